What follows belongs to an exercise in optimizing a design on an open flow for small area and a short achievable clock period; a production flow would make more cautious choices.
RTL that was checked went through simulation tests only; none was proved equivalent to the original.
Order is by start time. A run may have started before the one above it ended, and the first run may already hold edits.
Not every run is shown, and edits may drop behaviour that the tests do not exercise.
The RTL of runs 1 to 5 was laid out without a check of its function.

==> flow/design.v <==
module FA(a,b,cin,s,cout);
	output s,cout;
	input cin,a,b;
	wire x,y,z;
	xor(x,a,b); 
	xor(s,x,cin);
	and(y,a,b);
	and(z,cin,x);
	or (cout,y,z);
endmodule
module adder #(parameter DATA_WIDTH = 32) (s,co,cin,a,b);  
	output [DATA_WIDTH-1:0] s;
	output co;
	input cin;
	input [DATA_WIDTH-1:0] a,b;
	wire [DATA_WIDTH-1:0] cout;
	assign co = cout[DATA_WIDTH-1];
	genvar i;
	generate
		for(i = 0; i < DATA_WIDTH; i = i+1)
			begin :gen_loop
				if(i == 0) FA ins(a[i],b[i],cin,s[i],cout[i]); 
				else FA ins(a[i],b[i],cout[i-1],s[i],cout[i]);
			end
	endgenerate
endmodule
module D_FF #(parameter WIDTH = 16 )(CLK,RST,IN,Q,E);
input CLK,RST,E;
input [WIDTH-1:0] IN;
output reg [WIDTH-1:0] Q;
always @(posedge CLK or negedge RST) begin
	if	(!RST)	
		Q<=0;
	else if(E==1'b1)
		Q <= IN;
	else Q<=Q;
end
endmodule
module delay_clock #(parameter DATA_WIDTH = 8,	parameter N_CLOCKs = 12)(CLK,RST,E,IN,out);  
	input CLK,RST,E;
	input [DATA_WIDTH-1:0] IN;
	output [DATA_WIDTH-1:0] out;
	wire [DATA_WIDTH-1:0] tmp [0 : N_CLOCKs-1];
	assign out = tmp[N_CLOCKs-1];
genvar i;
generate
	for (i = 0; i < N_CLOCKs; i=i+1) begin: DFF
		if(i==0) D_FF#(DATA_WIDTH) D_FF_INS(.CLK(CLK),
														.RST(RST),
														.IN(IN),
														.Q(tmp[i]), 
														.E(E) );
		else 		 D_FF#(DATA_WIDTH) D_FF_INS(.CLK(CLK),
														.RST(RST),
														.IN(tmp[i-1]),
														.Q(tmp[i]),
														.E(E) );
	end
	endgenerate
endmodule
module delay_valid #(parameter N_CLOCKs = 12) (clk,resetn,valid_in,valid_out);
	input clk;
	input resetn;
	input valid_in;
	output valid_out;
    wire out_valid;
    delay_clock #(.DATA_WIDTH(1),.N_CLOCKs(N_CLOCKs)) valid_inst(clk,resetn,valid_in,valid_in,out_valid);
    assign valid_out = out_valid& valid_in;
endmodule
module LINE_BUFFER #(parameter DATA_WIDTH = 16,  parameter IMG_WIDTH = 28) (CLK,RST,IN,OUT,E);
input CLK,RST,E;
input [DATA_WIDTH-1:0] IN;
output [DATA_WIDTH-1:0] OUT;
wire [DATA_WIDTH-1:0] tmp [0:IMG_WIDTH-1];
assign OUT = tmp[IMG_WIDTH-1];
genvar i;
generate
	for (i = 0; i < IMG_WIDTH; i=i+1) begin: DFF
		if(i==0) D_FF#(DATA_WIDTH) D_FF_INS(.CLK(CLK),
														.RST(RST),
														.IN(IN),
														.Q(tmp[i]), 
														.E(E) );
		else 		 D_FF#(DATA_WIDTH) D_FF_INS(.CLK(CLK),
														.RST(RST),
														.IN(tmp[i-1]),
														.Q(tmp[i]),
														.E(E) );
	end
	endgenerate
endmodule
module four_line_buffer 	#(	parameter DATA_WIDTH = 16,parameter IMG_WIDTH = 28 )(CLK,RST,data_in,w1,w2,w3,w4,w5,w6,w7,w8,w9,w10,w11,w12,w13,w14,w15,w16,w17,w18,w19,w20,w21,w22,w23,w24,w25,data_valid_in,valid_out);
input CLK,RST,data_valid_in;
input [DATA_WIDTH-1:0] data_in;
output [DATA_WIDTH-1:0] w1,w2,w3,w4,w5,w6,w7,w8,w9,w10,w11,w12,w13,w14,w15,w16,w17,w18,w19,w20,w21,w22,w23,w24,w25;
output valid_out;
LINE_BUFFER #(DATA_WIDTH,IMG_WIDTH ) LB1(.CLK(CLK),
																.RST(RST),
																.IN(w25),
																.OUT(w20),
																.E(data_valid_in));
 LINE_BUFFER #(DATA_WIDTH,IMG_WIDTH ) LB2(.CLK(CLK),
																.RST(RST),
																.IN(w20),
																.OUT(w15),
																.E(data_valid_in));
 LINE_BUFFER #(DATA_WIDTH,IMG_WIDTH ) LB3(.CLK(CLK),
																.RST(RST),
																.IN(w15),
																.OUT(w10),
																.E(data_valid_in));																
LINE_BUFFER #(DATA_WIDTH,IMG_WIDTH ) LB4(.CLK(CLK),
																.RST(RST),
																.IN(w10),
																.OUT(w5),
																.E(data_valid_in));
D_FF #(DATA_WIDTH )DFF1 (	.CLK(CLK),
									.RST(RST),
									.IN(data_in),
									.Q(w25),
									.E(data_valid_in));
D_FF #(DATA_WIDTH )DFF2 (	.CLK(CLK),
									.RST(RST),
									.IN(w25),
									.Q(w24),
									.E(data_valid_in));
D_FF #(DATA_WIDTH )DFF3 (	.CLK(CLK),
									.RST(RST),
									.IN(w24),
									.Q(w23),
									.E(data_valid_in));
D_FF #(DATA_WIDTH )DFF4 (	.CLK(CLK),
									.RST(RST),
									.IN(w23),
									.Q(w22),
									.E(data_valid_in));
D_FF #(DATA_WIDTH )DFF5 (	.CLK(CLK),
									.RST(RST),
									.IN(w22),
									.Q(w21),
									.E(data_valid_in));	
D_FF #(DATA_WIDTH )DFF6 (	.CLK(CLK),
									.RST(RST),
									.IN(w20),
									.Q(w19),
									.E(data_valid_in));	
D_FF #(DATA_WIDTH )DFF7 (	.CLK(CLK),
									.RST(RST),
									.IN(w19),
									.Q(w18),
									.E(data_valid_in));	
D_FF #(DATA_WIDTH )DFF8 (	.CLK(CLK),
									.RST(RST),
									.IN(w18),
									.Q(w17),
									.E(data_valid_in));
D_FF #(DATA_WIDTH )DFF9 (	.CLK(CLK),
									.RST(RST),
									.IN(w17),
									.Q(w16),
									.E(data_valid_in));
D_FF #(DATA_WIDTH )DFF10 (	.CLK(CLK),
									.RST(RST),
									.IN(w15),
									.Q(w14),
									.E(data_valid_in));
D_FF #(DATA_WIDTH )DFF11 (	.CLK(CLK),
									.RST(RST),
									.IN(w14),
									.Q(w13),
									.E(data_valid_in));
D_FF #(DATA_WIDTH )DFF12 (	.CLK(CLK),
									.RST(RST),
									.IN(w13),
									.Q(w12),
									.E(data_valid_in));	
D_FF #(DATA_WIDTH )DFF13 (	.CLK(CLK),
									.RST(RST),
									.IN(w12),
									.Q(w11),
									.E(data_valid_in));	
D_FF #(DATA_WIDTH )DFF14 (	.CLK(CLK),
									.RST(RST),
									.IN(w10),
									.Q(w9),
									.E(data_valid_in));
D_FF #(DATA_WIDTH )DFF21 (	.CLK(CLK),
									.RST(RST),
									.IN(w9),
									.Q(w8),
									.E(data_valid_in));
D_FF #(DATA_WIDTH )DFF15 (	.CLK(CLK),
									.RST(RST),
									.IN(w8),
									.Q(w7),
									.E(data_valid_in));
D_FF #(DATA_WIDTH )DFF16 (	.CLK(CLK),
									.RST(RST),
									.IN(w7),
									.Q(w6),
									.E(data_valid_in));
D_FF #(DATA_WIDTH )DFF17 (	.CLK(CLK),
									.RST(RST),
									.IN(w5),
									.Q(w4),
									.E(data_valid_in));
D_FF #(DATA_WIDTH )DFF18 (	.CLK(CLK),
									.RST(RST),
									.IN(w4),
									.Q(w3),
									.E(data_valid_in));
D_FF #(DATA_WIDTH )DFF19 (	.CLK(CLK),
									.RST(RST),
									.IN(w3),
									.Q(w2),
									.E(data_valid_in));	
D_FF #(DATA_WIDTH )DFF20 (	.CLK(CLK),
									.RST(RST),
									.IN(w2),
									.Q(w1),
									.E(data_valid_in));	
delay_valid #(.N_CLOCKs(IMG_WIDTH*4+5)) valid_ins(CLK,RST,data_valid_in,valid_out);
endmodule 						
module mult_24bit #(parameter A_WIDTH = 8, parameter B_WIDTH = 8, parameter P_WIDTH = 16) (a,b,p);  
input [A_WIDTH-1:0] a;
input [B_WIDTH-1:0] b;
output [P_WIDTH-1:0] p;
wire [A_WIDTH-1:0] l [0:B_WIDTH-1];
wire [P_WIDTH-1:0] s [0:B_WIDTH-1];
genvar i;
generate
	for (i = 0; i < B_WIDTH; i = i+1) begin: ROW
		assign l[i] = {A_WIDTH{b[i]}}&a[A_WIDTH-1:0];
		if (i == 0) assign s[i] = {{(P_WIDTH-A_WIDTH){1'b0}},l[i]};
		else        assign s[i] = s[i-1] + ({{(P_WIDTH-A_WIDTH){1'b0}},l[i]}<<i);
	end
endgenerate
assign p= s[B_WIDTH-1];
endmodule
module conv2d #(  parameter DATA_WIDTH = 8,  parameter KERNEL_WIDTH = 8,  parameter IMG_WIDTH = 32,  parameter OUT_WIDTH = 21) (
	 input     wire            CLK,
    input     wire            RST,
    input     wire            data_valid_in,
    input     wire   [DATA_WIDTH-1:0]    data_in,
    input     wire            load_kernel,
    input     wire   [KERNEL_WIDTH-1:0]   kernel,    
    output    wire   [OUT_WIDTH-1:0]    data_out,
    output     valid_out, 
	 output reg load_kernel_done);
wire [DATA_WIDTH-1:0] w1,w2,w3,w4,w5,w6,w7,w8,w9,w10,w11,w12,w13,w14,w15,w16,w17,w18,w19,w20,w21,w22,w23,w24,w25;
    reg [KERNEL_WIDTH-1:0] kernelR [0:24];
	 reg [4:0] counter_load;
always @(posedge CLK)
      if (load_kernel)
        kernelR[counter_load] <= kernel;
    always @ (posedge CLK or negedge RST) begin
      if(RST == 1'b0) begin
        counter_load <= 4'b0;
      end
      else if (load_kernel == 1'b1) begin
        counter_load <= counter_load + 5'b1;
      end
      else if (load_kernel == 1'b0) begin
        counter_load <= counter_load;
      end
	  end
	always @ (posedge CLK or negedge RST) begin
		if(RST == 1'b0) begin
			load_kernel_done <= 1'b0;
		end
		else if (counter_load == 5'd25) begin
			load_kernel_done <= 1'b1;
		end
		else begin
			load_kernel_done <= load_kernel_done;
		end
	end
	 four_line_buffer #(.DATA_WIDTH(DATA_WIDTH),.IMG_WIDTH(IMG_WIDTH)) 
					four_lbs	  (CLK,
									RST,
									data_in,
									w1,
									w2,
									w3,
									w4,
									w5,
									w6,
									w7,
									w8,
									w9,
									w10,
									w11,
									w12,
									w13,
									w14,
									w15,
									w16,
									w17,
									w18,
									w19,
									w20,
									w21,
									w22,
									w23,
									w24,
									w25,
									data_valid_in,
									valid_out);
wire [OUT_WIDTH-1:0] m0,m1,m2,m3,m4,m5,m6,m7,m8,m9,m10,m11,m12,m13,m14,m15,m16,m17,m18,m19,m20,m21,m22,m23,m24;								
mult_24bit #(.A_WIDTH(KERNEL_WIDTH),.B_WIDTH(DATA_WIDTH),.P_WIDTH(OUT_WIDTH)) mult1(.a(kernelR[0]),.b(w25),.p(m0));
mult_24bit #(.A_WIDTH(KERNEL_WIDTH),.B_WIDTH(DATA_WIDTH),.P_WIDTH(OUT_WIDTH)) mult2(.a(kernelR[1]),.b(w24),.p(m1));
mult_24bit #(.A_WIDTH(KERNEL_WIDTH),.B_WIDTH(DATA_WIDTH),.P_WIDTH(OUT_WIDTH)) mult3(.a(kernelR[2]),.b(w23),.p(m2));
mult_24bit #(.A_WIDTH(KERNEL_WIDTH),.B_WIDTH(DATA_WIDTH),.P_WIDTH(OUT_WIDTH)) mult4(.a(kernelR[3]),.b(w22),.p(m3));
mult_24bit #(.A_WIDTH(KERNEL_WIDTH),.B_WIDTH(DATA_WIDTH),.P_WIDTH(OUT_WIDTH)) mult5(.a(kernelR[4]),.b(w21),.p(m4));
mult_24bit #(.A_WIDTH(KERNEL_WIDTH),.B_WIDTH(DATA_WIDTH),.P_WIDTH(OUT_WIDTH)) mult6(.a(kernelR[5]),.b(w20),.p(m5));
mult_24bit #(.A_WIDTH(KERNEL_WIDTH),.B_WIDTH(DATA_WIDTH),.P_WIDTH(OUT_WIDTH)) mult7(.a(kernelR[6]),.b(w19),.p(m6));
mult_24bit #(.A_WIDTH(KERNEL_WIDTH),.B_WIDTH(DATA_WIDTH),.P_WIDTH(OUT_WIDTH)) mult8(.a(kernelR[7]),.b(w18),.p(m7));
mult_24bit #(.A_WIDTH(KERNEL_WIDTH),.B_WIDTH(DATA_WIDTH),.P_WIDTH(OUT_WIDTH)) mult9(.a(kernelR[8]),.b(w17),.p(m8));
mult_24bit #(.A_WIDTH(KERNEL_WIDTH),.B_WIDTH(DATA_WIDTH),.P_WIDTH(OUT_WIDTH)) mult10(.a(kernelR[9]),.b(w16),.p(m9));
mult_24bit #(.A_WIDTH(KERNEL_WIDTH),.B_WIDTH(DATA_WIDTH),.P_WIDTH(OUT_WIDTH)) mult11(.a(kernelR[10]),.b(w15),.p(m10));
mult_24bit #(.A_WIDTH(KERNEL_WIDTH),.B_WIDTH(DATA_WIDTH),.P_WIDTH(OUT_WIDTH)) mult12(.a(kernelR[11]),.b(w14),.p(m11));
mult_24bit #(.A_WIDTH(KERNEL_WIDTH),.B_WIDTH(DATA_WIDTH),.P_WIDTH(OUT_WIDTH)) mult13(.a(kernelR[12]),.b(w13),.p(m12));
mult_24bit #(.A_WIDTH(KERNEL_WIDTH),.B_WIDTH(DATA_WIDTH),.P_WIDTH(OUT_WIDTH)) mult14(.a(kernelR[13]),.b(w12),.p(m13));
mult_24bit #(.A_WIDTH(KERNEL_WIDTH),.B_WIDTH(DATA_WIDTH),.P_WIDTH(OUT_WIDTH)) mult15(.a(kernelR[14]),.b(w11),.p(m14));
mult_24bit #(.A_WIDTH(KERNEL_WIDTH),.B_WIDTH(DATA_WIDTH),.P_WIDTH(OUT_WIDTH)) mult16(.a(kernelR[15]),.b(w10),.p(m15));
mult_24bit #(.A_WIDTH(KERNEL_WIDTH),.B_WIDTH(DATA_WIDTH),.P_WIDTH(OUT_WIDTH)) mult17(.a(kernelR[16]),.b(w9),.p(m16));
mult_24bit #(.A_WIDTH(KERNEL_WIDTH),.B_WIDTH(DATA_WIDTH),.P_WIDTH(OUT_WIDTH)) mult18(.a(kernelR[17]),.b(w8),.p(m17));
mult_24bit #(.A_WIDTH(KERNEL_WIDTH),.B_WIDTH(DATA_WIDTH),.P_WIDTH(OUT_WIDTH)) mult19(.a(kernelR[18]),.b(w7),.p(m18));
mult_24bit #(.A_WIDTH(KERNEL_WIDTH),.B_WIDTH(DATA_WIDTH),.P_WIDTH(OUT_WIDTH)) mult20(.a(kernelR[19]),.b(w6),.p(m19));
mult_24bit #(.A_WIDTH(KERNEL_WIDTH),.B_WIDTH(DATA_WIDTH),.P_WIDTH(OUT_WIDTH)) mult21(.a(kernelR[20]),.b(w5),.p(m20));
mult_24bit #(.A_WIDTH(KERNEL_WIDTH),.B_WIDTH(DATA_WIDTH),.P_WIDTH(OUT_WIDTH)) mult22(.a(kernelR[21]),.b(w4),.p(m21));
mult_24bit #(.A_WIDTH(KERNEL_WIDTH),.B_WIDTH(DATA_WIDTH),.P_WIDTH(OUT_WIDTH)) mult23(.a(kernelR[22]),.b(w3),.p(m22));
mult_24bit #(.A_WIDTH(KERNEL_WIDTH),.B_WIDTH(DATA_WIDTH),.P_WIDTH(OUT_WIDTH)) mult24(.a(kernelR[23]),.b(w2),.p(m23));
mult_24bit #(.A_WIDTH(KERNEL_WIDTH),.B_WIDTH(DATA_WIDTH),.P_WIDTH(OUT_WIDTH)) mult25(.a(kernelR[24]),.b(w1),.p(m24));
wire [OUT_WIDTH-1:0] s0,s1,s2,s3,s4,s5,s6,s7,s8,s9,s10,s11,s12,s13,s14,s15,s16,s17,s18,s19,s20,s21,s22,s23,s24;
adder #( .DATA_WIDTH(OUT_WIDTH) ) add1(.s(s0),.co(),.cin(1'b0),.a(m0),.b(m1));
adder #( .DATA_WIDTH(OUT_WIDTH) ) add2(.s(s1),.co(),.cin(1'b0),.a(s0),.b(m2));
adder #( .DATA_WIDTH(OUT_WIDTH) ) add3(.s(s2),.co(),.cin(1'b0),.a(s1),.b(m3));
adder #( .DATA_WIDTH(OUT_WIDTH) ) add4(.s(s3),.co(),.cin(1'b0),.a(s2),.b(m4));
adder #( .DATA_WIDTH(OUT_WIDTH) ) add5(.s(s4),.co(),.cin(1'b0),.a(s3),.b(m5));
adder #( .DATA_WIDTH(OUT_WIDTH) ) add6(.s(s5),.co(),.cin(1'b0),.a(s4),.b(m6));
adder #( .DATA_WIDTH(OUT_WIDTH) ) add7(.s(s6),.co(),.cin(1'b0),.a(s5),.b(m7));
adder #( .DATA_WIDTH(OUT_WIDTH) ) add8(.s(s7),.co(),.cin(1'b0),.a(s6),.b(m8));
adder #( .DATA_WIDTH(OUT_WIDTH) ) add9(.s(s8),.co(),.cin(1'b0),.a(s7),.b(m9));
adder #( .DATA_WIDTH(OUT_WIDTH) ) add10(.s(s9),.co(),.cin(1'b0),.a(s8),.b(m10));
adder #( .DATA_WIDTH(OUT_WIDTH) ) add11(.s(s10),.co(),.cin(1'b0),.a(s9),.b(m11));
adder #( .DATA_WIDTH(OUT_WIDTH) ) add12(.s(s11),.co(),.cin(1'b0),.a(s10),.b(m12));
adder #( .DATA_WIDTH(OUT_WIDTH) ) add13(.s(s12),.co(),.cin(1'b0),.a(s11),.b(m13));
adder #( .DATA_WIDTH(OUT_WIDTH) ) add14(.s(s13),.co(),.cin(1'b0),.a(s12),.b(m14));
adder #( .DATA_WIDTH(OUT_WIDTH) ) add15(.s(s14),.co(),.cin(1'b0),.a(s13),.b(m15));
adder #( .DATA_WIDTH(OUT_WIDTH) ) add16(.s(s15),.co(),.cin(1'b0),.a(s14),.b(m16));
adder #( .DATA_WIDTH(OUT_WIDTH) ) add17(.s(s16),.co(),.cin(1'b0),.a(s15),.b(m17));
adder #( .DATA_WIDTH(OUT_WIDTH) ) add18(.s(s17),.co(),.cin(1'b0),.a(s16),.b(m18));
adder #( .DATA_WIDTH(OUT_WIDTH) ) add19(.s(s18),.co(),.cin(1'b0),.a(s17),.b(m19));
adder #( .DATA_WIDTH(OUT_WIDTH) ) add20(.s(s19),.co(),.cin(1'b0),.a(s18),.b(m20));
adder #( .DATA_WIDTH(OUT_WIDTH) ) add21(.s(s20),.co(),.cin(1'b0),.a(s19),.b(m21));
adder #( .DATA_WIDTH(OUT_WIDTH) ) add22(.s(s21),.co(),.cin(1'b0),.a(s20),.b(m22));
adder #( .DATA_WIDTH(OUT_WIDTH) ) add23(.s(s22),.co(),.cin(1'b0),.a(s21),.b(m23));
adder #( .DATA_WIDTH(OUT_WIDTH) ) add24(.s(s23),.co(),.cin(1'b0),.a(s22),.b(m24));
assign data_out=s23;
endmodule
==> flow/run.sh <==
#!/bin/bash
# synth_recipe.tcl (not shown) runs the flow's synth.tcl, then flattens the netlist and writes it again
# the make line also repeats each setting of config.mk as NAME=value (left out here)
make -C /OpenROAD-flow-scripts/flow DESIGN_CONFIG=/design/flow/config.mk WORK_HOME=/design/flow/orfs CLKGATE_MAP_FILE= SYNTH_SCRIPT=/design/flow/synth_recipe.tcl finish
==> flow/config.mk <==
export PLATFORM = sky130hd
export DESIGN_NAME = conv2d
export DESIGN_NICKNAME = conv2d
export VERILOG_FILES = /design/flow/design.v
export SDC_FILE = /design/flow/constraint.sdc
export NUM_CORES = 4
export LEC_CHECK = 0
export CAP_MARGIN = 20
export CORE_MARGIN = 2
export CORE_UTILIZATION = 40
export SLEW_MARGIN = 20
==> flow/constraint.sdc <==
create_clock -name core_clock -period 35.0 [get_ports {CLK}]
set_input_delay 7.0000 -clock core_clock [delete_from_list [all_inputs] [get_ports {CLK}]]
set_output_delay 7.0000 -clock core_clock [all_outputs]
set_load 0.01 [all_outputs]
==> summary.md, run 1 <==
| Metric | Value |
|---|---|
| Antenna Violating Nets Remaining | 0 |
| Asr flop ratio synth | 85.7% |
| Synthesized flop and latch total | 1,403 |
| Clock skew | 50.0 ps |
| Fin crit period | 32,230 ps |
| Worst Reg-to-Reg Cells | 4 |
| WL/cell | 18.3 um |
| Remaining global-route overflow | 0 |
| Post-Syn Instances | 9,408 |
| Final Wtd Congestion | 0.876 |
| Met3 routed wirelength | 8240 um |
| H-Tree Depth | 4 |
| Hold Buf Count CTS | 0 |
| Kind of critical path | flop to output pin |
| Clock transition at path regs | 60 ps |
| CTS tree | yes |
| Mapped cell area | 112,000 um2 |
| Worst Setup Start Kind | flop |
| Yosys warning total | 6 |
| Hold Startpoint | four_lbs.LB2.DFF[6].genblk1.D_FF_INS.Q[7] |
| Worst hold path class | flop to flop |
| DRC | 0 |
| Pre-CTS setup slack | 3550 ps |
| Largest net degree at the start of global routing | 195 |
| Hold Crit Depth | 1 |
| Layout Nets | 11,700 |
| Distinct cell type count after synthesis | 47 |
| Post-CTS sizing | 0 |
| # IOs | 43 |
| Max-cap violation count | 0 |
| Post-synth EDFFs | 200 |
| Most common flop cell mapped by yosys | dfrtp_1 |
| R2r setup slk | 32,280 ps |
| Initial core utilization | 40.3% |
| TritonCTS buffer count | 169 |
| Worst setup margin | 2770 ps |
| M1 WL | 97,700 um |
| Die Footprint | 283,000 um2 |
| Hold EP | four_lbs.LB2.DFF[7].genblk1.D_FF_INS.Q[7] |
| CP endpoint kind | output pin |
| Crit path max-delay cell type | xnor2_1 |
| All-layer global routing usage | 17.5% |
| Vias in the first global route | 73,300 |
| Area grow syn2layout | 8.63% |
| FP Rows | 193 |
| Setup Fix Bufs, Post-CTS | 0 |
| Starting DRC count in detailed routing | 3,211 |
| Detail Placement HPWL | 182,000 um |
| Unrepaired setup endpoints after global routing | no |
| Setup TNS | 0 ps |
| Syn_area_per_cell | 11.9 um2 |
| Slew HR | 30.3% |
| Status | finished clean |
| Critical Path RT | 28,000 ps |
| Worst R2R End | kernelR[20][0] |
| FMAX | 31.0 MHz |
| WL met2 | 127,000 um |
| Largest stage delay on the critical path | 750 ps |
| Core box area | 277,000 um2 |
| Max clock buf depth | 4 |
| Clock Latency Late Sink | 830 ps |
| Overall routed net length | 242,000 um |
| Most Frequent Cell on Critical Path | fa_1 |
| DR top layer | met4 |
| TritonCTS Sinks | 1,403 |
| Slew of the pin with the lowest slew margin | 1040 ps |
| Critical Path AT | 25,230 ps |
| Detailed Routing Iterations Pass 1 | 5 |
| Die Y | 532 um |
| Root buf cell | clkbuf_16 |
| First-pass GRT wire length | 396,000 um |
| Final Setup Violations | 0 |
| Seq/Total Area, Yosys | 32.4% |
| Die X | 532 um |
| Initial antenna violation count | 11 |
| Final Hold Viols | 0 |
| Syn nets | 11,700 |
| Max Slew Vio Count | 0 |
| Tcrit/Tclk final | 92.1% |
| Layout cells sized above 1 | 13.1% |
| IO Port Bufs | 42 |
| Vias post-DR | 66,500 |
| FF-to-FF Start | counter_load[1] |
| Worst Path Max Fanout | 10 |
| Via density | 5.03 |
## placed cells by master, fill, tap and decap left out, types with 22 or more instances in the layout
| master | Yosys | final |
|---|---|---|
| nor3_1 | 84 | 84 |
| o21a_1 | 25 | 25 |
| ha_1 | 1021 | 1021 |
| inv_1 | 1011 | 1011 |
| nand2b_1 | 44 | 44 |
| o21bai_1 | 46 | 46 |
| edfxtp_1 | 200 | 200 |
| a2bb2oi_1 | 22 | 22 |
| nor2_1 | 263 | 263 |
| xor2_1 | 163 | 163 |
| clkbuf_8 | 0 | 35 |
| a21o_1 | 76 | 76 |
| clkinv_2 | 0 | 23 |
| nor2b_1 | 50 | 50 |
| xnor2_1 | 229 | 229 |
| mux2_2 | 894 | 894 |
| and2_1 | 1042 | 1042 |
| fa_1 | 1260 | 1260 |
| o21ai_0 | 32 | 32 |
| a21oi_1 | 104 | 104 |
| o21ai_1 | 105 | 105 |
| mux2_1 | 302 | 302 |
| a31oi_1 | 39 | 39 |
| nand2_1 | 738 | 738 |
| clkbuf_1 | 129 | 38 |
| a21oi_2 | 48 | 48 |
| o41ai_1 | 35 | 35 |
| or3_1 | 49 | 49 |
| buf_4 | 38 | 30 |
| dfrtp_1 | 1203 | 1203 |
| clkdlybuf4s50_1 | 0 | 32 |
| clkbuf_16 | 0 | 175 |
## layer usage
layer | vias up | track usage, %
met5 | - | 0
met4 | 0 | 6.56
met3 | 384 | 1.79
li1 | 30600 | -
met2 | 1064 | 32.1
met1 | 34500 | 21.0
## worst max-delay path by stage
stage                                                    startpoint      endpoint  slack (ps)  depth (start not counted)
after floorplan           four_lbs.LB1.DFF[0].genblk1.D_FF_INS.Q[1]  data_out[20]        6210                         63
after global placement                           four_lbs.DFF1.Q[1]  data_out[20]        3750                         63
after detailed placement                         four_lbs.DFF1.Q[1]  data_out[20]        3550                         63
after CTS                                        four_lbs.DFF1.Q[1]  data_out[20]        2610                         63
after global routing                             four_lbs.DFF1.Q[0]  data_out[20]        1980                         63
final                                            four_lbs.DFF1.Q[1]  data_out[20]        2770                         63
## flip-flops by register name, indices dropped and copies added (netlist names)
name	count
four_lbs.LB4.DFF.genblk1.D_FF_INS.Q	256
four_lbs.LB1.DFF.genblk1.D_FF_INS.Q	256
four_lbs.DFF20.Q	8
four_lbs.DFF19.Q	8
four_lbs.LB3.DFF.genblk1.D_FF_INS.Q	256
four_lbs.LB2.DFF.genblk1.D_FF_INS.Q	256
counter_load	5
four_lbs.DFF18.Q	8
load_kernel_done	1
four_lbs.DFF17.Q	8
four_lbs.valid_ins.valid_inst.DFF.genblk1.D_FF_INS.Q	133
kernelR	200
four_lbs.DFF1.Q	8
## cells by family after synthesis
| group | after synthesis | synth area share [%] |
|---|---|---|
| AOI/OAI and AO/OA | 553 | 3.27 |
| xor gates and xnor gates | 392 | 3.08 |
| adders and majority gates | 2281 | 34.1 |
| buffers and inverters | 1285 | 4.57 |
| DFF | 1403 | 32.4 |
| muxes | 1196 | 12.1 |
| and+or+nand+nor | 2298 | 10.6 |
## synth_stat cells (50+ instances only)
master / count / area, um2
edfxtp_1: 200 / 6010
nor2b_1: 50 / 313
buf_2: 107 / 536
clkbuf_1: 129 / 484
a21o_1: 76 / 571
nor3_1: 84 / 420
and2_1: 1042 / 6520
a21oi_1: 104 / 521
inv_1: 1011 / 3790
nor2_1: 263 / 987
ha_1: 1021 / 12800
dfrtp_1: 1203 / 30100
nand2_1: 738 / 2770
fa_1: 1260 / 25200
xnor2_1: 229 / 2010
xor2_1: 163 / 1430
o21ai_1: 105 / 526
mux2_1: 302 / 3400
mux2_2: 894 / 10100
## worst max-delay path: cells and delay by family, from the launching register on
kind	cells	cell delay [ps]
flip-flops	1	510
AO/OA/AOI/OAI	3	450
XOR/XNOR	6	1750
adder cells (fa/ha/maj)	43	20170
AND/OR/NAND/NOR	3	370
buffers and inverters	8	1130
## per-stage QoR
step                utilization [%]  cells  hold slack, ps  instance area (um2)
floorplan                         -   9408             433               112000
global placement               41.7  12900             446               116000
detailed placement             41.7  12900             462               116000
CTS                            43.7  13200             462               121000
global route                   43.7  13200             480               121000
finish                         43.7  13200             470               121000
## area by class of cell
class                   instances  area (um2)
diodes                          6        15.0
flip-flops and latches       1403       36100
multi-input cells            6720       70300
repair buffers                 71         741
fillers                     25600      156000
well taps                    3705        4640
clock inverters                48         536
clock buffers                 248        5000
inverters                    1011        3790
Power of run 1 is left out: the tool's default activity adds up to more than one toggle a clock period on the data nets, which glitch-free logic cannot reach.
==> inputs of run 2 (changes only) <==
==> flow/design.v (replaced) <==
module conv2d #(  parameter DATA_WIDTH = 8,  parameter KERNEL_WIDTH = 8,  parameter IMG_WIDTH = 32,  parameter OUT_WIDTH = 21) (
    input  wire                    CLK,
    input  wire                    RST,
    input  wire                    data_valid_in,
    input  wire [DATA_WIDTH-1:0]   data_in,
    input  wire                    load_kernel,
    input  wire [KERNEL_WIDTH-1:0] kernel,
    output wire [OUT_WIDTH-1:0]    data_out,
    output wire                    valid_out,
    output reg                     load_kernel_done);
localparam NTAP = 4*IMG_WIDTH + 5;        
localparam PW   = DATA_WIDTH*NTAP;
localparam KW   = KERNEL_WIDTH*25;
reg [KW-1:0] kr;
reg [4:0]    counter_load;
wire         k_we = load_kernel & (counter_load < 5'd25);
always @(posedge CLK)
    if (k_we) kr <= {kr[KW-KERNEL_WIDTH-1:0], kernel};
always @(posedge CLK or negedge RST)
    if (!RST) counter_load <= 5'd0;
    else if (load_kernel) counter_load <= counter_load + 5'd1;
always @(posedge CLK or negedge RST)
    if (!RST) load_kernel_done <= 1'b0;
    else if (counter_load == 5'd25) load_kernel_done <= 1'b1;
reg [PW-1:0] pv;
always @(posedge CLK)
    if (data_valid_in) pv <= {pv[PW-DATA_WIDTH-1:0], data_in};
reg [7:0] cnt;
reg       full;
always @(posedge CLK or negedge RST)
    if (!RST) begin
        cnt  <= 8'd0;
        full <= 1'b0;
    end else if (data_valid_in & ~full) begin
        cnt  <= cnt + 8'd1;
        full <= (cnt == NTAP-1);
    end
assign valid_out = data_valid_in & full;
function [KERNEL_WIDTH-1:0] K;
    input integer k;
    K = kr[KERNEL_WIDTH*(24-k) +: KERNEL_WIDTH];
endfunction
function [DATA_WIDTH-1:0] P;
    input integer j;
    P = pv[DATA_WIDTH*j +: DATA_WIDTH];
endfunction
reg [OUT_WIDTH-1:0] acc_d;
integer k;
always @* begin
    acc_d = 0;
    for (k = 1; k < 25; k = k + 1)
        acc_d = acc_d + K(k) * P((k % 5) + IMG_WIDTH*(k / 5) - 1);
end
reg [OUT_WIDTH-1:0] acc;
always @(posedge CLK)
    if (data_valid_in) acc <= acc_d;
assign data_out = acc + K(0) * P(0);
endmodule
==> run 2 against run 1 <==
Effect of this change: still clean on timing, DRC and antenna; critical path depth shrank 60; register-to-register slack lost 7300 ps; maximum frequency grew 110%; via count shrank 23%; wire length shrank 6.6%; design area shrank 14%; sequential share of layout area grew 7.1 points; synthesized cell count shrank 24%; highest routed layer is now met5.
==> summary.md, run 2 <==
| Metric | Value |
|---|---|
| Setup TNS | 0 ps |
| Max clock buf depth | 3 |
| Setup Fix Bufs, Post-CTS | 0 |
| Share of the synthesized area in the top cell type | 40.1% |
| FP Rows | 179 |
| FF-to-FF Start | pv[6] |
| Syn_area_per_cell | 13.3 um2 |
| Root buf cell | clkbuf_16 |
| DRC | 0 |
| Clock skew | 46.8 ps |
| Slew HR | 26.0% |
| R2r setup slk | 24,940 ps |
| Yosys warning total | 1 |
| Tcrit/Tclk final | 43.7% |
| WL/cell | 21.2 um |
| All-layer global routing usage | 19.4% |
| First-pass GRT wire length | 353,000 um |
| Area grow syn2layout | 9.72% |
| FMAX | 65.5 MHz |
| Worst Reg-to-Reg Cells | 25 |
| Post-synth EDFFs | 1,277 |
| Worst Path Max Fanout | 81 |
| Most frequent cells in the layout | 1,790 x inv_1, 1,554 x fa_1, 1,277 x edfxtp_1 |
| Worst Setup Start Kind | input port |
| Layout cells sized above 1 | 3.11% |
| Core box area | 238,000 um2 |
| Distinct cell type count after synthesis | 46 |
| Final Hold Viols | 0 |
| Largest Register | pv |
| Max Slew Vio Count | 0 |
| Setup crit start | data_valid_in |
| Synthesized flop and latch total | 1,292 |
| Clock transition at path regs | 60 ps |
| Regs by FF count | pv: 1056 flops, kr: 200 flops, acc: 21 flops |
| Remaining global-route overflow | 0 |
| Max-cap violation count | 0 |
| Detailed Routing Iterations Pass 1 | 7 |
| Fillers | 21,400 |
| # IOs | 43 |
| Antenna Violating Nets Remaining | 0 |
| Vias post-DR | 51,300 |
| Asr flop ratio synth | 1.16% |
| Detail Placement HPWL | 177,000 um |
| Final Setup Violations | 0 |
| Post-CTS sizing | 0 |
| Kind of critical path | input port to output pin |
| Worst R2R End | acc[19] |
| Max reg flops | 1,056 |
| Initial core utilization | 40.2% |
| Area leader, netlist | edfxtp_1 |
| Fin crit period | 15,280 ps |
| Via density | 4.81 |
| Ranking of synthesized cells by area | edfxtp_1 40%, fa_1 33%, ha_1 9.3% |
| Largest net degree at the start of global routing | 186 |
| Post-Syn Instances | 7,181 |
| Status | finished clean |
| Seq/Total Area, Yosys | 40.5% |
| Die Y | 493 um |
| Initial antenna violation count | 9 |
| CP endpoint kind | output pin |
| Most common flop cell mapped by yosys | edfxtp_1 |
| Starting DRC count in detailed routing | 3,716 |
| Slew of the pin with the lowest slew margin | 1110 ps |
| Overall routed net length | 226,000 um |
| Critical Path AT | 8280 ps |
| Worst hold path class | flop to flop |
| TritonCTS Sinks | 1,292 |
| Critical Path RT | 28,000 ps |
| TritonCTS buffer count | 140 |
| Die Footprint | 243,000 um2 |
| Crit path to | valid_out |
| Hold Buf Count CTS | 0 |
| Layout Nets | 9,653 |
| IO Port Bufs | 42 |
| Post-synth top cells | 1,790 x inv_1, 1,554 x fa_1, 1,277 x edfxtp_1 |
| Final Wtd Congestion | 0.916 |
| Most frequent cell after synthesis | inv_1 |
| Vias in the first global route | 55,900 |
| Most common cell after layout, fill and taps aside | inv_1 |
| Clock Latency Late Sink | 820 ps |
| Syn nets | 9,465 |
| H-Tree Depth | 4 |
| Mapped cell area | 95,500 um2 |
| Die X | 493 um |
| Unrepaired setup endpoints after global routing | no |
| CTS tree | yes |
run 2: cell count changes after synthesis, moves of 107 or more:
| cell | change |
|---|---|
| ha_1 | -311 |
| dfrtp_1 | -1188 |
| nand2_1 | -154 |
| nor2_1 | -248 |
| inv_1 | +779 |
| xnor2_1 | -200 |
| buf_2 | -107 |
| clkbuf_1 | -116 |
| edfxtp_1 | +1077 |
| xor2_1 | -149 |
| fa_1 | +294 |
| mux2_1 | -302 |
| mux2_2 | -894 |
run 2: stage by stage:
step / std cells / setup slack, ps / hold WS, ps / util, % / instance area, um2
5_1_grt: 10700 / 19650 / 415 / 44.1 / 105000
3_3_place_gp: 10400 / 19740 / 400 / 42.1 / 100000
4_1_cts: 10700 / 19680 / 405 / 44.1 / 105000
6_report: 10700 / 19720 / 406 / 44.1 / 105000
3_5_place_dp: 10400 / 19690 / 405 / 42.1 / 100000
2_1_floorplan: 7181 / 20850 / 400 / - / 95500
run 2: per-layer routing:
| layer | vias up | global-route usage [%] | part of all wire (%) |
|---|---|---|---|
| met5 | - | 0 | 0.0057 |
| met4 | 2 | 5.39 | 2.7 |
| met3 | 258 | 2.70 | 4.6 |
| met2 | 1083 | 30.6 | 47 |
| met1 | 27500 | 28.1 | 46 |
| li1 | 22500 | - | - |
run 2: critical path, stage by stage:
cell and delay [ps]:
buf_8 410, and2_1 240, clkdlybuf4s50_1 540
run 2: layout make-up:
| type | instances | area, um2 | area share [%] |
|---|---|---|---|
| Antenna cell | 3 | 7.51 | 0.00716 |
| Clock buffer | 169 | 3650 | 3.49 |
| Clock inverter | 88 | 1110 | 1.06 |
| Inverter | 1790 | 6720 | 6.41 |
| Multi-Input combinational cell | 4086 | 50000 | 47.7 |
| Sequential cell | 1292 | 38700 | 36.9 |
| Tap cell | 3167 | 3960 | 3.78 |
| Timing Repair Buffer | 59 | 594 | 0.567 |
run 2: worst min path at each step:
stage,from,endpoint,cells past startpoint
floorplan,pv[992],pv[1000],0
global placement,pv[501],pv[509],0
detailed placement,pv[105],pv[113],0
CTS,pv[1013],pv[1021],0
global route,pv[921],pv[929],0
finish,pv[907],pv[915],0
run 2: logic make-up after synthesis:
kind of cell / share of synthesized area [%]
AOI/OAI and AO/OA: 0.663
xor gates and xnor gates: 0.394
DFF: 40.5
adders and majority gates: 41.9
and+or+nand+nor: 9.45
buffers and inverters: 7.09
Power of run 2 is left out for the same reason.
## Run 3: large edit since run 2, in outline
flow/design.v: 58 -> 3322 lines; modules unchanged: 0
  FA: new, 10 lines
  conv2d: edited, 58 -> 3312 lines, shown in part
==> module FA as of run 3 <==
module FA(a,b,cin,s,cout);
	output s,cout;
	input cin,a,b;
	wire x,y,z;
	xor(x,a,b); 
	xor(s,x,cin);
	and(y,a,b);
	and(z,cin,x);
	or (cout,y,z);
endmodule
==> module conv2d, changes in run 3, first 45 of 3312 lines <==
@@ -15,7 +15,7 @@
 reg [4:0]    counter_load;
 wire         k_we = load_kernel & (counter_load < 5'd25);
 always @(posedge CLK)
-    if (k_we) kr <= {kr[KW-KERNEL_WIDTH-1:0], kernel};
+    if (k_we) kr <= {kr[KW-KERNEL_WIDTH-1:0], ~kernel};
 always @(posedge CLK or negedge RST)
     if (!RST) counter_load <= 5'd0;
     else if (load_kernel) counter_load <= counter_load + 5'd1;
@@ -24,7 +24,7 @@
     else if (counter_load == 5'd25) load_kernel_done <= 1'b1;
 reg [PW-1:0] pv;
 always @(posedge CLK)
-    if (data_valid_in) pv <= {pv[PW-DATA_WIDTH-1:0], data_in};
+    if (data_valid_in) pv <= {pv[PW-DATA_WIDTH-1:0], ~data_in};
 reg [7:0] cnt;
 reg       full;
 always @(posedge CLK or negedge RST)
@@ -36,23 +36,3277 @@
         full <= (cnt == NTAP-1);
     end
 assign valid_out = data_valid_in & full;
-function [KERNEL_WIDTH-1:0] K;
-    input integer k;
-    K = kr[KERNEL_WIDTH*(24-k) +: KERNEL_WIDTH];
-endfunction
-function [DATA_WIDTH-1:0] P;
-    input integer j;
-    P = pv[DATA_WIDTH*j +: DATA_WIDTH];
-endfunction
-reg [OUT_WIDTH-1:0] acc_d;
-integer k;
-always @* begin
-    acc_d = 0;
-    for (k = 1; k < 25; k = k + 1)
-        acc_d = acc_d + K(k) * P((k % 5) + IMG_WIDTH*(k / 5) - 1);
-end
+wire [KERNEL_WIDTH-1:0] K0 = kr[KERNEL_WIDTH*24 +: KERNEL_WIDTH];
+wire [KERNEL_WIDTH-1:0] K1 = kr[KERNEL_WIDTH*23 +: KERNEL_WIDTH];
+wire [KERNEL_WIDTH-1:0] K2 = kr[KERNEL_WIDTH*22 +: KERNEL_WIDTH];
+wire [KERNEL_WIDTH-1:0] K3 = kr[KERNEL_WIDTH*21 +: KERNEL_WIDTH];
+wire [KERNEL_WIDTH-1:0] K4 = kr[KERNEL_WIDTH*20 +: KERNEL_WIDTH];
+wire [KERNEL_WIDTH-1:0] K5 = kr[KERNEL_WIDTH*19 +: KERNEL_WIDTH];
+wire [KERNEL_WIDTH-1:0] K6 = kr[KERNEL_WIDTH*18 +: KERNEL_WIDTH];
+wire [KERNEL_WIDTH-1:0] K7 = kr[KERNEL_WIDTH*17 +: KERNEL_WIDTH];
==> run 3 against run 2 <==
Effect of this change: design area is 9.1% lower; flip-flop and latch count stayed put; via count decreased by 6.7%.
==> summary.md, run 3 <==
| Metric | Value |
|---|---|
| Status | finished clean |
| Unrepaired setup endpoints after global routing | no |
| Hold Buf Count CTS | 0 |
| Tcrit/Tclk final | 44.0% |
| Clock skew | 63.2 ps |
| # IOs | 43 |
| Vias in the first global route | 51,900 |
| Hold EP | pv[554] |
| Remaining global-route overflow | 0 |
| Worst Setup Start Kind | input port |
| Critical Path AT | 8380 ps |
| Most frequent cell after synthesis | inv_1 |
| First-pass GRT wire length | 383,000 um |
| Post-synth EDFFs | 1,277 |
| Via density | 5.04 |
| Asr flop ratio synth | 1.16% |
| Detailed Routing Iterations Pass 1 | 6 |
| Critical Path RT | 28,000 ps |
| Starting DRC count in detailed routing | 5,007 |
| Kind of critical path | input port to output pin |
| Setup TNS | 0 ps |
| Share of the synthesized area in the top cell type | 44.3% |
| Clock Latency Late Sink | 840 ps |
| Detail Placement HPWL | 214,000 um |
| Worst R2R End | acc[19] |
| Distinct cell type count after synthesis | 47 |
| Cell area after layout | 95,300 um2 |
| IO Port Bufs | 42 |
| Max Slew Vio Count | 0 |
| Initial antenna violation count | 9 |
| Final Setup Violations | 0 |
| Most common flop cell mapped by yosys | edfxtp_1 |
| Placement-stage cell area | 90,700 um2 |
| Worst Path Max Fanout | 107 |
| Syn nets | 7,985 |
| Clock transition at path regs | 60 ps |
| FF-to-FF Start | pv[2] |
| FMAX | 65.0 MHz |
| TritonCTS Sinks | 1,292 |
| WL/cell | 28.4 um |
| Initial core utilization | 40.3% |
| Hold Startpoint | pv[546] |
| Largest Register | pv |
| Max-cap violation count | 0 |
| Post-CTS sizing | 0 |
| Hold slack | 386 ps |
| Setup crit start | data_valid_in |
| Die Footprint | 220,000 um2 |
| Yosys warning total | 1 |
| CP endpoint kind | output pin |
| Post-synth top cells | 1,580 x inv_1, 1,547 x fa_1, 1,277 x edfxtp_1 |
| Max clock buf depth | 3 |
| Setup Fix Bufs, Post-CTS | 0 |
| Area grow syn2layout | 10.1% |
| Synthesized flop and latch total | 1,292 |
| Fin crit period | 15,380 ps |
| H-Tree Depth | 4 |
| CTS tree | yes |
| Worst Reg-to-Reg Cells | 25 |
| Area leader, netlist | edfxtp_1 |
| Multi-input gate area | 41,900 um2 |
| Most common cell after layout, fill and taps aside | inv_1 |
| Ranking of synthesized cells by area | edfxtp_1 44%, fa_1 36%, or2_2 7.0% |
| All-layer global routing usage | 24.8% |
| Core box area | 215,000 um2 |
| Syn_area_per_cell | 13.7 um2 |
| Overall routed net length | 269,000 um |
| Regs by FF count | pv: 1056 flops, kr: 200 flops, acc: 21 flops |
| Post-Syn Instances | 6,343 |
| Most frequent cells in the layout | 1,580 x inv_1, 1,547 x fa_1, 1,277 x edfxtp_1 |
| TritonCTS buffer count | 140 |
| Vias post-DR | 47,800 |
| Seq/Total Area, Yosys | 44.7% |
| Fillers | 19,500 |
| FP Rows | 170 |
| Mapped cell area | 86,600 um2 |
| Diodes inserted | 0 |
| Root buf cell | clkbuf_16 |
| Final Hold Viols | 0 |
| Register area | 38,700 um2 |
| DRC | 0 |
| Die Y | 469 um |
| Antenna Violating Nets Remaining | 0 |
| Largest net degree at the start of global routing | 108 |
| Die X | 469 um |
| Slew of the pin with the lowest slew margin | 1050 ps |
| Layout Nets | 8,178 |
| R2r setup slk | 24,840 ps |
| Slew HR | 30.3% |
| Layout cells sized above 1 | 17.9% |
| Max reg flops | 1,056 |
| Hold Crit Depth | 0 |
| Final Wtd Congestion | 1.01 |
| Worst hold path class | flop to flop |
## run 3: cell types whose count changed in the layout (fill, tap and decap cells not counted), sizes merged, moves of 213 or more
cell / delta
or2: +965
nand2: -563
inv: -213
and2: -1044
ha: -635
nor2: +642
## run 3: logic make-up after synthesis
family | after synthesis | synth area share (%)
adders and majority gates | 1622 | 36.8
muxes | 2 | 0.0231
and+or+nand+nor | 1682 | 10.2
DFF | 1292 | 44.7
AOI/OAI and AO/OA | 110 | 0.887
xor gates and xnor gates | 43 | 0.435
buffers and inverters | 1592 | 6.90
## run 3: area by class of cell
| type | count | area share, % |
|---|---|---|
| clock buffer | 174 | 3.83 |
| sequential | 1292 | 40.6 |
| tap | 2838 | 3.73 |
| timing repair buffer | 63 | 0.612 |
| inverter | 1580 | 6.22 |
| multi-input combinational | 3459 | 44.0 |
| clock inverter | 75 | 1.01 |
## run 3: worst max path at each step
stage	endpoint	slack, ps	depth (start not counted)
3_5_place_dp	valid_out	19540	3
2_1_floorplan	valid_out	20850	1
3_3_place_gp	valid_out	19590	3
5_1_grt	valid_out	19480	3
6_report	valid_out	19620	3
4_1_cts	valid_out	19550	3
## run 3: per-stage QoR
stage / util, % / instances / worst slack [ps]
after floorplan: - / 6343 / 20850
after global placement: 42.2 / 9232 / 19590
after detailed placement: 42.2 / 9232 / 19540
after CTS: 44.4 / 9481 / 19550
after global routing: 44.4 / 9481 / 19480
final: 44.4 / 9481 / 19620
## run 3: metal layers
metal	wire length (um)	track usage, %
met3	20500	4.91
met4	11800	9.74
met2	120000	37.3
met5	50	0
met1	116000	35.5
## run 3: worst max-delay path, cell delays in order
cell	delay, ps
buf_8	510
and2_1	250
clkdlybuf4s50_1	550
Power of run 3 is left out for the same reason.
## Run 4: large edit since run 3, in outline
flow/design.v: 3322 -> 3322 lines; modules unchanged: 1
  conv2d: edited, 3312 -> 3312 lines, shown in part
==> module conv2d as of run 4, first 42 of 3312 lines <==
module conv2d #(  parameter DATA_WIDTH = 8,  parameter KERNEL_WIDTH = 8,  parameter IMG_WIDTH = 32,  parameter OUT_WIDTH = 21) (
    input  wire                    CLK,
    input  wire                    RST,
    input  wire                    data_valid_in,
    input  wire [DATA_WIDTH-1:0]   data_in,
    input  wire                    load_kernel,
    input  wire [KERNEL_WIDTH-1:0] kernel,
    output wire [OUT_WIDTH-1:0]    data_out,
    output wire                    valid_out,
    output reg                     load_kernel_done);
localparam NTAP = 4*IMG_WIDTH + 5;        
localparam PW   = DATA_WIDTH*NTAP;
localparam KW   = KERNEL_WIDTH*25;
reg [KW-1:0] kr;
reg [4:0]    counter_load;
wire         k_we = load_kernel & (counter_load < 5'd25);
always @(posedge CLK)
    if (k_we) kr <= {kr[KW-KERNEL_WIDTH-1:0], ~kernel};
always @(posedge CLK or negedge RST)
    if (!RST) counter_load <= 5'd0;
    else if (load_kernel) counter_load <= counter_load + 5'd1;
always @(posedge CLK or negedge RST)
    if (!RST) load_kernel_done <= 1'b0;
    else if (counter_load == 5'd25) load_kernel_done <= 1'b1;
reg [PW-1:0] pv;
always @(posedge CLK)
    if (data_valid_in) pv <= {pv[PW-DATA_WIDTH-1:0], ~data_in};
reg [7:0] cnt;
reg       full;
always @(posedge CLK or negedge RST)
    if (!RST) begin
        cnt  <= 8'd0;
        full <= 1'b0;
    end else if (data_valid_in & ~full) begin
        cnt  <= cnt + 8'd1;
        full <= (cnt == NTAP-1);
    end
assign valid_out = data_valid_in & full;
wire [KERNEL_WIDTH-1:0] K0 = kr[KERNEL_WIDTH*24 +: KERNEL_WIDTH];
wire [KERNEL_WIDTH-1:0] K1 = kr[KERNEL_WIDTH*23 +: KERNEL_WIDTH];
wire [KERNEL_WIDTH-1:0] K2 = kr[KERNEL_WIDTH*22 +: KERNEL_WIDTH];
wire [KERNEL_WIDTH-1:0] K3 = kr[KERNEL_WIDTH*21 +: KERNEL_WIDTH];
removed: flow/run.sh
==> flow/flow/run.sh (new file) <==
#!/bin/bash
set -euo pipefail
W=$(pwd)
sed '1s/.*/proc synth {args} { yosys synth -nofsm -noshare -noabc {*}$args }/' \
    synth_recipe.tcl > own_synth.tcl
MARGIN=$(cat flow/margin.txt 2>/dev/null || echo 0)
bash standard.sh SYNTH_SCRIPT="$W/own_synth.tcl" SETUP_SLACK_MARGIN="$MARGIN" finish \
    > own_flow.log 2>&1
==> flow/standard.sh (new file) <==
#!/bin/bash
# synth_recipe.tcl (not shown) runs the flow's synth.tcl, then flattens the netlist and writes it again
# the make line also repeats each setting of config.mk as NAME=value (left out here)
make -C /OpenROAD-flow-scripts/flow DESIGN_CONFIG=/design/flow/config.mk WORK_HOME=/design/flow/orfs CLKGATE_MAP_FILE= SYNTH_SCRIPT=/design/flow/synth_recipe.tcl "${@:-finish}"
==> run 4 against run 3 <==
Effect of this change: utilization fell by 0.64 points; wire length decreased by 8.7%; global-route usage decreased by 0.21 points; count of clock-buffer cells in the layout is 8 lower; die area shrank 7.8%; synthesized area down 7.8%; register-to-register slack improved by 720 ps; highest routed layer unchanged; via count fell by 10%; critical path depth unchanged; worst hold slack improved by 12 ps; still clean on timing, DRC and antenna; cell count fell by 19%; design area decreased by 9.3%.
==> summary.md, run 4 <==
| Metric | Value |
|---|---|
| FP Rows | 163 |
| H-Tree Depth | 4 |
| Max Slew Vio Count | 0 |
| Share of the synthesized area in the top cell type | 48.0% |
| Die Footprint | 203,000 um2 |
| Syn_area_per_cell | 15.5 um2 |
| Overall routed net length | 245,000 um |
| Die X | 451 um |
| Largest net degree at the start of global routing | 119 |
| Slew HR | 29.0% |
| Seq/Total Area, Yosys | 48.5% |
| First-pass GRT wire length | 348,000 um |
| Post-Syn Instances | 5,165 |
| # IOs | 43 |
| Fin crit period | 15,410 ps |
| Post-CTS sizing | 0 |
| Root buf cell | clkbuf_16 |
| Remaining global-route overflow | 0 |
| Area grow syn2layout | 8.36% |
| Kind of critical path | input port to output pin |
| All-layer global routing usage | 24.5% |
| Regs by FF count | pv: 1056 flops, kr: 200 flops, acc: 21 flops |
| Ranking of synthesized cells by area | edfxtp_1 48%, fa_1 39%, nor2_1 7.6% |
| Max clock buf depth | 3 |
| Detailed Routing Iterations Pass 1 | 7 |
| Core box area | 198,000 um2 |
| Most frequent cells in the layout | 1,610 x nor2_1, 1,547 x fa_1, 1,277 x edfxtp_1 |
| Status | finished clean |
| Starting DRC count in detailed routing | 6,004 |
| FMAX | 64.9 MHz |
| Synthesized flop and latch total | 1,292 |
| Die Y | 451 um |
| Critical Path AT | 8410 ps |
| Initial antenna violation count | 8 |
| Yosys warning total | 1 |
| Final Hold Viols | 0 |
| Compound-Gate Fraction of Synth Area | 0.928% |
| Critical Path RT | 28,000 ps |
| Antenna Violating Nets Remaining | 0 |
| Vias in the first global route | 45,400 |
| Final Setup Violations | 0 |
| Clock transition at path regs | 60 ps |
| Setup TNS | 0 ps |
| Layout cells sized above 1 | 4.47% |
| Area leader, netlist | edfxtp_1 |
| Hold Crit Depth | 0 |
| Setup Fix Bufs, Post-CTS | 0 |
| DRC | 0 |
| Crit path max-delay cell type | clkdlybuf4s50_1 |
| Slew of the pin with the lowest slew margin | 1070 ps |
| R2r setup slk | 25,560 ps |
| Via density | 5.58 |
| Asr flop ratio synth | 1.16% |
| Max-cap violation count | 0 |
| Worst Reg-to-Reg Cells | 19 |
| Layout Nets | 6,601 |
| Worst hold path class | flop to flop |
| Simple-gate share of the synthesized area | 8.06% |
| Main combinational cell family by area after synthesis | adder cells |
| Most frequent cell after synthesis | nor2_1 |
| Tcrit/Tclk final | 44.0% |
| Initial core utilization | 40.3% |
| Post-synth EDFFs | 1,277 |
| Clock Latency Late Sink | 810 ps |
| Post-synth top cells | 1,610 x nor2_1, 1,547 x fa_1, 1,277 x edfxtp_1 |
| Mux contribution to synthesized area | 0.0188% |
| TritonCTS buffer count | 133 |
| Hold Buf Count CTS | 0 |
| Vias post-DR | 43,000 |
| Xor and xnor area share after synthesis | 0.483% |
| Most common flop cell mapped by yosys | edfxtp_1 |
| IO Port Bufs | 42 |
| Unrepaired setup endpoints after global routing | no |
| Syn nets | 6,807 |
| Post-synthesis adder-cell area fraction | 40.0% |
| Critical path, cell by cell | buf_8 -> and2_1 -> clkdlybuf4s50_1 |
| TritonCTS Sinks | 1,292 |
| CP endpoint kind | output pin |
| Most common cell after layout, fill and taps aside | nor2_1 |
| Worst Setup Start Kind | input port |
| Distinct cell type count after synthesis | 60 |
| Final Wtd Congestion | 1.03 |
| Clock skew | 37.4 ps |
| CTS tree | yes |
| Worst Path Max Fanout | 118 |
| Largest stage delay on the critical path | 540 ps |
| Largest Register | pv |
| Mapped cell area | 79,800 um2 |
| Max reg flops | 1,056 |
| Detail Placement HPWL | 193,000 um |
| WL/cell | 31.9 um |
## run 4: changes by cell type after synthesis, moves of 6 or more
cell,change
buf_1,+9
nor2_1,+953
clkbuf_1,+382
a21o_1,-6
inv_1,-1554
or2_2,-966
## run 4: logic make-up (layout without fill, tap and decap cells)
logic type	count (synthesis)	in the layout
mux	1	1
buf+inv	427	319
flops	1292	1292
compound gates	102	102
simple gates	1677	1677
xor+xnor	44	44
other cells	0	5
fa+ha+maj	1622	1622
## run 4: final timing paths
kind | startpoint | to
max in group asynchronous | RST | full
worst max-delay path | data_valid_in | valid_out
worst min-delay path | pv[474] | pv[482]
worst min register to register | pv[474] | pv[482]
worst max register to register | pv[3] | acc[15]
min in group asynchronous | RST | counter_load[3]
## run 4: metal layers
metal	vias up	part of all wire [%]	GRT usage [%]
li1	16400	-	-
met1	23600	42	35.7
met2	2576	43	34.4
met3	448	11	7.89
met4	8	4.6	9.30
met5	-	0.026	0
## run 4: through the flow
step | instances | area (um2) | hold WS (ps) | setup WS, ps | utilization, %
2_1_floorplan | 5165 | 79800 | 400 | 20840 | -
3_3_place_gp | 7464 | 82200 | 401 | 19590 | 41.5
3_5_place_dp | 7464 | 82200 | 405 | 19560 | 41.5
4_1_cts | 7697 | 86500 | 390 | 19570 | 43.7
5_1_grt | 7697 | 86500 | 395 | 19480 | 43.7
6_report | 7702 | 86500 | 398 | 19590 | 43.7
## run 4: worst max-delay path, delay by kind of cell
kind | cells | cell delay [ps]
and+or+nand+nor | 1 | 230
buffers and inverters | 2 | 1070
## run 4: layout make-up
class                           instances  area, um2
Multi-Input combinational cell       3446      39500
Inverter                               26       97.6
Clock buffer                          166       3500
Tap cell                             2640       3300
Antenna cell                            5       12.5
Timing Repair Buffer                   60        572
Fill cell                           17500     111000
Sequential cell                      1292      38700
Clock inverter                         67        792
Power of run 4 is left out for the same reason.
==> inputs of run 5 (changes only) <==
==> flow/flow/margin.txt (new file) <==
20.6
--- a/flow/config.mk
+++ b/flow/config.mk
@@ -8,4 +8,5 @@
 export CAP_MARGIN = 20
 export CORE_MARGIN = 2
 export CORE_UTILIZATION = 40
+export CTS_BUF_LIST = sky130_fd_sc_hd__clkbuf_8
 export SLEW_MARGIN = 20
==> run 5 against run 4 <==
Effect of this change: still clean; die area unchanged; wire length increased by 0.93%; critical path depth unchanged; design area down 0.32%; global-route usage is 0.17 points higher; via count increased by 0.83%; worst hold slack got worse by 50 ps; sequential share of layout area increased by 0.14 points; cell count up 1.7%; critical path type unchanged; largest cell class unchanged.
==> summary.md, run 5 <==
| Metric | Value |
|---|---|
| Status | finished clean |
| Setup TNS | 0 ps |
| Area leader, netlist | edfxtp_1 |
| Worst Path Max Fanout | 4 |
| Area grow syn2layout | 8.02% |
| DRC | 0 |
| Post-Syn Instances | 5,165 |
| R2r setup slk | 25,560 ps |
| TritonCTS Sinks | 1,292 |
| Distinct cell type count after synthesis | 60 |
| Critical Path AT | 7370 ps |
| Vias in the first global route | 46,100 |
| Clock transition at path regs | 60 ps |
| Max Slew Vio Count | 0 |
| Share of the synthesized area in the top cell type | 48.0% |
| Simple-gate share of the synthesized area | 8.06% |
| Main combinational cell family by area after synthesis | adder cells |
| Multi-input gate area | 39,500 um2 |
| Initial antenna violation count | 16 |
| Xor and xnor area share after synthesis | 0.483% |
| Layout cells sized above 1 | 5.86% |
| Worst Setup Start Kind | input port |
| Detailed Routing Iterations Pass 1 | 6 |
| CP endpoint kind | output pin |
| Fin crit period | 14,370 ps |
| WL/cell | 31.6 um |
| Clock Latency Late Sink | 990 ps |
| Max-cap violation count | 0 |
| Worst Reg-to-Reg Cells | 19 |
| Layout Nets | 6,673 |
| Post-synthesis adder-cell area fraction | 40.0% |
| Worst R2R End | acc[15] |
| H-Tree Depth | 4 |
| FP Rows | 163 |
| Remaining global-route overflow | 0 |
| Most common cell after layout, fill and taps aside | nor2_1 |
| Most frequent cells in the layout | 1,610 x nor2_1, 1,547 x fa_1, 1,277 x edfxtp_1 |
| Antenna Violating Nets Remaining | 0 |
| Most frequent cell after synthesis | nor2_1 |
| Final Hold Viols | 0 |
| Kind of critical path | input port to output pin |
| Die Footprint | 203,000 um2 |
| Final Setup Violations | 0 |
| Mapped cell area | 79,800 um2 |
| TritonCTS buffer count | 201 |
| Die X | 451 um |
| Hold Startpoint | pv[499] |
| Compound-Gate Fraction of Synth Area | 0.928% |
| Ranking of synthesized cells by area | edfxtp_1 48%, fa_1 39%, nor2_1 7.6% |
| Max reg flops | 1,056 |
| Die Y | 451 um |
| Initial core utilization | 40.3% |
| Worst hold path class | flop to flop |
| Regs by FF count | pv: 1056 flops, kr: 200 flops, acc: 21 flops |
| Root buf cell | clkbuf_8 |
| Final Wtd Congestion | 1.03 |
| Post-synth EDFFs | 1,277 |
| Hold Crit Depth | 0 |
| FF-to-FF Start | pv[3] |
| Critical Path RT | 28,000 ps |
| FMAX | 69.6 MHz |
| Via density | 5.54 |
| CTS tree | yes |
| Tcrit/Tclk final | 41.0% |
| Register area | 38,700 um2 |
| Clock skew | 72.7 ps |
| First-pass GRT wire length | 351,000 um |
| Post-synth top cells | 1,610 x nor2_1, 1,547 x fa_1, 1,277 x edfxtp_1 |
| Vias post-DR | 43,400 |
| Largest Register | pv |
| Fillers | 17,500 |
| Starting DRC count in detailed routing | 6,326 |
| # IOs | 43 |
| Seq/Total Area, Yosys | 48.5% |
| Asr flop ratio synth | 1.16% |
| Detail Placement HPWL | 193,000 um |
| Yosys warning total | 1 |
| Most common flop cell mapped by yosys | edfxtp_1 |
| Hold EP | pv[507] |
| Largest net degree at the start of global routing | 93 |
| Syn_area_per_cell | 15.5 um2 |
| Syn nets | 6,807 |
| Overall routed net length | 248,000 um |
| Slew of the pin with the lowest slew margin | 1050 ps |
| Max clock buf depth | 3 |
| Unrepaired setup endpoints after global routing | no |
| Core box area | 198,000 um2 |
| Synthesized flop and latch total | 1,292 |
| Mux contribution to synthesized area | 0.0188% |
| Slew HR | 30.3% |
| All-layer global routing usage | 24.7% |
| IO Port Bufs | 42 |
==> run 5: changes by cell type in the layout (fill, tap and decap cells not counted), sizes merged <==
cell and delta:
clkdlybuf4s50 -1, clkinv +28, clkinvlp -1, clkbuf +37, inv +57, bufbuf +3
bufinv +2, buf +2, diode +1
==> run 5: timing repair <==
action / CTS / global route
endpoints found under the setup margin: 1 / 0
gates resized for setup: 8 / 0
hold buffers: 0 / 0
buffers inserted: 1 / 0
==> run 5: area by class of cell <==
| class | count | area share, % |
|---|---|---|
| repair buffers | 64 | 0.801 |
| diodes | 6 | 0.0174 |
| clock buffers | 203 | 3.24 |
| flip-flops and latches | 1292 | 44.9 |
| clock inverters | 153 | 1.28 |
| well taps | 2640 | 3.83 |
| multi-input cells | 3446 | 45.8 |
| inverters | 26 | 0.113 |
==> run 5: cells by family (layout without fill, tap and decap cells) <==
family / after synthesis / after routing
AND/OR/NAND/NOR: 1677 / 1677
adder cells (fa/ha/maj): 1622 / 1622
flip-flops: 1292 / 1292
buffers and inverters: 427 / 446
AO/OA/AOI/OAI: 102 / 102
XOR/XNOR: 44 / 44
multiplexers: 1 / 1
other: 0 / 6
==> run 5: worst max-delay path by stage <==
stage	from	to	slack [ps]	cells after the start
2_1_floorplan	data_valid_in	valid_out	20840	1
3_3_place_gp	data_valid_in	valid_out	19590	3
3_5_place_dp	data_valid_in	valid_out	19560	3
4_1_cts	data_valid_in	valid_out	20630	3
5_1_grt	data_valid_in	valid_out	20630	3
6_report	data_valid_in	valid_out	20630	3
==> run 5: worst max-delay path, stage by stage <==
cell,delay [ps]
buf_16,110
and2_4,150
buf_6,110
==> run 5: per-stage QoR <==
step / util, % / area [um2] / cells / hold slack [ps] / setup slack, ps
floorplan: - / 79800 / 5165 / 400 / 20840
global placement: 41.5 / 82200 / 7464 / 401 / 19590
detailed placement: 41.5 / 82200 / 7464 / 405 / 19560
CTS: 43.6 / 86200 / 7824 / 347 / 20630
global route: 43.6 / 86200 / 7827 / 352 / 20630
finish: 43.6 / 86200 / 7830 / 347 / 20630
==> run 5: layer usage <==
layer	GRT usage, %	vias up	part of all wire (%)
met5	0	-	0.11
li1	-	16500	-
met2	34.4	2612	42
met1	35.5	23700	41
met3	8.34	510	12
met4	10.1	20	4.8
Power of run 5 is left out for the same reason.
==> inputs of run 6 (changes only) <==
--- a/flow/design.v
+++ b/flow/design.v
@@ -32,9 +32,10 @@
 always @(posedge CLK or negedge RST)
     if (!RST) load_kernel_done <= 1'b0;
     else if (counter_load == 5'd25) load_kernel_done <= 1'b1;
+wire [DATA_WIDTH-1:0] DI = ~data_in;
 reg [PW-1:0] pv;
 always @(posedge CLK)
-    if (data_valid_in) pv <= {pv[PW-DATA_WIDTH-1:0], ~data_in};
+    if (data_valid_in) pv <= {pv[PW-DATA_WIDTH-1:0], DI};
 reg [7:0] cnt;
 reg       full;
 always @(posedge CLK or negedge RST)
@@ -1631,70 +1632,70 @@
 wire pp24_7_5 = (~K24[7] & ~P131[5]);
 wire pp24_7_6 = (~K24[7] & ~P131[6]);
 wire pp24_7_7 = (~K24[7] & ~P131[7]);
-wire pp0_0_0 = (~K0[0] & ~P0[0]);
-wire pp0_0_1 = (~K0[0] & ~P0[1]);
-wire pp0_0_2 = (~K0[0] & ~P0[2]);
-wire pp0_0_3 = (~K0[0] & ~P0[3]);
-wire pp0_0_4 = (~K0[0] & ~P0[4]);
-wire pp0_0_5 = (~K0[0] & ~P0[5]);
-wire pp0_0_6 = (~K0[0] & ~P0[6]);
-wire pp0_0_7 = (~K0[0] & ~P0[7]);
-wire pp0_1_0 = (~K0[1] & ~P0[0]);
-wire pp0_1_1 = (~K0[1] & ~P0[1]);
-wire pp0_1_2 = (~K0[1] & ~P0[2]);
-wire pp0_1_3 = (~K0[1] & ~P0[3]);
-wire pp0_1_4 = (~K0[1] & ~P0[4]);
-wire pp0_1_5 = (~K0[1] & ~P0[5]);
-wire pp0_1_6 = (~K0[1] & ~P0[6]);
-wire pp0_1_7 = (~K0[1] & ~P0[7]);
-wire pp0_2_0 = (~K0[2] & ~P0[0]);
-wire pp0_2_1 = (~K0[2] & ~P0[1]);
-wire pp0_2_2 = (~K0[2] & ~P0[2]);
-wire pp0_2_3 = (~K0[2] & ~P0[3]);
-wire pp0_2_4 = (~K0[2] & ~P0[4]);
-wire pp0_2_5 = (~K0[2] & ~P0[5]);
-wire pp0_2_6 = (~K0[2] & ~P0[6]);
-wire pp0_2_7 = (~K0[2] & ~P0[7]);
-wire pp0_3_0 = (~K0[3] & ~P0[0]);
-wire pp0_3_1 = (~K0[3] & ~P0[1]);
-wire pp0_3_2 = (~K0[3] & ~P0[2]);
-wire pp0_3_3 = (~K0[3] & ~P0[3]);
-wire pp0_3_4 = (~K0[3] & ~P0[4]);
-wire pp0_3_5 = (~K0[3] & ~P0[5]);
-wire pp0_3_6 = (~K0[3] & ~P0[6]);
-wire pp0_3_7 = (~K0[3] & ~P0[7]);
-wire pp0_4_0 = (~K0[4] & ~P0[0]);
-wire pp0_4_1 = (~K0[4] & ~P0[1]);
-wire pp0_4_2 = (~K0[4] & ~P0[2]);
-wire pp0_4_3 = (~K0[4] & ~P0[3]);
-wire pp0_4_4 = (~K0[4] & ~P0[4]);
-wire pp0_4_5 = (~K0[4] & ~P0[5]);
-wire pp0_4_6 = (~K0[4] & ~P0[6]);
-wire pp0_4_7 = (~K0[4] & ~P0[7]);
-wire pp0_5_0 = (~K0[5] & ~P0[0]);
-wire pp0_5_1 = (~K0[5] & ~P0[1]);
-wire pp0_5_2 = (~K0[5] & ~P0[2]);
-wire pp0_5_3 = (~K0[5] & ~P0[3]);
-wire pp0_5_4 = (~K0[5] & ~P0[4]);
-wire pp0_5_5 = (~K0[5] & ~P0[5]);
-wire pp0_5_6 = (~K0[5] & ~P0[6]);
-wire pp0_5_7 = (~K0[5] & ~P0[7]);
-wire pp0_6_0 = (~K0[6] & ~P0[0]);
-wire pp0_6_1 = (~K0[6] & ~P0[1]);
-wire pp0_6_2 = (~K0[6] & ~P0[2]);
-wire pp0_6_3 = (~K0[6] & ~P0[3]);
-wire pp0_6_4 = (~K0[6] & ~P0[4]);
-wire pp0_6_5 = (~K0[6] & ~P0[5]);
-wire pp0_6_6 = (~K0[6] & ~P0[6]);
-wire pp0_6_7 = (~K0[6] & ~P0[7]);
-wire pp0_7_0 = (~K0[7] & ~P0[0]);
-wire pp0_7_1 = (~K0[7] & ~P0[1]);
-wire pp0_7_2 = (~K0[7] & ~P0[2]);
-wire pp0_7_3 = (~K0[7] & ~P0[3]);
-wire pp0_7_4 = (~K0[7] & ~P0[4]);
-wire pp0_7_5 = (~K0[7] & ~P0[5]);
-wire pp0_7_6 = (~K0[7] & ~P0[6]);
-wire pp0_7_7 = (~K0[7] & ~P0[7]);
+wire pp0_0_0 = (~K0[0] & ~DI[0]);
+wire pp0_0_1 = (~K0[0] & ~DI[1]);
+wire pp0_0_2 = (~K0[0] & ~DI[2]);
+wire pp0_0_3 = (~K0[0] & ~DI[3]);
+wire pp0_0_4 = (~K0[0] & ~DI[4]);
+wire pp0_0_5 = (~K0[0] & ~DI[5]);
+wire pp0_0_6 = (~K0[0] & ~DI[6]);
+wire pp0_0_7 = (~K0[0] & ~DI[7]);
+wire pp0_1_0 = (~K0[1] & ~DI[0]);
+wire pp0_1_1 = (~K0[1] & ~DI[1]);
+wire pp0_1_2 = (~K0[1] & ~DI[2]);
+wire pp0_1_3 = (~K0[1] & ~DI[3]);
+wire pp0_1_4 = (~K0[1] & ~DI[4]);
+wire pp0_1_5 = (~K0[1] & ~DI[5]);
+wire pp0_1_6 = (~K0[1] & ~DI[6]);
+wire pp0_1_7 = (~K0[1] & ~DI[7]);
+wire pp0_2_0 = (~K0[2] & ~DI[0]);
+wire pp0_2_1 = (~K0[2] & ~DI[1]);
+wire pp0_2_2 = (~K0[2] & ~DI[2]);
+wire pp0_2_3 = (~K0[2] & ~DI[3]);
+wire pp0_2_4 = (~K0[2] & ~DI[4]);
+wire pp0_2_5 = (~K0[2] & ~DI[5]);
+wire pp0_2_6 = (~K0[2] & ~DI[6]);
+wire pp0_2_7 = (~K0[2] & ~DI[7]);
+wire pp0_3_0 = (~K0[3] & ~DI[0]);
+wire pp0_3_1 = (~K0[3] & ~DI[1]);
+wire pp0_3_2 = (~K0[3] & ~DI[2]);
+wire pp0_3_3 = (~K0[3] & ~DI[3]);
+wire pp0_3_4 = (~K0[3] & ~DI[4]);
+wire pp0_3_5 = (~K0[3] & ~DI[5]);
+wire pp0_3_6 = (~K0[3] & ~DI[6]);
+wire pp0_3_7 = (~K0[3] & ~DI[7]);
+wire pp0_4_0 = (~K0[4] & ~DI[0]);
+wire pp0_4_1 = (~K0[4] & ~DI[1]);
+wire pp0_4_2 = (~K0[4] & ~DI[2]);
+wire pp0_4_3 = (~K0[4] & ~DI[3]);
+wire pp0_4_4 = (~K0[4] & ~DI[4]);
+wire pp0_4_5 = (~K0[4] & ~DI[5]);
+wire pp0_4_6 = (~K0[4] & ~DI[6]);
+wire pp0_4_7 = (~K0[4] & ~DI[7]);
+wire pp0_5_0 = (~K0[5] & ~DI[0]);
+wire pp0_5_1 = (~K0[5] & ~DI[1]);
+wire pp0_5_2 = (~K0[5] & ~DI[2]);
+wire pp0_5_3 = (~K0[5] & ~DI[3]);
+wire pp0_5_4 = (~K0[5] & ~DI[4]);
+wire pp0_5_5 = (~K0[5] & ~DI[5]);
+wire pp0_5_6 = (~K0[5] & ~DI[6]);
+wire pp0_5_7 = (~K0[5] & ~DI[7]);
+wire pp0_6_0 = (~K0[6] & ~DI[0]);
+wire pp0_6_1 = (~K0[6] & ~DI[1]);
+wire pp0_6_2 = (~K0[6] & ~DI[2]);
+wire pp0_6_3 = (~K0[6] & ~DI[3]);
+wire pp0_6_4 = (~K0[6] & ~DI[4]);
+wire pp0_6_5 = (~K0[6] & ~DI[5]);
+wire pp0_6_6 = (~K0[6] & ~DI[6]);
+wire pp0_6_7 = (~K0[6] & ~DI[7]);
+wire pp0_7_0 = (~K0[7] & ~DI[0]);
+wire pp0_7_1 = (~K0[7] & ~DI[1]);
+wire pp0_7_2 = (~K0[7] & ~DI[2]);
+wire pp0_7_3 = (~K0[7] & ~DI[3]);
+wire pp0_7_4 = (~K0[7] & ~DI[4]);
+wire pp0_7_5 = (~K0[7] & ~DI[5]);
+wire pp0_7_6 = (~K0[7] & ~DI[6]);
+wire pp0_7_7 = (~K0[7] & ~DI[7]);
 wire bt_w1, bt_w2, bt_w3, bt_w4, bt_w5, bt_w6, bt_w7, bt_w8, bt_w9, bt_w10, bt_w11, bt_w12, bt_w13, bt_w14, bt_w15, bt_w16, bt_w17, bt_w18, bt_w19, bt_w20, bt_w21, bt_w22, bt_w23, bt_w24, bt_w25, bt_w26, bt_w27, bt_w28, bt_w29, bt_w30, bt_w31, bt_w32, bt_w33, bt_w34, bt_w35, bt_w36, bt_w37, bt_w38, bt_w39, bt_w40, bt_w41, bt_w42, bt_w43, bt_w44, bt_w45, bt_w46, bt_w47, bt_w48, bt_w49, bt_w50, bt_w51, bt_w52, bt_w53, bt_w54, bt_w55, bt_w56, bt_w57, bt_w58, bt_w59, bt_w60, bt_w61, bt_w62, bt_w63, bt_w64, bt_w65, bt_w66, bt_w67, bt_w68, bt_w69, bt_w70, bt_w71, bt_w72, bt_w73, bt_w74, bt_w75, bt_w76, bt_w77, bt_w78, bt_w79, bt_w80, bt_w81, bt_w82, bt_w83, bt_w84, bt_w85, bt_w86, bt_w87, bt_w88, bt_w89, bt_w90, bt_w91, bt_w92, bt_w93, bt_w94, bt_w95, bt_w96, bt_w97, bt_w98, bt_w99, bt_w100, bt_w101, bt_w102, bt_w103, bt_w104, bt_w105, bt_w106, bt_w107, bt_w108, bt_w109, bt_w110, bt_w111, bt_w112, bt_w113, bt_w114, bt_w115, bt_w116, bt_w117, bt_w118, bt_w119, bt_w120, bt_w121, bt_w122, bt_w123, bt_w124, bt_w125, bt_w126, bt_w127, bt_w128, bt_w129, bt_w130, bt_w131, bt_w132, bt_w133, bt_w134, bt_w135, bt_w136, bt_w137, bt_w138, bt_w139, bt_w140, bt_w141, bt_w142, bt_w143, bt_w144, bt_w145, bt_w146, bt_w147, bt_w148, bt_w149, bt_w150, bt_w151, bt_w152, bt_w153, bt_w154, bt_w155, bt_w156, bt_w157, bt_w158, bt_w159, bt_w160, bt_w161, bt_w162, bt_w163, bt_w164, bt_w165, bt_w166, bt_w167, bt_w168, bt_w169, bt_w170, bt_w171, bt_w172, bt_w173, bt_w174, bt_w175, bt_w176, bt_w177, bt_w178, bt_w179, bt_w180, bt_w181, bt_w182, bt_w183, bt_w184, bt_w185, bt_w186, bt_w187, bt_w188, bt_w189, bt_w190, bt_w191, bt_w192, bt_w193, bt_w194, bt_w195, bt_w196, bt_w197, bt_w198, bt_w199, bt_w200, bt_w201, bt_w202, bt_w203, bt_w204, bt_w205, bt_w206, bt_w207, bt_w208, bt_w209, bt_w210, bt_w211, bt_w212, bt_w213, bt_w214, bt_w215, bt_w216, bt_w217, bt_w218, bt_w219, bt_w220, bt_w221, bt_w222, bt_w223, bt_w224, bt_w225, bt_w226, bt_w227, bt_w228, bt_w229, bt_w230, bt_w231, bt_w232, bt_w233, bt_w234, bt_w235, bt_w236, bt_w237, bt_w238, bt_w239, bt_w240, bt_w241, bt_w242, bt_w243, bt_w244, bt_w245, bt_w246, bt_w247, bt_w248, bt_w249, bt_w250, bt_w251, bt_w252, bt_w253, bt_w254, bt_w255, bt_w256, bt_w257, bt_w258, bt_w259, bt_w260, bt_w261, bt_w262, bt_w263, bt_w264, bt_w265, bt_w266, bt_w267, bt_w268, bt_w269, bt_w270, bt_w271, bt_w272, bt_w273, bt_w274, bt_w275, bt_w276, bt_w277, bt_w278, bt_w279, bt_w280, bt_w281, bt_w282, bt_w283, bt_w284, bt_w285, bt_w286, bt_w287, bt_w288, bt_w289, bt_w290, bt_w291, bt_w292, bt_w293, bt_w294, bt_w295, bt_w296, bt_w297, bt_w298, bt_w299, bt_w300, bt_w301, bt_w302, bt_w303, bt_w304, bt_w305, bt_w306, bt_w307, bt_w308, bt_w309, bt_w310, bt_w311, bt_w312, bt_w313, bt_w314, bt_w315, bt_w316, bt_w317, bt_w318, bt_w319, bt_w320, bt_w321, bt_w322, bt_w323, bt_w324, bt_w325, bt_w326, bt_w327, bt_w328, bt_w329, bt_w330, bt_w331, bt_w332, bt_w333, bt_w334, bt_w335, bt_w336, bt_w337, bt_w338, bt_w339, bt_w340, bt_w341, bt_w342, bt_w343, bt_w344, bt_w345, bt_w346, bt_w347, bt_w348, bt_w349, bt_w350, bt_w351, bt_w352, bt_w353, bt_w354, bt_w355, bt_w356, bt_w357, bt_w358, bt_w359, bt_w360, bt_w361, bt_w362, bt_w363, bt_w364, bt_w365, bt_w366, bt_w367, bt_w368, bt_w369, bt_w370, bt_w371, bt_w372, bt_w373, bt_w374, bt_w375, bt_w376, bt_w377, bt_w378, bt_w379, bt_w380, bt_w381, bt_w382, bt_w383, bt_w384, bt_w385, bt_w386, bt_w387, bt_w388, bt_w389, bt_w390, bt_w391, bt_w392, bt_w393, bt_w394, bt_w395, bt_w396, bt_w397, bt_w398, bt_w399, bt_w400, bt_w401, bt_w402, bt_w403, bt_w404, bt_w405, bt_w406, bt_w407, bt_w408, bt_w409, bt_w410, bt_w411, bt_w412, bt_w413, bt_w414, bt_w415, bt_w416, bt_w417, bt_w418, bt_w419, bt_w420, bt_w421, bt_w422, bt_w423, bt_w424, bt_w425, bt_w426, bt_w427, bt_w428, bt_w429, bt_w430, bt_w431, bt_w432, bt_w433, bt_w434, bt_w435, bt_w436, bt_w437, bt_w438, bt_w439, bt_w440, bt_w441, bt_w442, bt_w443, bt_w444, bt_w445, bt_w446, bt_w447, bt_w448, bt_w449, bt_w450, bt_w451, bt_w452, bt_w453, bt_w454, bt_w455, bt_w456, bt_w457, bt_w458, bt_w459, bt_w460, bt_w461, bt_w462, bt_w463, bt_w464, bt_w465, bt_w466, bt_w467, bt_w468, bt_w469, bt_w470, bt_w471, bt_w472, bt_w473, bt_w474, bt_w475, bt_w476, bt_w477, bt_w478, bt_w479, bt_w480, bt_w481, bt_w482, bt_w483, bt_w484, bt_w485, bt_w486, bt_w487, bt_w488, bt_w489, bt_w490, bt_w491, bt_w492, bt_w493, bt_w494, bt_w495, bt_w496, bt_w497, bt_w498, bt_w499, bt_w500, bt_w501, bt_w502, bt_w503, bt_w504, bt_w505, bt_w506, bt_w507, bt_w508, bt_w509, bt_w510, bt_w511, bt_w512, bt_w513, bt_w514, bt_w515, bt_w516, bt_w517, bt_w518, bt_w519, bt_w520, bt_w521, bt_w522, bt_w523, bt_w524, bt_w525, bt_w526, bt_w527, bt_w528, bt_w529, bt_w530, bt_w531, bt_w532, bt_w533, bt_w534, bt_w535, bt_w536, bt_w537, bt_w538, bt_w539, bt_w540, bt_w541, bt_w542, bt_w543, bt_w544, bt_w545, bt_w546, bt_w547, bt_w548, bt_w549, bt_w550, bt_w551, bt_w552, bt_w553, bt_w554, bt_w555, bt_w556, bt_w557, bt_w558, bt_w559, bt_w560, bt_w561, bt_w562, bt_w563, bt_w564, bt_w565, bt_w566, bt_w567, bt_w568, bt_w569, bt_w570, bt_w571, bt_w572, bt_w573, bt_w574, bt_w575, bt_w576, bt_w577, bt_w578, bt_w579, bt_w580, bt_w581, bt_w582, bt_w583, bt_w584, bt_w585, bt_w586, bt_w587, bt_w588, bt_w589, bt_w590, bt_w591, bt_w592, bt_w593, bt_w594, bt_w595, bt_w596, bt_w597, bt_w598, bt_w599, bt_w600, bt_w601, bt_w602, bt_w603, bt_w604, bt_w605, bt_w606, bt_w607, bt_w608, bt_w609, bt_w610, bt_w611, bt_w612, bt_w613, bt_w614, bt_w615, bt_w616, bt_w617, bt_w618, bt_w619, bt_w620, bt_w621, bt_w622, bt_w623, bt_w624, bt_w625, bt_w626, bt_w627, bt_w628, bt_w629, bt_w630, bt_w631, bt_w632, bt_w633, bt_w634, bt_w635, bt_w636, bt_w637, bt_w638, bt_w639, bt_w640, bt_w641, bt_w642, bt_w643, bt_w644, bt_w645, bt_w646, bt_w647, bt_w648, bt_w649, bt_w650, bt_w651, bt_w652, bt_w653, bt_w654, bt_w655, bt_w656, bt_w657, bt_w658, bt_w659, bt_w660, bt_w661, bt_w662, bt_w663, bt_w664, bt_w665, bt_w666, bt_w667, bt_w668, bt_w669, bt_w670, bt_w671, bt_w672, bt_w673, bt_w674, bt_w675, bt_w676, bt_w677, bt_w678, bt_w679, bt_w680, bt_w681, bt_w682, bt_w683, bt_w684, bt_w685, bt_w686, bt_w687, bt_w688, bt_w689, bt_w690, bt_w691, bt_w692, bt_w693, bt_w694, bt_w695, bt_w696, bt_w697, bt_w698, bt_w699, bt_w700, bt_w701, bt_w702, bt_w703, bt_w704, bt_w705, bt_w706, bt_w707, bt_w708, bt_w709, bt_w710, bt_w711, bt_w712, bt_w713, bt_w714, bt_w715, bt_w716, bt_w717, bt_w718, bt_w719, bt_w720, bt_w721, bt_w722, bt_w723, bt_w724, bt_w725, bt_w726, bt_w727, bt_w728, bt_w729, bt_w730, bt_w731, bt_w732, bt_w733, bt_w734, bt_w735, bt_w736, bt_w737, bt_w738, bt_w739, bt_w740, bt_w741, bt_w742, bt_w743, bt_w744, bt_w745, bt_w746, bt_w747, bt_w748, bt_w749, bt_w750, bt_w751, bt_w752, bt_w753, bt_w754, bt_w755, bt_w756, bt_w757, bt_w758, bt_w759, bt_w760, bt_w761, bt_w762, bt_w763, bt_w764, bt_w765, bt_w766, bt_w767, bt_w768, bt_w769, bt_w770, bt_w771, bt_w772, bt_w773, bt_w774, bt_w775, bt_w776, bt_w777, bt_w778, bt_w779, bt_w780, bt_w781, bt_w782, bt_w783, bt_w784, bt_w785, bt_w786, bt_w787, bt_w788, bt_w789, bt_w790, bt_w791, bt_w792, bt_w793, bt_w794, bt_w795, bt_w796, bt_w797, bt_w798, bt_w799, bt_w800, bt_w801, bt_w802, bt_w803, bt_w804, bt_w805, bt_w806, bt_w807, bt_w808, bt_w809, bt_w810, bt_w811, bt_w812, bt_w813, bt_w814, bt_w815, bt_w816, bt_w817, bt_w818, bt_w819, bt_w820, bt_w821, bt_w822, bt_w823, bt_w824, bt_w825, bt_w826, bt_w827, bt_w828, bt_w829, bt_w830, bt_w831, bt_w832, bt_w833, bt_w834, bt_w835, bt_w836, bt_w837, bt_w838, bt_w839, bt_w840, bt_w841, bt_w842, bt_w843, bt_w844, bt_w845, bt_w846, bt_w847, bt_w848, bt_w849, bt_w850, bt_w851, bt_w852, bt_w853, bt_w854, bt_w855, bt_w856, bt_w857, bt_w858, bt_w859, bt_w860, bt_w861, bt_w862, bt_w863, bt_w864, bt_w865, bt_w866, bt_w867, bt_w868, bt_w869, bt_w870, bt_w871, bt_w872, bt_w873, bt_w874, bt_w875, bt_w876, bt_w877, bt_w878, bt_w879, bt_w880, bt_w881, bt_w882, bt_w883, bt_w884, bt_w885, bt_w886, bt_w887, bt_w888, bt_w889, bt_w890, bt_w891, bt_w892, bt_w893, bt_w894, bt_w895, bt_w896, bt_w897, bt_w898, bt_w899, bt_w900, bt_w901, bt_w902, bt_w903, bt_w904, bt_w905, bt_w906, bt_w907, bt_w908, bt_w909, bt_w910, bt_w911, bt_w912, bt_w913, bt_w914, bt_w915, bt_w916, bt_w917, bt_w918, bt_w919, bt_w920, bt_w921, bt_w922, bt_w923, bt_w924, bt_w925, bt_w926, bt_w927, bt_w928, bt_w929, bt_w930, bt_w931, bt_w932, bt_w933, bt_w934, bt_w935, bt_w936, bt_w937, bt_w938, bt_w939, bt_w940, bt_w941, bt_w942, bt_w943, bt_w944, bt_w945, bt_w946, bt_w947, bt_w948, bt_w949, bt_w950, bt_w951, bt_w952, bt_w953, bt_w954, bt_w955, bt_w956, bt_w957, bt_w958, bt_w959, bt_w960, bt_w961, bt_w962, bt_w963, bt_w964, bt_w965, bt_w966, bt_w967, bt_w968, bt_w969, bt_w970, bt_w971, bt_w972, bt_w973, bt_w974, bt_w975, bt_w976, bt_w977, bt_w978, bt_w979, bt_w980, bt_w981, bt_w982, bt_w983, bt_w984, bt_w985, bt_w986, bt_w987, bt_w988, bt_w989, bt_w990, bt_w991, bt_w992, bt_w993, bt_w994, bt_w995, bt_w996, bt_w997, bt_w998, bt_w999, bt_w1000, bt_w1001, bt_w1002, bt_w1003, bt_w1004, bt_w1005, bt_w1006, bt_w1007, bt_w1008, bt_w1009, bt_w1010, bt_w1011, bt_w1012, bt_w1013, bt_w1014, bt_w1015, bt_w1016, bt_w1017, bt_w1018, bt_w1019, bt_w1020, bt_w1021, bt_w1022, bt_w1023, bt_w1024, bt_w1025, bt_w1026, bt_w1027, bt_w1028, bt_w1029, bt_w1030, bt_w1031, bt_w1032, bt_w1033, bt_w1034, bt_w1035, bt_w1036, bt_w1037, bt_w1038, bt_w1039, bt_w1040, bt_w1041, bt_w1042, bt_w1043, bt_w1044, bt_w1045, bt_w1046, bt_w1047, bt_w1048, bt_w1049, bt_w1050, bt_w1051, bt_w1052, bt_w1053, bt_w1054, bt_w1055, bt_w1056, bt_w1057, bt_w1058, bt_w1059, bt_w1060, bt_w1061, bt_w1062, bt_w1063, bt_w1064, bt_w1065, bt_w1066, bt_w1067, bt_w1068, bt_w1069, bt_w1070, bt_w1071, bt_w1072, bt_w1073, bt_w1074, bt_w1075, bt_w1076, bt_w1077, bt_w1078, bt_w1079, bt_w1080, bt_w1081, bt_w1082, bt_w1083, bt_w1084, bt_w1085, bt_w1086, bt_w1087, bt_w1088, bt_w1089, bt_w1090, bt_w1091, bt_w1092, bt_w1093, bt_w1094, bt_w1095, bt_w1096, bt_w1097, bt_w1098, bt_w1099, bt_w1100, bt_w1101, bt_w1102, bt_w1103, bt_w1104, bt_w1105, bt_w1106, bt_w1107, bt_w1108, bt_w1109, bt_w1110, bt_w1111, bt_w1112, bt_w1113, bt_w1114, bt_w1115, bt_w1116, bt_w1117, bt_w1118, bt_w1119, bt_w1120, bt_w1121, bt_w1122, bt_w1123, bt_w1124, bt_w1125, bt_w1126, bt_w1127, bt_w1128, bt_w1129, bt_w1130, bt_w1131, bt_w1132, bt_w1133, bt_w1134, bt_w1135, bt_w1136, bt_w1137, bt_w1138, bt_w1139, bt_w1140, bt_w1141, bt_w1142, bt_w1143, bt_w1144, bt_w1145, bt_w1146, bt_w1147, bt_w1148, bt_w1149, bt_w1150, bt_w1151, bt_w1152, bt_w1153, bt_w1154, bt_w1155, bt_w1156, bt_w1157, bt_w1158, bt_w1159, bt_w1160, bt_w1161, bt_w1162, bt_w1163, bt_w1164, bt_w1165, bt_w1166, bt_w1167, bt_w1168, bt_w1169, bt_w1170, bt_w1171, bt_w1172, bt_w1173, bt_w1174, bt_w1175, bt_w1176, bt_w1177, bt_w1178, bt_w1179, bt_w1180, bt_w1181, bt_w1182, bt_w1183, bt_w1184, bt_w1185, bt_w1186, bt_w1187, bt_w1188, bt_w1189, bt_w1190, bt_w1191, bt_w1192, bt_w1193, bt_w1194, bt_w1195, bt_w1196, bt_w1197, bt_w1198, bt_w1199, bt_w1200, bt_w1201, bt_w1202, bt_w1203, bt_w1204, bt_w1205, bt_w1206, bt_w1207, bt_w1208, bt_w1209, bt_w1210, bt_w1211, bt_w1212, bt_w1213, bt_w1214, bt_w1215, bt_w1216, bt_w1217, bt_w1218, bt_w1219, bt_w1220, bt_w1221, bt_w1222, bt_w1223, bt_w1224, bt_w1225, bt_w1226, bt_w1227, bt_w1228, bt_w1229, bt_w1230, bt_w1231, bt_w1232, bt_w1233, bt_w1234, bt_w1235, bt_w1236, bt_w1237, bt_w1238, bt_w1239, bt_w1240, bt_w1241, bt_w1242, bt_w1243, bt_w1244, bt_w1245, bt_w1246, bt_w1247, bt_w1248, bt_w1249, bt_w1250, bt_w1251, bt_w1252, bt_w1253, bt_w1254, bt_w1255, bt_w1256, bt_w1257, bt_w1258, bt_w1259, bt_w1260, bt_w1261, bt_w1262, bt_w1263, bt_w1264, bt_w1265, bt_w1266, bt_w1267, bt_w1268, bt_w1269, bt_w1270, bt_w1271, bt_w1272, bt_w1273, bt_w1274, bt_w1275, bt_w1276, bt_w1277, bt_w1278, bt_w1279, bt_w1280, bt_w1281, bt_w1282, bt_w1283, bt_w1284, bt_w1285, bt_w1286, bt_w1287, bt_w1288, bt_w1289, bt_w1290, bt_w1291, bt_w1292, bt_w1293, bt_w1294, bt_w1295, bt_w1296, bt_w1297, bt_w1298, bt_w1299, bt_w1300, bt_w1301, bt_w1302, bt_w1303, bt_w1304, bt_w1305, bt_w1306, bt_w1307, bt_w1308, bt_w1309, bt_w1310, bt_w1311, bt_w1312, bt_w1313, bt_w1314, bt_w1315, bt_w1316, bt_w1317, bt_w1318, bt_w1319, bt_w1320, bt_w1321, bt_w1322, bt_w1323, bt_w1324, bt_w1325, bt_w1326, bt_w1327, bt_w1328, bt_w1329, bt_w1330, bt_w1331, bt_w1332, bt_w1333, bt_w1334, bt_w1335, bt_w1336, bt_w1337, bt_w1338, bt_w1339, bt_w1340, bt_w1341, bt_w1342, bt_w1343, bt_w1344, bt_w1345, bt_w1346, bt_w1347, bt_w1348, bt_w1349, bt_w1350, bt_w1351, bt_w1352, bt_w1353, bt_w1354, bt_w1355, bt_w1356, bt_w1357, bt_w1358, bt_w1359, bt_w1360, bt_w1361, bt_w1362, bt_w1363, bt_w1364, bt_w1365, bt_w1366, bt_w1367, bt_w1368, bt_w1369, bt_w1370, bt_w1371, bt_w1372, bt_w1373, bt_w1374, bt_w1375, bt_w1376, bt_w1377, bt_w1378, bt_w1379, bt_w1380, bt_w1381, bt_w1382, bt_w1383, bt_w1384, bt_w1385, bt_w1386, bt_w1387, bt_w1388, bt_w1389, bt_w1390, bt_w1391, bt_w1392, bt_w1393, bt_w1394, bt_w1395, bt_w1396, bt_w1397, bt_w1398, bt_w1399, bt_w1400, bt_w1401, bt_w1402, bt_w1403, bt_w1404, bt_w1405, bt_w1406, bt_w1407, bt_w1408, bt_w1409, bt_w1410, bt_w1411, bt_w1412, bt_w1413, bt_w1414, bt_w1415, bt_w1416, bt_w1417, bt_w1418, bt_w1419, bt_w1420, bt_w1421, bt_w1422, bt_w1423, bt_w1424, bt_w1425, bt_w1426, bt_w1427, bt_w1428, bt_w1429, bt_w1430, bt_w1431, bt_w1432, bt_w1433, bt_w1434, bt_w1435, bt_w1436, bt_w1437, bt_w1438, bt_w1439, bt_w1440, bt_w1441, bt_w1442, bt_w1443, bt_w1444, bt_w1445, bt_w1446, bt_w1447, bt_w1448, bt_w1449, bt_w1450, bt_w1451, bt_w1452, bt_w1453, bt_w1454, bt_w1455, bt_w1456, bt_w1457, bt_w1458, bt_w1459, bt_w1460, bt_w1461, bt_w1462, bt_w1463, bt_w1464, bt_w1465, bt_w1466, bt_w1467, bt_w1468, bt_w1469, bt_w1470, bt_w1471, bt_w1472, bt_w1473, bt_w1474, bt_w1475, bt_w1476, bt_w1477, bt_w1478, bt_w1479, bt_w1480, bt_w1481, bt_w1482, bt_w1483, bt_w1484, bt_w1485, bt_w1486, bt_w1487, bt_w1488, bt_w1489, bt_w1490, bt_w1491, bt_w1492, bt_w1493, bt_w1494, bt_w1495, bt_w1496, bt_w1497, bt_w1498, bt_w1499, bt_w1500, bt_w1501, bt_w1502, bt_w1503, bt_w1504, bt_w1505, bt_w1506, bt_w1507, bt_w1508, bt_w1509, bt_w1510, bt_w1511, bt_w1512, bt_w1513, bt_w1514, bt_w1515, bt_w1516, bt_w1517, bt_w1518, bt_w1519, bt_w1520, bt_w1521, bt_w1522, bt_w1523, bt_w1524, bt_w1525, bt_w1526, bt_w1527, bt_w1528, bt_w1529, bt_w1530, bt_w1531, bt_w1532, bt_w1533, bt_w1534, bt_w1535, bt_w1536, bt_w1537, bt_w1538, bt_w1539, bt_w1540, bt_w1541, bt_w1542, bt_w1543, bt_w1544, bt_w1545, bt_w1546, bt_w1547, bt_w1548, bt_w1549, bt_w1550, bt_w1551, bt_w1552, bt_w1553, bt_w1554, bt_w1555, bt_w1556, bt_w1557, bt_w1558, bt_w1559, bt_w1560, bt_w1561, bt_w1562, bt_w1563, bt_w1564, bt_w1565, bt_w1566, bt_w1567, bt_w1568, bt_w1569, bt_w1570, bt_w1571, bt_w1572, bt_w1573, bt_w1574, bt_w1575, bt_w1576, bt_w1577, bt_w1578, bt_w1579, bt_w1580, bt_w1581, bt_w1582, bt_w1583, bt_w1584, bt_w1585, bt_w1586, bt_w1587, bt_w1588, bt_w1589, bt_w1590, bt_w1591, bt_w1592, bt_w1593, bt_w1594, bt_w1595, bt_w1596, bt_w1597, bt_w1598, bt_w1599, bt_w1600, bt_w1601, bt_w1602, bt_w1603, bt_w1604, bt_w1605, bt_w1606, bt_w1607, bt_w1608, bt_w1609, bt_w1610, bt_w1611, bt_w1612, bt_w1613, bt_w1614, bt_w1615, bt_w1616, bt_w1617, bt_w1618, bt_w1619, bt_w1620, bt_w1621, bt_w1622, bt_w1623, bt_w1624, bt_w1625, bt_w1626, bt_w1627, bt_w1628, bt_w1629, bt_w1630, bt_w1631, bt_w1632, bt_w1633, bt_w1634, bt_w1635, bt_w1636, bt_w1637, bt_w1638, bt_w1639, bt_w1640, bt_w1641, bt_w1642, bt_w1643, bt_w1644, bt_w1645, bt_w1646, bt_w1647, bt_w1648, bt_w1649, bt_w1650, bt_w1651, bt_w1652, bt_w1653, bt_w1654, bt_w1655, bt_w1656, bt_w1657, bt_w1658, bt_w1659, bt_w1660, bt_w1661, bt_w1662, bt_w1663, bt_w1664, bt_w1665, bt_w1666, bt_w1667, bt_w1668, bt_w1669, bt_w1670, bt_w1671, bt_w1672, bt_w1673, bt_w1674, bt_w1675, bt_w1676, bt_w1677, bt_w1678, bt_w1679, bt_w1680, bt_w1681, bt_w1682, bt_w1683, bt_w1684, bt_w1685, bt_w1686, bt_w1687, bt_w1688, bt_w1689, bt_w1690, bt_w1691, bt_w1692, bt_w1693, bt_w1694, bt_w1695, bt_w1696, bt_w1697, bt_w1698, bt_w1699, bt_w1700, bt_w1701, bt_w1702, bt_w1703, bt_w1704, bt_w1705, bt_w1706, bt_w1707, bt_w1708, bt_w1709, bt_w1710, bt_w1711, bt_w1712, bt_w1713, bt_w1714, bt_w1715, bt_w1716, bt_w1717, bt_w1718, bt_w1719, bt_w1720, bt_w1721, bt_w1722, bt_w1723, bt_w1724, bt_w1725, bt_w1726, bt_w1727, bt_w1728, bt_w1729, bt_w1730, bt_w1731, bt_w1732, bt_w1733, bt_w1734, bt_w1735, bt_w1736, bt_w1737, bt_w1738, bt_w1739, bt_w1740, bt_w1741, bt_w1742, bt_w1743, bt_w1744, bt_w1745, bt_w1746, bt_w1747, bt_w1748, bt_w1749, bt_w1750, bt_w1751, bt_w1752, bt_w1753, bt_w1754, bt_w1755, bt_w1756, bt_w1757, bt_w1758, bt_w1759, bt_w1760, bt_w1761, bt_w1762, bt_w1763, bt_w1764, bt_w1765, bt_w1766, bt_w1767, bt_w1768, bt_w1769, bt_w1770, bt_w1771, bt_w1772, bt_w1773, bt_w1774, bt_w1775, bt_w1776, bt_w1777, bt_w1778, bt_w1779, bt_w1780, bt_w1781, bt_w1782, bt_w1783, bt_w1784, bt_w1785, bt_w1786, bt_w1787, bt_w1788, bt_w1789, bt_w1790, bt_w1791, bt_w1792, bt_w1793, bt_w1794, bt_w1795, bt_w1796, bt_w1797, bt_w1798, bt_w1799, bt_w1800, bt_w1801, bt_w1802, bt_w1803, bt_w1804, bt_w1805, bt_w1806, bt_w1807, bt_w1808, bt_w1809, bt_w1810, bt_w1811, bt_w1812, bt_w1813, bt_w1814, bt_w1815, bt_w1816, bt_w1817, bt_w1818, bt_w1819, bt_w1820, bt_w1821, bt_w1822, bt_w1823, bt_w1824, bt_w1825, bt_w1826, bt_w1827, bt_w1828, bt_w1829, bt_w1830, bt_w1831, bt_w1832, bt_w1833, bt_w1834, bt_w1835, bt_w1836, bt_w1837, bt_w1838, bt_w1839, bt_w1840, bt_w1841, bt_w1842, bt_w1843, bt_w1844, bt_w1845, bt_w1846, bt_w1847, bt_w1848, bt_w1849, bt_w1850, bt_w1851, bt_w1852, bt_w1853, bt_w1854, bt_w1855, bt_w1856, bt_w1857, bt_w1858, bt_w1859, bt_w1860, bt_w1861, bt_w1862, bt_w1863, bt_w1864, bt_w1865, bt_w1866, bt_w1867, bt_w1868, bt_w1869, bt_w1870, bt_w1871, bt_w1872, bt_w1873, bt_w1874, bt_w1875, bt_w1876, bt_w1877, bt_w1878, bt_w1879, bt_w1880, bt_w1881, bt_w1882, bt_w1883, bt_w1884, bt_w1885, bt_w1886, bt_w1887, bt_w1888, bt_w1889, bt_w1890, bt_w1891, bt_w1892, bt_w1893, bt_w1894, bt_w1895, bt_w1896, bt_w1897, bt_w1898, bt_w1899, bt_w1900, bt_w1901, bt_w1902, bt_w1903, bt_w1904, bt_w1905, bt_w1906, bt_w1907, bt_w1908, bt_w1909, bt_w1910, bt_w1911, bt_w1912, bt_w1913, bt_w1914, bt_w1915, bt_w1916, bt_w1917, bt_w1918, bt_w1919, bt_w1920, bt_w1921, bt_w1922, bt_w1923, bt_w1924, bt_w1925, bt_w1926, bt_w1927, bt_w1928, bt_w1929, bt_w1930, bt_w1931, bt_w1932, bt_w1933, bt_w1934, bt_w1935, bt_w1936, bt_w1937, bt_w1938, bt_w1939, bt_w1940, bt_w1941, bt_w1942, bt_w1943, bt_w1944, bt_w1945, bt_w1946, bt_w1947, bt_w1948, bt_w1949, bt_w1950, bt_w1951, bt_w1952, bt_w1953, bt_w1954, bt_w1955, bt_w1956, bt_w1957, bt_w1958, bt_w1959, bt_w1960, bt_w1961, bt_w1962, bt_w1963, bt_w1964, bt_w1965, bt_w1966, bt_w1967, bt_w1968, bt_w1969, bt_w1970, bt_w1971, bt_w1972, bt_w1973, bt_w1974, bt_w1975, bt_w1976, bt_w1977, bt_w1978, bt_w1979, bt_w1980, bt_w1981, bt_w1982, bt_w1983, bt_w1984, bt_w1985, bt_w1986, bt_w1987, bt_w1988, bt_w1989, bt_w1990, bt_w1991, bt_w1992, bt_w1993, bt_w1994, bt_w1995, bt_w1996, bt_w1997, bt_w1998, bt_w1999, bt_w2000, bt_w2001, bt_w2002, bt_w2003, bt_w2004, bt_w2005, bt_w2006, bt_w2007, bt_w2008, bt_w2009, bt_w2010, bt_w2011, bt_w2012, bt_w2013, bt_w2014, bt_w2015, bt_w2016, bt_w2017, bt_w2018, bt_w2019, bt_w2020, bt_w2021, bt_w2022, bt_w2023, bt_w2024, bt_w2025, bt_w2026, bt_w2027, bt_w2028, bt_w2029, bt_w2030, bt_w2031, bt_w2032, bt_w2033, bt_w2034, bt_w2035, bt_w2036, bt_w2037, bt_w2038, bt_w2039, bt_w2040, bt_w2041, bt_w2042, bt_w2043, bt_w2044, bt_w2045, bt_w2046, bt_w2047, bt_w2048, bt_w2049, bt_w2050, bt_w2051, bt_w2052, bt_w2053, bt_w2054, bt_w2055, bt_w2056, bt_w2057, bt_w2058, bt_w2059, bt_w2060, bt_w2061, bt_w2062, bt_w2063, bt_w2064, bt_w2065, bt_w2066, bt_w2067, bt_w2068, bt_w2069, bt_w2070, bt_w2071, bt_w2072, bt_w2073, bt_w2074, bt_w2075, bt_w2076, bt_w2077, bt_w2078, bt_w2079, bt_w2080, bt_w2081, bt_w2082, bt_w2083, bt_w2084, bt_w2085, bt_w2086, bt_w2087, bt_w2088, bt_w2089, bt_w2090, bt_w2091, bt_w2092, bt_w2093, bt_w2094, bt_w2095, bt_w2096, bt_w2097, bt_w2098, bt_w2099, bt_w2100, bt_w2101, bt_w2102, bt_w2103, bt_w2104, bt_w2105, bt_w2106, bt_w2107, bt_w2108, bt_w2109, bt_w2110, bt_w2111, bt_w2112, bt_w2113, bt_w2114, bt_w2115, bt_w2116, bt_w2117, bt_w2118, bt_w2119, bt_w2120, bt_w2121, bt_w2122, bt_w2123, bt_w2124, bt_w2125, bt_w2126, bt_w2127, bt_w2128, bt_w2129, bt_w2130, bt_w2131, bt_w2132, bt_w2133, bt_w2134, bt_w2135, bt_w2136, bt_w2137, bt_w2138, bt_w2139, bt_w2140, bt_w2141, bt_w2142, bt_w2143, bt_w2144, bt_w2145, bt_w2146, bt_w2147, bt_w2148, bt_w2149, bt_w2150, bt_w2151, bt_w2152, bt_w2153, bt_w2154, bt_w2155, bt_w2156, bt_w2157, bt_w2158, bt_w2159, bt_w2160, bt_w2161, bt_w2162, bt_w2163, bt_w2164, bt_w2165, bt_w2166, bt_w2167, bt_w2168, bt_w2169, bt_w2170, bt_w2171, bt_w2172, bt_w2173, bt_w2174, bt_w2175, bt_w2176, bt_w2177, bt_w2178, bt_w2179, bt_w2180, bt_w2181, bt_w2182, bt_w2183, bt_w2184, bt_w2185, bt_w2186, bt_w2187, bt_w2188, bt_w2189, bt_w2190, bt_w2191, bt_w2192, bt_w2193, bt_w2194, bt_w2195, bt_w2196, bt_w2197, bt_w2198, bt_w2199, bt_w2200, bt_w2201, bt_w2202, bt_w2203, bt_w2204, bt_w2205, bt_w2206, bt_w2207, bt_w2208, bt_w2209, bt_w2210, bt_w2211, bt_w2212, bt_w2213, bt_w2214, bt_w2215, bt_w2216, bt_w2217, bt_w2218, bt_w2219, bt_w2220, bt_w2221, bt_w2222, bt_w2223, bt_w2224, bt_w2225, bt_w2226, bt_w2227, bt_w2228, bt_w2229, bt_w2230, bt_w2231, bt_w2232, bt_w2233, bt_w2234, bt_w2235, bt_w2236, bt_w2237, bt_w2238, bt_w2239, bt_w2240, bt_w2241, bt_w2242, bt_w2243, bt_w2244, bt_w2245, bt_w2246, bt_w2247, bt_w2248, bt_w2249, bt_w2250, bt_w2251, bt_w2252, bt_w2253, bt_w2254, bt_w2255, bt_w2256, bt_w2257, bt_w2258, bt_w2259, bt_w2260, bt_w2261, bt_w2262, bt_w2263, bt_w2264, bt_w2265, bt_w2266, bt_w2267, bt_w2268, bt_w2269, bt_w2270, bt_w2271, bt_w2272, bt_w2273, bt_w2274, bt_w2275, bt_w2276, bt_w2277, bt_w2278, bt_w2279, bt_w2280, bt_w2281, bt_w2282, bt_w2283, bt_w2284, bt_w2285, bt_w2286, bt_w2287, bt_w2288, bt_w2289, bt_w2290, bt_w2291, bt_w2292, bt_w2293, bt_w2294, bt_w2295, bt_w2296, bt_w2297, bt_w2298, bt_w2299, bt_w2300, bt_w2301, bt_w2302, bt_w2303, bt_w2304, bt_w2305, bt_w2306, bt_w2307, bt_w2308, bt_w2309, bt_w2310, bt_w2311, bt_w2312, bt_w2313, bt_w2314, bt_w2315, bt_w2316, bt_w2317, bt_w2318, bt_w2319, bt_w2320, bt_w2321, bt_w2322, bt_w2323, bt_w2324, bt_w2325, bt_w2326, bt_w2327, bt_w2328, bt_w2329, bt_w2330, bt_w2331, bt_w2332, bt_w2333, bt_w2334, bt_w2335, bt_w2336, bt_w2337, bt_w2338, bt_w2339, bt_w2340, bt_w2341, bt_w2342, bt_w2343, bt_w2344, bt_w2345, bt_w2346, bt_w2347, bt_w2348, bt_w2349, bt_w2350, bt_w2351, bt_w2352, bt_w2353, bt_w2354, bt_w2355, bt_w2356, bt_w2357, bt_w2358, bt_w2359, bt_w2360, bt_w2361, bt_w2362, bt_w2363, bt_w2364, bt_w2365, bt_w2366, bt_w2367, bt_w2368, bt_w2369, bt_w2370, bt_w2371, bt_w2372, bt_w2373, bt_w2374, bt_w2375, bt_w2376, bt_w2377, bt_w2378, bt_w2379, bt_w2380, bt_w2381, bt_w2382, bt_w2383, bt_w2384, bt_w2385, bt_w2386, bt_w2387, bt_w2388, bt_w2389, bt_w2390, bt_w2391, bt_w2392, bt_w2393, bt_w2394, bt_w2395, bt_w2396, bt_w2397, bt_w2398, bt_w2399, bt_w2400, bt_w2401, bt_w2402, bt_w2403, bt_w2404, bt_w2405, bt_w2406, bt_w2407, bt_w2408, bt_w2409, bt_w2410, bt_w2411, bt_w2412, bt_w2413, bt_w2414, bt_w2415, bt_w2416, bt_w2417, bt_w2418, bt_w2419, bt_w2420, bt_w2421, bt_w2422, bt_w2423, bt_w2424, bt_w2425, bt_w2426, bt_w2427, bt_w2428, bt_w2429, bt_w2430, bt_w2431, bt_w2432, bt_w2433, bt_w2434, bt_w2435, bt_w2436, bt_w2437, bt_w2438, bt_w2439, bt_w2440, bt_w2441, bt_w2442, bt_w2443, bt_w2444, bt_w2445, bt_w2446, bt_w2447, bt_w2448, bt_w2449, bt_w2450, bt_w2451, bt_w2452, bt_w2453, bt_w2454, bt_w2455, bt_w2456, bt_w2457, bt_w2458, bt_w2459, bt_w2460, bt_w2461, bt_w2462, bt_w2463, bt_w2464, bt_w2465, bt_w2466, bt_w2467, bt_w2468, bt_w2469, bt_w2470, bt_w2471, bt_w2472, bt_w2473, bt_w2474, bt_w2475, bt_w2476, bt_w2477, bt_w2478, bt_w2479, bt_w2480, bt_w2481, bt_w2482, bt_w2483, bt_w2484, bt_w2485, bt_w2486, bt_w2487, bt_w2488, bt_w2489, bt_w2490, bt_w2491, bt_w2492, bt_w2493, bt_w2494, bt_w2495, bt_w2496, bt_w2497, bt_w2498, bt_w2499, bt_w2500, bt_w2501, bt_w2502, bt_w2503, bt_w2504, bt_w2505, bt_w2506, bt_w2507, bt_w2508, bt_w2509, bt_w2510, bt_w2511, bt_w2512, bt_w2513, bt_w2514, bt_w2515, bt_w2516, bt_w2517, bt_w2518, bt_w2519, bt_w2520, bt_w2521, bt_w2522, bt_w2523, bt_w2524, bt_w2525, bt_w2526, bt_w2527, bt_w2528, bt_w2529, bt_w2530, bt_w2531, bt_w2532, bt_w2533, bt_w2534, bt_w2535, bt_w2536, bt_w2537, bt_w2538, bt_w2539, bt_w2540, bt_w2541, bt_w2542, bt_w2543, bt_w2544, bt_w2545, bt_w2546, bt_w2547, bt_w2548, bt_w2549, bt_w2550, bt_w2551, bt_w2552, bt_w2553, bt_w2554, bt_w2555, bt_w2556, bt_w2557, bt_w2558, bt_w2559, bt_w2560, bt_w2561, bt_w2562, bt_w2563, bt_w2564, bt_w2565, bt_w2566, bt_w2567, bt_w2568, bt_w2569, bt_w2570, bt_w2571, bt_w2572, bt_w2573, bt_w2574, bt_w2575, bt_w2576, bt_w2577, bt_w2578, bt_w2579, bt_w2580, bt_w2581, bt_w2582, bt_w2583, bt_w2584, bt_w2585, bt_w2586, bt_w2587, bt_w2588, bt_w2589, bt_w2590, bt_w2591, bt_w2592, bt_w2593, bt_w2594, bt_w2595, bt_w2596, bt_w2597, bt_w2598, bt_w2599, bt_w2600, bt_w2601, bt_w2602, bt_w2603, bt_w2604, bt_w2605, bt_w2606, bt_w2607, bt_w2608, bt_w2609, bt_w2610, bt_w2611, bt_w2612, bt_w2613, bt_w2614, bt_w2615, bt_w2616, bt_w2617, bt_w2618, bt_w2619, bt_w2620, bt_w2621, bt_w2622, bt_w2623, bt_w2624, bt_w2625, bt_w2626, bt_w2627, bt_w2628, bt_w2629, bt_w2630, bt_w2631, bt_w2632, bt_w2633, bt_w2634, bt_w2635, bt_w2636, bt_w2637, bt_w2638, bt_w2639, bt_w2640, bt_w2641, bt_w2642, bt_w2643, bt_w2644, bt_w2645, bt_w2646, bt_w2647, bt_w2648, bt_w2649, bt_w2650, bt_w2651, bt_w2652, bt_w2653, bt_w2654, bt_w2655, bt_w2656, bt_w2657, bt_w2658, bt_w2659, bt_w2660, bt_w2661, bt_w2662, bt_w2663, bt_w2664, bt_w2665, bt_w2666, bt_w2667, bt_w2668, bt_w2669, bt_w2670, bt_w2671, bt_w2672, bt_w2673, bt_w2674, bt_w2675, bt_w2676, bt_w2677, bt_w2678, bt_w2679, bt_w2680, bt_w2681, bt_w2682, bt_w2683, bt_w2684, bt_w2685, bt_w2686, bt_w2687, bt_w2688, bt_w2689, bt_w2690, bt_w2691, bt_w2692, bt_w2693, bt_w2694, bt_w2695, bt_w2696, bt_w2697, bt_w2698, bt_w2699, bt_w2700, bt_w2701, bt_w2702, bt_w2703, bt_w2704, bt_w2705, bt_w2706, bt_w2707, bt_w2708, bt_w2709, bt_w2710, bt_w2711, bt_w2712, bt_w2713, bt_w2714, bt_w2715, bt_w2716, bt_w2717, bt_w2718, bt_w2719, bt_w2720, bt_w2721, bt_w2722, bt_w2723, bt_w2724, bt_w2725, bt_w2726, bt_w2727, bt_w2728, bt_w2729, bt_w2730, bt_w2731, bt_w2732, bt_w2733, bt_w2734, bt_w2735, bt_w2736, bt_w2737, bt_w2738, bt_w2739, bt_w2740, bt_w2741, bt_w2742, bt_w2743, bt_w2744, bt_w2745, bt_w2746, bt_w2747, bt_w2748, bt_w2749, bt_w2750, bt_w2751, bt_w2752, bt_w2753, bt_w2754, bt_w2755, bt_w2756, bt_w2757, bt_w2758, bt_w2759, bt_w2760, bt_w2761, bt_w2762, bt_w2763, bt_w2764, bt_w2765, bt_w2766, bt_w2767, bt_w2768, bt_w2769, bt_w2770, bt_w2771, bt_w2772, bt_w2773, bt_w2774, bt_w2775, bt_w2776, bt_w2777, bt_w2778, bt_w2779, bt_w2780, bt_w2781, bt_w2782, bt_w2783, bt_w2784, bt_w2785, bt_w2786, bt_w2787, bt_w2788, bt_w2789, bt_w2790, bt_w2791, bt_w2792, bt_w2793, bt_w2794, bt_w2795, bt_w2796, bt_w2797, bt_w2798, bt_w2799, bt_w2800, bt_w2801, bt_w2802, bt_w2803, bt_w2804, bt_w2805, bt_w2806, bt_w2807, bt_w2808, bt_w2809, bt_w2810, bt_w2811, bt_w2812, bt_w2813, bt_w2814, bt_w2815, bt_w2816, bt_w2817, bt_w2818, bt_w2819, bt_w2820, bt_w2821, bt_w2822, bt_w2823, bt_w2824, bt_w2825, bt_w2826, bt_w2827, bt_w2828, bt_w2829, bt_w2830, bt_w2831, bt_w2832, bt_w2833, bt_w2834, bt_w2835, bt_w2836, bt_w2837, bt_w2838, bt_w2839, bt_w2840, bt_w2841, bt_w2842, bt_w2843, bt_w2844, bt_w2845, bt_w2846, bt_w2847, bt_w2848, bt_w2849, bt_w2850, bt_w2851, bt_w2852, bt_w2853, bt_w2854, bt_w2855, bt_w2856, bt_w2857, bt_w2858, bt_w2859, bt_w2860, bt_w2861, bt_w2862, bt_w2863, bt_w2864, bt_w2865, bt_w2866, bt_w2867, bt_w2868, bt_w2869, bt_w2870, bt_w2871, bt_w2872, bt_w2873, bt_w2874, bt_w2875, bt_w2876, bt_w2877, bt_w2878, bt_w2879, bt_w2880, bt_w2881, bt_w2882, bt_w2883, bt_w2884, bt_w2885, bt_w2886, bt_w2887, bt_w2888, bt_w2889, bt_w2890, bt_w2891, bt_w2892, bt_w2893, bt_w2894, bt_w2895, bt_w2896, bt_w2897, bt_w2898, bt_w2899, bt_w2900, bt_w2901, bt_w2902, bt_w2903, bt_w2904, bt_w2905, bt_w2906, bt_w2907, bt_w2908, bt_w2909, bt_w2910, bt_w2911, bt_w2912, bt_w2913, bt_w2914, bt_w2915, bt_w2916, bt_w2917, bt_w2918, bt_w2919, bt_w2920, bt_w2921, bt_w2922, bt_w2923, bt_w2924, bt_w2925, bt_w2926, bt_w2927, bt_w2928, bt_w2929, bt_w2930, bt_w2931, bt_w2932, bt_w2933, bt_w2934, bt_w2935, bt_w2936, bt_w2937, bt_w2938, bt_w2939, bt_w2940, bt_w2941, bt_w2942, bt_w2943, bt_w2944, bt_w2945, bt_w2946, bt_w2947, bt_w2948, bt_w2949, bt_w2950, bt_w2951, bt_w2952, bt_w2953, bt_w2954, bt_w2955, bt_w2956, bt_w2957, bt_w2958, bt_w2959, bt_w2960, bt_w2961, bt_w2962, bt_w2963, bt_w2964, bt_w2965, bt_w2966, bt_w2967, bt_w2968, bt_w2969, bt_w2970, bt_w2971, bt_w2972, bt_w2973, bt_w2974, bt_w2975, bt_w2976, bt_w2977, bt_w2978, bt_w2979, bt_w2980, bt_w2981, bt_w2982, bt_w2983, bt_w2984, bt_w2985, bt_w2986, bt_w2987, bt_w2988, bt_w2989, bt_w2990, bt_w2991, bt_w2992, bt_w2993, bt_w2994, bt_w2995, bt_w2996, bt_w2997, bt_w2998, bt_w2999, bt_w3000, bt_w3001, bt_w3002, bt_w3003, bt_w3004, bt_w3005, bt_w3006, bt_w3007, bt_w3008, bt_w3009, bt_w3010, bt_w3011, bt_w3012, bt_w3013, bt_w3014, bt_w3015, bt_w3016, bt_w3017, bt_w3018, bt_w3019, bt_w3020, bt_w3021, bt_w3022, bt_w3023, bt_w3024, bt_w3025, bt_w3026, bt_w3027, bt_w3028, bt_w3029, bt_w3030, bt_w3031, bt_w3032, bt_w3033, bt_w3034, bt_w3035, bt_w3036, bt_w3037, bt_w3038, bt_w3039, bt_w3040, bt_w3041, bt_w3042, bt_w3043, bt_w3044, bt_w3045, bt_w3046, bt_w3047, bt_w3048, bt_w3049, bt_w3050;
 FA bt_fa2 (pp1_0_5, pp1_1_4, pp1_2_3, bt_w1, bt_w2);
 assign bt_w3 = pp1_3_2 ^ pp1_4_1;
@@ -3249,74 +3250,97 @@
 FA bt_fa3046 (bt_w2971, bt_w3008, bt_w3009, bt_w3045, bt_w3046);
 FA bt_fa3048 (bt_w2975, bt_w3010, bt_w3011, bt_w3047, bt_w3048);
 FA bt_fa3050 (bt_w2974, bt_w2976, bt_w3012, bt_w3049, bt_w3050);
-wire ot_w1, ot_w2, ot_w3, ot_w4, ot_w5, ot_w6, ot_w7, ot_w8, ot_w9, ot_w10, ot_w11, ot_w12, ot_w13, ot_w14, ot_w15, ot_w16, ot_w17, ot_w18, ot_w19, ot_w20, ot_w21, ot_w22, ot_w23, ot_w24, ot_w25, ot_w26, ot_w27, ot_w28, ot_w29, ot_w30, ot_w31, ot_w32, ot_w33, ot_w34, ot_w35, ot_w36, ot_w37, ot_w38, ot_w39, ot_w40, ot_w41, ot_w42, ot_w43, ot_w44, ot_w45, ot_w46, ot_w47, ot_w48, ot_w49, ot_w50, ot_w51, ot_w52, ot_w53, ot_w54, ot_w55, ot_w56, ot_w57, ot_w58, ot_w59, ot_w60, ot_w61, ot_w62, ot_w63, ot_w64, ot_w65, ot_w66, ot_w67, ot_w68, ot_w69, ot_w70, ot_w71, ot_w72, ot_w73, ot_w74, ot_w75, ot_w76, ot_w77, ot_w78, ot_w79, ot_w80, ot_w81, ot_w82, ot_w83, ot_w84, ot_w85, ot_w86, ot_w87, ot_w88, ot_w89, ot_w90, ot_w91, ot_w92, ot_w93, ot_w94, ot_w95, ot_w96, ot_w97, ot_w98, ot_w99, ot_w100, ot_w101, ot_w102, ot_w103, ot_w104, ot_w105, ot_w106, ot_w107, ot_w108, ot_w109, ot_w110, ot_w111, ot_w112;
-assign ot_w1 = acc[5] ^ pp0_0_5;
-assign ot_w2 = acc[5] & pp0_0_5;
-FA ot_fa4 (acc[6], pp0_0_6, pp0_1_5, ot_w3, ot_w4);
-assign ot_w5 = pp0_2_4 ^ pp0_3_3;
-assign ot_w6 = pp0_2_4 & pp0_3_3;
-FA ot_fa8 (acc[7], pp0_0_7, pp0_1_6, ot_w7, ot_w8);
-FA ot_fa10 (pp0_2_5, pp0_3_4, pp0_4_3, ot_w9, ot_w10);
-assign ot_w11 = pp0_5_2 ^ pp0_6_1;
-assign ot_w12 = pp0_5_2 & pp0_6_1;
-FA ot_fa14 (acc[8], pp0_1_7, pp0_2_6, ot_w13, ot_w14);
-FA ot_fa16 (pp0_3_5, pp0_4_4, pp0_5_3, ot_w15, ot_w16);
-assign ot_w17 = pp0_6_2 ^ pp0_7_1;
-assign ot_w18 = pp0_6_2 & pp0_7_1;
-FA ot_fa20 (acc[9], pp0_2_7, pp0_3_6, ot_w19, ot_w20);
-FA ot_fa22 (pp0_4_5, pp0_5_4, pp0_6_3, ot_w21, ot_w22);
-FA ot_fa24 (acc[10], pp0_3_7, pp0_4_6, ot_w23, ot_w24);
-assign ot_w25 = acc[3] ^ pp0_0_3;
-assign ot_w26 = acc[3] & pp0_0_3;
-FA ot_fa28 (acc[4], pp0_0_4, pp0_1_3, ot_w27, ot_w28);
-assign ot_w29 = pp0_2_2 ^ pp0_3_1;
-assign ot_w30 = pp0_2_2 & pp0_3_1;
-FA ot_fa32 (pp0_1_4, pp0_2_3, pp0_3_2, ot_w31, ot_w32);
-FA ot_fa34 (pp0_4_1, pp0_5_0, ot_w1, ot_w33, ot_w34);
-FA ot_fa36 (pp0_4_2, pp0_5_1, pp0_6_0, ot_w35, ot_w36);
-FA ot_fa38 (ot_w2, ot_w3, ot_w5, ot_w37, ot_w38);
-FA ot_fa40 (pp0_7_0, ot_w4, ot_w6, ot_w39, ot_w40);
-FA ot_fa42 (ot_w7, ot_w9, ot_w11, ot_w41, ot_w42);
-FA ot_fa44 (ot_w8, ot_w10, ot_w12, ot_w43, ot_w44);
-FA ot_fa46 (ot_w13, ot_w15, ot_w17, ot_w45, ot_w46);
-FA ot_fa48 (pp0_7_2, ot_w14, ot_w16, ot_w47, ot_w48);
-FA ot_fa50 (ot_w18, ot_w19, ot_w21, ot_w49, ot_w50);
-FA ot_fa52 (pp0_5_5, pp0_6_4, pp0_7_3, ot_w51, ot_w52);
-FA ot_fa54 (ot_w20, ot_w22, ot_w23, ot_w53, ot_w54);
-FA ot_fa56 (acc[11], pp0_4_7, pp0_5_6, ot_w55, ot_w56);
-FA ot_fa58 (pp0_6_5, pp0_7_4, ot_w24, ot_w57, ot_w58);
-FA ot_fa60 (acc[12], pp0_5_7, pp0_6_6, ot_w59, ot_w60);
-assign ot_w61 = acc[2] ^ pp0_0_2;
-assign ot_w62 = acc[2] & pp0_0_2;
-FA ot_fa64 (pp0_1_2, pp0_2_1, pp0_3_0, ot_w63, ot_w64);
-FA ot_fa66 (pp0_4_0, ot_w26, ot_w27, ot_w65, ot_w66);
-FA ot_fa68 (ot_w28, ot_w30, ot_w31, ot_w67, ot_w68);
-FA ot_fa70 (ot_w32, ot_w34, ot_w35, ot_w69, ot_w70);
-FA ot_fa72 (ot_w36, ot_w38, ot_w39, ot_w71, ot_w72);
-FA ot_fa74 (ot_w40, ot_w42, ot_w43, ot_w73, ot_w74);
-FA ot_fa76 (ot_w44, ot_w46, ot_w47, ot_w75, ot_w76);
-FA ot_fa78 (ot_w48, ot_w50, ot_w51, ot_w77, ot_w78);
-FA ot_fa80 (ot_w52, ot_w54, ot_w55, ot_w79, ot_w80);
-FA ot_fa82 (pp0_7_5, ot_w56, ot_w58, ot_w81, ot_w82);
-FA ot_fa84 (acc[13], pp0_6_7, pp0_7_6, ot_w83, ot_w84);
-assign ot_w85 = acc[1] ^ pp0_0_1;
-assign ot_w86 = acc[1] & pp0_0_1;
-FA ot_fa88 (pp0_1_1, pp0_2_0, ot_w61, ot_w87, ot_w88);
-FA ot_fa90 (ot_w25, ot_w62, ot_w63, ot_w89, ot_w90);
-FA ot_fa92 (ot_w29, ot_w64, ot_w65, ot_w91, ot_w92);
-FA ot_fa94 (ot_w33, ot_w66, ot_w67, ot_w93, ot_w94);
-FA ot_fa96 (ot_w37, ot_w68, ot_w69, ot_w95, ot_w96);
-FA ot_fa98 (ot_w41, ot_w70, ot_w71, ot_w97, ot_w98);
-FA ot_fa100 (ot_w45, ot_w72, ot_w73, ot_w99, ot_w100);
-FA ot_fa102 (ot_w49, ot_w74, ot_w75, ot_w101, ot_w102);
-FA ot_fa104 (ot_w53, ot_w76, ot_w77, ot_w103, ot_w104);
-FA ot_fa106 (ot_w57, ot_w78, ot_w79, ot_w105, ot_w106);
-FA ot_fa108 (ot_w59, ot_w80, ot_w81, ot_w107, ot_w108);
-FA ot_fa110 (ot_w60, ot_w82, ot_w83, ot_w109, ot_w110);
-FA ot_fa112 (acc[14], pp0_7_7, ot_w84, ot_w111, ot_w112);
-wire [OUT_WIDTH-1:0] acc_d = {1'b0, bt_w3050, bt_w3048, bt_w3046, bt_w3044, bt_w3042, bt_w3040, bt_w3038, bt_w3036, bt_w3034, bt_w3032, bt_w3030, bt_w3028, bt_w3026, bt_w3024, bt_w3022, bt_w3020, bt_w3018, bt_w3016, bt_w3014, bt_w2977} + {1'b0, 1'b0, bt_w3049, bt_w3047, bt_w3045, bt_w3043, bt_w3041, bt_w3039, bt_w3037, bt_w3035, bt_w3033, bt_w3031, bt_w3029, bt_w3027, bt_w3025, bt_w3023, bt_w3021, bt_w3019, bt_w3017, bt_w3015, bt_w3013};
-reg [OUT_WIDTH-1:0] acc;
+wire ot_w1, ot_w2, ot_w3, ot_w4, ot_w5, ot_w6, ot_w7, ot_w8, ot_w9, ot_w10, ot_w11, ot_w12, ot_w13, ot_w14, ot_w15, ot_w16, ot_w17, ot_w18, ot_w19, ot_w20, ot_w21, ot_w22, ot_w23, ot_w24, ot_w25, ot_w26, ot_w27, ot_w28, ot_w29, ot_w30, ot_w31, ot_w32, ot_w33, ot_w34, ot_w35, ot_w36, ot_w37, ot_w38, ot_w39, ot_w40, ot_w41, ot_w42, ot_w43, ot_w44, ot_w45, ot_w46, ot_w47, ot_w48, ot_w49, ot_w50, ot_w51, ot_w52, ot_w53, ot_w54, ot_w55, ot_w56, ot_w57, ot_w58, ot_w59, ot_w60, ot_w61, ot_w62, ot_w63, ot_w64, ot_w65, ot_w66, ot_w67, ot_w68, ot_w69, ot_w70, ot_w71, ot_w72, ot_w73, ot_w74, ot_w75, ot_w76, ot_w77, ot_w78, ot_w79, ot_w80, ot_w81, ot_w82, ot_w83, ot_w84, ot_w85, ot_w86, ot_w87, ot_w88, ot_w89, ot_w90, ot_w91, ot_w92, ot_w93, ot_w94, ot_w95, ot_w96, ot_w97, ot_w98, ot_w99, ot_w100, ot_w101, ot_w102, ot_w103, ot_w104, ot_w105, ot_w106, ot_w107, ot_w108, ot_w109, ot_w110, ot_w111, ot_w112, ot_w113, ot_w114, ot_w115, ot_w116, ot_w117, ot_w118, ot_w119, ot_w120, ot_w121, ot_w122, ot_w123, ot_w124, ot_w125, ot_w126, ot_w127, ot_w128, ot_w129, ot_w130, ot_w131, ot_w132, ot_w133, ot_w134, ot_w135, ot_w136, ot_w137, ot_w138, ot_w139, ot_w140, ot_w141, ot_w142, ot_w143, ot_w144, ot_w145, ot_w146, ot_w147, ot_w148, ot_w149, ot_w150;
+assign ot_w1 = bt_w3026 ^ bt_w3027;
+assign ot_w2 = bt_w3026 & bt_w3027;
+assign ot_w3 = bt_w3028 ^ bt_w3029;
+assign ot_w4 = bt_w3028 & bt_w3029;
+assign ot_w5 = bt_w3020 ^ bt_w3021;
+assign ot_w6 = bt_w3020 & bt_w3021;
+FA ot_fa8 (bt_w3022, bt_w3023, pp0_0_5, ot_w7, ot_w8);
+assign ot_w9 = pp0_1_4 ^ pp0_2_3;
+assign ot_w10 = pp0_1_4 & pp0_2_3;
+FA ot_fa12 (bt_w3024, bt_w3025, pp0_0_6, ot_w11, ot_w12);
+FA ot_fa14 (pp0_1_5, pp0_2_4, pp0_3_3, ot_w13, ot_w14);
+assign ot_w15 = pp0_4_2 ^ pp0_5_1;
+assign ot_w16 = pp0_4_2 & pp0_5_1;
+FA ot_fa18 (pp0_0_7, pp0_1_6, pp0_2_5, ot_w17, ot_w18);
+FA ot_fa20 (pp0_3_4, pp0_4_3, pp0_5_2, ot_w19, ot_w20);
+FA ot_fa22 (pp0_6_1, pp0_7_0, ot_w1, ot_w21, ot_w22);
+FA ot_fa24 (pp0_1_7, pp0_2_6, pp0_3_5, ot_w23, ot_w24);
+FA ot_fa26 (pp0_4_4, pp0_5_3, pp0_6_2, ot_w25, ot_w26);
+FA ot_fa28 (pp0_7_1, ot_w2, ot_w3, ot_w27, ot_w28);
+FA ot_fa30 (bt_w3030, bt_w3031, pp0_2_7, ot_w29, ot_w30);
+FA ot_fa32 (pp0_3_6, pp0_4_5, pp0_5_4, ot_w31, ot_w32);
+FA ot_fa34 (pp0_6_3, pp0_7_2, ot_w4, ot_w33, ot_w34);
+FA ot_fa36 (bt_w3032, bt_w3033, pp0_3_7, ot_w35, ot_w36);
+FA ot_fa38 (pp0_4_6, pp0_5_5, pp0_6_4, ot_w37, ot_w38);
+FA ot_fa40 (bt_w3034, bt_w3035, pp0_4_7, ot_w39, ot_w40);
+assign ot_w41 = bt_w3016 ^ bt_w3017;
+assign ot_w42 = bt_w3016 & bt_w3017;
+FA ot_fa44 (bt_w3018, bt_w3019, pp0_0_3, ot_w43, ot_w44);
+assign ot_w45 = pp0_1_2 ^ pp0_2_1;
+assign ot_w46 = pp0_1_2 & pp0_2_1;
+FA ot_fa48 (pp0_0_4, pp0_1_3, pp0_2_2, ot_w47, ot_w48);
+FA ot_fa50 (pp0_3_1, pp0_4_0, ot_w5, ot_w49, ot_w50);
+FA ot_fa52 (pp0_3_2, pp0_4_1, pp0_5_0, ot_w51, ot_w52);
+FA ot_fa54 (ot_w6, ot_w7, ot_w9, ot_w53, ot_w54);
+FA ot_fa56 (pp0_6_0, ot_w8, ot_w10, ot_w55, ot_w56);
+FA ot_fa58 (ot_w11, ot_w13, ot_w15, ot_w57, ot_w58);
+FA ot_fa60 (ot_w12, ot_w14, ot_w16, ot_w59, ot_w60);
+FA ot_fa62 (ot_w17, ot_w19, ot_w21, ot_w61, ot_w62);
+FA ot_fa64 (ot_w18, ot_w20, ot_w22, ot_w63, ot_w64);
+FA ot_fa66 (ot_w23, ot_w25, ot_w27, ot_w65, ot_w66);
+FA ot_fa68 (ot_w24, ot_w26, ot_w28, ot_w67, ot_w68);
+FA ot_fa70 (ot_w29, ot_w31, ot_w33, ot_w69, ot_w70);
+FA ot_fa72 (pp0_7_3, ot_w30, ot_w32, ot_w71, ot_w72);
+FA ot_fa74 (ot_w34, ot_w35, ot_w37, ot_w73, ot_w74);
+FA ot_fa76 (pp0_5_6, pp0_6_5, pp0_7_4, ot_w75, ot_w76);
+FA ot_fa78 (ot_w36, ot_w38, ot_w39, ot_w77, ot_w78);
+FA ot_fa80 (bt_w3036, bt_w3037, pp0_5_7, ot_w79, ot_w80);
+FA ot_fa82 (pp0_6_6, pp0_7_5, ot_w40, ot_w81, ot_w82);
+FA ot_fa84 (bt_w3038, bt_w3039, pp0_6_7, ot_w83, ot_w84);
+assign ot_w85 = bt_w3014 ^ bt_w3015;
+assign ot_w86 = bt_w3014 & bt_w3015;
+FA ot_fa88 (pp0_0_2, pp0_1_1, pp0_2_0, ot_w87, ot_w88);
+FA ot_fa90 (pp0_3_0, ot_w42, ot_w43, ot_w89, ot_w90);
+FA ot_fa92 (ot_w44, ot_w46, ot_w47, ot_w91, ot_w92);
+FA ot_fa94 (ot_w48, ot_w50, ot_w51, ot_w93, ot_w94);
+FA ot_fa96 (ot_w52, ot_w54, ot_w55, ot_w95, ot_w96);
+FA ot_fa98 (ot_w56, ot_w58, ot_w59, ot_w97, ot_w98);
+FA ot_fa100 (ot_w60, ot_w62, ot_w63, ot_w99, ot_w100);
+FA ot_fa102 (ot_w64, ot_w66, ot_w67, ot_w101, ot_w102);
+FA ot_fa104 (ot_w68, ot_w70, ot_w71, ot_w103, ot_w104);
+FA ot_fa106 (ot_w72, ot_w74, ot_w75, ot_w105, ot_w106);
+FA ot_fa108 (ot_w76, ot_w78, ot_w79, ot_w107, ot_w108);
+FA ot_fa110 (pp0_7_6, ot_w80, ot_w82, ot_w109, ot_w110);
+FA ot_fa112 (bt_w3040, bt_w3041, pp0_7_7, ot_w111, ot_w112);
+assign ot_w113 = bt_w2977 ^ bt_w3013;
+assign ot_w114 = bt_w2977 & bt_w3013;
+FA ot_fa116 (pp0_0_1, pp0_1_0, ot_w85, ot_w115, ot_w116);
+FA ot_fa118 (ot_w41, ot_w86, ot_w87, ot_w117, ot_w118);
+FA ot_fa120 (ot_w45, ot_w88, ot_w89, ot_w119, ot_w120);
+FA ot_fa122 (ot_w49, ot_w90, ot_w91, ot_w121, ot_w122);
+FA ot_fa124 (ot_w53, ot_w92, ot_w93, ot_w123, ot_w124);
+FA ot_fa126 (ot_w57, ot_w94, ot_w95, ot_w125, ot_w126);
+FA ot_fa128 (ot_w61, ot_w96, ot_w97, ot_w127, ot_w128);
+FA ot_fa130 (ot_w65, ot_w98, ot_w99, ot_w129, ot_w130);
+FA ot_fa132 (ot_w69, ot_w100, ot_w101, ot_w131, ot_w132);
+FA ot_fa134 (ot_w73, ot_w102, ot_w103, ot_w133, ot_w134);
+FA ot_fa136 (ot_w77, ot_w104, ot_w105, ot_w135, ot_w136);
+FA ot_fa138 (ot_w81, ot_w106, ot_w107, ot_w137, ot_w138);
+FA ot_fa140 (ot_w83, ot_w108, ot_w109, ot_w139, ot_w140);
+FA ot_fa142 (ot_w84, ot_w110, ot_w111, ot_w141, ot_w142);
+FA ot_fa144 (bt_w3042, bt_w3043, ot_w112, ot_w143, ot_w144);
+assign ot_w145 = bt_w3044 ^ bt_w3045;
+assign ot_w146 = bt_w3044 & bt_w3045;
+assign ot_w147 = bt_w3046 ^ bt_w3047;
+assign ot_w148 = bt_w3046 & bt_w3047;
+assign ot_w149 = bt_w3048 ^ bt_w3049;
+assign ot_w150 = bt_w3048 & bt_w3049;
+wire [OUT_WIDTH-1:0] sum = {1'b0, bt_w3050, ot_w148, ot_w146, ot_w144, ot_w142, ot_w140, ot_w138, ot_w136, ot_w134, ot_w132, ot_w130, ot_w128, ot_w126, ot_w124, ot_w122, ot_w120, ot_w118, ot_w116, ot_w114, pp0_0_0} + {1'b0, ot_w150, ot_w149, ot_w147, ot_w145, ot_w143, ot_w141, ot_w139, ot_w137, ot_w135, ot_w133, ot_w131, ot_w129, ot_w127, ot_w125, ot_w123, ot_w121, ot_w119, ot_w117, ot_w115, ot_w113};
+reg [OUT_WIDTH-1:0] out_r;
 always @(posedge CLK)
-    if (data_valid_in) acc <= acc_d;
-assign data_out = {acc[20], acc[19], acc[18], acc[17], acc[16], acc[15], ot_w110, ot_w108, ot_w106, ot_w104, ot_w102, ot_w100, ot_w98, ot_w96, ot_w94, ot_w92, ot_w90, ot_w88, ot_w86, pp0_1_0, acc[0]} + {1'b0, 1'b0, 1'b0, 1'b0, 1'b0, ot_w112, ot_w111, ot_w109, ot_w107, ot_w105, ot_w103, ot_w101, ot_w99, ot_w97, ot_w95, ot_w93, ot_w91, ot_w89, ot_w87, ot_w85, pp0_0_0};
+    if (data_valid_in) out_r <= sum;
+assign data_out = out_r;
 endmodule
==> flow/flow/run.sh (replaced) <==
#!/bin/bash
set -euo pipefail
W=$(pwd)
sed '1s/.*/proc synth {args} { yosys synth -nofsm -noshare -noabc {*}$args }/' \
    synth_recipe.tcl > own_synth.tcl
MARGIN=$(cat flow/margin.txt 2>/dev/null || echo 0)
bash standard.sh SYNTH_SCRIPT="$W/own_synth.tcl" SETUP_SLACK_MARGIN="$MARGIN" SKIP_GATE_CLONING=1 finish \
    > own_flow.log 2>&1
==> flow/flow/margin.txt (replaced) <==
20.7
--- a/flow/config.mk
+++ b/flow/config.mk
@@ -7,6 +7,8 @@
 export LEC_CHECK = 0
 export CAP_MARGIN = 20
 export CORE_MARGIN = 2
-export CORE_UTILIZATION = 40
+export CORE_UTILIZATION = 65
 export CTS_BUF_LIST = sky130_fd_sc_hd__clkbuf_8
+export CTS_CLUSTER_DIAMETER = 60
+export CTS_CLUSTER_SIZE = 20
 export SLEW_MARGIN = 20
==> run 6 against run 5 <==
Effect of this change: sequential share of layout area is 2.0 points higher; critical path depth stayed put; cell count is 17% lower; clock skew is 20 ps lower; wire length is 6.2% lower; still clean; worst hold slack better by 53 ps; critical endpoint unchanged; design area is 4.3% lower; synthesized cell count is 2.0% lower; setup slack better by 12 ps; critical path type unchanged; largest cell class unchanged; utilization is 24 points higher.
==> summary.md, run 6 <==
| Metric | Value |
|---|---|
| First-pass GRT wire length | 329,000 um |
| Xor and xnor area share after synthesis | 0.321% |
| Status | finished clean |
| Largest net degree at the start of global routing | 207 |
| CTS tree | yes |
| M1 GR Usage | 54.9% |
| CP bufs+invs | 2 |
| Post-Syn Instances | 5,063 |
| Post-synth top cells | 1,611 x nor2_1, 1,561 x fa_1, 1,277 x edfxtp_1 |
| Die Footprint | 125,000 um2 |
| Area grow syn2layout | 4.12% |
| Setup TNS | 0 ps |
| Clock skew | 52.2 ps |
| Critical Path AT | 7350 ps |
| Simple-gate share of the synthesized area | 7.90% |
| Syn nets | 6,708 |
| Root buf cell | clkbuf_8 |
| Slew HR | 22.9% |
| TritonCTS Sinks | 1,292 |
| Area leader, netlist | edfxtp_1 |
| Mux contribution to synthesized area | 0% |
| Post-synthesis adder-cell area fraction | 40.5% |
| Critical path, cell by cell | buf_16 -> and2_4 -> buf_6 |
| Overall routed net length | 232,000 um |
| Synthesized flop and latch total | 1,292 |
| GR Util met2 | 52.5% |
| Layout cells sized above 1 | 3.52% |
| WL/cell | 35.7 um |
| Starting DRC count in detailed routing | 6,125 |
| Seq/Total Area, Yosys | 48.9% |
| Clock Latency Late Sink | 890 ps |
| FP Rows | 128 |
| Final Setup Violations | 0 |
| Distinct cell type count after synthesis | 42 |
| Final Wtd Congestion | 1.06 |
| Gr busiest metal | met1 |
| Fin crit period | 14,350 ps |
| Regs by FF count | pv: 1056 flops, kr: 200 flops, out_r: 21 flops |
| Detailed Routing Iterations Pass 1 | 8 |
| Compound-Gate Fraction of Synth Area | 0.460% |
| Max Slew Vio Count | 0 |
| Final Hold Viols | 0 |
| Detail Placement HPWL | 183,000 um |
| Kind of critical path | input port to output pin |
| Die Y | 353 um |
| # IOs | 43 |
| Worst hold path class | flop to flop |
| Share of the synthesized area in the top cell type | 48.4% |
| Post-synth EDFFs | 1,277 |
| Layout Nets | 6,472 |
| Yosys warning total | 1 |
| Max reg flops | 1,056 |
| DRC | 0 |
| Most common cell after layout, fill and taps aside | nor2_1 |
| Critical Path RT | 28,000 ps |
| Via density | 6.49 |
| Die X | 353 um |
| Most frequent cell after synthesis | nor2_1 |
| Hold Buf Count CTS | 0 |
| Slew of the pin with the lowest slew margin | 1160 ps |
| Max clock buf depth | 3 |
| CP endpoint kind | output pin |
| Syn_area_per_cell | 15.6 um2 |
| FMAX | 69.7 MHz |
| Most common flop cell mapped by yosys | edfxtp_1 |
| Family with the most delay on the worst path | buffers and inverters |
| Antenna Violating Nets Remaining | 0 |
| Asr flop ratio synth | 1.16% |
| Mapped cell area | 79,200 um2 |
| Initial antenna violation count | 11 |
| Max-cap violation count | 0 |
| Unrepaired setup endpoints after global routing | yes |
| Largest stage delay on the critical path | 130 ps |
| Clock transition at path regs | 110 ps |
| Largest Register | pv |
| H-Tree Depth | 3 |
| Initial core utilization | 65.2% |
| Tcrit/Tclk final | 41.0% |
| Worst Setup Start Kind | input port |
| Crit path max-delay cell type | and2_4 |
| TritonCTS buffer count | 98 |
| Remaining global-route overflow | 0 |
| Ranking of synthesized cells by area | edfxtp_1 48%, fa_1 39%, nor2_1 7.6% |
| All-layer global routing usage | 38.8% |
| IO Port Bufs | 42 |
| Most frequent cells in the layout | 1,611 x nor2_1, 1,561 x fa_1, 1,277 x edfxtp_1 |
| Vias post-DR | 42,300 |
| Core box area | 121,000 um2 |
| Worst Path Max Fanout | 2 |
| Vias in the first global route | 44,400 |
| Met3 Usage GRT | 13.9% |
| Main combinational cell family by area after synthesis | adder cells |
## run 6: cell count changes in the layout (fill, tap and decap cells not counted), moves of 8 or more
cell | before | now
a21oi_1 | 23 | 14
o21ai_0 | 15 | 5
clkinv_2 | 22 | 4
clkbuf_8 | 203 | 100
inv_1 | 81 | 25
fa_1 | 1547 | 1561
xnor2_1 | 30 | 20
clkinv_1 | 48 | 10
nand2_1 | 25 | 12
clkinv_8 | 1 | 9
ha_1 | 75 | 64
inv_6 | 0 | 10
## run 6: worst reg2reg max path: stages (launching register included)
cell and delay [ps]:
edfxtp_1 850, nor2_1 170, fa_1 840, fa_1 510, fa_1 630, fa_1 520
fa_1 470, fa_1 570, fa_1 440, fa_1 540, fa_1 460, fa_1 410
fa_1 500, fa_1 640, fa_1 470, fa_1 410, fa_1 570, fa_1 420
ha_1 400, a21o_1 230, a311o_1 310, o211ai_1 90, a21oi_1 90, a311oi_1 380
xnor2_1 100
## run 6: final timing paths
path / slack, ps / to / cells after the start / from
setup / recovery: 20650 / valid_out / 3 / data_valid_in
hold / removal: 400 / pv[858] / 0 / pv[850]
setup reg to reg: 23720 / out_r[17] / 24 / kr[187]
hold reg to reg: 400 / pv[858] / 0 / pv[850]
max in group asynchronous: 28050 / cnt[3] / 1 / RST
min in group asynchronous: 6520 / load_kernel_done / 1 / RST
## run 6: cells by family after synthesis
group / Yosys count
simple gates: 1650
fa+ha+maj: 1625
flops: 1292
buf+inv: 417
compound gates: 50
xor+xnor: 29
## run 6: area by class of cell
class	instances	area [um2]
Fill cell	8197	38900
Inverter	23	86.3
Sequential cell	1292	38700
Tap cell	1625	2030
Antenna cell	4	10.0
Clock inverter	59	682
Multi-Input combinational cell	3354	38900
Timing Repair Buffer	58	633
Clock buffer	100	1380
## run 6: per-stage QoR
step                setup slack (ps)  std cells  instance area, um2  hold slack, ps  utilization [%]
floorplan                      20840       5063               79200             400                -
global placement               19770       6348               80300             400             66.2
detailed placement             19750       6348               80300             405             66.2
CTS                            20640       6511               82500             393             67.9
global route                   20640       6512               82500             419             67.9
finish                         20650       6515               82500             401             67.9
## run 6: repair_timing
action | in CTS | in global routing
pin swaps | 1 | 0
gates resized for setup | 6 | 3
buffers inserted | 4 | 0
setup endpoints to repair | 1 | 1
## run 6: per-layer routing
metal / routed length, um / vias up / share of wire (%)
li1: - / 15900 / -
met1: 84200 / 22700 / 36
met2: 97300 / 3109 / 42
met3: 32900 / 655 / 14
met4: 18000 / 8 / 7.7
met5: 52 / - / 0.022
Power of run 6 is left out for the same reason.
==> inputs of run 7 (changes only) <==
--- a/flow/config.mk
+++ b/flow/config.mk
@@ -7,7 +7,7 @@
 export LEC_CHECK = 0
 export CAP_MARGIN = 20
 export CORE_MARGIN = 2
-export CORE_UTILIZATION = 65
+export CORE_UTILIZATION = 40
 export CTS_BUF_LIST = sky130_fd_sc_hd__clkbuf_8
 export CTS_CLUSTER_DIAMETER = 60
 export CTS_CLUSTER_SIZE = 20
==> run 7 against run 6 <==
Effect of this change: still clean on timing, DRC and antenna; synthesized cell count did not move; first-iteration DRC count fell by 2.2%; worst hold slack got worse by 0.83 ps; register-to-register slack got worse by 40 ps; cell count rose by 16%; flip-flop and latch count did not move; critical path type unchanged; critical endpoint unchanged; largest cell class unchanged; highest routed layer unchanged.
==> summary.md, run 7 <==
| Metric | Value |
|---|---|
| Status | finished clean |
| Most common flop cell mapped by yosys | edfxtp_1 |
| CTS tree | yes |
| Most common cell after layout, fill and taps aside | nor2_1 |
| Die Footprint | 202,000 um2 |
| Overall routed net length | 246,000 um |
| Final Wtd Congestion | 1.06 |
| Syn_area_per_cell | 15.6 um2 |
| Max-cap violation count | 0 |
| Slew HR | 31.1% |
| # IOs | 43 |
| Root buf cell | clkbuf_8 |
| Max reg flops | 1,056 |
| Tcrit/Tclk final | 41.0% |
| Worst Path Max Fanout | 2 |
| Layout Nets | 6,479 |
| Layout cells sized above 1 | 3.81% |
| Fin crit period | 14,360 ps |
| Core box area | 197,000 um2 |
| CP endpoint kind | output pin |
| Distinct cell type count after synthesis | 42 |
| Asr flop ratio synth | 1.16% |
| DRC | 0 |
| Area grow syn2layout | 5.86% |
| Via density | 5.57 |
| R2r setup slk | 23,680 ps |
| WL/cell | 32.6 um |
| Detail Placement HPWL | 193,000 um |
| Post-synth EDFFs | 1,277 |
| Final core utilization | 42.6% |
| Initial core utilization | 40.2% |
| Simple-gate share of the synthesized area | 7.90% |
| TritonCTS buffer count | 102 |
| Setup TNS | 0 ps |
| Yosys warning total | 1 |
| Post-Syn Instances | 5,063 |
| Detailed Routing Iterations Pass 1 | 6 |
| Post-synth top cells | 1,611 x nor2_1, 1,561 x fa_1, 1,277 x edfxtp_1 |
| Fillers | 17,600 |
| Worst Setup Start Kind | input port |
| Critical Path RT | 28,000 ps |
| Die X | 449 um |
| Die Y | 449 um |
| Clock transition at path regs | 110 ps |
| FP Rows | 163 |
| Largest Register | pv |
| Vias in the first global route | 44,500 |
| Antenna Violating Nets Remaining | 0 |
| Syn nets | 6,708 |
| Clock skew | 59.4 ps |
| Starting DRC count in detailed routing | 5,990 |
| Compound-Gate Fraction of Synth Area | 0.460% |
| TritonCTS Sinks | 1,292 |
| Most frequent cell after synthesis | nor2_1 |
| Final Hold Viols | 0 |
| Remaining global-route overflow | 0 |
| Vias post-DR | 42,100 |
| Most frequent cells in the layout | 1,611 x nor2_1, 1,561 x fa_1, 1,277 x edfxtp_1 |
| IO Port Bufs | 42 |
| Share of the synthesized area in the top cell type | 48.4% |
| Ranking of synthesized cells by area | edfxtp_1 48%, fa_1 39%, nor2_1 7.6% |
| Mapped cell area | 79,200 um2 |
| FMAX | 69.6 MHz |
| Initial antenna violation count | 12 |
| Worst hold path class | flop to flop |
| Kind of critical path | input port to output pin |
| Largest net degree at the start of global routing | 163 |
| Xor and xnor area share after synthesis | 0.321% |
| H-Tree Depth | 3 |
| Clock Latency Late Sink | 970 ps |
| First-pass GRT wire length | 345,000 um |
| Seq/Total Area, Yosys | 48.9% |
| Final Setup Violations | 0 |
| Synthesized flop and latch total | 1,292 |
| Max clock buf depth | 3 |
| Critical Path AT | 7360 ps |
| Main combinational cell family by area after synthesis | adder cells |
| Mux contribution to synthesized area | 0% |
| Max Slew Vio Count | 0 |
| Slew of the pin with the lowest slew margin | 1030 ps |
| Unrepaired setup endpoints after global routing | yes |
| Post-synthesis adder-cell area fraction | 40.5% |
| All-layer global routing usage | 24.6% |
| Area leader, netlist | edfxtp_1 |
| Regs by FF count | pv: 1056 flops, kr: 200 flops, out_r: 21 flops |
| Hold slack | 400 ps |
==> run 7: cell count changes in the layout (fill, tap and decap cells not counted), moves of 4 or more <==
cell	change
clkinv_1	+7
clkinvlp_4	+6
buf_4	+5
inv_1	-5
clkinv_4	+4
inv_6	-4
==> run 7: what timing repair did <==
item / 4_1_cts / 5_1_grt
setup endpoints to repair: 1 / 1
hold buffers: 0 / 0
setup buffers: 4 / 0
resized for setup: 8 / 0
==> run 7: final cells by class <==
class	instances	area, um2	area share, %
multi-input cells	3354	38900	46.4
clock inverters	70	746	0.889
repair buffers	61	634	0.757
flip-flops and latches	1292	38700	46.2
inverters	23	86.3	0.103
clock buffers	103	1420	1.69
diodes	5	12.5	0.0149
well taps	2640	3300	3.94
==> run 7: critical path, cell delays in order <==
cell and delay [ps]:
buf_16 100, and2_4 150, buf_6 110
==> run 7: per-layer routing <==
layer  GRT usage (%)  vias to the layer above  share of wire [%]
li1                -                    15900                  -
met1            35.1                    23100                 41
met2            36.1                     2567                 44
met3            5.83                      463                 10
met4            10.6                       10                5.1
met5               0                        -              0.025
==> run 7: cell families after synthesis <==
family                   Yosys count
AO/OA/AOI/OAI                     50
XOR/XNOR                          29
adder cells (fa/ha/maj)         1625
buffers and inverters            417
flip-flops                      1292
AND/OR/NAND/NOR                 1650
==> run 7: stage by stage <==
step	setup WS [ps]	cells	cell area, um2
3_3_place_gp	19520	7366	81600
4_1_cts	20640	7543	83800
6_report	20640	7548	83900
2_1_floorplan	20840	5063	79200
3_5_place_dp	19490	7366	81600
5_1_grt	20630	7547	83800
==> run 7: worst paths after layout <==
| check | from | to | cells after the start |
|---|---|---|---|
| setup / recovery | data_valid_in | valid_out | 3 |
| hold / removal | pv[557] | pv[565] | 0 |
| setup reg to reg | pv[25] | out_r[17] | 24 |
| hold reg to reg | pv[557] | pv[565] | 0 |
| max in group asynchronous | RST | cnt[5] | 1 |
| min in group asynchronous | RST | counter_load[2] | 1 |
Power of run 7 is left out for the same reason.
--- run 8: outline of the changes from run 7 ---
flow/design.v: 3346 -> 2726 lines; modules unchanged: 1
  conv2d: edited, 3336 -> 2716 lines, shown in part
==> module conv2d as of run 8, first 43 of 2716 lines <==
module conv2d #(  parameter DATA_WIDTH = 8,  parameter KERNEL_WIDTH = 8,  parameter IMG_WIDTH = 32,  parameter OUT_WIDTH = 21) (
    input  wire                    CLK,
    input  wire                    RST,
    input  wire                    data_valid_in,
    input  wire [DATA_WIDTH-1:0]   data_in,
    input  wire                    load_kernel,
    input  wire [KERNEL_WIDTH-1:0] kernel,
    output wire [OUT_WIDTH-1:0]    data_out,
    output wire                    valid_out,
    output reg                     load_kernel_done);
localparam NTAP = 4*IMG_WIDTH + 5;        
localparam PW   = DATA_WIDTH*NTAP;
localparam KW   = KERNEL_WIDTH*25;
reg [KW-1:0] kr;
reg [4:0]    counter_load;
wire         k_we = load_kernel & (counter_load < 5'd25);
always @(posedge CLK)
    if (k_we) kr <= {kr[KW-KERNEL_WIDTH-1:0], kernel};
always @(posedge CLK or negedge RST)
    if (!RST) counter_load <= 5'd0;
    else if (load_kernel) counter_load <= counter_load + 5'd1;
always @(posedge CLK or negedge RST)
    if (!RST) load_kernel_done <= 1'b0;
    else if (counter_load == 5'd25) load_kernel_done <= 1'b1;
wire [DATA_WIDTH-1:0] DI = data_in;
reg [PW-1:0] pv;
always @(posedge CLK)
    if (data_valid_in) pv <= {pv[PW-DATA_WIDTH-1:0], DI};
reg [7:0] cnt;
reg       full;
always @(posedge CLK or negedge RST)
    if (!RST) begin
        cnt  <= 8'd0;
        full <= 1'b0;
    end else if (data_valid_in & ~full) begin
        cnt  <= cnt + 8'd1;
        full <= (cnt == NTAP-1);
    end
assign valid_out = data_valid_in & full;
wire [KERNEL_WIDTH-1:0] K0 = kr[KERNEL_WIDTH*24 +: KERNEL_WIDTH];
wire [KERNEL_WIDTH-1:0] K1 = kr[KERNEL_WIDTH*23 +: KERNEL_WIDTH];
wire [KERNEL_WIDTH-1:0] K2 = kr[KERNEL_WIDTH*22 +: KERNEL_WIDTH];
wire [KERNEL_WIDTH-1:0] K3 = kr[KERNEL_WIDTH*21 +: KERNEL_WIDTH];
==> flow/config.mk (replaced) <==
export PLATFORM = sky130hd
export DESIGN_NAME = conv2d
export DESIGN_NICKNAME = conv2d
export VERILOG_FILES = /design/flow/design.v
export SDC_FILE = /design/flow/constraint.sdc
export NUM_CORES = 4
export LEC_CHECK = 0
export ABC_AREA = 1
export CAP_MARGIN = 20
export CORE_MARGIN = 2
export CORE_UTILIZATION = 40
export CTS_BUF_LIST = sky130_fd_sc_hd__clkbuf_8
export CTS_CLUSTER_DIAMETER = 50
export CTS_CLUSTER_SIZE = 16
export SLEW_MARGIN = 20
==> run 8 against run 7 <==
Effect of this change: still clean; first-iteration DRC count is 5.8% lower; clock skew rose by 20 ps; count of clock-buffer cells in the layout rose by 36; critical path type unchanged; highest routed layer unchanged.
==> summary.md, run 8 <==
| Metric | Value |
|---|---|
| Max clock buf depth | 3 |
| CP endpoint kind | output pin |
| Area leader, netlist | edfxtp_1 |
| Root buf cell | clkbuf_8 |
| H-Tree Depth | 4 |
| CTS tree | yes |
| Critical Path RT | 28,000 ps |
| Hold Crit Depth | 0 |
| Worst Path Max Fanout | 2 |
| FF-to-FF Start | kr[120] |
| TritonCTS buffer count | 138 |
| Detailed Routing Iterations Pass 1 | 9 |
| Final core utilization | 43.6% |
| Synthesized flop and latch total | 1,292 |
| Initial core utilization | 40.2% |
| Layout Nets | 6,712 |
| Max reg flops | 1,056 |
| Yosys warning total | 1 |
| Final Hold Viols | 0 |
| Die Footprint | 194,000 um2 |
| Family with the most delay on the worst path | buffers and inverters |
| IO Port Bufs | 42 |
| Die Y | 440 um |
| Max Slew Vio Count | 0 |
| # IOs | 43 |
| First-pass GRT wire length | 349,000 um |
| Post-Syn Instances | 5,374 |
| Fin crit period | 14,290 ps |
| Critical Path AT | 7290 ps |
| Initial antenna violation count | 7 |
| Detail Placement HPWL | 196,000 um |
| Vias in the first global route | 47,500 |
| Slew HR | 30.0% |
| TritonCTS Sinks | 1,292 |
| Max-cap violation count | 0 |
| Placed Cells | 7,875 |
| Largest Register | pv |
| Most frequent cell after synthesis | edfxtp_1 |
| Non-filler cells, final | 8,119 |
| Largest net degree at the start of global routing | 182 |
| Syn_area_per_cell | 14.2 um2 |
| Clock transition at path regs | 90 ps |
| Post-synth top cells | 1,277 x edfxtp_1, 1,120 x fa_1, 778 x o22ai_1 |
| Crit path max-delay cell type | buf_16 |
| Fillers | 17,000 |
| Core box area | 190,000 um2 |
| Clock skew | 79.4 ps |
| FMAX | 70.0 MHz |
| CP bufs+invs | 3 |
| All-layer global routing usage | 25.4% |
| Hold Buf Count CTS | 0 |
| Slew of the pin with the lowest slew margin | 1050 ps |
| Syn nets | 6,578 |
| Regs by FF count | pv: 1056 flops, kr: 200 flops, out_r: 21 flops |
| Worst Reg-to-Reg Cells | 35 |
| Post-synth EDFFs | 1,277 |
| Distinct cell type count after synthesis | 30 |
| Critical path, cell by cell | buf_16 -> nand2_4 -> inv_2 -> buf_6 |
| WL/cell | 30.1 um |
| Layout cells sized above 1 | 5.94% |
| Vias post-DR | 46,700 |
| Ranking of synthesized cells by area | edfxtp_1 50%, fa_1 29%, o22ai_1 6.4% |
| Path length in cells of the critical path | 4 |
| Unrepaired setup endpoints after global routing | no |
| Most frequent cells in the layout | 1,277 x edfxtp_1, 1,120 x fa_1, 778 x o22ai_1 |
| Most common cell after layout, fill and taps aside | edfxtp_1 |
| Seq/Total Area, Yosys | 50.8% |
| Kind of critical path | input port to output pin |
| Mapped cell area | 76,200 um2 |
| Area grow syn2layout | 8.49% |
| Final Wtd Congestion | 1.02 |
| Remaining global-route overflow | 0 |
| DRC | 0 |
| Die X | 440 um |
| Hold Startpoint | pv[583] |
| Setup TNS | 0 ps |
| Hold slack | 401 ps |
| FP Rows | 160 |
| Largest stage delay on the critical path | 110 ps |
| Worst hold path class | flop to flop |
| Clock Latency Late Sink | 980 ps |
| Share of the synthesized area in the top cell type | 50.3% |
| Setup crit start | data_valid_in |
| Worst Setup Start Kind | input port |
| Asr flop ratio synth | 1.16% |
| Via density | 5.75 |
| Antenna Violating Nets Remaining | 0 |
| Overall routed net length | 244,000 um |
| Final Setup Violations | 0 |
| Most common flop cell mapped by yosys | edfxtp_1 |
| Status | finished clean |
| Tcrit/Tclk final | 40.8% |
| Starting DRC count in detailed routing | 5,643 |
==> run 8: kinds of logic (layout without fill, tap and decap cells) <==
logic type,after synthesis,after routing,synth area share (%)
compound gates,1498,1498,11.3
flops,1292,1292,50.8
fa+ha+maj,1184,1184,30.5
buf+inv,717,949,3.56
simple gates,663,663,3.62
xor+xnor,20,20,0.230
other cells,0,2,0
==> run 8: layer usage <==
metal	track usage, %	part of all wire [%]
met5	0	0.028
met4	9.33	3.9
met3	4.93	7.3
met2	38.4	45
met1	36.6	44
==> run 8: repair_timing <==
item,CTS,global route
gates resized for setup,10,0
buffers inserted,4,0
endpoints found under the setup margin,1,0
==> run 8: cell type report <==
class	count	area (um2)	share of cell area, %
Sequential cell	1292	38700	46.9
Multi-Input combinational cell	3365	34700	42.0
Tap cell	2511	3140	3.80
Inverter	649	2440	2.95
Clock buffer	139	1910	2.32
Clock inverter	99	1020	1.23
Timing Repair Buffer	62	651	0.787
Antenna cell	2	5.00	0.00606
==> run 8: worst reg2reg max path, delay by kind of cell (launching register included) <==
| family | cells | cell delay, ps |
|---|---|---|
| DFF | 1 | 550 |
| adders and majority gates | 25 | 11160 |
| and+or+nand+nor | 6 | 610 |
| AOI/OAI and AO/OA | 1 | 300 |
| buffers and inverters | 3 | 290 |
==> run 8: stage by stage <==
step	area [um2]	setup slack, ps
2_1_floorplan	76200	20890
3_3_place_gp	79600	19610
3_5_place_dp	79600	19630
4_1_cts	82600	20710
5_1_grt	82600	20700
6_report	82600	20710
==> run 8: path summary, 6_finish.rpt <==
path	endpoint	slack, ps
setup / recovery	valid_out	20710
hold / removal	pv[591]	400
setup reg to reg	out_r[17]	21890
hold reg to reg	pv[591]	400
max in group asynchronous	counter_load[0]	28050
min in group asynchronous	counter_load[2]	6470
Power of run 8 is left out for the same reason.
==> inputs of run 9 (changes only) <==
==> flow/flow/run.sh (replaced) <==
#!/bin/bash
# Own layout flow: the standard ORFS flow (standard.sh), with these changes.
#  2. Repair steps aim for extra setup slack (SETUP_SLACK_MARGIN, from
#     flow/margin.txt), so that the resizer also works on paths that
#     already meet the 35 ns clock.  Gate cloning is off, so that each input
#     port keeps driving its one input buffer only.
#  3. Port buffers are inserted as buf_1; the resizer sizes them up where
#     timing needs it.
# Every tool's output goes to own_flow.log in this folder and to orfs/logs.
set -euo pipefail
W=$(pwd)
bash flow/mksynth.sh synth_recipe.tcl "$W/flow/abc.script" > own_synth.tcl
MARGIN=$(cat flow/margin.txt)
bash standard.sh SYNTH_SCRIPT="$W/own_synth.tcl" SETUP_SLACK_MARGIN="$MARGIN" \
    SKIP_GATE_CLONING=1 BUFFER_PORTS_ARGS="-buffer_cell sky130_fd_sc_hd__buf_1" finish \
    > own_flow.log 2>&1
==> flow/flow/abc.script (new file) <==
&get -n
&st
&dch
&nf
&put
==> flow/flow/mksynth.sh (new file) <==
#!/bin/bash
# usage: mksynth.sh synth_recipe.tcl ABC_SCRIPT > own_synth.tcl
# synth_recipe.tcl with -noabc added to every "synth" call and the final ABC
# mapping run with ABC_SCRIPT instead of ORFS's abc_speed/abc_area script.
sed '1s/.*/proc synth {args} { yosys synth -nofsm -noshare -noabc {*}$args }/' "$1" | {
  IFS= read -r first; printf '%s\n' "$first"
  cat <<EOT
proc abc {args} {
  set i [lsearch -exact \$args -script]
  if {\$i >= 0} { set args [lreplace \$args [expr {\$i + 1}] [expr {\$i + 1}] {$2}] }
  yosys abc {*}\$args
}
EOT
  cat; }
--- a/flow/config.mk
+++ b/flow/config.mk
@@ -5,11 +5,10 @@
 export SDC_FILE = /design/flow/constraint.sdc
 export NUM_CORES = 4
 export LEC_CHECK = 0
-export ABC_AREA = 1
 export CAP_MARGIN = 20
 export CORE_MARGIN = 2
 export CORE_UTILIZATION = 40
 export CTS_BUF_LIST = sky130_fd_sc_hd__clkbuf_8
 export CTS_CLUSTER_DIAMETER = 50
-export CTS_CLUSTER_SIZE = 16
+export CTS_CLUSTER_SIZE = 18
 export SLEW_MARGIN = 20
==> run 9 against run 8 <==
Effect of this change: first-iteration DRC count down 9.8%; highest routed layer unchanged; global-route usage is 2.6 points lower; via count decreased by 6.7%; maximum frequency is 0.55% lower; flip-flop and latch count stayed put; cell count is 9.0% lower; utilization increased by 0.16 points; setup slack lost 79 ps; non-clock buffer count decreased by 4; synthesized area shrank 0.57%; still clean.
==> summary.md, run 9 <==
| Metric | Value |
|---|---|
| Status | finished clean |
| Vias post-DR | 43,500 |
| Worst Path Max Fanout | 2 |
| Worst Setup Start Kind | input port |
| Hold Crit Depth | 0 |
| Clock transition at path regs | 100 ps |
| CTS tree | yes |
| Layout cells sized above 1 | 4.87% |
| Critical Path AT | 7370 ps |
| Vias in the first global route | 43,700 |
| Max clock buf depth | 3 |
| Most common flop cell mapped by yosys | edfxtp_1 |
| Slew of the pin with the lowest slew margin | 1020 ps |
| Unrepaired setup endpoints after global routing | yes |
| TritonCTS buffer count | 132 |
| Starting DRC count in detailed routing | 5,090 |
| Seq/Total Area, Yosys | 51.1% |
| Largest stage delay on the critical path | 130 ps |
| DRC | 0 |
| Post-synth EDFFs | 1,277 |
| Root buf cell | clkbuf_8 |
| Initial antenna violation count | 4 |
| Setup TNS | 0 ps |
| Overall routed net length | 219,000 um |
| Max reg flops | 1,056 |
| Post-synth top cells | 1,277 x edfxtp_1, 1,120 x fa_1, 711 x a21oi_1 |
| Fillers | 16,700 |
| All-layer global routing usage | 22.9% |
| Detailed Routing Iterations Pass 1 | 5 |
| Layout Nets | 5,997 |
| Worst Reg-to-Reg Cells | 30 |
| Antenna Violating Nets Remaining | 0 |
| Max-cap violation count | 0 |
| FP Rows | 159 |
| Final Wtd Congestion | 1.02 |
| Area leader, netlist | edfxtp_1 |
| TritonCTS Sinks | 1,292 |
| Fin crit period | 14,370 ps |
| Clock skew | 47.3 ps |
| Syn_area_per_cell | 16.5 um2 |
| Final Hold Viols | 0 |
| CP endpoint kind | output pin |
| Initial core utilization | 40.3% |
| Kind of critical path | input port to output pin |
| Slew HR | 32.1% |
| Detail Placement HPWL | 171,000 um |
| Post-Syn Instances | 4,601 |
| Clock Latency Late Sink | 950 ps |
| Largest net degree at the start of global routing | 177 |
| Asr flop ratio synth | 1.16% |
| WL/cell | 29.6 um |
| Synthesized flop and latch total | 1,292 |
| Remaining global-route overflow | 0 |
| Most frequent cell after synthesis | edfxtp_1 |
| Area grow syn2layout | 8.60% |
| Worst hold path class | flop to flop |
| Ranking of synthesized cells by area | edfxtp_1 51%, fa_1 30%, a22o_1 8.1% |
| Max Slew Vio Count | 0 |
| Die X | 439 um |
| Final Setup Violations | 0 |
| H-Tree Depth | 4 |
| Share of the synthesized area in the top cell type | 50.6% |
| Crit path max-delay cell type | and2_4 |
| Most frequent cells in the layout | 1,277 x edfxtp_1, 1,120 x fa_1, 711 x a21oi_1 |
| Critical path, cell by cell | clkbuf_16 -> and2_4 -> buf_6 |
| Family with the most delay on the worst path | buffers and inverters |
| Largest Register | pv |
| # IOs | 43 |
| Path length in cells of the critical path | 3 |
| Critical Path RT | 28,000 ps |
| CP bufs+invs | 2 |
| Mapped cell area | 75,700 um2 |
| Via density | 5.89 |
| Tcrit/Tclk final | 41.1% |
| Die Footprint | 193,000 um2 |
| Core box area | 188,000 um2 |
| Distinct cell type count after synthesis | 33 |
| Regs by FF count | pv: 1056 flops, kr: 200 flops, out_r: 21 flops |
| IO Port Bufs | 42 |
| Most common cell after layout, fill and taps aside | edfxtp_1 |
| First-pass GRT wire length | 317,000 um |
| Yosys warning total | 1 |
| Syn nets | 5,805 |
| Die Y | 439 um |
| FMAX | 69.6 MHz |
| Hold slack | 400 ps |
run 9: cell types whose count changed after synthesis, sizes merged, moves of 50 or more:
| cell | change |
|---|---|
| o22ai | -778 |
| a22o | +700 |
| inv | -649 |
| nand2 | -273 |
| nor2b | +204 |
| and2 | +102 |
| a22oi | +100 |
| nor2 | -75 |
| or2 | -67 |
| clkbuf | -50 |
run 9: per-stage QoR:
step                util, %  setup slack [ps]  cells  instance area, um2
global placement       42.1             19770   7151               79100
CTS                    43.7             20620   7385               82200
detailed placement     42.1             19820   7151               79100
finish                 43.7             20630   7390               82200
global route           43.7             20620   7386               82200
floorplan                 -             20830   4601               75700
run 9: final cells by class:
class	count	area [um2]	area share, %
Antenna cell	5	12.5	0.0152
Clock buffer	138	1900	2.31
Clock inverter	93	1100	1.34
Inverter	11	41.3	0.0502
Multi-Input combinational cell	3298	37000	44.9
Sequential cell	1292	38700	47.1
Tap cell	2495	3120	3.80
Timing Repair Buffer	58	372	0.452
run 9: worst reg2reg max path: cells and delay by family (launching register included):
kind | cells | cell delay (ps)
AO/OA/AOI/OAI | 2 | 750
XOR/XNOR | 1 | 120
adder cells (fa/ha/maj) | 25 | 11210
flip-flops | 1 | 610
AND/OR/NAND/NOR | 2 | 420
run 9: logic make-up after synthesis:
kind of cell	count (synthesis)	synth area share (%)
adders and majority gates	1184	30.7
and+or+nand+nor	549	3.79
DFF	1292	51.1
buffers and inverters	11	0.0545
AOI/OAI and AO/OA	1538	14.0
xor gates and xnor gates	27	0.312
run 9: what timing repair did:
action	in CTS	in global routing
setup endpoints to repair	1	1
hold buffers	0	0
resized for setup	7	0
setup buffers	3	0
run 9: layer usage:
| layer | track usage [%] | vias up | wire length (um) |
|---|---|---|---|
| met5 | 0 | - | 34 |
| met4 | 8.31 | 6 | 8530 |
| met3 | 4.96 | 356 | 16900 |
| met2 | 33.4 | 1853 | 96600 |
| met1 | 33.7 | 23200 | 96600 |
| li1 | - | 18100 | - |
run 9: final timing paths:
path,start,end,slack [ps]
max in group asynchronous,RST,counter_load[3],28350
hold reg to reg,pv[164],pv[172],400
min in group asynchronous,RST,full,6140
setup / recovery,data_valid_in,valid_out,20630
hold / removal,pv[164],pv[172],400
setup reg to reg,kr[184],out_r[17],21590
Power of run 9 is left out for the same reason.
==> inputs of run 10 (changes only) <==
==> flow/flow/abc.script (replaced) <==
&get -n
&st
&nf
&put
--- a/flow/config.mk
+++ b/flow/config.mk
@@ -9,6 +9,7 @@
 export CORE_MARGIN = 2
 export CORE_UTILIZATION = 40
 export CTS_BUF_LIST = sky130_fd_sc_hd__clkbuf_8
-export CTS_CLUSTER_DIAMETER = 50
-export CTS_CLUSTER_SIZE = 18
+export CTS_CLUSTER_DIAMETER = 60
+export CTS_CLUSTER_SIZE = 20
+export PLACE_DENSITY = 0.45
 export SLEW_MARGIN = 20
==> run 10 against run 9 <==
Effect of this change: still clean; critical path depth unchanged; critical endpoint unchanged; worst hold slack got worse by 6.0 ps; design area down 3.4%; synthesized area shrank 3.1%; utilization decreased by 0.28 points; wire length up 2.8%; cell count is 11% lower; first-iteration DRC count rose by 58%; die area fell by 3.1%.
==> summary.md, run 10 <==
| Metric | Value |
|---|---|
| Tcrit/Tclk final | 41.0% |
| Die X | 432 um |
| Distinct cell type count after synthesis | 40 |
| FP Rows | 157 |
| Multi-input gate area | 34,600 um2 |
| Regs by FF count | pv: 1056 flops, kr: 200 flops, out_r: 21 flops |
| Final Hold Viols | 0 |
| Seq/Total Area, Yosys | 52.8% |
| Root buf cell | clkbuf_8 |
| Critical Path RT | 28,000 ps |
| Worst R2R End | out_r[19] |
| CP endpoint kind | output pin |
| Largest Register | pv |
| Post-Syn Instances | 3,941 |
| Max-cap violation count | 0 |
| All-layer global routing usage | 24.1% |
| Max reg flops | 1,056 |
| Unrepaired setup endpoints after global routing | yes |
| Die Y | 432 um |
| CP bufs+invs | 2 |
| Clock skew | 53.1 ps |
| Die Footprint | 187,000 um2 |
| Kind of critical path | input port to output pin |
| TritonCTS Sinks | 1,292 |
| Synthesized flop and latch total | 1,292 |
| Post-synth EDFFs | 1,277 |
| Via density | 6.35 |
| Worst Reg-to-Reg Cells | 29 |
| Register area | 38,700 um2 |
| DRC | 0 |
| Path length in cells of the critical path | 3 |
| WL/cell | 34.1 um |
| Setup TNS | 0 ps |
| Layout Nets | 5,322 |
| Most frequent cell after synthesis | edfxtp_1 |
| Worst Path Max Fanout | 2 |
| Starting DRC count in detailed routing | 8,066 |
| Area grow syn2layout | 8.25% |
| Core box area | 183,000 um2 |
| Vias post-DR | 41,900 |
| Initial antenna violation count | 4 |
| Detail Placement HPWL | 175,000 um |
| Most common cell after layout, fill and taps aside | edfxtp_1 |
| Syn_area_per_cell | 18.6 um2 |
| Max Slew Vio Count | 0 |
| R2r setup slk | 21,380 ps |
| Max clock buf depth | 3 |
| Largest stage delay on the critical path | 130 ps |
| Yosys warning total | 1 |
| Layout cells sized above 1 | 5.18% |
| Largest net degree at the start of global routing | 170 |
| Critical Path AT | 7360 ps |
| # IOs | 43 |
| FF-to-FF Start | kr[105] |
| Fin crit period | 14,360 ps |
| Status | finished clean |
| Most common flop cell mapped by yosys | edfxtp_1 |
| Fillers | 16,000 |
| Vias in the first global route | 42,100 |
| Area leader, netlist | edfxtp_1 |
| Final Setup Violations | 0 |
| H-Tree Depth | 3 |
| Syn nets | 5,145 |
| Final Wtd Congestion | 0.954 |
| Setup crit start | data_valid_in |
| FMAX | 69.6 MHz |
| Family with the most delay on the worst path | buffers and inverters |
| Worst hold path class | flop to flop |
| Post-synth top cells | 1,277 x edfxtp_1, 1,120 x fa_1, 700 x a222oi_1 |
| Detailed Routing Iterations Pass 1 | 15 |
| Crit path max-delay cell type | and2_4 |
| Remaining global-route overflow | 0 |
| Ranking of synthesized cells by area | edfxtp_1 52%, fa_1 31%, a222oi_1 9.6% |
| Asr flop ratio synth | 1.16% |
| First-pass GRT wire length | 320,000 um |
| Critical path, cell by cell | clkbuf_16 -> and2_4 -> buf_6 |
| TritonCTS buffer count | 115 |
| Initial core utilization | 40.2% |
| Clock Latency Late Sink | 960 ps |
| CTS tree | yes |
| IO Port Bufs | 42 |
| Slew of the pin with the lowest slew margin | 1030 ps |
| Most frequent cells in the layout | 1,277 x edfxtp_1, 1,120 x fa_1, 700 x a222oi_1 |
| Worst Setup Start Kind | input port |
| Slew HR | 31.5% |
| Antenna Violating Nets Remaining | 0 |
| Clock transition at path regs | 110 ps |
| Share of the synthesized area in the top cell type | 52.3% |
| Crit path to | valid_out |
| Overall routed net length | 225,000 um |
| Mapped cell area | 73,400 um2 |
run 10: changes by cell type after synthesis, moves of 3 or more:
| cell | delta |
|---|---|
| a21oi_1 | -700 |
| a222oi_1 | +700 |
| a22o_1 | -700 |
| mux2_1 | +3 |
| nand2b_1 | +8 |
| nor2_1 | +3 |
| o21ai_0 | +10 |
| o21bai_1 | -3 |
| or3_1 | +3 |
| xor2_1 | +3 |
run 10: cell families (layout without fill, tap and decap cells):
family | after synthesis | count (layout) | synth area share (%)
flip-flops | 1292 | 1292 | 52.8
adder cells (fa/ha/maj) | 1184 | 1184 | 31.7
AO/OA/AOI/OAI | 850 | 850 | 11.0
AND/OR/NAND/NOR | 570 | 570 | 4.10
XOR/XNOR | 28 | 28 | 0.334
buffers and inverters | 13 | 280 | 0.0665
multiplexers | 4 | 4 | 0.0597
other | 0 | 5 | 0
run 10: timing repair:
| item | in CTS | in global routing |
|---|---|---|
| hold buffers | 0 | 0 |
| setup buffers | 3 | 0 |
| resized for setup | 6 | 0 |
| setup endpoints to repair | 1 | 1 |
run 10: worst reg2reg max path: cells and delay by family, from the launching register on:
family,cells,cell delay (ps)
adders and majority gates,23,10860
xor gates and xnor gates,1,90
DFF,1,590
AOI/OAI and AO/OA,2,570
and+or+nand+nor,3,1230
run 10: how the worst min path moves through the flow:
stage,startpoint,end,slack [ps],depth (start not counted)
6_report,pv[502],pv[510],390,0
5_1_grt,pv[583],pv[591],410,0
4_1_cts,pv[502],pv[510],400,0
3_5_place_dp,pv[997],pv[1005],400,0
3_3_place_gp,pv[609],pv[617],400,0
2_1_floorplan,pv[992],pv[1000],400,0
run 10: through the flow:
| stage | utilization, % | hold WS (ps) | std cells | cell area, um2 | setup WS [ps] |
|---|---|---|---|---|---|
| 2_1_floorplan | - | 400 | 3941 | 73400 | 20830 |
| 3_3_place_gp | 42.0 | 400 | 6383 | 76600 | 19750 |
| 3_5_place_dp | 42.0 | 405 | 6383 | 76600 | 19800 |
| 4_1_cts | 43.5 | 402 | 6593 | 79400 | 20630 |
| 5_1_grt | 43.5 | 407 | 6598 | 79400 | 20630 |
| 6_report | 43.5 | 394 | 6598 | 79400 | 20640 |
run 10: per-layer routing:
layer | vias to the layer above | wire (um) | track usage, %
met5 | - | 13 | 0
met4 | 2 | 6700 | 6.52
met3 | 269 | 15600 | 4.12
met2 | 1961 | 102000 | 36.1
met1 | 22900 | 101000 | 36.4
li1 | 16800 | - | -
run 10: layout make-up:
| cell class | instances | area share (%) |
|---|---|---|
| clock buffer | 115 | 1.99 |
| multi-input combinational | 2636 | 43.6 |
| inverter | 13 | 0.0615 |
| antenna | 5 | 0.0158 |
| timing repair buffer | 60 | 0.482 |
| sequential | 1292 | 48.8 |
| clock inverter | 92 | 1.36 |
| tap | 2385 | 3.76 |
Power of run 10 is left out for the same reason.
==> inputs of run 11 (changes only) <==
--- a/flow/config.mk
+++ b/flow/config.mk
@@ -6,10 +6,11 @@
 export NUM_CORES = 4
 export LEC_CHECK = 0
 export CAP_MARGIN = 20
+export CELL_PAD_IN_SITES_DETAIL_PLACEMENT = 1
+export CELL_PAD_IN_SITES_GLOBAL_PLACEMENT = 1
 export CORE_MARGIN = 2
 export CORE_UTILIZATION = 40
 export CTS_BUF_LIST = sky130_fd_sc_hd__clkbuf_8
 export CTS_CLUSTER_DIAMETER = 60
 export CTS_CLUSTER_SIZE = 20
-export PLACE_DENSITY = 0.45
 export SLEW_MARGIN = 20
==> run 11 against run 10 <==
Effect of this change: register-to-register slack worse by 130 ps; wire length is 0.36% lower; critical path depth unchanged; design area about the same; flip-flop and latch count did not move; worst hold slack improved by 2.4 ps; sequential share of layout area about the same; critical path type unchanged; critical endpoint unchanged.
==> summary.md, run 11 <==
| Metric | Value |
|---|---|
| Clock skew | 60.6 ps |
| WL/cell | 34.0 um |
| Final Setup Violations | 0 |
| Ranking of synthesized cells by area | edfxtp_1 52%, fa_1 31%, a222oi_1 9.6% |
| Max clock buf depth | 3 |
| Most frequent cell after synthesis | edfxtp_1 |
| CTS tree | yes |
| Vias post-DR | 42,100 |
| Max-cap violation count | 0 |
| Most frequent cells in the layout | 1,277 x edfxtp_1, 1,120 x fa_1, 700 x a222oi_1 |
| Overall routed net length | 224,000 um |
| Max reg flops | 1,056 |
| Hold Buf Count CTS | 0 |
| Largest net degree at the start of global routing | 204 |
| Worst Reg-to-Reg Cells | 29 |
| Final Hold Viols | 0 |
| Slew of the pin with the lowest slew margin | 1030 ps |
| Clock Latency Late Sink | 950 ps |
| Worst Path Max Fanout | 2 |
| Share of the synthesized area in the top cell type | 52.3% |
| All-layer global routing usage | 24.2% |
| Detailed Routing Iterations Pass 1 | 14 |
| FP Rows | 157 |
| Initial antenna violation count | 5 |
| Multi-input gate area | 34,600 um2 |
| # IOs | 43 |
| Most common cell after layout, fill and taps aside | edfxtp_1 |
| H-Tree Depth | 3 |
| CP endpoint kind | output pin |
| Post-Syn Instances | 3,941 |
| Syn_area_per_cell | 18.6 um2 |
| Mapped cell area | 73,400 um2 |
| First-pass GRT wire length | 324,000 um |
| Remaining global-route overflow | 0 |
| Root buf cell | clkbuf_8 |
| Status | finished clean |
| Kind of critical path | input port to output pin |
| IO Port Bufs | 42 |
| Hold Crit Depth | 0 |
| Worst Setup Start Kind | input port |
| Slew HR | 31.5% |
| Critical Path AT | 7370 ps |
| Regs by FF count | pv: 1056 flops, kr: 200 flops, out_r: 21 flops |
| Area leader, netlist | edfxtp_1 |
| Register area | 38,700 um2 |
| Asr flop ratio synth | 1.16% |
| FMAX | 69.6 MHz |
| Tcrit/Tclk final | 41.0% |
| Yosys warning total | 1 |
| Post-synth EDFFs | 1,277 |
| Critical Path RT | 28,000 ps |
| Fillers | 17,300 |
| Initial core utilization | 40.2% |
| Unrepaired setup endpoints after global routing | yes |
| Die Y | 432 um |
| Vias in the first global route | 44,100 |
| Detail Placement HPWL | 175,000 um |
| Seq/Total Area, Yosys | 52.8% |
| Most common flop cell mapped by yosys | edfxtp_1 |
| TritonCTS buffer count | 110 |
| Synthesized flop and latch total | 1,292 |
| Final Wtd Congestion | 0.994 |
| Antenna Violating Nets Remaining | 0 |
| Clock transition at path regs | 120 ps |
| Largest Register | pv |
| DRC | 0 |
| Setup TNS | 0 ps |
| Worst hold path class | flop to flop |
| Area grow syn2layout | 8.20% |
| Post-synth top cells | 1,277 x edfxtp_1, 1,120 x fa_1, 700 x a222oi_1 |
| Syn nets | 5,145 |
| Layout Nets | 5,319 |
| Starting DRC count in detailed routing | 8,290 |
| Layout cells sized above 1 | 4.89% |
| Fin crit period | 14,370 ps |
| Die Footprint | 187,000 um2 |
| Distinct cell type count after synthesis | 40 |
| Via density | 6.40 |
| Die X | 432 um |
| Core box area | 183,000 um2 |
| Max Slew Vio Count | 0 |
| TritonCTS Sinks | 1,292 |
[run 11: cell count changes in the layout (fill, tap and decap cells not counted), sizes merged]
cell / previous run / this run
inv: 48 / 38
clkbuf: 116 / 112
clkinvlp: 9 / 6
buf: 59 / 61
clkinv: 42 / 40
diode: 5 / 3
bufinv: 6 / 7
[run 11: critical path, cell delays in order]
cell and delay, ps:
clkbuf_16 120, and2_4 130, buf_6 110
[run 11: path summary, 6_finish.rpt]
| kind | start | endpoint | slack, ps |
|---|---|---|---|
| hold reg to reg | pv[826] | pv[834] | 400 |
| min in group asynchronous | RST | counter_load[1] | 6150 |
| max in group asynchronous | RST | cnt[6] | 28330 |
| setup / recovery | data_valid_in | valid_out | 20630 |
| hold / removal | pv[826] | pv[834] | 400 |
| setup reg to reg | kr[120] | out_r[19] | 21250 |
[run 11: cell families (layout without fill, tap and decap cells)]
kind of cell               after synthesis  after routing  share of synthesized area, %
and+or+nand+nor                        570            570                          4.10
DFF                                   1292           1292                          52.8
buffers and inverters                   13            264                        0.0665
xor gates and xnor gates                28             28                         0.334
muxes                                    4              4                        0.0597
AOI/OAI and AO/OA                      850            850                          11.0
adders and majority gates             1184           1184                          31.7
other                                    0              3                             0
[run 11: final cells by class]
class                      count  share of cell area, %
sequential                  1292                   48.8
multi-input combinational   2636                   43.6
tap                         2385                   3.76
clock buffer                 111                   1.92
clock inverter                78                   1.40
timing repair buffer          62                  0.481
inverter                      13                 0.0615
antenna                        3                0.00946
[run 11: per-layer routing]
layer / vias to the layer above / GRT usage, % / share of wire, %
met3: 308 / 3.97 / 7.7
met2: 2097 / 37.2 / 46
met1: 22900 / 34.9 / 42
li1: 16800 / - / -
met4: 2 / 8.44 / 3.7
met5: - / 0 / 0.0085
[run 11: through the flow]
stage	hold slack [ps]	area [um2]	setup WS (ps)	cells	util (%)
2_1_floorplan	400	73400	20830	3941	-
3_3_place_gp	400	76600	19840	6384	41.9
3_5_place_dp	405	76600	19870	6384	41.9
4_1_cts	397	79300	20630	6576	43.4
5_1_grt	413	79400	20630	6578	43.4
6_report	396	79400	20630	6580	43.4
[run 11: timing repair]
action,in CTS,in global routing
buffers inserted,3,0
setup endpoints to repair,1,1
gates resized for setup,6,0
pin swaps,0,0
Power of run 11 is left out for the same reason.
==> inputs of run 12 (changes only) <==
==> flow/flow/margin.txt (replaced) <==
21.0
--- a/flow/config.mk
+++ b/flow/config.mk
@@ -6,11 +6,10 @@
 export NUM_CORES = 4
 export LEC_CHECK = 0
 export CAP_MARGIN = 20
-export CELL_PAD_IN_SITES_DETAIL_PLACEMENT = 1
-export CELL_PAD_IN_SITES_GLOBAL_PLACEMENT = 1
 export CORE_MARGIN = 2
 export CORE_UTILIZATION = 40
 export CTS_BUF_LIST = sky130_fd_sc_hd__clkbuf_8
 export CTS_CLUSTER_DIAMETER = 60
 export CTS_CLUSTER_SIZE = 20
+export PLACE_DENSITY = 0.45
 export SLEW_MARGIN = 20
==> run 12 against run 11 <==
Effect of this change: synthesized cell count did not move; still clean; first-iteration DRC count rose by 3.5%; via count rose by 0.43%; clock skew rose by 15 ps; global-route usage barely moved; flip-flop and latch count did not move.
==> summary.md, run 12 <==
| Metric | Value |
|---|---|
| Slew of the pin with the lowest slew margin | 1050 ps |
| Final Wtd Congestion | 0.973 |
| Share of the synthesized area in the top cell type | 52.3% |
| FP Rows | 157 |
| All-layer global routing usage | 24.2% |
| Max clock buf depth | 3 |
| Layout cells sized above 1 | 6.29% |
| Xor and xnor area share after synthesis | 0.334% |
| Layout Nets | 5,365 |
| Initial antenna violation count | 5 |
| Worst hold path class | flop to flop |
| Seq/Total Area, Yosys | 52.8% |
| Hold EP | pv[509] |
| Main combinational cell family by area after synthesis | adder cells |
| Unrepaired setup endpoints after global routing | yes |
| Starting DRC count in detailed routing | 8,580 |
| Mapped cell area | 73,400 um2 |
| Tcrit/Tclk final | 41.0% |
| Compound-Gate Fraction of Synth Area | 11.0% |
| Slew HR | 30.2% |
| Post-Syn Instances | 3,941 |
| WL/cell | 34.0 um |
| Asr flop ratio synth | 1.16% |
| Vias post-DR | 42,300 |
| Area leader, netlist | edfxtp_1 |
| Critical Path AT | 7360 ps |
| First-pass GRT wire length | 321,000 um |
| Via density | 6.36 |
| Post-synth top cells | 1,277 x edfxtp_1, 1,120 x fa_1, 700 x a222oi_1 |
| Final Setup Violations | 0 |
| CTS tree | yes |
| Most frequent cell after synthesis | edfxtp_1 |
| Setup TNS | 0 ps |
| Clock Latency Late Sink | 970 ps |
| Detailed Routing Iterations Pass 1 | 17 |
| Yosys warning total | 1 |
| Max Slew Vio Count | 0 |
| CP bufs+invs | 2 |
| Post-synthesis adder-cell area fraction | 31.7% |
| Area grow syn2layout | 8.91% |
| Mux contribution to synthesized area | 0.0597% |
| Kind of critical path | input port to output pin |
| Initial core utilization | 40.2% |
| Antenna Violating Nets Remaining | 0 |
| Regs by FF count | pv: 1056 flops, kr: 200 flops, out_r: 21 flops |
| Simple-gate share of the synthesized area | 4.10% |
| Most common cell after layout, fill and taps aside | edfxtp_1 |
| CP endpoint kind | output pin |
| Syn_area_per_cell | 18.6 um2 |
| Most frequent cells in the layout | 1,277 x edfxtp_1, 1,120 x fa_1, 700 x a222oi_1 |
| Worst Setup Start Kind | input port |
| Die Footprint | 187,000 um2 |
| Detail Placement HPWL | 176,000 um |
| Status | finished clean |
| Hold Crit Depth | 0 |
| Die X | 432 um |
| Family with the most delay on the worst path | buffers and inverters |
| Largest Register | pv |
| R2r setup slk | 21,370 ps |
| Largest stage delay on the critical path | 130 ps |
| H-Tree Depth | 3 |
| Hold Startpoint | pv[501] |
| Die Y | 432 um |
| TritonCTS buffer count | 116 |
| Root buf cell | clkbuf_8 |
| Clock transition at path regs | 110 ps |
| Clock skew | 75.9 ps |
| DRC | 0 |
| Vias in the first global route | 42,500 |
| Overall routed net length | 226,000 um |
| Max-cap violation count | 0 |
| Distinct cell type count after synthesis | 40 |
| # IOs | 43 |
| FF-to-FF Start | kr[137] |
| Critical path, cell by cell | clkbuf_16 -> and2_4 -> buf_6 |
| Post-synth EDFFs | 1,277 |
| IO Port Bufs | 42 |
| Ranking of synthesized cells by area | edfxtp_1 52%, fa_1 31%, a222oi_1 9.6% |
| Largest net degree at the start of global routing | 168 |
| Syn nets | 5,145 |
| Most common flop cell mapped by yosys | edfxtp_1 |
| Crit path max-delay cell type | and2_4 |
| Fillers | 15,900 |
| Worst Path Max Fanout | 2 |
| Remaining global-route overflow | 0 |
| Fin crit period | 14,360 ps |
| Final Hold Viols | 0 |
| FMAX | 69.6 MHz |
| Worst R2R End | out_r[19] |
| Final core utilization | 43.7% |
| Worst Reg-to-Reg Cells | 31 |
| TritonCTS Sinks | 1,292 |
| Max reg flops | 1,056 |
| Critical Path RT | 28,000 ps |
| Synthesized flop and latch total | 1,292 |
| Core box area | 183,000 um2 |
## run 12: timing repair
action / 4_1_cts / 5_1_grt
resized for setup: 4 / 1
hold buffers: 0 / 0
setup endpoints to repair: 1 / 2
setup buffers: 3 / 41
## run 12: final cells by class
class                           count  area [um2]  area share (%)
Multi-Input combinational cell   2636       34600            43.3
Clock inverter                     99        1250            1.57
Clock buffer                      116        1600            2.00
Timing Repair Buffer              102         669           0.838
Inverter                           13        48.8          0.0611
Antenna cell                        7        17.5          0.0219
Sequential cell                  1292       38700            48.5
Tap cell                         2385        2980            3.74
## run 12: routing by layer
metal	global-route usage (%)	up-vias	part of all wire, %
met4	7.01	4	3.2
li1	-	16900	-
met5	0	-	0.013
met2	36.3	2170	45
met3	4.43	304	7.5
met1	36.1	22900	44
## run 12: how the worst max path moves through the flow
stage	slack, ps	to	cells past startpoint	from
after floorplan	20880	valid_out	1	data_valid_in
after global placement	19810	valid_out	3	data_valid_in
after detailed placement	19850	valid_out	3	data_valid_in
after CTS	20640	valid_out	3	data_valid_in
after global routing	20630	valid_out	3	data_valid_in
final	20640	valid_out	3	data_valid_in
## run 12: cell families (layout without fill, tap and decap cells)
kind of cell	count (synthesis)	count (layout)
AOI/OAI and AO/OA	850	850
xor gates and xnor gates	28	28
and+or+nand+nor	570	570
other	0	7
DFF	1292	1292
adders and majority gates	1184	1184
muxes	4	4
buffers and inverters	13	330
## run 12: through the flow
| step | worst slack [ps] | hold WS, ps | instance area (um2) | std cells |
|---|---|---|---|---|
| after floorplan | 20880 | 400 | 73400 | 3941 |
| after global placement | 19810 | 400 | 76600 | 6384 |
| after detailed placement | 19850 | 405 | 76600 | 6384 |
| after CTS | 20640 | 373 | 79600 | 6602 |
| after global routing | 20630 | 370 | 79900 | 6649 |
| final | 20640 | 368 | 79900 | 6650 |
Power of run 12 is left out for the same reason.
==> inputs of run 13 (changes only) <==
==> flow/flow/margin.txt (replaced) <==
20.7
--- a/flow/config.mk
+++ b/flow/config.mk
@@ -5,11 +5,11 @@
 export SDC_FILE = /design/flow/constraint.sdc
 export NUM_CORES = 4
 export LEC_CHECK = 0
-export CAP_MARGIN = 20
+export CAP_MARGIN = 10
 export CORE_MARGIN = 2
 export CORE_UTILIZATION = 40
 export CTS_BUF_LIST = sky130_fd_sc_hd__clkbuf_8
 export CTS_CLUSTER_DIAMETER = 60
 export CTS_CLUSTER_SIZE = 20
 export PLACE_DENSITY = 0.45
-export SLEW_MARGIN = 20
+export SLEW_MARGIN = 10
==> run 13 against run 12 <==
Effect of this change: utilization fell by 0.27 points; count of clock-buffer cells in the layout fell by 1; cell count fell by 0.78%; first-iteration DRC count fell by 6.0%; design area fell by 0.61%; clock skew fell by 23 ps; register-to-register slack barely moved; setup slack got worse by 4.0 ps; synthesized cell count did not move; worst hold slack improved by 26 ps; flip-flop and latch count did not move; die area did not move.
==> summary.md, run 13 <==
| Metric | Value |
|---|---|
| Die Footprint | 187,000 um2 |
| Worst Path Max Fanout | 2 |
| Kind of critical path | input port to output pin |
| Core box area | 183,000 um2 |
| # IOs | 43 |
| Remaining global-route overflow | 0 |
| WL/cell | 34.0 um |
| Seq/Total Area, Yosys | 52.8% |
| Post-synth top cells | 1,277 x edfxtp_1, 1,120 x fa_1, 700 x a222oi_1 |
| Layout cells sized above 1 | 5.18% |
| Syn nets | 5,145 |
| Largest Register | pv |
| Post-synthesis adder-cell area fraction | 31.7% |
| Initial core utilization | 40.2% |
| Initial antenna violation count | 4 |
| Xor and xnor area share after synthesis | 0.334% |
| FF-to-FF Start | kr[105] |
| Main combinational cell family by area after synthesis | adder cells |
| Share of the synthesized area in the top cell type | 52.3% |
| Mapped cell area | 73,400 um2 |
| IO Port Bufs | 42 |
| Antenna Violating Nets Remaining | 0 |
| Overall routed net length | 225,000 um |
| DRC | 0 |
| Final Wtd Congestion | 0.954 |
| Tcrit/Tclk final | 41.0% |
| Worst Setup Start Kind | input port |
| Final Setup Violations | 0 |
| Starting DRC count in detailed routing | 8,066 |
| Most common flop cell mapped by yosys | edfxtp_1 |
| Most common cell after layout, fill and taps aside | edfxtp_1 |
| CP endpoint kind | output pin |
| Crit path max-delay cell type | and2_4 |
| Most frequent cells in the layout | 1,277 x edfxtp_1, 1,120 x fa_1, 700 x a222oi_1 |
| Unrepaired setup endpoints after global routing | yes |
| Status | finished clean |
| H-Tree Depth | 3 |
| Most frequent cell after synthesis | edfxtp_1 |
| Vias post-DR | 41,900 |
| Critical path, cell by cell | clkbuf_16 -> and2_4 -> buf_6 |
| Simple-gate share of the synthesized area | 4.10% |
| FP Rows | 157 |
| All-layer global routing usage | 24.1% |
| Die Y | 432 um |
| Largest stage delay on the critical path | 130 ps |
| Post-Syn Instances | 3,941 |
| Max reg flops | 1,056 |
| Ranking of synthesized cells by area | edfxtp_1 52%, fa_1 31%, a222oi_1 9.6% |
| Via density | 6.36 |
| First-pass GRT wire length | 320,000 um |
| Detailed Routing Iterations Pass 1 | 17 |
| Setup TNS | 0 ps |
| Syn_area_per_cell | 18.6 um2 |
| Clock transition at path regs | 110 ps |
| Detail Placement HPWL | 175,000 um |
| Final core utilization | 43.5% |
| Die X | 432 um |
| FMAX | 69.6 MHz |
| Max-cap violation count | 0 |
| Fin crit period | 14,360 ps |
| Critical Path RT | 28,000 ps |
| Hold Startpoint | pv[502] |
| Slew HR | 25.0% |
| Slew of the pin with the lowest slew margin | 1120 ps |
| Setup crit start | data_valid_in |
| Critical Path AT | 7360 ps |
| Area grow syn2layout | 8.24% |
| Final Hold Viols | 0 |
| Mux contribution to synthesized area | 0.0597% |
| TritonCTS buffer count | 115 |
| CP bufs+invs | 2 |
| Post-synth EDFFs | 1,277 |
| Area leader, netlist | edfxtp_1 |
| Synthesized flop and latch total | 1,292 |
| TritonCTS Sinks | 1,292 |
| Yosys warning total | 1 |
| Max Slew Vio Count | 0 |
| Asr flop ratio synth | 1.16% |
| Max clock buf depth | 3 |
| Largest net degree at the start of global routing | 170 |
| Hold Buf Count CTS | 0 |
| Worst hold path class | flop to flop |
| Clock Latency Late Sink | 960 ps |
| Root buf cell | clkbuf_8 |
| Vias in the first global route | 42,100 |
| Compound-Gate Fraction of Synth Area | 11.0% |
| Regs by FF count | pv: 1056 flops, kr: 200 flops, out_r: 21 flops |
| Distinct cell type count after synthesis | 40 |
| Clock skew | 53.2 ps |
| CTS tree | yes |
| Family with the most delay on the worst path | buffers and inverters |
| Layout Nets | 5,322 |
==> run 13: cell counts after synthesis <==
No cell type changed its count.
==> run 13: kinds of logic (layout without fill, tap and decap cells) <==
group | count (synthesis) | count (layout)
DFF | 1292 | 1292
adders and majority gates | 1184 | 1184
AOI/OAI and AO/OA | 850 | 850
and+or+nand+nor | 570 | 570
xor gates and xnor gates | 28 | 28
buffers and inverters | 13 | 280
muxes | 4 | 4
other | 0 | 5
==> run 13: final cells by class <==
type	count	area, um2
diodes	5	12.5
clock buffers	115	1580
clock inverters	92	1080
fillers	16000	103000
inverters	13	48.8
multi-input cells	2636	34600
flip-flops and latches	1292	38700
well taps	2385	2980
repair buffers	60	379
==> run 13: path summary, 6_finish.rpt <==
path,endpoint,slack [ps],cells after the start
max in group asynchronous,cnt[3],28320,1
setup reg to reg,out_r[19],21370,30
setup / recovery,valid_out,20640,3
hold / removal,pv[510],390,0
min in group asynchronous,counter_load[2],6120,1
hold reg to reg,pv[510],390,0
==> run 13: repair_timing <==
item	4_1_cts	5_1_grt
gates resized for setup	6	0
buffers inserted	3	0
pin swaps	0	0
setup endpoints to repair	1	1
==> run 13: metrics by stage <==
stage / hold WS (ps) / area [um2] / std cells / setup slack, ps
finish: 394 / 79400 / 6598 / 20640
global route: 407 / 79400 / 6598 / 20630
CTS: 402 / 79400 / 6593 / 20630
detailed placement: 405 / 76600 / 6383 / 19800
global placement: 400 / 76600 / 6383 / 19750
floorplan: 400 / 73400 / 3941 / 20830
==> run 13: metal layers <==
layer	wire length, um	part of all wire (%)	up-vias	track usage, %
met5	13	0.0058	-	0
met4	6710	3.0	2	6.52
met3	15700	7.0	270	4.12
met2	102000	45	2026	36.1
met1	100000	45	22900	36.4
li1	-	-	16800	-
==> run 13: worst register-to-register path: cells and delay by family, from the launching register on <==
family,cells,cell delay (ps)
AND/OR/NAND/NOR,3,990
adder cells (fa/ha/maj),24,11090
XOR/XNOR,1,90
flip-flops,1,590
AO/OA/AOI/OAI,2,570
Power of run 13 is left out for the same reason.
==> inputs of run 14 (changes only) <==
==> flow/config.mk (replaced) <==
export PLATFORM = sky130hd
export DESIGN_NAME = conv2d
export DESIGN_NICKNAME = conv2d
export VERILOG_FILES = /design/flow/design.v
export SDC_FILE = /design/flow/constraint.sdc
export NUM_CORES = 4
export LEC_CHECK = 0
export CAP_MARGIN = 20
export CELL_PAD_IN_SITES_DETAIL_PLACEMENT = 1
export CELL_PAD_IN_SITES_GLOBAL_PLACEMENT = 1
export CORE_MARGIN = 2
export CORE_UTILIZATION = 40
export CTS_BUF_LIST = sky130_fd_sc_hd__clkbuf_16
export CTS_CLUSTER_DIAMETER = 80
export CTS_CLUSTER_SIZE = 30
export SLEW_MARGIN = 20
==> run 14 against run 13 <==
Effect of this change: via count increased by 0.15%; worst hold slack improved by 15 ps; sequential share of layout area decreased by 0.26 points; register-to-register slack got worse by 100 ps.
==> summary.md, run 14 <==
| Metric | Value |
|---|---|
| Critical Path RT | 28,000 ps |
| CP endpoint kind | output pin |
| FMAX | 69.6 MHz |
| Area leader, netlist | edfxtp_1 |
| H-Tree Depth | 3 |
| Worst Reg-to-Reg Cells | 29 |
| Family with the most delay on the worst path | buffers and inverters |
| Clock skew | 53.1 ps |
| TritonCTS buffer count | 80 |
| Max clock buf depth | 3 |
| Worst hold path class | flop to flop |
| FP Rows | 157 |
| Mux contribution to synthesized area | 0.0597% |
| Largest stage delay on the critical path | 130 ps |
| First-pass GRT wire length | 323,000 um |
| Slew HR | 30.2% |
| TritonCTS Sinks | 1,292 |
| Max Slew Vio Count | 0 |
| Most frequent cells in the layout | 1,277 x edfxtp_1, 1,120 x fa_1, 700 x a222oi_1 |
| Die X | 432 um |
| DRC | 0 |
| Root buf cell | clkbuf_16 |
| Simple-gate share of the synthesized area | 4.10% |
| Core box area | 183,000 um2 |
| Most common flop cell mapped by yosys | edfxtp_1 |
| Worst Setup Start Kind | input port |
| Critical path, cell by cell | clkbuf_16 -> and2_4 -> buf_6 |
| Yosys warning total | 1 |
| Area grow syn2layout | 8.83% |
| Largest net degree at the start of global routing | 204 |
| Die Y | 432 um |
| Cell area after layout | 79,800 um2 |
| Worst setup margin | 20,630 ps |
| Antenna Violating Nets Remaining | 0 |
| Post-synth top cells | 1,277 x edfxtp_1, 1,120 x fa_1, 700 x a222oi_1 |
| R2r setup slk | 21,270 ps |
| Mapped cell area | 73,400 um2 |
| Most common cell after layout, fill and taps aside | edfxtp_1 |
| Setup TNS | 0 ps |
| Fin crit period | 14,370 ps |
| Largest Register | pv |
| Final Setup Violations | 0 |
| Die Footprint | 187,000 um2 |
| Pre-CTS setup slack | 19,870 ps |
| Share of the synthesized area in the top cell type | 52.3% |
| Final core utilization | 43.7% |
| Final Wtd Congestion | 0.994 |
| Vias post-DR | 42,000 |
| Syn nets | 5,145 |
| Post-synth EDFFs | 1,277 |
| Post-synthesis adder-cell area fraction | 31.7% |
| Kind of critical path | input port to output pin |
| Remaining global-route overflow | 0 |
| Initial core utilization | 40.2% |
| IO Port Bufs | 42 |
| Unrepaired setup endpoints after global routing | yes |
| Vias in the first global route | 43,900 |
| Crit path max-delay cell type | and2_4 |
| Placement-stage cell area | 76,600 um2 |
| Synthesized flop and latch total | 1,292 |
| WL/cell | 34.2 um |
| Overall routed net length | 223,000 um |
| Layout Nets | 5,289 |
| Max-cap violation count | 0 |
| Worst Path Max Fanout | 2 |
| Post-Syn Instances | 3,941 |
| Asr flop ratio synth | 1.16% |
| All-layer global routing usage | 24.1% |
| CP bufs+invs | 2 |
| Via density | 6.44 |
| Tcrit/Tclk final | 41.0% |
| Clock transition at path regs | 100 ps |
| Ranking of synthesized cells by area | edfxtp_1 52%, fa_1 31%, a222oi_1 9.6% |
| Detail Placement HPWL | 175,000 um |
| Status | finished clean |
| Hold Crit Depth | 0 |
| Main combinational cell family by area after synthesis | adder cells |
| Initial antenna violation count | 3 |
| Fillers | 17,200 |
| Compound-Gate Fraction of Synth Area | 11.0% |
| Regs by FF count | pv: 1056 flops, kr: 200 flops, out_r: 21 flops |
| CTS tree | yes |
| Syn_area_per_cell | 18.6 um2 |
| Clock Latency Late Sink | 780 ps |
| # IOs | 43 |
| Detailed Routing Iterations Pass 1 | 14 |
| Critical Path AT | 7370 ps |
| Final Hold Viols | 0 |
| Distinct cell type count after synthesis | 40 |
| Path length in cells of the critical path | 3 |
| Xor and xnor area share after synthesis | 0.334% |
| Most frequent cell after synthesis | edfxtp_1 |
| Layout cells sized above 1 | 3.89% |
| Seq/Total Area, Yosys | 52.8% |
| Register area | 38,700 um2 |
| Slew of the pin with the lowest slew margin | 1050 ps |
| Multi-input gate area | 34,600 um2 |
| Starting DRC count in detailed routing | 8,371 |
| Max reg flops | 1,056 |
==> run 14: cell counts after synthesis <==
Identical to the previous run, type by type.
==> run 14: path summary, 6_finish.rpt <==
kind / end / startpoint
min in group asynchronous: counter_load[1] / RST
hold / removal: pv[867] / pv[859]
max in group asynchronous: counter_load[4] / RST
hold reg to reg: pv[867] / pv[859]
setup reg to reg: out_r[19] / kr[73]
setup / recovery: valid_out / data_valid_in
==> run 14: worst register-to-register path: cells and delay by family (launching register included) <==
family	cells	cell delay [ps]
compound gates	2	620
xor+xnor	1	90
fa+ha+maj	23	10900
flops	1	610
simple gates	3	1290
==> run 14: kinds of logic (layout without fill, tap and decap cells) <==
kind of cell             count (synthesis)  count (layout)
other                                    0               1
AO/OA/AOI/OAI                          850             850
flip-flops                            1292            1292
buffers and inverters                   13             214
adder cells (fa/ha/maj)               1184            1184
AND/OR/NAND/NOR                        570             570
multiplexers                             4               4
XOR/XNOR                                28              28
==> run 14: layout make-up <==
class	count	share of cell area, %
Antenna cell	1	0.00313
Clock buffer	81	2.54
Clock inverter	58	1.34
Inverter	13	0.0611
Multi-Input combinational cell	2636	43.3
Sequential cell	1292	48.5
Tap cell	2385	3.74
Timing Repair Buffer	62	0.487
==> run 14: through the flow <==
step,std cells,hold slack (ps)
floorplan,3941,400
global placement,6384,400
detailed placement,6384,405
CTS,6526,405
global route,6527,406
finish,6528,408
==> run 14: what timing repair did <==
item,4_1_cts,5_1_grt
setup endpoints to repair,1,1
hold buffers,0,0
resized for setup,6,0
setup buffers,3,0
==> run 14: metal layers <==
layer  GRT usage [%]  vias up  share of wire (%)
li1                -    16700                  -
met1            34.9    22900                 42
met2            37.1     2123                 46
met3            3.85      253                7.6
met4            8.40        2                3.6
met5               0        -             0.0090
Power of run 14 is left out for the same reason.
==> inputs of run 15 (changes only) <==
--- a/flow/config.mk
+++ b/flow/config.mk
@@ -10,7 +10,7 @@
 export CELL_PAD_IN_SITES_GLOBAL_PLACEMENT = 1
 export CORE_MARGIN = 2
 export CORE_UTILIZATION = 40
-export CTS_BUF_LIST = sky130_fd_sc_hd__clkbuf_16
-export CTS_CLUSTER_DIAMETER = 80
-export CTS_CLUSTER_SIZE = 30
+export CTS_BUF_LIST = sky130_fd_sc_hd__clkbuf_4
+export CTS_CLUSTER_DIAMETER = 40
+export CTS_CLUSTER_SIZE = 12
 export SLEW_MARGIN = 20
==> run 15 against run 14 <==
Effect of this change: still clean; design area increased by 0.37%; maximum frequency barely moved; sequential share of layout area down 0.18 points; utilization is 0.16 points higher; via count rose by 2.1%; wire length up 1.3%; clock skew increased by 61 ps; first-iteration DRC count decreased by 2.7%; non-clock buffer count unchanged; synthesized area did not move.
==> summary.md, run 15 <==
| Metric | Value |
|---|---|
| Largest net degree at the start of global routing | 204 |
| Status | finished clean |
| Syn nets | 5,145 |
| Ranking of synthesized cells by area | edfxtp_1 52%, fa_1 31%, a222oi_1 9.6% |
| Area grow syn2layout | 9.23% |
| # IOs | 43 |
| Hold Crit Depth | 0 |
| IO Port Bufs | 42 |
| Die X | 432 um |
| Clock skew | 114 ps |
| Tcrit/Tclk final | 41.0% |
| DRC | 0 |
| Yosys warning total | 1 |
| Final Setup Violations | 0 |
| Critical Path RT | 28,000 ps |
| Detail Placement HPWL | 175,000 um |
| Layout cells sized above 1 | 8.55% |
| Worst R2R End | out_r[19] |
| Most frequent cell after synthesis | edfxtp_1 |
| Met3 Usage GRT | 4.61% |
| R2r setup slk | 21,310 ps |
| H-Tree Depth | 4 |
| Max clock buf depth | 3 |
| CP endpoint kind | output pin |
| Gr busiest metal | met2 |
| Core box area | 183,000 um2 |
| Initial core utilization | 40.2% |
| Crit path max-delay cell type | and2_4 |
| Max Slew Vio Count | 0 |
| Critical path, cell by cell | clkbuf_16 -> and2_4 -> buf_6 |
| Seq/Total Area, Yosys | 52.8% |
| Vias in the first global route | 44,900 |
| Worst Setup Start Kind | input port |
| Fin crit period | 14,370 ps |
| Unrepaired setup endpoints after global routing | yes |
| Fillers | 17,400 |
| Max-cap violation count | 0 |
| Mapped cell area | 73,400 um2 |
| Hold Startpoint | pv[950] |
| Placement-stage cell area | 76,600 um2 |
| Regs by FF count | pv: 1056 flops, kr: 200 flops, out_r: 21 flops |
| Die Y | 432 um |
| Max reg flops | 1,056 |
| Final Hold Viols | 0 |
| Largest Register | pv |
| WL/cell | 33.4 um |
| Syn_area_per_cell | 18.6 um2 |
| Die Footprint | 187,000 um2 |
| Hold EP | pv[958] |
| Cell area after layout | 80,100 um2 |
| Layout Nets | 5,411 |
| Setup TNS | 0 ps |
| Via density | 6.34 |
| TritonCTS Sinks | 1,292 |
| Final Wtd Congestion | 0.994 |
| First-pass GRT wire length | 327,000 um |
| Distinct cell type count after synthesis | 40 |
| Detailed Routing Iterations Pass 1 | 15 |
| Synthesized flop and latch total | 1,292 |
| Post-Syn Instances | 3,941 |
| Post-synth EDFFs | 1,277 |
| Vias post-DR | 42,900 |
| FF-to-FF Start | kr[121] |
| Root buf cell | clkbuf_4 |
| Largest stage delay on the critical path | 130 ps |
| Overall routed net length | 226,000 um |
| CTS tree | yes |
| Kind of critical path | input port to output pin |
| Post-synth top cells | 1,277 x edfxtp_1, 1,120 x fa_1, 700 x a222oi_1 |
| Slew of the pin with the lowest slew margin | 1060 ps |
| Most frequent cells in the layout | 1,277 x edfxtp_1, 1,120 x fa_1, 700 x a222oi_1 |
| Asr flop ratio synth | 1.16% |
| Clock transition at path regs | 110 ps |
| Share of the synthesized area in the top cell type | 52.3% |
| Antenna Violating Nets Remaining | 0 |
| FP Rows | 157 |
| FMAX | 69.6 MHz |
| Area leader, netlist | edfxtp_1 |
| Worst Reg-to-Reg Cells | 29 |
| GR Util met2 | 37.6% |
| Initial antenna violation count | 8 |
| Starting DRC count in detailed routing | 8,147 |
| TritonCTS buffer count | 202 |
| M1 GR Usage | 35.0% |
| Clock Latency Late Sink | 1330 ps |
| All-layer global routing usage | 24.4% |
| Most common cell after layout, fill and taps aside | edfxtp_1 |
| Most common flop cell mapped by yosys | edfxtp_1 |
| Worst hold path class | flop to flop |
| Worst Path Max Fanout | 2 |
| Critical Path AT | 7370 ps |
| Remaining global-route overflow | 0 |
| Slew HR | 29.1% |
-- run 15: cell counts after synthesis --
No cell type changed its count.
-- run 15: layer usage --
metal  wire length, um  vias up
met5                63        -
met4              7740        8
met2            105000     2179
li1                  -    17100
met3             17500      334
met1             95900    23300
-- run 15: logic make-up (layout without fill, tap and decap cells) --
group                      count (synthesis)  count (layout)  share of synthesized area [%]
muxes                                      4               4                         0.0597
adders and majority gates               1184            1184                           31.7
buffers and inverters                     13             446                         0.0665
AOI/OAI and AO/OA                        850             850                           11.0
xor gates and xnor gates                  28              28                          0.334
DFF                                     1292            1292                           52.8
and+or+nand+nor                          570             570                           4.10
other                                      0              10                              0
-- run 15: how the worst max path moves through the flow --
stage	endpoint	slack, ps	depth (start not counted)	start
after floorplan	valid_out	20830	1	data_valid_in
after global placement	valid_out	19840	3	data_valid_in
after detailed placement	valid_out	19870	3	data_valid_in
after CTS	valid_out	20630	3	data_valid_in
after global routing	valid_out	20630	3	data_valid_in
final	valid_out	20630	3	data_valid_in
-- run 15: through the flow --
| stage | instances | setup slack, ps | hold slack [ps] | utilization, % |
|---|---|---|---|---|
| floorplan | 3941 | 20830 | 400 | - |
| global placement | 6384 | 19840 | 400 | 41.9 |
| detailed placement | 6384 | 19870 | 405 | 41.9 |
| CTS | 6758 | 20630 | 360 | 43.8 |
| global route | 6768 | 20630 | 368 | 43.9 |
| finish | 6769 | 20630 | 378 | 43.9 |
-- run 15: worst max-delay path, delay by kind of cell --
family                 cells  cell delay [ps]
and+or+nand+nor            1              130
buffers and inverters      2              230
-- run 15: what timing repair did --
item	4_1_cts	5_1_grt
cloned	0	0
buffers inserted	3	0
resized for setup	6	0
setup endpoints to repair	1	1
hold buffers	0	0
-- run 15: final cells by class --
class / count / area [um2] / area share (%)
Antenna cell: 10 / 25.0 / 0.0312
Clock buffer: 224 / 1680 / 2.10
Clock inverter: 147 / 1680 / 2.10
Inverter: 13 / 48.8 / 0.0609
Multi-Input combinational cell: 2636 / 34600 / 43.2
Sequential cell: 1292 / 38700 / 48.3
Tap cell: 2385 / 2980 / 3.72
Timing Repair Buffer: 62 / 389 / 0.486
Power of run 15 is left out for the same reason.
==> inputs of run 16 (changes only) <==
--- a/flow/design.v
+++ b/flow/design.v
@@ -23,9 +23,11 @@
 localparam KW   = KERNEL_WIDTH*25;
 reg [KW-1:0] kr;
 reg [4:0]    counter_load;
-wire         k_we = load_kernel & (counter_load < 5'd25);
+integer      w;
 always @(posedge CLK)
-    if (k_we) kr <= {kr[KW-KERNEL_WIDTH-1:0], kernel};
+    for (w = 0; w < 25; w = w + 1)
+        if (load_kernel && counter_load == w)
+            kr[KERNEL_WIDTH*(24-w) +: KERNEL_WIDTH] <= kernel;
 always @(posedge CLK or negedge RST)
     if (!RST) counter_load <= 5'd0;
     else if (load_kernel) counter_load <= counter_load + 5'd1;
--- a/flow/config.mk
+++ b/flow/config.mk
@@ -10,7 +10,7 @@
 export CELL_PAD_IN_SITES_GLOBAL_PLACEMENT = 1
 export CORE_MARGIN = 2
 export CORE_UTILIZATION = 40
-export CTS_BUF_LIST = sky130_fd_sc_hd__clkbuf_4
-export CTS_CLUSTER_DIAMETER = 40
-export CTS_CLUSTER_SIZE = 12
+export CTS_BUF_LIST = sky130_fd_sc_hd__clkbuf_8
+export CTS_CLUSTER_DIAMETER = 60
+export CTS_CLUSTER_SIZE = 20
 export SLEW_MARGIN = 20
==> run 16 against run 15 <==
Effect of this change: synthesized cell count rose by 0.76%; flip-flop and latch count unchanged; largest cell class unchanged; design area decreased by 0.49%; global-route usage increased by 1.9 points; cell count shrank 1.0%; sequential share of layout area increased by 0.24 points; synthesized area increased by 0.39%; critical path depth is the same; wire length grew 8.1%; die area is 0.38% higher; non-clock buffer count is 9 higher.
==> summary.md, run 16 <==
| Metric | Value |
|---|---|
| Initial core utilization | 40.2% |
| Kind of critical path | input port to output pin |
| Met3 Usage GRT | 5.29% |
| Syn_area_per_cell | 18.5 um2 |
| IO Port Bufs | 42 |
| Mapped cell area | 73,600 um2 |
| DRC | 0 |
| Slew HR | 25.4% |
| Remaining global-route overflow | 0 |
| Die Footprint | 188,000 um2 |
| Root buf cell | clkbuf_8 |
| Largest Register | pv |
| Area leader, netlist | edfxtp_1 |
| Die X | 433 um |
| Share of the synthesized area in the top cell type | 52.1% |
| Max Slew Vio Count | 0 |
| Most common cell after layout, fill and taps aside | edfxtp_1 |
| Vias post-DR | 43,200 |
| Layout cells sized above 1 | 4.97% |
| WL/cell | 36.5 um |
| Critical Path RT | 28,000 ps |
| Hold Buf Count CTS | 0 |
| CP endpoint kind | output pin |
| Starting DRC count in detailed routing | 9,257 |
| Detailed Routing Iterations Pass 1 | 17 |
| Hold Crit Depth | 0 |
| Synthesized flop and latch total | 1,292 |
| FMAX | 69.5 MHz |
| Seq/Total Area, Yosys | 52.6% |
| Initial antenna violation count | 17 |
| Largest net degree at the start of global routing | 169 |
| Syn nets | 5,178 |
| Regs by FF count | pv: 1056 flops, kr: 200 flops, out_r: 21 flops |
| M1 GR Usage | 38.8% |
| Core box area | 183,000 um2 |
| Yosys warning total | 1 |
| First-pass GRT wire length | 345,000 um |
| Most frequent cell after synthesis | edfxtp_1 |
| Worst Path Max Fanout | 2 |
| Distinct cell type count after synthesis | 40 |
| Detail Placement HPWL | 191,000 um |
| Fin crit period | 14,390 ps |
| Worst Setup Start Kind | input port |
| Slew of the pin with the lowest slew margin | 1120 ps |
| Most frequent cells in the layout | 1,277 x edfxtp_1, 1,120 x fa_1, 700 x a222oi_1 |
| Ranking of synthesized cells by area | edfxtp_1 52%, fa_1 30%, a222oi_1 9.5% |
| Status | finished clean |
| # IOs | 43 |
| Fillers | 17,500 |
| H-Tree Depth | 3 |
| GR Util met2 | 38.8% |
| Post-synth EDFFs | 1,277 |
| Final Wtd Congestion | 0.998 |
| Setup TNS | 0 ps |
| Clock Latency Late Sink | 990 ps |
| Die Y | 433 um |
| TritonCTS Sinks | 1,292 |
| Max clock buf depth | 3 |
| Unrepaired setup endpoints after global routing | yes |
| Critical Path AT | 7390 ps |
| Max reg flops | 1,056 |
| Antenna Violating Nets Remaining | 0 |
| Post-Syn Instances | 3,971 |
| Most common flop cell mapped by yosys | edfxtp_1 |
| Clock skew | 100 ps |
| All-layer global routing usage | 26.3% |
| Worst Reg-to-Reg Cells | 29 |
| CTS tree | yes |
| Final Setup Violations | 0 |
| FP Rows | 157 |
| Final Hold Viols | 0 |
| Post-synth top cells | 1,277 x edfxtp_1, 1,120 x fa_1, 700 x a222oi_1 |
| Worst hold path class | flop to flop |
| Overall routed net length | 244,000 um |
| Area grow syn2layout | 8.27% |
| Asr flop ratio synth | 1.16% |
| Vias in the first global route | 44,100 |
| Clock transition at path regs | 120 ps |
| Gr busiest metal | met2 |
| TritonCTS buffer count | 105 |
| Layout Nets | 5,356 |
| Max-cap violation count | 0 |
| Tcrit/Tclk final | 41.1% |
| Via density | 6.46 |
## run 16: changes by cell type after synthesis, sizes merged, moves of 2 or more
cell	change
and4	+9
and4b	+16
ha	+3
nor2b	+2
## run 16: critical path: stages
cell and delay, ps:
clkbuf_16 130, and2_4 140, buf_6 110
## run 16: path summary, 6_finish.rpt
| path | from | endpoint | slack, ps |
|---|---|---|---|
| setup / recovery | data_valid_in | valid_out | 20610 |
| hold / removal | pv[502] | pv[510] | 380 |
| setup reg to reg | kr[25] | out_r[19] | 21230 |
| hold reg to reg | pv[502] | pv[510] | 380 |
| max in group asynchronous | RST | cnt[3] | 28710 |
| min in group asynchronous | RST | counter_load[1] | 5950 |
## run 16: stage by stage
step	util [%]	cell area (um2)	hold WS (ps)	worst slack, ps	instances
after floorplan	-	73600	400	20830	3971
after global placement	42.1	77100	400	20010	6503
after detailed placement	42.1	77100	405	20000	6503
after CTS	43.5	79700	376	20610	6689
after global routing	43.5	79700	388	20610	6696
final	43.5	79700	378	20610	6698
## run 16: cells by family after synthesis
group | synth area share [%]
AOI/OAI and AO/OA | 10.9
xor gates and xnor gates | 0.333
adders and majority gates | 31.6
buffers and inverters | 0.0663
DFF | 52.6
muxes | 0.0612
and+or+nand+nor | 4.43
## run 16: layout make-up
class | count | area, um2 | share of cell area (%)
diodes | 9 | 22.5 | 0.0282
clock buffers | 106 | 1460 | 1.83
clock inverters | 77 | 1070 | 1.34
inverters | 13 | 48.8 | 0.0612
multi-input cells | 2666 | 34900 | 43.7
flip-flops and latches | 1292 | 38700 | 48.6
well taps | 2464 | 3080 | 3.87
repair buffers | 71 | 454 | 0.570
## run 16: timing repair
| action | 4_1_cts | 5_1_grt |
|---|---|---|
| setup endpoints to repair | 1 | 1 |
| setup buffers | 3 | 0 |
| gates resized for setup | 6 | 0 |
## run 16: routing by layer
metal	vias up	routed length, um
met5	-	13
met2	2432	109000
met4	2	9980
met3	391	22500
li1	16900	-
met1	23500	103000
Power of run 16 is left out for the same reason.

==> re-timing with driven ports <==
In the flow no input, the clock included, has a driving cell. The finished layouts below were timed again as built, in two steps.
Step 1 sets driving cells, clkbuf_16 on the clock port and buf_2 on the other inputs (assumed; they add their load-dependent delay and slew).
Step 2 also shifts input and output timing later by t, the mid clock arrival at the registers, as if the neighbouring blocks saw the same clock.
a / b / c = ideal ports / drivers / drivers and shift; a / b = the first two.
run	t, ns	slack for setup (ns)	slew at the worst register clock pin (ns)	cell pins on the clock port's net
run 1	0.899	2.768 / 2.675 / 3.574	0.07 / 0.07	1
run 2	0.893	19.722 / 19.617 / 19.617	0.07 / 0.07	1
run 3	0.898	19.616 / 19.566 / 19.566	0.07 / 0.07	1
run 4	0.879	19.588 / 19.542 / 19.542	0.08 / 0.08	1
run 5	1.034	20.634 / 20.471 / 20.471	0.10 / 0.10	1
run 6	0.939	20.647 / 20.588 / 20.588	0.12 / 0.12	1
run 7	1.018	20.641 / 20.572 / 20.572	0.12 / 0.12	1
run 8	1.021	20.710 / 20.651 / 20.651	0.10 / 0.10	1
run 9	1.004	20.632 / 20.591 / 20.591	0.11 / 0.11	1
run 10	1.023	20.636 / 20.594 / 20.594	0.12 / 0.12	1
run 11	0.997	20.633 / 20.591 / 20.591	0.12 / 0.12	1
run 12	0.998	20.640 / 20.600 / 20.600	0.12 / 0.12	1
run 13	1.022	20.636 / 20.594 / 20.594	0.12 / 0.12	1
run 14	0.840	20.635 / 20.593 / 20.593	0.11 / 0.11	1
run 15	1.349	20.634 / 20.592 / 20.592	0.12 / 0.12	1
run 16	1.017	20.613 / 20.574 / 20.574	0.12 / 0.12	1
After both steps setup and hold are still met in every run listed. For run 5, which loses most, drivers alone change the setup slack by -0.163 ns; drivers and shift together by -0.163 ns.
